Background: an optimization exercise with open tools, aiming at small area. Do not read the settings as production practice.
At most, simulation tests tie the RTL to the original design; equivalence was not proved.
Order is by start time. A run may have started before the one above it ended, and the first run may already hold edits.
Not every run is shown, and edits may drop behaviour that the tests do not exercise.
Function not checked in runs 1 and 10: the RTL went through the layout flow alone.
The clock port is modelled as an ideal driver; clocking choices that lean on that would not hold on a real chip.

File: flow/run.sh
#!/bin/bash
# synth_recipe.tcl (not shown) runs the flow's synth.tcl, then flattens the netlist and writes it again
# the make line also repeats each setting of config.mk as NAME=value (left out here)
make -C /OpenROAD-flow-scripts/flow DESIGN_CONFIG=/design/flow/config.mk WORK_HOME=/design/flow/orfs CLKGATE_MAP_FILE= SYNTH_SCRIPT=/design/flow/synth_recipe.tcl finish
File: flow/config.mk
export PLATFORM = sky130hd
export DESIGN_NAME = temp_top
export DESIGN_NICKNAME = temp_top
export VERILOG_FILES = /design/flow/design.v
export SDC_FILE = /design/flow/constraint.sdc
export NUM_CORES = 4
export LEC_CHECK = 0
export CAP_MARGIN = 20
export CORE_MARGIN = 2
export CORE_UTILIZATION = 40
export SLEW_MARGIN = 20
File: flow/constraint.sdc
create_clock -name core_clock -period 250.0 [get_ports {clk}]
set_input_delay 50.0000 -clock core_clock [delete_from_list [all_inputs] [get_ports {clk}]]
set_output_delay 50.0000 -clock core_clock [all_outputs]
set_load 0.01 [all_outputs]
File: flow/design.v
module dig_demo #(parameter MS_1= 16'd50000)(
    input                                   clk                 ,    
    input                                   rst_n               ,    
    input               [15:0]              data_in             ,
    input               [ 1:0]              ratio               ,
    output      reg     [ 5:0]              SEL                 ,    
    output      reg     [ 7:0]              DIG                      
);
    reg                 [15:0]              cnt_flicker         ;    
    wire                                    SEL_change          ;    
    reg                 [ 3:0]              tmp_data            ;    
    reg                                     point               ;
    wire                [ 6:0]              part_integer        ;    
    reg                 [13:0]              part_decimal        ;    
    always @(posedge clk or negedge rst_n) begin
        if (!rst_n) begin
            cnt_flicker <= 'd0;
        end
        else if (SEL_change) begin
            cnt_flicker <= 'd0;
        end
        else begin
            cnt_flicker <= cnt_flicker + 'd1; 
        end
    end
    assign SEL_change = cnt_flicker >= MS_1 - 'd1 ? 1'b1 : 1'b0;
    always @(posedge clk or negedge rst_n) begin
        if (!rst_n) begin
            SEL <= 6'b011_111;
        end
        else if (SEL_change) begin
            SEL <= {SEL[4:0],SEL[5]};
        end
        else begin
            SEL <= SEL;
        end
    end
    assign part_integer = data_in[10:4];
    always @(*) begin
        case (ratio)
            2'd1 : part_decimal = data_in[3] ? 5 : 0;
            2'd2 : part_decimal = data_in[3] * 50 + data_in[2] * 25;
            2'd3 : part_decimal = data_in[3] * 500 + data_in[2] * 250 + data_in[1] * 125;
            default: part_decimal = data_in[3] * 5000 + data_in[2] * 2500 + data_in[1] * 1250 + data_in[0] * 625;
        endcase
    end
    always @(*) begin
        tmp_data = 4'd10;
        point = 1'b1;
        case (ratio)
            2'd0 : 
                begin 
                    case (SEL)
                        6'b111_110 : begin tmp_data = part_integer % 100 / 10;point = 1;end
                        6'b111_101 : begin tmp_data = part_integer % 100 % 10;point = 0;end
                        6'b111_011 : begin tmp_data = part_decimal / 1000;point = 1;end
                        6'b110_111 : begin tmp_data = part_decimal % 1000 / 100;point = 1;end
                        6'b101_111 : begin tmp_data = part_decimal % 1000 % 100 / 10;point = 1;end
                        6'b011_111 : begin tmp_data = part_decimal % 1000 % 100 % 10;point = 1;end
                    endcase
                end
            2'd1 : 
                begin 
                    case (SEL)
                        6'b111_110 : begin tmp_data = data_in[11] ? 11 : 10;point = 1;end
                        6'b111_101 : begin tmp_data = 10;point = 1;end
                        6'b111_011 : begin tmp_data = part_integer / 100 ? 1 : 10;point = 1;end
                        6'b110_111 : begin tmp_data = part_integer % 100 / 10;point = 1;end
                        6'b101_111 : begin tmp_data = part_integer % 100 % 10;point = 0;end
                        6'b011_111 : begin tmp_data = part_decimal;point = 1;end
                    endcase
                end
            2'd2 : 
                begin 
                    case (SEL)
                        6'b111_110 : begin tmp_data = data_in[11] ? 11 : 10;point = 1;end
                        6'b111_101 : begin tmp_data = part_integer / 100 ? 1 : 10;point = 1;end
                        6'b111_011 : begin tmp_data = part_integer % 100 / 10;point = 1;end
                        6'b110_111 : begin tmp_data = part_integer % 100 % 10;point = 0;end
                        6'b101_111 : begin tmp_data = part_decimal / 10;point = 1;end
                        6'b011_111 : begin tmp_data = part_decimal % 10;point = 1;end
                    endcase
                end
            2'd3 : 
                begin 
                    case (SEL)
                        6'b111_110 : begin tmp_data = data_in[11] ? 11 : 10;point = 1;end
                        6'b111_101 : begin tmp_data = part_integer % 100 / 10;point = 1;end
                        6'b111_011 : begin tmp_data = part_integer % 100 % 10;point = 0;end
                        6'b110_111 : begin tmp_data = part_decimal / 100;point = 1;end
                        6'b101_111 : begin tmp_data = part_decimal % 100 / 10;point = 1;end
                        6'b011_111 : begin tmp_data = part_decimal % 100 % 10;point = 1;end
                    endcase
                end
        endcase
    end
    always @(*) begin
        case (tmp_data)
            4'd0 : DIG = {point, 7'b100_0000};
            4'd1 : DIG = {point, 7'b111_1001};
            4'd2 : DIG = {point, 7'b010_0100};
            4'd3 : DIG = {point, 7'b011_0000};
            4'd4 : DIG = {point, 7'b001_1001};
            4'd5 : DIG = {point, 7'b001_0010};
            4'd6 : DIG = {point, 7'b000_0010};
            4'd7 : DIG = {point, 7'b111_1000};
            4'd8 : DIG = {point, 7'b000_0000};
            4'd9 : DIG = {point, 7'b001_0000};
            4'd10: DIG = {point, 7'b111_1111};
            4'd11: DIG = {point, 7'b011_1111};
            default : DIG = 8'b1111_1111;
        endcase
    end
endmodule
module ds18b20 #(parameter MS_200 = 24'd10_000_000)(
    input                               clk             ,
    input                               rst_n           ,
    input           [ 2:0]              press           ,
    input                               dq_in           ,
    output  reg                         dq_out          ,
    output  reg     [15:0]              data_out        ,
    output  reg     [ 1:0]              ratio_out
);
    parameter   IDLE            =   6'b000_001  ,
                INIT            =   6'b000_010  ,
                SKROM           =   6'b000_100  ,
                SET             =   6'b001_000  ,
                CONVERT         =   6'b010_000  ,
                READ            =   6'b100_000  ;
    parameter   order_skrom     =   8'hcc       ,
                order_wrscr     =   8'h4e       ,
                order_convert   =   8'h44       ,
                order_rdscr     =   8'hbe       ,
                temp_hight      =   8'h28       ,  
                temp_low        =   8'hf6       ;  
    reg             [ 5:0]              state_c         ;  
    reg             [ 5:0]              state_n         ;  
    wire                                idle2init       ;
    wire                                init2idle       ;  
    wire                                init2skrom      ;
    wire                                skrom2set       ;
    wire                                skrom2convert   ;
    wire                                skrom2read      ;
    wire                                set2idle        ;
    wire                                convert2idle    ;
    wire                                read2idle       ;
    reg             [23:0]              cnt_400ms       ;
    wire                                add_cnt_400ms   ;
    wire                                end_cnt_400ms   ;
    reg             [14:0]              MAX_slot        ;  
    reg             [ 2:0]              MAX_bit         ;  
    reg             [ 2:0]              MAX_byte        ;  
    reg             [14:0]              cnt_slot        ;  
    wire                                add_cnt_slot    ;
    wire                                end_cnt_slot    ;
    reg             [ 2:0]              cnt_bit         ;  
    wire                                add_cnt_bit     ;
    wire                                end_cnt_bit     ;
    reg             [ 3:0]              cnt_byte        ;  
    wire                                add_cnt_byte    ;
    wire                                end_cnt_byte    ;
    reg             [ 7:0]              send_data       ;  
    reg                                 flag_set        ;  
    reg                                 flag_convert    ;  
    reg                                 flag_read       ;  
    reg             [ 7:0]              ratio           ;
    reg                                 receive_en      ;  
    reg             [15:0]              receive_data    ;  
    always @(posedge clk or negedge rst_n) begin
        if (!rst_n) begin
            state_c <= IDLE;
        end
        else begin
            state_c <= state_n;
        end
    end
    always @(*) begin
        case (state_c)
            IDLE    :
                begin
                    if (idle2init) begin
                        state_n = INIT;
                    end
                    else begin
                        state_n = state_c;
                    end
                end
            INIT    :
                begin
                    if (init2idle) begin
                        state_n = IDLE;
                    end
                    else if (init2skrom) begin
                        state_n = SKROM;
                    end
                    else begin
                        state_n = state_c;
                    end
                end
            SKROM   :
                begin
                    if (skrom2set) begin
                        state_n = SET;
                    end
                    else if (skrom2convert) begin
                        state_n = CONVERT;
                    end
                    else if (skrom2read) begin
                        state_n = READ;
                    end
                    else begin
                        state_n = state_c;
                    end
                end
            SET     :
                begin
                    if (set2idle) begin
                        state_n = IDLE;
                    end
                    else begin
                        state_n = state_c;
                    end
                end
            CONVERT :
                begin
                    if (convert2idle) begin
                        state_n = IDLE;
                    end
                    else begin
                        state_n = state_c;
                    end
                end
            READ    :
                begin
                    if (read2idle) begin
                        state_n = IDLE;
                    end
                    else begin
                        state_n = state_c;
                    end
                end
            default : state_n = state_c;
        endcase
    end
    assign idle2init     = state_c == IDLE && (flag_convert || flag_set || flag_read);
    assign init2idle     = state_c == INIT && receive_en && end_cnt_byte && receive_data != 'd1;
    assign init2skrom    = state_c == INIT && receive_en && end_cnt_byte && receive_data == 'd1;
    assign skrom2set     = state_c == SKROM && flag_set && end_cnt_byte;
    assign skrom2convert = state_c == SKROM && flag_convert && end_cnt_byte;
    assign skrom2read    = state_c == SKROM && flag_read && end_cnt_byte;
    assign set2idle      = state_c == SET && end_cnt_byte;
    assign convert2idle  = state_c == CONVERT && receive_data == 'd1;
    assign read2idle     = state_c == READ && receive_en && end_cnt_byte;
    always @(posedge clk or negedge rst_n) begin
        if (!rst_n) begin
            cnt_400ms <= 'd0;
        end
        else if (add_cnt_400ms) begin
            if (end_cnt_400ms) begin
                cnt_400ms <= 'd0;
            end
            else begin
                cnt_400ms <= cnt_400ms + 'd1;
            end
        end
        else begin
            cnt_400ms <= 'd0;
        end
    end
    assign add_cnt_400ms = 1'b1;
    assign end_cnt_400ms = add_cnt_400ms && cnt_400ms >= MS_200 - 'd1;
    always @(posedge clk or negedge rst_n) begin
        if (!rst_n) begin
            flag_set <= 1'b0;
        end
        else if (press) begin
            flag_set <= 1'b1;
        end
        else if (set2idle) begin
            flag_set <= 1'b0;
        end
        else begin
            flag_set <= flag_set;
        end
    end
    always @(posedge clk or negedge rst_n) begin
        if (!rst_n) begin
            ratio <= 8'h7f; 
        end
        else begin
            case (press)
                3'b000 : ratio <= ratio;
                3'b100 : ratio <= 8'h1f;
                3'b010 : ratio <= 8'h3f;
                3'b001 : ratio <= 8'h5f;
                default: ratio <= 8'h7f;
            endcase
        end
    end
    always @(posedge clk or negedge rst_n) begin
        if (!rst_n) begin
            ratio_out <= 'd0;
        end
        else if (state_c == READ && receive_en && end_cnt_byte) begin
            case (ratio)
                8'h1f : ratio_out <= 'd1;  
                8'h3f : ratio_out <= 'd2;  
                8'h5f : ratio_out <= 'd3;  
                default: ratio_out <= 'd0;  
            endcase
        end
        else begin
            ratio_out <= ratio_out;
        end
    end
    always @(posedge clk or negedge rst_n) begin
        if (!rst_n) begin
            flag_convert <= 'd0;
        end
        else if (end_cnt_400ms) begin
            flag_convert <= 'd1;
        end
        else if (convert2idle) begin
            flag_convert <= 'd0;
        end
        else begin
            flag_convert <= flag_convert;
        end
    end
    always @(posedge clk or negedge rst_n) begin
        if (!rst_n) begin
            flag_read <= 'd0;
        end
        else if (convert2idle) begin
            flag_read <= 'd1;
        end
        else if (read2idle) begin
            flag_read <= 'd0;
        end
        else begin
            flag_read <= flag_read;
        end
    end
    always @(posedge clk or negedge rst_n) begin
        if (!rst_n) begin
            receive_en <= 'd0;
        end
        else if (state_c == INIT || state_c == CONVERT || state_c == READ) begin
            if (end_cnt_byte) begin
                receive_en <= 'd1;
            end
            else begin
                receive_en <= receive_en;
            end
        end
        else begin
            receive_en <= 'd0;
        end
    end
    always @(*) begin
        case (state_c)
            IDLE :
                begin
                    MAX_slot = 15'd5; 
                    MAX_bit = 3'd0; 
                    MAX_byte = 2'd0;
                end
            INIT : 
                begin
                    MAX_slot = 15'd25000;  
                    MAX_bit = 3'd0;  
                    MAX_byte = 2'd0;
                end
            SKROM :
                begin
                    MAX_slot = 15'd4000;  
                    MAX_bit = 3'd7;  
                    MAX_byte = 2'd0;  
                end
            SET :
                begin
                    MAX_slot = 15'd4000;  
                    MAX_bit = 3'd7;  
                    MAX_byte = 2'd3;  
                end
            CONVERT :
                begin
                    MAX_slot = 15'd4000;  
                    MAX_bit = 3'd7;  
                    MAX_byte = 2'd0;  
                end
            READ :
                begin
                    if (receive_en) begin
                        MAX_slot = 15'd4000;  
                        MAX_bit = 3'd7;  
                        MAX_byte = 2'd1;  
                    end
                    else begin
                        MAX_slot = 15'd4000;  
                        MAX_bit = 3'd7;  
                        MAX_byte = 2'd0;  
                    end
                end
            default :
                begin
                    MAX_slot = 15'd5;
                    MAX_bit = 3'd0;
                    MAX_byte = 2'd0;
                end
        endcase
    end
    always @(posedge clk or negedge rst_n) begin
        if (!rst_n) begin
            cnt_slot <= 15'd0;
        end
        else if (add_cnt_slot) begin
            if (end_cnt_slot) begin
                cnt_slot <= 15'd0;
            end
            else begin
                cnt_slot <= cnt_slot + 15'd1;
            end
        end
        else begin
            cnt_slot <= 15'd0;
        end
    end
    assign add_cnt_slot = state_c != IDLE;
    assign end_cnt_slot = add_cnt_slot && cnt_slot >= MAX_slot - 15'd1;
    always @(posedge clk or negedge rst_n) begin
        if (!rst_n) begin
            cnt_bit <= 3'd0;
        end
        else if (add_cnt_bit) begin
            if (end_cnt_bit) begin
                cnt_bit <= 3'd0;
            end
            else begin
                cnt_bit <= cnt_bit + 3'd1;
            end
        end
        else begin
            cnt_bit <= cnt_bit;
        end
    end
    assign add_cnt_bit = end_cnt_slot;
    assign end_cnt_bit = add_cnt_bit && cnt_bit >= MAX_bit;
    always @(posedge clk or negedge rst_n) begin
        if (!rst_n) begin
            cnt_byte <= 'd0;
        end
        else if (add_cnt_byte) begin
            if (end_cnt_byte) begin
                cnt_byte <= 'd0;
            end
            else begin
                cnt_byte <= cnt_byte + 'd1;
            end
        end
        else begin
            cnt_byte <= cnt_byte;
        end
    end
    assign add_cnt_byte = end_cnt_bit;
    assign end_cnt_byte = add_cnt_byte && cnt_byte >= MAX_byte;
    always @(*) begin
        case (state_c)
            SKROM : send_data = order_skrom;
            SET : 
                begin
                    case (cnt_byte)
                        0 : send_data = order_wrscr;
                        1 : send_data = temp_hight;  
                        2 : send_data = temp_low;  
                        3 : send_data = ratio;  
                        default: send_data = 'd0;
                    endcase
                end
            CONVERT : send_data = order_convert;
            READ : send_data = order_rdscr;
            default: send_data = 'd0;
        endcase
    end
    always @(*) begin
        case (state_c)
            IDLE : dq_out = 1'b1;
            INIT : 
                begin
                    if (receive_en) begin
                        dq_out = 1'b1;
                    end
                    else begin
                        dq_out = 1'b0;
                    end
                end
            SKROM, SET, CONVERT, READ: 
                begin
                    if (receive_en) begin
                        if (cnt_slot <= 150) begin
                            dq_out = 1'b0;
                        end
                        else begin
                            dq_out = 1'b1;
                        end
                    end
                    else begin  
                        if (send_data[cnt_bit]) begin  
                            if (cnt_slot <= 350) begin  
                                dq_out = 1'b0;
                            end
                            else begin
                                dq_out = 1'b1;
                            end
                        end
                        else begin  
                            if (cnt_slot <= 3500) begin  
                                dq_out = 1'b0;
                            end
                            else begin
                                dq_out = 1'b1;  
                            end
                        end 
                    end
                end
            default: dq_out = 1'b1;
        endcase
    end
    always @(posedge clk or negedge rst_n) begin
        if (!rst_n) begin
            receive_data <= 'd0;
        end
        else if (receive_en) begin
            if (state_c == INIT) begin
                if (dq_in == 1'b0) begin
                    receive_data <= 'd1;
                end
                else begin
                    receive_data <= receive_data;
                end
            end
            else if (state_c == CONVERT) begin
                if (cnt_slot == 600) begin
                    receive_data[0] <= dq_in;
                end
                else begin
                    receive_data <= receive_data;
                end
            end
            else begin
                if (cnt_slot == 600) begin
                    receive_data[(cnt_byte << 3) + cnt_bit] <= dq_in;
                end
                else begin
                    receive_data <= receive_data;
                end
            end
        end
        else begin
            receive_data <= 'd0;
        end
    end
    always @(posedge clk or negedge rst_n) begin
        if (!rst_n) begin
            data_out <= 'd0;
        end
        else if (state_c == READ && receive_en && end_cnt_byte) begin
            data_out <= receive_data;
        end
        else begin
            data_out <= data_out;
        end
    end
endmodule
module key_filter #(parameter MS_20 = 20'd1000_000)(
    input                               clk         ,
    input                               rst_n       ,
    input           [ 2:0]              key_in      ,
    output  reg     [ 2:0]              press
);
    reg             [ 2:0]              key_0       ;  
    reg             [ 2:0]              key_1       ;  
    wire            [ 2:0]              key_nedge   ;  
    reg                                 add_flag    ;  
    reg             [19:0]              delay_cnt   ;  
    always @(posedge clk or negedge rst_n) begin
        if (!rst_n) begin
            key_0 <= 'b1;
            key_1 <= 'b1;
        end
        else begin
            key_0 <= key_in;
            key_1 <= key_0;
        end
    end
    assign key_nedge = ~key_0 & key_1;
    always @(posedge clk or negedge rst_n) begin
        if (!rst_n) begin
            add_flag <= 'b0;
        end
        else if (key_nedge) begin
            add_flag <= 'b1;
        end
        else if (delay_cnt >= MS_20 - 1) begin
            add_flag <= 'b0;
        end
        else begin
            add_flag <= add_flag;
        end
    end
    always @(posedge clk or negedge rst_n) begin
        if (!rst_n) begin
            delay_cnt <= 20'd0;
        end
        else if (add_flag) begin
            if (delay_cnt >= MS_20 - 1) begin
                delay_cnt <= 20'd0;
            end
            else begin
                delay_cnt <= delay_cnt + 1;
            end
        end
        else begin
            delay_cnt <= 20'd0;
        end
    end
    always @(posedge clk or negedge rst_n) begin
        if (!rst_n) begin
            press <= 'b0;
        end
        else if (delay_cnt >= MS_20 - 1) begin
            press <= ~key_in;
        end
        else begin
            press <= 'b0;
        end
    end
endmodule
module temp_top #(parameter   MS_200 = 24'd400_000)(
    input                               clk             ,
    input                               rst_n           ,
    input           [ 2:0]              key_in          ,
    input                               dq_in           ,
    output                              dq_out          ,
    output          [ 5:0]              SEL             ,
    output          [ 7:0]              DIG
);
    wire            [15:0]              data            ;
    wire            [ 2:0]              press           ;
    wire            [ 1:0]              ratio           ;
    ds18b20 #(.MS_200(MS_200))      U_ds18b20(
           .clk            (clk    ),
           .rst_n          (rst_n  ),
           .press          (press  ),
           .dq_in          (dq_in  ),
           .dq_out         (dq_out ),
           .data_out       (data   ),
           .ratio_out      (ratio  )
    );
    dig_demo                        U_dig_demo(
           .clk            (clk    ),  
           .rst_n          (rst_n  ),  
           .data_in        (data   ),
           .ratio          (ratio  ),
           .SEL            (SEL    ),  
           .DIG            (DIG    )   
    );
    key_filter                      U_key_filter(
           .clk            (clk    ),
           .rst_n          (rst_n  ),
           .key_in         (key_in ),
           .press          (press  )   
    );
endmodule
==> results of run 1 <==
flip-flops by register name, indices dropped and copies added, names as in the netlist, 6 cells and up:
| name | cells |
|---|---|
| U_dig_demo.SEL | 6 |
| U_dig_demo.cnt_flicker | 16 |
| U_ds18b20.cnt_400ms | 24 |
| U_ds18b20.cnt_slot | 15 |
| U_ds18b20.data_out | 12 |
| U_ds18b20.receive_data | 16 |
| U_ds18b20.state_c | 6 |
| U_key_filter.delay_cnt | 20 |
area by class of cell:
class | count | area share [%]
Clock buffer | 18 | 2.29
Clock inverter | 14 | 0.756
Inverter | 57 | 1.11
Multi-Input combinational cell | 2074 | 71.6
Sequential cell | 140 | 18.3
Tap cell | 592 | 3.86
Timing Repair Buffer | 46 | 2.07
cells by family (layout without fill, tap and decap cells):
logic type / count (synthesis) / after routing / share of synthesized area, %
other cells: 2 / 7 / 0.0419
fa+ha+maj: 70 / 70 / 4.90
flops: 140 / 140 / 19.6
compound gates: 839 / 839 / 34.0
xor+xnor: 138 / 138 / 7.03
mux: 59 / 59 / 3.72
simple gates: 961 / 961 / 26.6
buf+inv: 175 / 135 / 4.02
cells in the final DEF, fill, tap and decap left out, types with 26 or more instances in the layout:
cell type / count
dfrtp_1: 130
nand3_1: 109
a211oi_1: 29
o211ai_1: 39
buf_4: 26
o21ai_0: 160
xor2_1: 45
and3_1: 42
a31oi_1: 39
nor3_1: 73
nand2_1: 221
o22ai_1: 28
xnor2_1: 88
or3_1: 27
mux2_2: 34
and2_1: 31
ha_1: 59
nor2_1: 244
inv_1: 55
a21oi_1: 161
nor4_1: 30
nand2b_1: 32
nand4_1: 36
through the flow:
step                      hold WS, ns  setup slack [ns]  util, %  instances
after detailed placement        0.361            184.10     42.1       2909
after CTS                       0.371            183.60     43.4       2941
after global routing            0.376            182.01     43.4       2941
after global placement          0.355            184.59     42.1       2909
after floorplan                 0.354            187.20        -       2389
final                           0.369            183.41     43.4       2941
how the worst max path moves through the flow:
stage,end,from,slack (ns),cells after the start
2_1_floorplan,DIG[3],U_ds18b20.data_out[3],187.20,55
3_3_place_gp,DIG[3],U_ds18b20.data_out[2],184.59,47
3_5_place_dp,DIG[1],U_ds18b20.data_out[2],184.10,47
4_1_cts,DIG[1],U_ds18b20.data_out[2],183.60,47
5_1_grt,DIG[1],U_ds18b20.data_out[2],182.01,47
6_report,DIG[1],U_ds18b20.data_out[2],183.41,47
per-layer routing:
metal / track usage (%) / routed length [um] / part of all wire, % / up-vias
met5: 0 / 0 / 0 / -
met1: 30.3 / 23900 / 45 / 8894
li1: - / - / - / 9020
met4: 8.51 / 1540 / 2.9 / 0
met2: 37.0 / 24600 / 47 / 677
met3: 2.18 / 2930 / 5.5 / 124
==> metrics.md, run 1 <==
| Metric | Value |
|---|---|
| Cell mode on critical path | ha_1 |
| Via density | 6.36 |
| CTS tree | yes |
| Synth top cells by count | nor2_1 (244), nand2_1 (221), a21oi_1 (161) |
| Worst Path Arrival | 16.59 ns |
| Postcts setup bufs | 0 |
| Clock root cell | clkbuf_16 |
| ANT nets after route | 0 |
| Mapped Cells | 2384 |
| Routed WL per cell | 18.0 um |
| Htree depth | 4 |
| FILL cells | 4440 |
| Placed Area | 18600 um2 |
| Synthesis-to-layout area growth | 6.97% |
| Core region area | 44200 um2 |
| Total iterations of the first detailed-routing run | 6 |
| Synthesized flop and latch total | 140 |
| Yosys cell types | 130 |
| Total GRT Usage | 22.4% |
| Vias | 18.7k |
| Hold Vio Cnt, Final | 0 |
| Vias in the first global route | 17.7k |
| Num CTS Buffers | 17 |
| Resized cells post-CTS | 0 |
| Most used DFF post-synth | dfrtp_1 |
| Clock Sinks | 140 |
| Largest net degree at the start of global routing | 77 |
| Sequential area share after synthesis | 19.6% |
| Fin crit share | 26.6% |
| Starting density of the core | 40.6% |
| Crit-path leading delay family | compound AO/OA/AOI/OAI gates |
| Crit end category | output pin |
| Global route total overflow | 0 |
| Initial DRC Count | 1807 |
| Most numerous cell in the Yosys netlist | nor2_1 |
| Setup tns final | 0 ns |
| RD Place Congestion | 0.894 |
| Die area | 46600 um2 |
| Final wirelength | 53.0 mm |
| RSZ-0062 raised after global routing | false |
| RR Startpoint | U_ds18b20.state_c[3] |
| Path depth of the worst reg2reg path | 29 |
| Slew margin rel. | 30.9% |
| CP Buf/Inv Count | 4 |
| Initial antenna violation count | 0 |
| Clk latency of the worst-skew pair | 0.44 ns |
| I/O pin count | 21 |
| Fin crit period | 66.59 ns |
| Ys async rst share | 100% |
| First-pass GRT wire length | 88.7 mm |
| HP Start | U_key_filter.key_0[0] |
| Max Cap Viol | 0 |
| Layout net count | 2404 |
| Slew at the pin with the worst max-slew slack | 1.03 ns |
| Final instance area | 19200 um2 |
| Hold Path Class | reg -> reg |
| RR Endpoint | U_ds18b20.data_out[0] |
| Cell Area, Synth | 17900 um2 |
| Setup Skew | 0.00919 ns |
| Number of remaining DRC errors | 0 |
| Dpl hpwl | 39.5 mm |
| WS Path Type | reg -> out |
| Reg area | 3520 um2 |
| Layout cells sized above 1 | 9.37% |
| Synth top area share | 18.1% |
| Final setup vio count | 0 |
| Die Span X | 216 um |
| Synth top area cells | dfrtp_1 (18%), nor2_1 (5.1%), nand2_1 (4.6%) |
| Hold path endpoint | U_key_filter.key_1[0] |
| CP Max Fanout | 25 |
| IO Port Bufs | 20 |
| Worst-path clk slew | 0.07 ns |
| Worst-path cell with the longest stage delay | dfrtp_1 |
| Fin. max-slew vios | 0 |
| EDFF count, synth | 0 |
| Die Y | 216 um |
| Synth Warn # | 3 |
| Critical path required time | 200.00 ns |
| Hold depth | 0 |
| Final antenna diode count | 0 |
| Synth Area per Inst | 7.53 um2 |
| R2R setup slack | 244.09 ns |
| Status | timing/DRC/antenna clean |
| Crit start category | flip-flop |
| CTS Hold Bufs | 0 |
| Max incr delay on CP | 0.75 ns |
| Multi-input gate area | 13700 um2 |
| # rows | 77 |
| Largest area contributor in the netlist | dfrtp_1 |
| CTS Buffer Depth | 2 |
| FMAX | 0.0150 GHz |
Power of run 1 is not shown: the default activity estimate is doubtful for this run.
==> inputs of run 2 (changes only) <==
==> flow/design.v (replaced) <==
module temp_top #(parameter MS_200 = 24'd400_000)(
    input               clk,
    input               rst_n,
    input       [2:0]   key_in,
    input               dq_in,
    output reg          dq_out,
    output      [5:0]   SEL,
    output reg  [7:0]   DIG
);
    reg  [15:0] fcnt;
    wire        tick = (fcnt == 16'hbcf9);       
    reg  [2:0]  jc;                              
    reg  [2:0]  q;
    wire        end400 = tick & (&q);
    always @(posedge clk or negedge rst_n) begin
        if (!rst_n) begin
            fcnt <= 16'd0;
            jc   <= 3'b100;
            q    <= 3'd0;
        end else begin
            fcnt <= tick ? 16'd0 : {~fcnt[14:0], ~(fcnt[15] ^ fcnt[6])};
            if (tick) begin
                jc <= {jc[1:0], ~jc[2]};
                q  <= q + 3'd1;
            end
        end
    end
    wire d0 = ~jc[2] & ~jc[0];
    wire d1 = ~jc[1] &  jc[0];
    wire d2 =  jc[1] & ~jc[2];
    wire d3 =  jc[2] &  jc[0];
    wire d4 =  jc[1] & ~jc[0];
    wire d5 =  jc[2] & ~jc[1];
    assign SEL = ~{d5, d4, d3, d2, d1, d0};
    reg  [2:0]  k0;
    reg         nreg, add_flag, dd;
    reg  [19:0] dcnt;
    wire        E   = add_flag & (dcnt == 20'h96226);    
    wire        run = add_flag & ~E;
    always @(posedge clk or negedge rst_n) begin
        if (!rst_n) begin
            k0       <= 3'b001;
            nreg     <= 1'b0;
            add_flag <= 1'b0;
            dd       <= 1'b0;
        end else begin
            k0       <= key_in;
            nreg     <= |(~key_in & k0);
            add_flag <= nreg | run;
            dd       <= E;
        end
    end
    always @(posedge clk)
        dcnt <= run ? {~dcnt[18:0], ~(dcnt[19] ^ dcnt[2])} : 20'd0;
    wire        anypress = dd & ~(&k0);
    localparam [3:0] S_IDLE  = 4'b0000,
                     S_INIT0 = 4'b0010,
                     S_INIT1 = 4'b0011,
                     S_SKROM = 4'b0100,
                     S_SET   = 4'b0101,
                     S_CONVW = 4'b0110,
                     S_READW = 4'b0111,
                     S_CONVR = 4'b1010,
                     S_READR = 4'b1011;
    reg  [3:0]  st;
    reg  [14:0] cnt;
    reg  [2:0]  bitc;
    reg  [1:0]  bytec;
    reg         rx;
    reg  [11:0] sr;
    reg  [11:0] data;
    reg  [1:0]  r;           
    reg  [1:0]  ro;          
    reg         flag_set, flag_convert, flag_read;
    wire s_idle  = (st == S_IDLE);
    wire s_init  = (st == S_INIT0) | (st == S_INIT1);
    wire s_write = (st == S_SKROM) | (st == S_SET) | (st == S_CONVW) | (st == S_READW);
    wire s_read  = (st == S_CONVR) | (st == S_READR);
    wire cnt_end  = s_init ? (cnt == 15'd24999) : (cnt == 15'd3999);
    wire se       = ~s_idle & cnt_end;
    wire byte_end = se & (&bitc);
    wire samp     = (cnt == 15'd600);
    wire set2idle  = (st == S_SET)   & byte_end & (&bytec);
    wire conv2idle = (st == S_CONVR) & rx;
    wire read2idle = (st == S_READR) & byte_end & bytec[0];
    reg  [7:0] sbyte;
    always @(*) begin
        case (st)
            S_SKROM: sbyte = 8'hcc;
            S_CONVW: sbyte = 8'h44;
            S_READW: sbyte = 8'hbe;
            default:
                case (bytec)
                    2'd0: sbyte = 8'h4e;
                    2'd1: sbyte = 8'h28;
                    2'd2: sbyte = 8'hf6;
                    default: sbyte = {1'b0, r, 5'h1f};
                endcase
        endcase
    end
    wire sbit = sbyte[bitc];
    always @(*) begin
        if (s_read)
            dq_out = (cnt > 15'd150);
        else if (s_write)
            dq_out = sbit ? (cnt > 15'd350) : (cnt > 15'd3500);
        else
            dq_out = (st != S_INIT0);
    end
    always @(posedge clk or negedge rst_n) begin
        if (!rst_n) begin
            st <= S_IDLE;
        end else begin
            case (st)
                S_IDLE:  if (flag_set | flag_convert | flag_read) st <= S_INIT0;
                S_INIT0: if (se) st <= S_INIT1;
                S_INIT1: if (se) st <= rx ? S_SKROM : S_IDLE;
                S_SKROM: if (byte_end) st <= flag_set ? S_SET : flag_convert ? S_CONVW : S_READW;
                S_SET:   if (set2idle) st <= S_IDLE;
                S_CONVW: if (byte_end) st <= S_CONVR;
                S_CONVR: if (rx) st <= S_IDLE;
                S_READW: if (byte_end) st <= S_READR;
                S_READR: if (read2idle) st <= S_IDLE;
                default: st <= S_IDLE;
            endcase
        end
    end
    always @(posedge clk) begin
        cnt <= (s_idle | cnt_end) ? 15'd0 : cnt + 15'd1;
        if (s_idle | s_init)
            bitc <= 3'd0;
        else if (se)
            bitc <= bitc + 3'd1;
        if (!((st == S_SET) | (st == S_READR)))
            bytec <= 2'd0;
        else if (byte_end)
            bytec <= bytec + 2'd1;
        if ((st == S_INIT0) | (st == S_CONVW))
            rx <= 1'b0;
        else if (st == S_INIT1)
            rx <= rx | ~dq_in;
        else if (samp)
            rx <= dq_in;
        if ((st == S_READR) & samp & ~(bytec[0] & bitc[2]))
            sr <= {dq_in, sr[11:1]};
    end
    always @(posedge clk or negedge rst_n) begin
        if (!rst_n) begin
            flag_set     <= 1'b0;
            flag_convert <= 1'b0;
            flag_read    <= 1'b0;
            r            <= 2'd3;
            ro           <= 2'd3;
            data         <= 12'd0;
        end else begin
            if (anypress)
                flag_set <= 1'b1;
            else if (set2idle)
                flag_set <= 1'b0;
            if (end400)
                flag_convert <= 1'b1;
            else if (conv2idle)
                flag_convert <= 1'b0;
            if (conv2idle)
                flag_read <= 1'b1;
            else if (read2idle)
                flag_read <= 1'b0;
            if (anypress)
                case (k0)
                    3'b011:  r <= 2'd0;
                    3'b101:  r <= 2'd1;
                    3'b110:  r <= 2'd2;
                    default: r <= 2'd3;
                endcase
            if (read2idle) begin
                data <= sr;
                ro   <= r;
            end
        end
    end
    wire [6:0] pi = data[10:4];
    wire       hund = (pi >= 7'd100);
    reg  [3:0] tens, units;
    always @(*) begin
        tens  = (pi % 7'd100) / 7'd10;
        units = pi % 7'd10;
    end
    reg  [3:0] m0a, m0b, m0c, m0d;       
    always @(*) begin
        case (data[3:0])
            4'd0:  {m0a, m0b, m0c, m0d} = 16'h0000;
            4'd1:  {m0a, m0b, m0c, m0d} = 16'h0625;
            4'd2:  {m0a, m0b, m0c, m0d} = 16'h1250;
            4'd3:  {m0a, m0b, m0c, m0d} = 16'h1875;
            4'd4:  {m0a, m0b, m0c, m0d} = 16'h2500;
            4'd5:  {m0a, m0b, m0c, m0d} = 16'h3125;
            4'd6:  {m0a, m0b, m0c, m0d} = 16'h3750;
            4'd7:  {m0a, m0b, m0c, m0d} = 16'h4375;
            4'd8:  {m0a, m0b, m0c, m0d} = 16'h5000;
            4'd9:  {m0a, m0b, m0c, m0d} = 16'h5625;
            4'd10: {m0a, m0b, m0c, m0d} = 16'h6250;
            4'd11: {m0a, m0b, m0c, m0d} = 16'h6875;
            4'd12: {m0a, m0b, m0c, m0d} = 16'h7500;
            4'd13: {m0a, m0b, m0c, m0d} = 16'h8125;
            4'd14: {m0a, m0b, m0c, m0d} = 16'h8750;
            default: {m0a, m0b, m0c, m0d} = 16'h9375;
        endcase
    end
    reg  [3:0] m3a, m3b, m3c;
    always @(*) begin
        case (data[3:1])
            3'd0: {m3a, m3b, m3c} = 12'h000;
            3'd1: {m3a, m3b, m3c} = 12'h125;
            3'd2: {m3a, m3b, m3c} = 12'h250;
            3'd3: {m3a, m3b, m3c} = 12'h375;
            3'd4: {m3a, m3b, m3c} = 12'h500;
            3'd5: {m3a, m3b, m3c} = 12'h625;
            3'd6: {m3a, m3b, m3c} = 12'h750;
            default: {m3a, m3b, m3c} = 12'h875;
        endcase
    end
    reg  [3:0] m2a, m2b;
    always @(*) begin
        case (data[3:2])
            2'd0: {m2a, m2b} = 8'h00;
            2'd1: {m2a, m2b} = 8'h25;
            2'd2: {m2a, m2b} = 8'h50;
            default: {m2a, m2b} = 8'h75;
        endcase
    end
    wire [3:0] sgn   = data[11] ? 4'd11 : 4'd10;
    wire [3:0] hdig  = hund ? 4'd1 : 4'd10;
    wire [1:0] mode  = ro + 2'd1;       
    reg  [3:0] tmp;
    reg        point;
    always @(*) begin
        point = 1'b1;
        tmp   = 4'd10;
        case (mode)
            2'd0: begin
                if (d0) tmp = tens;
                if (d1) begin tmp = units; point = 1'b0; end
                if (d2) tmp = m0a;
                if (d3) tmp = m0b;
                if (d4) tmp = m0c;
                if (d5) tmp = m0d;
            end
            2'd1: begin
                if (d0) tmp = sgn;
                if (d2) tmp = hdig;
                if (d3) tmp = tens;
                if (d4) begin tmp = units; point = 1'b0; end
                if (d5) tmp = data[3] ? 4'd5 : 4'd0;
            end
            2'd2: begin
                if (d0) tmp = sgn;
                if (d1) tmp = hdig;
                if (d2) tmp = tens;
                if (d3) begin tmp = units; point = 1'b0; end
                if (d4) tmp = m2a;
                if (d5) tmp = m2b;
            end
            default: begin
                if (d0) tmp = sgn;
                if (d1) tmp = tens;
                if (d2) begin tmp = units; point = 1'b0; end
                if (d3) tmp = m3a;
                if (d4) tmp = m3b;
                if (d5) tmp = m3c;
            end
        endcase
    end
    always @(*) begin
        case (tmp)
            4'd0 : DIG = {point, 7'b100_0000};
            4'd1 : DIG = {point, 7'b111_1001};
            4'd2 : DIG = {point, 7'b010_0100};
            4'd3 : DIG = {point, 7'b011_0000};
            4'd4 : DIG = {point, 7'b001_1001};
            4'd5 : DIG = {point, 7'b001_0010};
            4'd6 : DIG = {point, 7'b000_0010};
            4'd7 : DIG = {point, 7'b111_1000};
            4'd8 : DIG = {point, 7'b000_0000};
            4'd9 : DIG = {point, 7'b001_0000};
            4'd10: DIG = {point, 7'b111_1111};
            default: DIG = {point, 7'b011_1111};
        endcase
    end
endmodule
==> metrics.md, run 2 <==
| Metric | Value |
|---|---|
| Status | timing/DRC/antenna clean (unchanged) |
| Initial DRC Count | 505 (was 1807) |
| RR Endpoint | data[5] (was U_ds18b20.data_out[0]) |
| Slew margin rel. | 33.9% (was 30.9%) |
| CTS Hold Bufs | 0 (unchanged) |
| Die Span X | 127 um (was 216 um) |
| Critical path required time | 200.00 ns (about the same) |
| Final Util | 45.1% (was 43.4%) |
| Synth top area cells | dfrtp_1 (19%), dfxtp_1 (14%), edfxtp_1 (5.9%) (was dfrtp_1 (18%), nor2_1 (5.1%), nand2_1 (4.6%)) |
| Largest register by flop count | dcnt (was U_ds18b20.cnt_400ms) |
| Resized cells post-CTS | 0 (unchanged) |
| Critical path launch point | data[8] (was U_ds18b20.data_out[2]) |
| Htree depth | 3 (was 4) |
| Synth Warn # | 1 (was 3) |
| Initial antenna violation count | 0 (unchanged) |
| Largest net degree at the start of global routing | 52 (was 77) |
| Routed WL per cell | 16.2 um (was 18.0 um) |
| Most numerous cell in the Yosys netlist | nor2_1 (unchanged) |
| Global route total overflow | 0 (unchanged) |
| Fin crit period | 55.26 ns (was 66.59 ns) |
| Fin. max-slew vios | 0 (unchanged) |
| Ys async rst share | 49.0% (was 100%) |
| Vias in the first global route | 4819 (was 17.7k) |
| Worst Path Arrival | 5.26 ns (was 16.59 ns) |
| CTS tree | yes (unchanged) |
| Postcts setup bufs | 0 (unchanged) |
| Largest register FFs | 20 (was 24) |
| Crit end category | output pin (unchanged) |
| ANT nets after route | 0 (unchanged) |
| M1 wire length | 6.59 mm (was 23.9 mm) |
| FMAX | 0.0181 GHz (was 0.0150 GHz) |
| Synthesized flop and latch total | 104 (was 140) |
| Commonest cells after routing, fill and taps aside | nor2_1 (83), nand2_1 (45), dfrtp_1 (45) (was nor2_1 (244), nand2_1 (221), a21oi_1 (161)) |
| Via density | 5.89 (was 6.36) |
| Vias | 5087 (was 18.7k) |
| Final antenna diode count | 0 (unchanged) |
| Total GRT Usage | 17.9% (was 22.4%) |
| Final wirelength | 14.0 mm (was 53.0 mm) |
| CP Max Fanout | 25 (unchanged) |
| RR Startpoint | cnt[1] (was U_ds18b20.state_c[3]) |
| IO Port Bufs | 20 (unchanged) |
| Max Cap Viol | 0 (unchanged) |
| Starting density of the core | 41.4% (was 40.6%) |
| Most used DFF post-synth | dfrtp_1 (unchanged) |
| Clock root cell | clkbuf_16 (unchanged) |
| Clock Sinks | 104 (was 140) |
| Worst Setup EP | DIG[0] (was DIG[1]) |
| Core region area | 14600 um2 (was 44200 um2) |
| Synth top area share | 18.6% (was 18.1%) |
| Yosys cell types | 82 (was 130) |
| WS Path Type | reg -> out (unchanged) |
| Total iterations of the first detailed-routing run | 5 (was 6) |
| Die Y | 127 um (was 216 um) |
| Hold depth | 1 (was 0) |
| Setup tns final | 0 ns (unchanged) |
| Met2 wire len | 6.42 mm (was 24.6 mm) |
| Path depth of the worst reg2reg path | 7 (was 29) |
| Fin cells | 864 (was 2941) |
| Crit start category | flip-flop (unchanged) |
| Synthesis-to-layout area growth | 8.98% (was 6.97%) |
| Num CTS Buffers | 9 (was 17) |
| RD Place Congestion | 0.924 (was 0.894) |
| CTS Buffer Depth | 2 (unchanged) |
| Mapped Cells | 686 (was 2384) |
| I/O pin count | 21 (unchanged) |
| Worst-path clk slew | 0.07 ns (about the same) |
| Fin crit share | 22.1% (was 26.6%) |
| Clk latency of the worst-skew pair | 0.35 ns (was 0.44 ns) |
| R2R setup slack | 246.84 ns (was 244.09 ns) |
| RSZ-0062 raised after global routing | false (unchanged) |
| # rows | 44 (was 77) |
| Hold Path Class | reg -> reg (unchanged) |
| Number of remaining DRC errors | 0 (unchanged) |
| Sequential area share after synthesis | 40.7% (was 19.6%) |
| Layout net count | 699 (was 2404) |
| EDFF count, synth | 12 (was 0) |
| Max Used Layer | met4 (unchanged) |
| Largest area contributor in the netlist | dfrtp_1 (unchanged) |
| Slew at the pin with the worst max-slew slack | 0.986 ns (was 1.03 ns) |
| Biggest regs | dcnt (20), fcnt (16), cnt (15) (was U_ds18b20.cnt_400ms (24), U_key_filter.delay_cnt (20)) |
| Hold Vio Cnt, Final | 0 (unchanged) |
| First-pass GRT wire length | 23.9 mm (was 88.7 mm) |
| Die area | 16200 um2 (was 46600 um2) |
| Placed insts | 848 (was 2909) |
| Most common cell after layout, fill and taps aside | nor2_1 (unchanged) |
| Setup Skew | 0.00580 ns (was 0.00919 ns) |
| Cell Area, Synth | 6060 um2 (was 17900 um2) |
| Synth top cells by count | nor2_1 (83), dfrtp_1 (45), nand2_1 (45) (was nor2_1 (244), nand2_1 (221), a21oi_1 (161)) |
| Layout cells sized above 1 | 8.38% (was 9.37%) |
| Dpl hpwl | 10.0 mm (was 39.5 mm) |
| Final setup vio count | 0 (unchanged) |
| Synth Area per Inst | 8.84 um2 (was 7.53 um2) |
| Met3 Wirelength | 624 um (was 2.93 mm) |
-- run 2: cell types whose count changed after synthesis, sizes merged, moves of 34 or more --
cell,previous run,this run
ha,59,18
and3,42,3
o211ai,44,10
nor2,246,84
nand2,222,45
dfxtp,0,41
dfrtp,130,45
clkbuf,90,30
xnor2,90,8
nand3,110,22
o21ai,180,45
a21oi,167,28
nor3,77,14
-- run 2: metrics by stage --
| step | worst slack, ns | hold slack (ns) | area, um2 |
|---|---|---|---|
| floorplan | 196.59 | 0.377 | 6060 |
| global placement | 195.41 | 0.384 | 6310 |
| detailed placement | 195.22 | 0.392 | 6310 |
| CTS | 194.82 | 0.403 | 6600 |
| global route | 194.40 | 0.422 | 6610 |
| finish | 194.74 | 0.399 | 6610 |
-- run 2: area by class of cell --
type / instances / area, um2
clock buffer: 9 / 225
tap: 184 / 230
fill: 1422 / 8040
inverter: 38 / 143
timing repair buffer: 21 / 205
sequential: 104 / 2460
clock inverter: 7 / 66.3
multi-input combinational: 501 / 3270
-- run 2: worst min path at each step --
stage              from        to  slack (ns)
2_1_floorplan   fcnt[7]   fcnt[8]        0.38
3_3_place_gp    fcnt[0]   fcnt[1]        0.38
3_5_place_dp   dcnt[16]  dcnt[17]        0.39
4_1_cts        fcnt[11]  fcnt[12]        0.40
5_1_grt         fcnt[0]   fcnt[1]        0.42
6_report       fcnt[13]  fcnt[14]        0.40
-- run 2: worst max-delay path, cell delays in order (launching register included) --
cell	delay (ns)
dfrtp_1	0.78
nor2b_1	0.57
a22oi_1	0.14
o221a_2	0.32
ha_1	0.32
nor2b_1	0.23
a22oi_1	0.23
o21ai_0	0.14
a311oi_2	0.41
a41oi_1	0.19
o31ai_2	0.61
o21ai_0	0.18
a211o_1	0.33
clkdlybuf4s50_1	0.47
-- run 2: kinds of logic (layout without fill, tap and decap cells) --
group | after synthesis | after routing | share of synthesized area [%]
buf+inv | 81 | 75 | 5.47
flops | 104 | 104 | 40.7
mux | 28 | 28 | 4.98
fa+ha+maj | 18 | 18 | 3.72
simple gates | 254 | 254 | 21.3
compound gates | 178 | 178 | 20.6
xor+xnor | 23 | 23 | 3.32
-- run 2: per-layer routing --
| layer | track usage [%] | vias to the layer above |
|---|---|---|
| met3 | 2.60 | 28 |
| met5 | 0 | - |
| met4 | 7.05 | 0 |
| met2 | 28.7 | 134 |
| met1 | 24.4 | 2445 |
| li1 | - | 2480 |
Power of run 2 is not shown: the default activity estimate is doubtful for this run.
==> inputs of run 3 (changes only) <==
==> flow/design.v (replaced) <==
module disp_logic(
    input      [11:0] data,
    input      [1:0]  ro,
    input      [2:0]  pos,
    output reg [7:0]  DIG,
    output     [5:0]  SEL
);
    assign SEL = ~(6'b1 << pos);
    wire [5:0] p = data[10:5];
    reg        hund;
    reg  [3:0] tens;
    reg  [2:0] rm;
    always @(*) begin
        case (p)
            6'd0: {hund, tens, rm} = 8'b0_0000_000;
            6'd1: {hund, tens, rm} = 8'b0_0000_001;
            6'd2: {hund, tens, rm} = 8'b0_0000_010;
            6'd3: {hund, tens, rm} = 8'b0_0000_011;
            6'd4: {hund, tens, rm} = 8'b0_0000_100;
            6'd5: {hund, tens, rm} = 8'b0_0001_000;
            6'd6: {hund, tens, rm} = 8'b0_0001_001;
            6'd7: {hund, tens, rm} = 8'b0_0001_010;
            6'd8: {hund, tens, rm} = 8'b0_0001_011;
            6'd9: {hund, tens, rm} = 8'b0_0001_100;
            6'd10: {hund, tens, rm} = 8'b0_0010_000;
            6'd11: {hund, tens, rm} = 8'b0_0010_001;
            6'd12: {hund, tens, rm} = 8'b0_0010_010;
            6'd13: {hund, tens, rm} = 8'b0_0010_011;
            6'd14: {hund, tens, rm} = 8'b0_0010_100;
            6'd15: {hund, tens, rm} = 8'b0_0011_000;
            6'd16: {hund, tens, rm} = 8'b0_0011_001;
            6'd17: {hund, tens, rm} = 8'b0_0011_010;
            6'd18: {hund, tens, rm} = 8'b0_0011_011;
            6'd19: {hund, tens, rm} = 8'b0_0011_100;
            6'd20: {hund, tens, rm} = 8'b0_0100_000;
            6'd21: {hund, tens, rm} = 8'b0_0100_001;
            6'd22: {hund, tens, rm} = 8'b0_0100_010;
            6'd23: {hund, tens, rm} = 8'b0_0100_011;
            6'd24: {hund, tens, rm} = 8'b0_0100_100;
            6'd25: {hund, tens, rm} = 8'b0_0101_000;
            6'd26: {hund, tens, rm} = 8'b0_0101_001;
            6'd27: {hund, tens, rm} = 8'b0_0101_010;
            6'd28: {hund, tens, rm} = 8'b0_0101_011;
            6'd29: {hund, tens, rm} = 8'b0_0101_100;
            6'd30: {hund, tens, rm} = 8'b0_0110_000;
            6'd31: {hund, tens, rm} = 8'b0_0110_001;
            6'd32: {hund, tens, rm} = 8'b0_0110_010;
            6'd33: {hund, tens, rm} = 8'b0_0110_011;
            6'd34: {hund, tens, rm} = 8'b0_0110_100;
            6'd35: {hund, tens, rm} = 8'b0_0111_000;
            6'd36: {hund, tens, rm} = 8'b0_0111_001;
            6'd37: {hund, tens, rm} = 8'b0_0111_010;
            6'd38: {hund, tens, rm} = 8'b0_0111_011;
            6'd39: {hund, tens, rm} = 8'b0_0111_100;
            6'd40: {hund, tens, rm} = 8'b0_1000_000;
            6'd41: {hund, tens, rm} = 8'b0_1000_001;
            6'd42: {hund, tens, rm} = 8'b0_1000_010;
            6'd43: {hund, tens, rm} = 8'b0_1000_011;
            6'd44: {hund, tens, rm} = 8'b0_1000_100;
            6'd45: {hund, tens, rm} = 8'b0_1001_000;
            6'd46: {hund, tens, rm} = 8'b0_1001_001;
            6'd47: {hund, tens, rm} = 8'b0_1001_010;
            6'd48: {hund, tens, rm} = 8'b0_1001_011;
            6'd49: {hund, tens, rm} = 8'b0_1001_100;
            6'd50: {hund, tens, rm} = 8'b1_0000_000;
            6'd51: {hund, tens, rm} = 8'b1_0000_001;
            6'd52: {hund, tens, rm} = 8'b1_0000_010;
            6'd53: {hund, tens, rm} = 8'b1_0000_011;
            6'd54: {hund, tens, rm} = 8'b1_0000_100;
            6'd55: {hund, tens, rm} = 8'b1_0001_000;
            6'd56: {hund, tens, rm} = 8'b1_0001_001;
            6'd57: {hund, tens, rm} = 8'b1_0001_010;
            6'd58: {hund, tens, rm} = 8'b1_0001_011;
            6'd59: {hund, tens, rm} = 8'b1_0001_100;
            6'd60: {hund, tens, rm} = 8'b1_0010_000;
            6'd61: {hund, tens, rm} = 8'b1_0010_001;
            6'd62: {hund, tens, rm} = 8'b1_0010_010;
            6'd63: {hund, tens, rm} = 8'b1_0010_011;
            default: {hund, tens, rm} = 8'b0;
        endcase
    end
    wire [3:0] units = {rm, data[4]};
    wire [2:0] nd = {1'b0, ro} + 3'd1;           
    wire [3:0] w  = {1'b0, pos} + {1'b0, nd};    
    wire [3:0] nm = data[3:0] & ~(4'b0111 >> ro);
    wire [1:0] k  = w[1:0] + 2'd2;               
    reg  [3:0] dec;
    always @(*) begin
        case ({k, nm})
            6'd0: dec = 4'd0;
            6'd1: dec = 4'd0;
            6'd2: dec = 4'd1;
            6'd3: dec = 4'd1;
            6'd4: dec = 4'd2;
            6'd5: dec = 4'd3;
            6'd6: dec = 4'd3;
            6'd7: dec = 4'd4;
            6'd8: dec = 4'd5;
            6'd9: dec = 4'd5;
            6'd10: dec = 4'd6;
            6'd11: dec = 4'd6;
            6'd12: dec = 4'd7;
            6'd13: dec = 4'd8;
            6'd14: dec = 4'd8;
            6'd15: dec = 4'd9;
            6'd16: dec = 4'd0;
            6'd17: dec = 4'd6;
            6'd18: dec = 4'd2;
            6'd19: dec = 4'd8;
            6'd20: dec = 4'd5;
            6'd21: dec = 4'd1;
            6'd22: dec = 4'd7;
            6'd23: dec = 4'd3;
            6'd24: dec = 4'd0;
            6'd25: dec = 4'd6;
            6'd26: dec = 4'd2;
            6'd27: dec = 4'd8;
            6'd28: dec = 4'd5;
            6'd29: dec = 4'd1;
            6'd30: dec = 4'd7;
            6'd31: dec = 4'd3;
            6'd32: dec = 4'd0;
            6'd33: dec = 4'd2;
            6'd34: dec = 4'd5;
            6'd35: dec = 4'd7;
            6'd36: dec = 4'd0;
            6'd37: dec = 4'd2;
            6'd38: dec = 4'd5;
            6'd39: dec = 4'd7;
            6'd40: dec = 4'd0;
            6'd41: dec = 4'd2;
            6'd42: dec = 4'd5;
            6'd43: dec = 4'd7;
            6'd44: dec = 4'd0;
            6'd45: dec = 4'd2;
            6'd46: dec = 4'd5;
            6'd47: dec = 4'd7;
            6'd48: dec = 4'd0;
            6'd49: dec = 4'd5;
            6'd50: dec = 4'd0;
            6'd51: dec = 4'd5;
            6'd52: dec = 4'd0;
            6'd53: dec = 4'd5;
            6'd54: dec = 4'd0;
            6'd55: dec = 4'd5;
            6'd56: dec = 4'd0;
            6'd57: dec = 4'd5;
            6'd58: dec = 4'd0;
            6'd59: dec = 4'd5;
            6'd60: dec = 4'd0;
            6'd61: dec = 4'd5;
            6'd62: dec = 4'd0;
            6'd63: dec = 4'd5;
            default: dec = 4'd0;
        endcase
    end
    reg  [3:0] tmp;
    reg        point;
    always @(*) begin
        point = 1'b1;
        if (pos == 3'd0 && ro != 2'd3)
            tmp = data[11] ? 4'd11 : 4'd10;
        else if (w >= 4'd6)
            tmp = dec;
        else if (w == 4'd5) begin
            tmp = units;
            point = 1'b0;
        end else if (w == 4'd4)
            tmp = tens;
        else if (w == 4'd3)
            tmp = hund ? 4'd1 : 4'd10;
        else
            tmp = 4'd10;
    end
    always @(*) begin
        case (tmp)
            4'd0 : DIG = {point, 7'b100_0000};
            4'd1 : DIG = {point, 7'b111_1001};
            4'd2 : DIG = {point, 7'b010_0100};
            4'd3 : DIG = {point, 7'b011_0000};
            4'd4 : DIG = {point, 7'b001_1001};
            4'd5 : DIG = {point, 7'b001_0010};
            4'd6 : DIG = {point, 7'b000_0010};
            4'd7 : DIG = {point, 7'b111_1000};
            4'd8 : DIG = {point, 7'b000_0000};
            4'd9 : DIG = {point, 7'b001_0000};
            4'd10: DIG = {point, 7'b111_1111};
            default: DIG = {point, 7'b011_1111};
        endcase
    end
endmodule
module temp_top #(parameter MS_200 = 24'd400_000)(
    input               clk,
    input               rst_n,
    input       [2:0]   key_in,
    input               dq_in,
    output reg          dq_out,
    output      [5:0]   SEL,
    output      [7:0]   DIG
);
    reg  [15:0] fcnt;
    wire        tick = (fcnt == 16'hbcf9);       
    reg  [2:0]  pos;                             
    reg  [2:0]  q;
    wire        end400 = tick & (&q);
    always @(posedge clk or negedge rst_n) begin
        if (!rst_n) begin
            fcnt <= 16'd0;
            pos  <= 3'd5;
            q    <= 3'd0;
        end else begin
            fcnt <= tick ? 16'd0 : {~fcnt[14:0], ~(fcnt[15] ^ fcnt[6])};
            if (tick) begin
                pos <= (pos == 3'd5) ? 3'd0 : pos + 3'd1;
                q   <= q + 3'd1;
            end
        end
    end
    reg  [2:0]  k0;
    reg         nreg, add_flag, dd;
    reg  [19:0] dcnt;
    wire        E   = add_flag & (dcnt == 20'h96226);    
    wire        run = add_flag & ~E;
    always @(posedge clk or negedge rst_n) begin
        if (!rst_n) begin
            k0       <= 3'b001;
            nreg     <= 1'b0;
            add_flag <= 1'b0;
            dd       <= 1'b0;
        end else begin
            k0       <= key_in;
            nreg     <= |(~key_in & k0);
            add_flag <= nreg | run;
            dd       <= E;
        end
    end
    always @(posedge clk)
        dcnt <= run ? {~dcnt[18:0], ~(dcnt[19] ^ dcnt[2])} : 20'd0;
    wire        anypress = dd & ~(&k0);
    localparam [3:0] S_IDLE  = 4'b0000,
                     S_INIT0 = 4'b0010,
                     S_INIT1 = 4'b0011,
                     S_SKROM = 4'b0100,
                     S_SET   = 4'b0101,
                     S_CONVW = 4'b0110,
                     S_READW = 4'b0111,
                     S_CONVR = 4'b1010,
                     S_READR = 4'b1011;
    reg  [3:0]  st;
    reg  [11:0] cnt;
    reg  [2:0]  bitc;
    reg  [1:0]  bytec;
    reg         rx;
    reg  [11:0] sr;
    reg  [11:0] data;
    reg  [1:0]  r;           
    reg  [1:0]  ro;          
    reg         flag_set, flag_convert, flag_read;
    wire s_idle  = (st == S_IDLE);
    wire s_init  = (st == S_INIT0) | (st == S_INIT1);
    wire s_write = (st == S_SKROM) | (st == S_SET) | (st == S_CONVW) | (st == S_READW);
    wire s_read  = (st == S_CONVR) | (st == S_READR);
    wire c3999    = (cnt == 12'd3999);
    wire cnt_end  = s_init ? ((bitc == 3'd6) & (cnt == 12'd999)) : c3999;
    wire se       = ~s_idle & cnt_end;
    wire byte_end = se & (&bitc);
    wire samp     = (cnt == 12'd600);
    wire set2idle  = (st == S_SET)   & byte_end & (&bytec);
    wire conv2idle = (st == S_CONVR) & rx;
    wire read2idle = (st == S_READR) & byte_end & bytec[0];
    reg  [7:0] sbyte;
    always @(*) begin
        case (st)
            S_SKROM: sbyte = 8'hcc;
            S_CONVW: sbyte = 8'h44;
            S_READW: sbyte = 8'hbe;
            default:
                case (bytec)
                    2'd0: sbyte = 8'h4e;
                    2'd1: sbyte = 8'h28;
                    2'd2: sbyte = 8'hf6;
                    default: sbyte = {1'b0, r, 5'h1f};
                endcase
        endcase
    end
    wire sbit = sbyte[bitc];
    always @(*) begin
        if (s_read)
            dq_out = (cnt > 12'd150);
        else if (s_write)
            dq_out = sbit ? (cnt > 12'd350) : (cnt > 12'd3500);
        else
            dq_out = (st != S_INIT0);
    end
    always @(posedge clk or negedge rst_n) begin
        if (!rst_n) begin
            st <= S_IDLE;
        end else begin
            case (st)
                S_IDLE:  if (flag_set | flag_convert | flag_read) st <= S_INIT0;
                S_INIT0: if (se) st <= S_INIT1;
                S_INIT1: if (se) st <= rx ? S_SKROM : S_IDLE;
                S_SKROM: if (byte_end) st <= flag_set ? S_SET : flag_convert ? S_CONVW : S_READW;
                S_SET:   if (set2idle) st <= S_IDLE;
                S_CONVW: if (byte_end) st <= S_CONVR;
                S_CONVR: if (rx) st <= S_IDLE;
                S_READW: if (byte_end) st <= S_READR;
                S_READR: if (read2idle) st <= S_IDLE;
                default: st <= S_IDLE;
            endcase
        end
    end
    always @(posedge clk) begin
        cnt <= (s_idle | cnt_end | c3999) ? 12'd0 : cnt + 12'd1;
        if (s_idle | (s_init & cnt_end))
            bitc <= 3'd0;
        else if (c3999)
            bitc <= bitc + 3'd1;
        if (!((st == S_SET) | (st == S_READR)))
            bytec <= 2'd0;
        else if (byte_end)
            bytec <= bytec + 2'd1;
        if ((st == S_INIT0) | (st == S_CONVW))
            rx <= 1'b0;
        else if (st == S_INIT1)
            rx <= rx | ~dq_in;
        else if (samp)
            rx <= dq_in;
        if ((st == S_READR) & samp & ~(bytec[0] & bitc[2]))
            sr <= {dq_in, sr[11:1]};
    end
    always @(posedge clk or negedge rst_n) begin
        if (!rst_n) begin
            flag_set     <= 1'b0;
            flag_convert <= 1'b0;
            flag_read    <= 1'b0;
            r            <= 2'd3;
            ro           <= 2'd3;
            data         <= 12'd0;
        end else begin
            if (anypress)
                flag_set <= 1'b1;
            else if (set2idle)
                flag_set <= 1'b0;
            if (end400)
                flag_convert <= 1'b1;
            else if (conv2idle)
                flag_convert <= 1'b0;
            if (conv2idle)
                flag_read <= 1'b1;
            else if (read2idle)
                flag_read <= 1'b0;
            if (anypress)
                case (k0)
                    3'b011:  r <= 2'd0;
                    3'b101:  r <= 2'd1;
                    3'b110:  r <= 2'd2;
                    default: r <= 2'd3;
                endcase
            if (read2idle) begin
                data <= sr;
                ro   <= r;
            end
        end
    end
    disp_logic u_disp (
        .data (data),
        .ro   (ro),
        .pos  (pos),
        .DIG  (DIG),
        .SEL  (SEL)
    );
endmodule
--- a/flow/config.mk
+++ b/flow/config.mk
@@ -6,6 +6,8 @@
 export NUM_CORES = 4
 export LEC_CHECK = 0
+export ABC_AREA = 1
 export CAP_MARGIN = 20
 export CORE_MARGIN = 2
 export CORE_UTILIZATION = 40
+export CTS_BUF_LIST = sky130_fd_sc_hd__clkbuf_8
 export SLEW_MARGIN = 20
==> metrics.md, run 3 <==
| Metric | Value |
|---|---|
| Starting density of the core | 41.3% (was 41.4%) |
| Worst-path cell with the longest stage delay | dfstp_2 (was dfrtp_1) |
| Slew margin rel. | 42.8% (was 33.9%) |
| Die Y | 121 um (was 127 um) |
| Max Used Layer | met4 (unchanged) |
| CTS Buffer Depth | 2 (unchanged) |
| Vias in the first global route | 4510 (was 4819) |
| Die Span X | 121 um (was 127 um) |
| Num CTS Buffers | 9 (unchanged) |
| Hold Vio Cnt, Final | 0 (unchanged) |
| Initial DRC Count | 257 (was 505) |
| RD Place Congestion | 0.890 (was 0.924) |
| Layout net count | 788 (was 699) |
| Sequential area share after synthesis | 43.6% (was 40.7%) |
| Fin crit share | 21.5% (was 22.1%) |
| Pre-CTS setup slack | 196.73 ns (was 195.22 ns) |
| CTS tree | yes (unchanged) |
| First-pass GRT wire length | 20.0 mm (was 23.9 mm) |
| CTS Hold Bufs | 0 (unchanged) |
| Most common cell after layout, fill and taps aside | nand2_1 (was nor2_1) |
| Final setup vio count | 0 (unchanged) |
| Synthesized flop and latch total | 101 (was 104) |
| Setup Skew | 0.0141 ns (was 0.00580 ns) |
| Status | timing/DRC/antenna clean (unchanged) |
| Slew at the pin with the worst max-slew slack | 0.856 ns (was 0.986 ns) |
| FMAX | 0.0186 GHz (was 0.0181 GHz) |
| Global route total overflow | 0 (unchanged) |
| Clock root cell | clkbuf_8 (was clkbuf_16) |
| Crit start category | flip-flop (unchanged) |
| Total GRT Usage | 16.5% (was 17.9%) |
| EDFF count, synth | 12 (unchanged) |
| Clock Sinks | 101 (was 104) |
| Most used DFF post-synth | dfrtp_1 (unchanged) |
| Commonest cells after routing, fill and taps aside | nand2_1 (203), inv_1 (101), nor2_1 (78) (was nor2_1 (83), nand2_1 (45), dfrtp_1 (45)) |
| Clk latency of the worst-skew pair | 0.37 ns (was 0.35 ns) |
| Final wirelength | 11.4 mm (was 14.0 mm) |
| Largest area contributor in the netlist | dfrtp_1 (unchanged) |
| Resized cells post-CTS | 0 (unchanged) |
| Postcts setup bufs | 0 (unchanged) |
| Met2 wire len | 5.45 mm (was 6.42 mm) |
| Largest register by flop count | dcnt (unchanged) |
| RSZ-0062 raised after global routing | false (unchanged) |
| Mapped Cells | 738 (was 686) |
| Yosys cell types | 48 (was 82) |
| Synth Warn # | 2 (was 1) |
| Largest net degree at the start of global routing | 52 (unchanged) |
| Layout cells sized above 1 | 5.66% (was 8.38%) |
| M1 wire length | 5.45 mm (was 6.59 mm) |
| Met3 Wirelength | 376 um (was 624 um) |
| Crit end category | output pin (unchanged) |
| Synth Area per Inst | 7.47 um2 (was 8.84 um2) |
| Via density | 5.02 (was 5.89) |
| Worst-path clk slew | 0.11 ns (was 0.07 ns) |
| Max incr delay on CP | 0.57 ns (was 0.78 ns) |
| Cell mode on critical path | nand2_1 |
| I/O pin count | 21 (unchanged) |
| Total iterations of the first detailed-routing run | 7 (was 5) |
| Number of remaining DRC errors | 0 (unchanged) |
| Initial antenna violation count | 0 (unchanged) |
| Crit-path leading delay family | simple AND/OR/NAND/NOR gates (was compound AO/OA/AOI/OAI gates) |
| Synthesis-to-layout area growth | 9.62% (was 8.98%) |
| # rows | 42 (was 44) |
| Most numerous cell in the Yosys netlist | nand2_1 (was nor2_1) |
| Ys async rst share | 50.5% (was 49.0%) |
| WS Path Type | reg -> out (unchanged) |
| Max Cap Viol | 0 (unchanged) |
| Cell Area, Synth | 5510 um2 (was 6060 um2) |
| Setup tns final | 0 ns (unchanged) |
| Htree depth | 3 (unchanged) |
| Final antenna diode count | 0 (unchanged) |
| Synth top area cells | dfrtp_1 (20%), nand2_1 (14%), dfxtp_1 (14%) (was dfrtp_1 (19%), dfxtp_1 (14%), edfxtp_1 (5.9%)) |
| CP Max Fanout | 6 (was 25) |
| Biggest regs | dcnt (20), fcnt (16) (was dcnt (20), fcnt (16), cnt (15)) |
| Synth top area share | 20.0% (was 18.6%) |
| FILL cells | 1384 (was 1422) |
| Critical path required time | 200.00 ns (about the same) |
| IO Port Bufs | 20 (unchanged) |
| Synth top cells by count | nand2_1 (203), inv_1 (101), nor2_1 (78) (was nor2_1 (83), dfrtp_1 (45), nand2_1 (45)) |
| Cell chain of the critical path | inv_1 > ha_1 > fa_1 > nor2_1 > nand2_1 > nor2_1 > nand3_1 > nand2_1 > nand2_1 > nand3_1 > nand2_1 > nor2_1 > nand3_1 > nand2_1 > nor2_1 > nand2_1 > clkdlybuf4s50_1 (was nor2b_1 > a22oi_1 > o221a_2 > ha_1 > nor2b_1 > a22oi_1 > o21ai_0 > a311oi_2 > a41oi_1 > o31ai_2 > o21ai_0 > a211o_1 > clkdlybuf4s50_1) |
| ANT nets after route | 0 (unchanged) |
| CP Buf/Inv Count | 2 (was 1) |
| Dpl hpwl | 8.55 mm (was 10.0 mm) |
| Fin. max-slew vios | 0 (unchanged) |
| Largest register FFs | 20 (unchanged) |
| Core region area | 13300 um2 (was 14600 um2) |
| Vias | 4700 (was 5087) |
| Worst Path Arrival | 3.73 ns (was 5.26 ns) |
| Fin worst setup slack | 196.27 ns (was 194.74 ns) |
| Die area | 14700 um2 (was 16200 um2) |
| Fin crit period | 53.73 ns (was 55.26 ns) |
| Hold Path Class | reg -> reg (unchanged) |
| Routed WL per cell | 12.2 um (was 16.2 um) |
run 3: cell types whose count changed after synthesis, moves of 9 or more:
cell,previous run,this run
a31oi_1,11,1
nor2b_1,14,0
a21oi_1,28,18
nand3_1,22,75
o21ai_0,40,28
mux2_2,17,1
nand2_1,45,203
nand2b_1,18,0
mux2i_1,11,0
clkbuf_1,30,2
inv_1,34,101
xor2_1,15,6
run 3: worst register-to-register path, stage by stage (launching register included):
cell and delay [ns]:
dfxtp_1 0.39, ha_1 0.23, nand2_2 0.09, nor2_1 0.20, nand3_2 0.18, o21ai_2 0.20, nand2_4 0.12, nor3_4 0.67
inv_1 0.21, nand2_1 0.12, nand2_1 0.05
run 3: logic make-up (layout without fill, tap and decap cells):
logic type | Yosys count | in the layout | synth area share [%]
flip-flops | 101 | 101 | 43.6
XOR/XNOR | 7 | 7 | 1.11
AND/OR/NAND/NOR | 406 | 406 | 31.9
AO/OA/AOI/OAI | 75 | 75 | 7.94
multiplexers | 1 | 1 | 0.204
buffers and inverters | 121 | 143 | 8.92
adder cells (fa/ha/maj) | 27 | 27 | 6.26
run 3: routing by layer:
layer  GRT usage, %  vias up
li1               -     2420
met1           21.7     2180
met2           28.2       92
met3           2.40        8
met4           4.60        0
met5              0        -
run 3: through the flow:
stage          instances  hold slack [ns]  utilization, %  instance area [um2]
3_3_place_gp         920            0.389            43.8                 5850
3_5_place_dp         920            0.390            43.8                 5850
5_1_grt              936            0.423            45.3                 6040
6_report             936            0.383            45.3                 6040
2_1_floorplan        738            0.377               -                 5510
4_1_cts              936            0.397            45.3                 6040
run 3: worst paths after layout:
path	start	end	slack, ns	cells after the start
setup reg to reg	cnt[1]	data[11]	247.43	10
min in group asynchronous	rst_n	data[3]	49.71	2
max in group asynchronous	rst_n	data[8]	199.85	2
hold / removal	fcnt[3]	fcnt[4]	0.38	1
hold reg to reg	fcnt[3]	fcnt[4]	0.38	1
setup / recovery	pos[0]	DIG[3]	196.27	17
run 3: layout make-up:
cell class | instances | area (um2) | area share [%]
clock buffer | 9 | 124 | 2.05
sequential | 101 | 2410 | 39.8
timing repair buffer | 22 | 210 | 3.48
clock inverter | 7 | 73.8 | 1.22
tap | 176 | 220 | 3.64
multi-input combinational | 516 | 2620 | 43.3
inverter | 105 | 394 | 6.52
Power of run 3 is not shown: the default activity estimate is doubtful for this run.
==> inputs of run 4 (changes only) <==
==> flow/flow/run.sh (new file) <==
#!/bin/bash
# Own layout flow: the standard synthesis, then its combinational logic
# mapped again with a stronger, area-oriented ABC script (the flip-flops,
# their names and cell types are kept as the standard synthesis made them),
# then the standard layout, with 1x buffers on the ports.
# Each tool's output goes to a log file of its own in the work folder.
set -euo pipefail
W=$(pwd)
F=$W/flow
R=$W/orfs/results/$FLOW_PLATFORM/temp_top/base
L=$W/orfs/logs/$FLOW_PLATFORM/temp_top/base
LIB=$FLOW_HOME/platforms/$FLOW_PLATFORM/lib/sky130_fd_sc_hd__tt_025C_1v80.lib
YOSYS=$FLOW_HOME/../tools/install/yosys/bin/yosys
[[ -x $YOSYS ]] || YOSYS=$(command -v yosys)

# 1. standard synthesis
bash standard.sh "$R/1_2_yosys.v" > "$W/flow_synth.log" 2>&1
cp "$R/1_2_yosys.v" "$W/std_1_2_yosys.v"

# 2. remap the combinational logic
python3 "$F/gen_models.py" "$LIB" "$W/combmodels.v" > "$W/flow_models.log" 2>&1
DONT_USE=$(grep -o -- '-dont_use [A-Za-z0-9_]*' "$L/1_2_yosys.log" | sort -u | tr '\n' ' ')
cat > "$W/remap.ys" <<EOF
read_liberty -lib $LIB
read_verilog -overwrite $W/combmodels.v
read_verilog $W/std_1_2_yosys.v
hierarchy -top $FLOW_TOP
flatten
proc
techmap
opt -fast -purge
abc -liberty $LIB $DONT_USE -script $F/remap.abc
opt_clean -purge
hilomap -singleton -hicell sky130_fd_sc_hd__conb_1 HI -locell sky130_fd_sc_hd__conb_1 LO
insbuf -buf sky130_fd_sc_hd__buf_4 A X
opt_clean -purge
stat -liberty $LIB
write_verilog -noattr -nohex -nodec $W/remap_1_2_yosys.v
EOF
"$YOSYS" -s "$W/remap.ys" > "$W/flow_remap.log" 2>&1
cat > "$W/remap_check.ys" <<EOF
read_liberty -lib $LIB
read_verilog $W/remap_1_2_yosys.v
hierarchy -top $FLOW_TOP
check -assert -mapped
stat -liberty $LIB
EOF
"$YOSYS" -s "$W/remap_check.ys" > "$W/flow_remap_check.log" 2>&1
cp "$W/remap_1_2_yosys.v" "$R/1_2_yosys.v"

# 3. standard layout from the remapped netlist
export BUFFER_PORTS_ARGS="-buffer_cell sky130_fd_sc_hd__buf_1"
bash standard.sh > "$W/flow_layout.log" 2>&1
==> flow/flow/gen_models.py (new file) <==
#!/usr/bin/env python3
"""Write a Verilog model (assign statements) of every combinational cell of a
liberty file, so that Yosys can flatten a mapped netlist's gates back into
logic while the flip-flops stay as library cells.
usage: gen_models.py LIB OUT.v"""
import re
import sys

lib = open(sys.argv[1]).read()
out = []
for c in re.split(r'\n\s*cell\s*\(', lib)[1:]:
    name = re.match(r'\s*"?(\w+)"?', c).group(1)
    if re.search(r'\n\s*(ff|ff_bank|latch|latch_bank|statetable)\s*\(', c):
        continue
    ins, outs = [], []
    for m in re.finditer(r'(?<![\w])pin\s*\(\s*"?(\w+)"?\s*\)\s*\{', c):
        body = c[m.end():]
        d = re.search(r'direction\s*:\s*"?(\w+)"?', body).group(1)
        if d == 'input':
            ins.append(m.group(1))
        elif d == 'output':
            head = body.split('timing')[0]
            f = re.search(r'function\s*:\s*"([^"]*)"', head)
            outs.append((m.group(1), f.group(1) if f else None))
    if not outs or any(f is None or 'VPWR' in f or 'VGND' in f for _, f in outs):
        continue
    s = 'module %s(%s);\n' % (name, ', '.join(ins + [o for o, _ in outs]))
    for i in ins:
        s += '  input %s;\n' % i
    for o, f in outs:
        s += '  output %s;\n  assign %s = %s;\n' % (o, o, f.replace('!', '~'))
    out.append(s + 'endmodule\n')
open(sys.argv[2], 'w').write(''.join(out))
print(len(out), 'combinational cell models')
==> flow/flow/remap.abc (new file) <==
strash
&get -n
&deepsyn -T 30
&put
strash
dch -f
amap
topo
==> flow/standard.sh (new file) <==
#!/bin/bash
# synth_recipe.tcl (not shown) runs the flow's synth.tcl, then flattens the netlist and writes it again
# the make line also repeats each setting of config.mk as NAME=value (left out here)
make -C /OpenROAD-flow-scripts/flow DESIGN_CONFIG=/design/flow/config.mk WORK_HOME=/design/flow/orfs CLKGATE_MAP_FILE= SYNTH_SCRIPT=/design/flow/synth_recipe.tcl "${@:-finish}"
--- a/flow/config.mk
+++ b/flow/config.mk
@@ -6,5 +6,4 @@
 export NUM_CORES = 4
 export LEC_CHECK = 0
-export ABC_AREA = 1
 export CAP_MARGIN = 20
 export CORE_MARGIN = 2
removed: flow/run.sh
==> metrics.md, run 4 <==
| Metric | Value |
|---|---|
| Synthesis-to-layout area growth | 10.3% (was 9.62%) |
| # rows | 38 (was 42) |
| Worst-path cell with the longest stage delay | dfstp_2 (unchanged) |
| Final antenna diode count | 0 (unchanged) |
| RSZ-0062 raised after global routing | false (unchanged) |
| R2R setup slack | 246.55 ns (was 247.43 ns) |
| Htree depth | 3 (unchanged) |
| Routed WL per cell | 13.0 um (was 12.2 um) |
| Setup tns final | 0 ns (unchanged) |
| CP Buf/Inv Count | 5 (was 2) |
| Crit end category | output pin (unchanged) |
| Total GRT Usage | 16.5% (about the same) |
| Resized cells post-CTS | 0 (unchanged) |
| Placed Area | 4630 um2 (was 5850 um2) |
| Starting density of the core | 40.6% (was 41.3%) |
| FMAX | 0.0186 GHz (about the same) |
| First-pass GRT wire length | 15.6 mm (was 20.0 mm) |
| Commonest cells after routing, fill and taps aside | nor2_1 (120), clkinv_1 (83), dfrtp_1 (44) (was nand2_1 (203), inv_1 (101), nor2_1 (78)) |
| Clk latency of the worst-skew pair | 0.36 ns (was 0.37 ns) |
| Biggest regs | dcnt (20), fcnt (16) (unchanged) |
| Max Cap Viol | 0 (unchanged) |
| Synth Warn # | 2 (unchanged) |
| Layout cells sized above 1 | 4.57% (was 5.66%) |
| Worst-path clk slew | 0.11 ns (about the same) |
| Final wirelength | 8.92 mm (was 11.4 mm) |
| CTS Hold Bufs | 0 (unchanged) |
| Hold path endpoint | dcnt[17] (was fcnt[4]) |
| Cell Area, Synth | 4360 um2 (was 5510 um2) |
| Status | timing/DRC/antenna clean (unchanged) |
| Slew margin rel. | 35.5% (was 42.8%) |
| Synth Area per Inst | 8.57 um2 (was 7.47 um2) |
| Largest register by flop count | dcnt (unchanged) |
| RR Startpoint | cnt[2] (was cnt[1]) |
| Setup Skew | 0.0140 ns (was 0.0141 ns) |
| Path depth of the worst reg2reg path | 14 (was 10) |
| CTS tree | yes (unchanged) |
| Hold Path Class | reg -> reg (unchanged) |
| Final setup vio count | 0 (unchanged) |
| Clock root cell | clkbuf_8 (unchanged) |
| Number of remaining DRC errors | 0 (unchanged) |
| Num CTS Buffers | 9 (unchanged) |
| Layout net count | 548 (was 788) |
| HP Start | dcnt[16] (was fcnt[3]) |
| Global route total overflow | 0 (unchanged) |
| Crit start category | flip-flop (unchanged) |
| Fin. max-slew vios | 0 (unchanged) |
| IO Port Bufs | 20 (unchanged) |
| Crit-path leading delay family | compound AO/OA/AOI/OAI gates (was simple AND/OR/NAND/NOR gates) |
| Initial DRC Count | 223 (was 257) |
| Fin crit period | 53.66 ns (was 53.73 ns) |
| Die Span X | 108 um (was 121 um) |
| Die area | 11800 um2 (was 14700 um2) |
| Initial antenna violation count | 0 (unchanged) |
| Final instance area | 4810 um2 (was 6040 um2) |
| FILL cells | 1130 (was 1384) |
| Largest register FFs | 20 (unchanged) |
| Cell mode on critical path | clkinv_1 (was nand2_1) |
| Clock Sinks | 101 (unchanged) |
| Cell chain of the critical path | clkinv_1 > nor2_1 > clkinv_1 > o211ai_1 > clkinv_1 > o2111ai_1 > a32o_1 > nor2_1 > o221ai_1 > o311ai_0 > clkinv_1 > o21ai_0 > a31oi_1 > nand2_1 > o21ai_0 > buf_1 (was inv_1 > ha_1 > fa_1 > nor2_1 > nand2_1 > nor2_1 > nand3_1 > nand2_1 > nand2_1 > nand3_1 > nand2_1 > nor2_1 > nand3_1 > nand2_1 > nor2_1 > nand2_1 > clkdlybuf4s50_1) |
| Postcts setup bufs | 0 (unchanged) |
| Most common cell after layout, fill and taps aside | nor2_1 (was nand2_1) |
| Die Y | 108 um (was 121 um) |
| Worst Path Arrival | 3.66 ns (was 3.73 ns) |
| Max incr delay on CP | 0.60 ns (was 0.57 ns) |
| ANT nets after route | 0 (unchanged) |
| CTS Buffer Depth | 2 (unchanged) |
| Fin crit share | 21.5% (about the same) |
| Hold Vio Cnt, Final | 0 (unchanged) |
| Via density | 5.15 (was 5.02) |
| Vias | 3540 (was 4700) |
| Critical path required time | 200.00 ns (about the same) |
| Vias in the first global route | 3376 (was 4510) |
| CP Max Fanout | 6 (unchanged) |
| Mapped Cells | 509 (was 738) |
| Core region area | 10700 um2 (was 13300 um2) |
| Total iterations of the first detailed-routing run | 6 (was 7) |
| Dpl hpwl | 6.67 mm (was 8.55 mm) |
| I/O pin count | 21 (unchanged) |
| Hold depth | 1 (unchanged) |
| RR Endpoint | data[11] (unchanged) |
| RD Place Congestion | 0.996 (was 0.890) |
| Largest net degree at the start of global routing | 52 (unchanged) |
| Slew at the pin with the worst max-slew slack | 0.958 ns (was 0.856 ns) |
| WS Path Type | reg -> out (unchanged) |
[run 4: changes by cell type in the layout (fill, tap and decap cells not counted), moves of 19 or more]
cell / delta
nand2_1: -165
inv_1: -100
clkinv_1: +83
nand3_1: -67
nor2_1: +42
ha_1: -26
buf_1: +19
clkdlybuf4s50_1: -19
[run 4: per-stage QoR]
step / setup slack (ns) / util [%] / hold slack [ns] / instances
CTS: 196.38 / 44.8 / 0.409 / 687
global placement: 196.93 / 43.1 / 0.392 / 671
floorplan: 197.19 / - / 0.378 / 509
finish: 196.34 / 44.8 / 0.404 / 687
detailed placement: 196.81 / 43.1 / 0.394 / 671
global route: 195.91 / 44.8 / 0.421 / 687
[run 4: worst max-delay path by stage]
stage           start  endpoint  slack, ns  cells after the start
2_1_floorplan   ro[0]    DIG[3]     197.19                     14
3_3_place_gp   pos[0]    DIG[6]     196.93                     16
3_5_place_dp   pos[0]    DIG[6]     196.81                     16
4_1_cts        pos[0]    DIG[6]     196.38                     16
5_1_grt        pos[0]    DIG[6]     195.91                     16
6_report       pos[0]    DIG[6]     196.34                     16
[run 4: area by class of cell]
class | instances | area [um2] | share of cell area, %
sequential | 101 | 2410 | 50.0
multi-input combinational | 325 | 1650 | 34.2
inverter | 83 | 312 | 6.48
tap | 140 | 175 | 3.64
clock buffer | 9 | 124 | 2.57
timing repair buffer | 22 | 91.3 | 1.90
clock inverter | 7 | 57.6 | 1.20
[run 4: routing by layer]
metal / up-vias / GRT usage (%) / part of all wire (%)
met5: - / 0 / 0
met1: 1636 / 22.1 / 50
met3: 10 / 2.89 / 3.8
li1: 1819 / - / -
met4: 0 / 5.40 / 1.2
met2: 75 / 27.1 / 45
Power of run 4 is not shown: the default activity estimate is doubtful for this run.
==> inputs of run 5 (changes only) <==
--- a/flow/flow/run.sh
+++ b/flow/flow/run.sh
@@ -51,3 +51,4 @@
 # 3. standard layout from the remapped netlist
 export BUFFER_PORTS_ARGS="-buffer_cell sky130_fd_sc_hd__buf_1"
+export CTS_ARGS="-sink_clustering_enable -repair_clock_nets -buf_list {sky130_fd_sc_hd__clkbuf_4 sky130_fd_sc_hd__clkbuf_8} -root_buf sky130_fd_sc_hd__clkbuf_8 -dont_use_dummy_load -sink_clustering_size 12"
 bash standard.sh > "$W/flow_layout.log" 2>&1
==> metrics.md, run 5 <==
| Metric | Value |
|---|---|
| Crit end category | output pin (unchanged) |
| Biggest regs | dcnt (20), fcnt (16) (unchanged) |
| Die Span X | 108 um (about the same) |
| CTS Hold Bufs | 0 (unchanged) |
| Core region area | 10700 um2 (about the same) |
| Max incr delay on CP | 0.56 ns (was 0.60 ns) |
| # rows | 38 (unchanged) |
| Global route total overflow | 0 (unchanged) |
| Clock Sinks | 101 (unchanged) |
| Largest net degree at the start of global routing | 52 (unchanged) |
| Total iterations of the first detailed-routing run | 4 (was 6) |
| Hold Path Class | reg -> reg (unchanged) |
| Final Util | 44.4% (was 44.8%) |
| Crit-path leading delay family | simple AND/OR/NAND/NOR gates (was compound AO/OA/AOI/OAI gates) |
| Fin crit share | 21.6% (was 21.5%) |
| Hold Vio Cnt, Final | 0 (unchanged) |
| Resized cells post-CTS | 0 (unchanged) |
| CP Depth | 16 (unchanged) |
| FILL cells | 1102 (was 1130) |
| Die Y | 108 um (about the same) |
| Critical path required time | 200.00 ns (about the same) |
| Layout net count | 536 (was 548) |
| RSZ-0062 raised after global routing | false (unchanged) |
| CTS Buffer Depth | 2 (unchanged) |
| Starting density of the core | 40.6% (about the same) |
| RD Place Congestion | 0.935 (was 0.996) |
| Setup tns final | 0 ns (unchanged) |
| Cell mode on critical path | nor2_1 (was clkinv_1) |
| Setup Skew | 0.0227 ns (was 0.0140 ns) |
| Routed WL per cell | 13.5 um (was 13.0 um) |
| Slew at the pin with the worst max-slew slack | 0.947 ns (was 0.958 ns) |
| Vias in the first global route | 3396 (was 3376) |
| Slew margin rel. | 36.7% (was 35.5%) |
| Most common cell after layout, fill and taps aside | nor2_1 (unchanged) |
| FMAX | 0.0185 GHz (was 0.0186 GHz) |
| Initial DRC Count | 244 (was 223) |
| ANT nets after route | 0 (unchanged) |
| Total GRT Usage | 16.6% (was 16.5%) |
| Reg area | 2410 um2 (unchanged) |
| Clk latency of the worst-skew pair | 0.37 ns (was 0.36 ns) |
| Vias | 3550 (was 3540) |
| CP Buf/Inv Count | 4 (was 5) |
| Status | timing/DRC/antenna clean (unchanged) |
| WS Path Type | reg -> out (unchanged) |
| Final antenna diode count | 0 (unchanged) |
| Layout cells sized above 1 | 4.17% (was 4.57%) |
| Max Cap Viol | 0 (unchanged) |
| Number of remaining DRC errors | 0 (unchanged) |
| First-pass GRT wire length | 15.5 mm (was 15.6 mm) |
| IO Port Bufs | 20 (unchanged) |
| Worst Path Arrival | 4.12 ns (was 3.66 ns) |
| Fin worst setup slack | 195.88 ns (was 196.34 ns) |
| Largest register FFs | 20 (unchanged) |
| Fin. max-slew vios | 0 (unchanged) |
| I/O pin count | 21 (unchanged) |
| Final wirelength | 9.00 mm (was 8.92 mm) |
| CTS tree | yes (unchanged) |
| Worst-path cell with the longest stage delay | dfstp_2 (unchanged) |
| Commonest cells after routing, fill and taps aside | nor2_1 (112), clkinv_1 (71), dfrtp_1 (44) (was nor2_1 (120), clkinv_1 (83), dfrtp_1 (44)) |
| Placed Area | 4630 um2 (unchanged) |
| Num CTS Buffers | 9 (unchanged) |
| Multi-input gate area | 1680 um2 (was 1650 um2) |
| Via density | 5.31 (was 5.15) |
| Largest register by flop count | dcnt (unchanged) |
| Synth Warn # | 2 (unchanged) |
| Final instance area | 4750 um2 (was 4810 um2) |
| Path depth of the worst reg2reg path | 14 (unchanged) |
| Postcts setup bufs | 0 (unchanged) |
| Synthesis-to-layout area growth | 9.48% (was 10.3%) |
| Initial antenna violation count | 0 (unchanged) |
| Cell chain of the critical path | clkinv_1 > nor2_1 > clkinv_1 > nor4_1 > nor2b_1 > o32ai_1 > o22a_1 > nor2_1 > nor2_1 > o311a_1 > nor3_1 > clkinv_1 > a21oi_1 > nor2_1 > a21o_1 > buf_1 (was clkinv_1 > nor2_1 > clkinv_1 > o211ai_1 > clkinv_1 > o2111ai_1 > a32o_1 > nor2_1 > o221ai_1 > o311ai_0 > clkinv_1 > o21ai_0 > a31oi_1 > nand2_1 > o21ai_0 > buf_1) |
| CP Max Fanout | 7 (was 6) |
| Final setup vio count | 0 (unchanged) |
| Die area | 11700 um2 (was 11800 um2) |
| Dpl hpwl | 6.63 mm (was 6.67 mm) |
| Clock root cell | clkbuf_8 (unchanged) |
| Worst-path clk slew | 0.10 ns (was 0.11 ns) |
| Crit start category | flip-flop (unchanged) |
| Mapped Cells | 495 (was 509) |
| Htree depth | 3 (unchanged) |
| Pre-CTS setup slack | 196.35 ns (was 196.81 ns) |
| Synth Area per Inst | 8.77 um2 (was 8.57 um2) |
| Cell Area, Synth | 4340 um2 (was 4360 um2) |
| Fin crit period | 54.12 ns (was 53.66 ns) |
| Hold depth | 1 (unchanged) |
==> run 5: routing by layer <==
layer / GRT usage, % / routed length, um / share of wire [%]
met5: 0 / 0 / 0
met4: 6.59 / 176 / 2.0
met3: 2.71 / 338 / 3.8
met2: 27.3 / 4170 / 46
met1: 22.0 / 4310 / 48
==> run 5: final cells by class <==
| class | count | area share, % |
|---|---|---|
| Tap cell | 140 | 3.69 |
| Timing Repair Buffer | 24 | 2.24 |
| Sequential cell | 101 | 50.6 |
| Inverter | 71 | 5.61 |
| Clock buffer | 9 | 2.61 |
| Multi-Input combinational cell | 323 | 35.2 |
==> run 5: path summary, 6_finish.rpt <==
| kind | from | end | slack, ns |
|---|---|---|---|
| max reg2reg | cnt[2] | st[0] | 246.22 |
| max | pos[0] | DIG[3] | 195.88 |
| min in group asynchronous | rst_n | k0[2] | 49.72 |
| min reg2reg | dcnt[14] | dcnt[15] | 0.39 |
| min | dcnt[14] | dcnt[15] | 0.39 |
| max in group asynchronous | rst_n | data[2] | 199.83 |
==> run 5: per-stage QoR <==
| stage | std cells | hold slack [ns] |
|---|---|---|
| global route | 668 | 0.403 |
| CTS | 668 | 0.393 |
| finish | 668 | 0.391 |
| detailed placement | 659 | 0.398 |
| floorplan | 495 | 0.378 |
| global placement | 659 | 0.390 |
Power of run 5 is not shown: the default activity estimate is doubtful for this run.
==> inputs of run 6 (changes only) <==
--- a/flow/design.v
+++ b/flow/design.v
@@ -200,5 +200,5 @@
 );
     reg  [15:0] fcnt;
-    wire        tick = (fcnt == 16'hbcf9);       
+    wire        tick = (fcnt == 16'h98c6);
     reg  [2:0]  pos;                             
     reg  [2:0]  q;
@@ -206,9 +206,9 @@
     always @(posedge clk or negedge rst_n) begin
         if (!rst_n) begin
-            fcnt <= 16'd0;
+            fcnt <= 16'h218c;
             pos  <= 3'd5;
             q    <= 3'd0;
         end else begin
-            fcnt <= tick ? 16'd0 : {~fcnt[14:0], ~(fcnt[15] ^ fcnt[6])};
+            fcnt <= {fcnt[14:12], fcnt[11] ^ tick, fcnt[10:0], fcnt[15] ^ fcnt[2]};
             if (tick) begin
                 pos <= (pos == 3'd5) ? 3'd0 : pos + 3'd1;
@@ -252,5 +252,5 @@
     reg  [1:0]  bytec;
     reg         rx;
-    reg  [11:0] sr;
+    reg  [12:0] sr;          
     reg  [11:0] data;
     reg  [1:0]  r;           
@@ -266,4 +266,12 @@
     wire byte_end = se & (&bitc);
     wire samp     = (cnt == 12'd600);
+    wire ins = (st == S_READR) & samp & ~(bytec[0] & bitc[2]);
+    wire [11:0] rd;
+    genvar gk;
+    generate
+        for (gk = 0; gk < 12; gk = gk + 1) begin : g_rd
+            assign rd[gk] = sr[(9 * gk + 2) % 13];
+        end
+    endgenerate
     wire set2idle  = (st == S_SET)   & byte_end & (&bytec);
     wire conv2idle = (st == S_CONVR) & rx;
@@ -327,6 +335,5 @@
         else if (samp)
             rx <= dq_in;
-        if ((st == S_READR) & samp & ~(bytec[0] & bitc[2]))
-            sr <= {dq_in, sr[11:1]};
+        sr <= {ins ? dq_in : sr[0], sr[12:1]};
     end
     always @(posedge clk or negedge rst_n) begin
@@ -359,5 +366,5 @@
                 endcase
             if (read2idle) begin
-                data <= sr;
+                data <= rd;
                 ro   <= r;
             end
==> metrics.md, run 6 <==
| Metric | Value |
|---|---|
| Starting density of the core | 41.1% (was 40.6%) |
| FILL cells | 1036 (was 1102) |
| Crit end category | output pin (unchanged) |
| Initial antenna violation count | 0 (unchanged) |
| Worst-path clk slew | 0.09 ns (was 0.10 ns) |
| Die area | 11400 um2 (was 11700 um2) |
| Htree depth | 3 (unchanged) |
| Hold Vio Cnt, Final | 0 (unchanged) |
| Clock root cell | clkbuf_8 (unchanged) |
| Num CTS Buffers | 9 (unchanged) |
| Layout net count | 529 (was 536) |
| RD Place Congestion | 0.903 (was 0.935) |
| Critical path required time | 200.00 ns (about the same) |
| Met2 wire len | 4.14 mm (was 4.17 mm) |
| Final wirelength | 8.85 mm (was 9.00 mm) |
| Setup Skew | 0.0266 ns (was 0.0227 ns) |
| Synthesis-to-layout area growth | 8.91% (was 9.48%) |
| Max Used Layer | met4 (unchanged) |
| Resized cells post-CTS | 0 (unchanged) |
| IO Port Bufs | 20 (unchanged) |
| Crit start category | flip-flop (unchanged) |
| Layout cells sized above 1 | 4.41% (was 4.17%) |
| Total iterations of the first detailed-routing run | 5 (was 4) |
| Core region area | 10300 um2 (was 10700 um2) |
| Worst Path Arrival | 3.96 ns (was 4.12 ns) |
| Vias in the first global route | 3412 (was 3396) |
| Synth Area per Inst | 8.64 um2 (was 8.77 um2) |
| Max Cap Viol | 0 (unchanged) |
| Path depth of the worst reg2reg path | 14 (unchanged) |
| Most common cell after layout, fill and taps aside | nor2_1 (unchanged) |
| Hold depth | 0 (was 1) |
| Fin crit share | 21.6% (about the same) |
| Vias | 3474 (was 3550) |
| Dpl hpwl | 6.68 mm (was 6.63 mm) |
| Commonest cells after routing, fill and taps aside | nor2_1 (104), clkinv_1 (66), dfxtp_1 (51) (was nor2_1 (112), clkinv_1 (71), dfrtp_1 (44)) |
| Fin crit period | 53.96 ns (was 54.12 ns) |
| Die Y | 107 um (was 108 um) |
| CTS Buffer Depth | 2 (unchanged) |
| CTS Hold Bufs | 0 (unchanged) |
| M1 wire length | 4.19 mm (was 4.31 mm) |
| Routed WL per cell | 13.5 um (about the same) |
| Initial DRC Count | 145 (was 244) |
| Largest register by flop count | dcnt (unchanged) |
| CP Max Fanout | 6 (was 7) |
| Hold Path Class | reg -> reg (unchanged) |
| Clk latency of the worst-skew pair | 0.36 ns (was 0.37 ns) |
| Biggest regs | dcnt (20), fcnt (16), sr (13) (was dcnt (20), fcnt (16)) |
| Via density | 5.29 (was 5.31) |
| First-pass GRT wire length | 15.7 mm (was 15.5 mm) |
| Mapped Cells | 491 (was 495) |
| Setup tns final | 0 ns (unchanged) |
| Slew at the pin with the worst max-slew slack | 0.851 ns (was 0.947 ns) |
| Clock Sinks | 102 (was 101) |
| ANT nets after route | 0 (unchanged) |
| Die Span X | 107 um (was 108 um) |
| Slew margin rel. | 42.8% (was 36.7%) |
| RSZ-0062 raised after global routing | false (unchanged) |
| CTS tree | yes (unchanged) |
| Final antenna diode count | 0 (unchanged) |
| Number of remaining DRC errors | 0 (unchanged) |
| Met3 Wirelength | 311 um (was 338 um) |
| Largest register FFs | 20 (unchanged) |
| Largest net degree at the start of global routing | 52 (unchanged) |
| Total GRT Usage | 17.0% (was 16.6%) |
| I/O pin count | 21 (unchanged) |
| FMAX | 0.0185 GHz (about the same) |
| Fin. max-slew vios | 0 (unchanged) |
| Postcts setup bufs | 0 (unchanged) |
| WS Path Type | reg -> out (unchanged) |
| Global route total overflow | 0 (unchanged) |
| Cell Area, Synth | 4240 um2 (was 4340 um2) |
| Final setup vio count | 0 (unchanged) |
| Synth Warn # | 2 (unchanged) |
| Status | timing/DRC/antenna clean (unchanged) |
| # rows | 37 (was 38) |
-- run 6: cell types whose count changed in the layout (fill, tap and decap cells not counted), sizes merged, moves of 7 or more --
cell    change
nor2        -8
nand2      +10
dfxtp      +13
a21oi       -7
nand3       +7
edfxtp     -12
-- run 6: per-layer routing --
| layer | track usage [%] | up-vias |
|---|---|---|
| met2 | 27.9 | 77 |
| met5 | 0 | - |
| li1 | - | 1772 |
| met1 | 22.0 | 1610 |
| met4 | 6.96 | 0 |
| met3 | 3.47 | 15 |
-- run 6: worst max-delay path, stage by stage (launching register included) --
cell and delay [ns]:
dfstp_2 0.59, clkinv_1 0.15, nor2_1 0.22, clkinv_1 0.16
o21ai_0 0.25, nor3_1 0.16, a211oi_1 0.34, nand3_1 0.11
nor2_1 0.16, o32ai_1 0.12, o311a_1 0.12, o22ai_1 0.24
clkinv_1 0.17, nor2_1 0.21, nand2_1 0.12, o32ai_1 0.17
nor2b_1 0.17, buf_1 0.15
-- run 6: final cells by class --
class	instances	area (um2)	area share [%]
sequential	102	2310	50.1
multi-input combinational	323	1680	36.4
inverter	66	248	5.36
tap	136	170	3.68
clock buffer	9	124	2.68
timing repair buffer	21	83.8	1.81
-- run 6: per-stage QoR --
| step | util [%] | area (um2) | worst slack [ns] | hold WS [ns] | std cells |
|---|---|---|---|---|---|
| 2_1_floorplan | - | 4240 | 196.97 | 0.310 | 491 |
| 3_3_place_gp | 43.5 | 4500 | 196.64 | 0.311 | 648 |
| 3_5_place_dp | 43.5 | 4500 | 196.54 | 0.321 | 648 |
| 4_1_cts | 44.7 | 4620 | 196.12 | 0.332 | 657 |
| 5_1_grt | 44.7 | 4620 | 195.63 | 0.350 | 657 |
| 6_report | 44.7 | 4620 | 196.04 | 0.331 | 657 |
-- run 6: path summary, 6_finish.rpt --
kind	from	end	slack (ns)
worst max register to register	cnt[2]	data[2]	245.89
worst min register to register	sr[6]	sr[5]	0.33
max in group asynchronous	rst_n	data[3]	199.83
min in group asynchronous	rst_n	st[3]	49.74
worst max-delay path	pos[0]	DIG[0]	196.04
worst min-delay path	sr[6]	sr[5]	0.33
Power of run 6 is not shown: the default activity estimate is doubtful for this run.
==> inputs of run 7 (changes only) <==
--- a/flow/design.v
+++ b/flow/design.v
@@ -201,5 +201,6 @@
     reg  [15:0] fcnt;
     wire        tick = (fcnt == 16'h98c6);
-    reg  [2:0]  pos;                             
+    reg  [2:0]  posx;                            
+    wire [2:0]  pos = posx ^ 3'd5;
     reg  [2:0]  q;
     wire        end400 = tick & (&q);
@@ -207,15 +208,16 @@
         if (!rst_n) begin
             fcnt <= 16'h218c;
-            pos  <= 3'd5;
+            posx <= 3'd0;
             q    <= 3'd0;
         end else begin
             fcnt <= {fcnt[14:12], fcnt[11] ^ tick, fcnt[10:0], fcnt[15] ^ fcnt[2]};
             if (tick) begin
-                pos <= (pos == 3'd5) ? 3'd0 : pos + 3'd1;
+                posx <= ((pos == 3'd5) ? 3'd0 : pos + 3'd1) ^ 3'd5;
                 q   <= q + 3'd1;
             end
         end
     end
-    reg  [2:0]  k0;
+    reg  [2:0]  k0x;                             
+    wire [2:0]  k0 = k0x ^ 3'b001;
     reg         nreg, add_flag, dd;
     reg  [19:0] dcnt;
@@ -224,10 +226,10 @@
     always @(posedge clk or negedge rst_n) begin
         if (!rst_n) begin
-            k0       <= 3'b001;
+            k0x      <= 3'b000;
             nreg     <= 1'b0;
             add_flag <= 1'b0;
             dd       <= 1'b0;
         end else begin
-            k0       <= key_in;
+            k0x      <= key_in ^ 3'b001;
             nreg     <= |(~key_in & k0);
             add_flag <= nreg | run;
@@ -253,7 +255,10 @@
     reg         rx;
     reg  [12:0] sr;          
-    reg  [11:0] data;
-    reg  [1:0]  r;           
-    reg  [1:0]  ro;          
+    reg  [11:0] data;        
+    reg         valid;
+    reg  [1:0]  rn;          
+    reg  [1:0]  ron;         
+    wire [1:0]  r  = ~rn;
+    wire [1:0]  ro = ~ron;
     reg         flag_set, flag_convert, flag_read;
     wire s_idle  = (st == S_IDLE);
@@ -337,4 +342,7 @@
         sr <= {ins ? dq_in : sr[0], sr[12:1]};
     end
+    always @(posedge clk)
+        if (read2idle)
+            data <= rd;
     always @(posedge clk or negedge rst_n) begin
         if (!rst_n) begin
@@ -342,7 +350,7 @@
             flag_convert <= 1'b0;
             flag_read    <= 1'b0;
-            r            <= 2'd3;
-            ro           <= 2'd3;
-            data         <= 12'd0;
+            rn           <= 2'd0;
+            ron          <= 2'd0;
+            valid        <= 1'b0;
         end else begin
             if (anypress)
@@ -360,17 +368,17 @@
             if (anypress)
                 case (k0)
-                    3'b011:  r <= 2'd0;
-                    3'b101:  r <= 2'd1;
-                    3'b110:  r <= 2'd2;
-                    default: r <= 2'd3;
+                    3'b011:  rn <= 2'd3;
+                    3'b101:  rn <= 2'd2;
+                    3'b110:  rn <= 2'd1;
+                    default: rn <= 2'd0;
                 endcase
             if (read2idle) begin
-                data <= rd;
-                ro   <= r;
+                valid <= 1'b1;
+                ron   <= rn;
             end
         end
     end
     disp_logic u_disp (
-        .data (data),
+        .data (data & {12{valid}}),
         .ro   (ro),
         .pos  (pos),
--- a/flow/flow/run.sh
+++ b/flow/flow/run.sh
@@ -3,5 +3,6 @@
 # mapped again with a stronger, area-oriented ABC script (the flip-flops,
 # their names and cell types are kept as the standard synthesis made them),
-# then the standard layout, with 1x buffers on the ports.
+# then the standard layout, with 1x buffers on the ports and a clock
+# tree without dummy loads.
 # Each tool's output goes to a log file of its own in the work folder.
 set -euo pipefail
@@ -18,11 +19,20 @@
 cp "$R/1_2_yosys.v" "$W/std_1_2_yosys.v"
 
-# 2. remap the combinational logic
+# 2. remap the combinational logic: rounds of ABC runs with different seeds,
+#    each round starting from the smallest netlist so far
 python3 "$F/gen_models.py" "$LIB" "$W/combmodels.v" > "$W/flow_models.log" 2>&1
 DONT_USE=$(grep -o -- '-dont_use [A-Za-z0-9_]*' "$L/1_2_yosys.log" | sort -u | tr '\n' ' ')
-cat > "$W/remap.ys" <<EOF
+area() { grep 'Chip area' "$1" | tail -1 | awk '{print $NF}'; }
+
+cur=$W/std_1_2_yosys.v
+best=""
+for round in 1 2 3; do
+  for s in 1 2 3 4; do
+    tag=r${round}_s${s}
+    sed "s/&deepsyn -T 30/\&deepsyn -T 60 -S $s/" "$F/remap.abc" > "$W/remap_$tag.abc"
+    cat > "$W/remap_$tag.ys" <<EOF
 read_liberty -lib $LIB
 read_verilog -overwrite $W/combmodels.v
-read_verilog $W/std_1_2_yosys.v
+read_verilog $cur
 hierarchy -top $FLOW_TOP
 flatten
@@ -30,5 +40,5 @@
 techmap
 opt -fast -purge
-abc -liberty $LIB $DONT_USE -script $F/remap.abc
+abc -liberty $LIB $DONT_USE -script $W/remap_$tag.abc
 opt_clean -purge
 hilomap -singleton -hicell sky130_fd_sc_hd__conb_1 HI -locell sky130_fd_sc_hd__conb_1 LO
@@ -36,10 +46,23 @@
 opt_clean -purge
 stat -liberty $LIB
-write_verilog -noattr -nohex -nodec $W/remap_1_2_yosys.v
+write_verilog -noattr -nohex -nodec $W/remap_$tag.v
 EOF
-"$YOSYS" -s "$W/remap.ys" > "$W/flow_remap.log" 2>&1
+    "$YOSYS" -s "$W/remap_$tag.ys" > "$W/flow_remap_$tag.log" 2>&1 &
+  done
+  wait
+  for s in 1 2 3 4; do
+    tag=r${round}_s${s}
+    a=$(area "$W/flow_remap_$tag.log" || true)
+    [[ -n "$a" && -s "$W/remap_$tag.v" ]] || continue
+    if [[ -z "$best" ]] || python3 -c "import sys; sys.exit(0 if $a < $best else 1)"; then
+      best=$a; cur=$W/remap_$tag.v
+    fi
+  done
+  echo "round $round: best $best from $cur" >> "$W/flow_remap_rounds.log"
+done
+
 cat > "$W/remap_check.ys" <<EOF
 read_liberty -lib $LIB
-read_verilog $W/remap_1_2_yosys.v
+read_verilog $cur
 hierarchy -top $FLOW_TOP
 check -assert -mapped
@@ -47,5 +70,5 @@
 EOF
 "$YOSYS" -s "$W/remap_check.ys" > "$W/flow_remap_check.log" 2>&1
-cp "$W/remap_1_2_yosys.v" "$R/1_2_yosys.v"
+cp "$cur" "$R/1_2_yosys.v"
 
 # 3. standard layout from the remapped netlist
==> metrics.md, run 7 <==
| Metric | Value |
|---|---|
| Final antenna diode count | 0 (unchanged) |
| Hold Path Class | reg -> reg (unchanged) |
| Htree depth | 3 (unchanged) |
| IO Port Bufs | 20 (unchanged) |
| Biggest regs | dcnt (20), fcnt (16), sr (13) (unchanged) |
| Fin crit period | 54.21 ns (was 53.96 ns) |
| Vias in the first global route | 3122 (was 3412) |
| Clk latency of the worst-skew pair | 0.36 ns (about the same) |
| Status | timing/DRC/antenna clean (unchanged) |
| Clock root cell | clkbuf_8 (unchanged) |
| HP Start | sr[6] (unchanged) |
| Critical path required time | 200.00 ns (about the same) |
| Largest net degree at the start of global routing | 41 (was 52) |
| Slew at the pin with the worst max-slew slack | 0.936 ns (was 0.851 ns) |
| Met2 Usage GRT | 24.3% (was 27.9%) |
| ANT nets after route | 0 (unchanged) |
| Largest register FFs | 20 (unchanged) |
| Routed WL per cell | 12.8 um (was 13.5 um) |
| Synth Warn # | 2 (unchanged) |
| CP Max Fanout | 8 (was 6) |
| GR peak layer | met2 (unchanged) |
| Synth Area per Inst | 9.05 um2 (was 8.64 um2) |
| Crit end category | output pin (unchanged) |
| Crit start category | flip-flop (unchanged) |
| Worst-path clk slew | 0.08 ns (was 0.09 ns) |
| Die area | 11200 um2 (was 11400 um2) |
| FMAX | 0.0184 GHz (was 0.0185 GHz) |
| Final setup vio count | 0 (unchanged) |
| Fin crit share | 21.7% (was 21.6%) |
| Starting density of the core | 40.7% (was 41.1%) |
| Cell Area, Synth | 4140 um2 (was 4240 um2) |
| RD Place Congestion | 0.871 (was 0.903) |
| Reg area | 2390 um2 (was 2310 um2) |
| Resized cells post-CTS | 0 (unchanged) |
| RSZ-0062 raised after global routing | false (unchanged) |
| Final wirelength | 7.98 mm (was 8.85 mm) |
| Met3 GRT Util | 3.34% (was 3.47%) |
| Fin. max-slew vios | 0 (unchanged) |
| WS Path Type | reg -> out (unchanged) |
| I/O pin count | 21 (unchanged) |
| CTS Buffer Depth | 2 (unchanged) |
| Global route total overflow | 0 (unchanged) |
| Commonest cells after routing, fill and taps aside | nor2_1 (100), clkinv_1 (53), dfxtp_1 (51) (was nor2_1 (104), clkinv_1 (66), dfxtp_1 (51)) |
| Die Y | 106 um (was 107 um) |
| Setup tns final | 0 ns (unchanged) |
| Total GRT Usage | 15.4% (was 17.0%) |
| # rows | 37 (unchanged) |
| CTS tree | yes (unchanged) |
| Synthesis-to-layout area growth | 9.30% (was 8.91%) |
| Initial DRC Count | 191 (was 145) |
| Slew margin rel. | 37.6% (was 42.8%) |
| Vias | 3281 (was 3474) |
| Hold Vio Cnt, Final | 0 (unchanged) |
| Layout net count | 497 (was 529) |
| Most common cell after layout, fill and taps aside | nor2_1 (unchanged) |
| Initial antenna violation count | 0 (unchanged) |
| FILL cells | 1012 (was 1036) |
| First-pass GRT wire length | 13.9 mm (was 15.7 mm) |
| Met1 Use GR | 20.2% (was 22.0%) |
| Critical path launch point | posx[0] (was pos[0]) |
| Num CTS Buffers | 9 (unchanged) |
| Via density | 5.25 (was 5.29) |
| Largest register by flop count | dcnt (unchanged) |
| Postcts setup bufs | 0 (unchanged) |
| Multi-input gate area | 1560 um2 (was 1680 um2) |
| Dpl hpwl | 5.95 mm (was 6.68 mm) |
| RR Startpoint | cnt[1] (was cnt[2]) |
| Number of remaining DRC errors | 0 (unchanged) |
| Layout cells sized above 1 | 3.48% (was 4.41%) |
| Worst Path Arrival | 4.21 ns (was 3.96 ns) |
| CTS Hold Bufs | 0 (unchanged) |
| Total iterations of the first detailed-routing run | 5 (unchanged) |
| Mapped Cells | 458 (was 491) |
| Clock Sinks | 103 (was 102) |
| Die Span X | 106 um (was 107 um) |
| Max Cap Viol | 0 (unchanged) |
| Setup Skew | 0.0251 ns (was 0.0266 ns) |
| Core region area | 10200 um2 (was 10300 um2) |
-- run 7: layout make-up --
type                            instances  share of cell area, %
Timing Repair Buffer                   22                   2.02
Tap cell                              136                   3.76
Clock buffer                            9                   2.74
Multi-Input combinational cell        302                   34.3
Sequential cell                       103                   52.7
Inverter                               53                   4.39
-- run 7: worst paths after layout --
path / endpoint / slack (ns) / cells past startpoint
max: DIG[3] / 195.79 / 16
min: sr[5] / 0.33 / 0
max in group asynchronous: st[2] / 199.63 / 1
min reg2reg: sr[5] / 0.33 / 0
max reg2reg: st[1] / 247.16 / 15
min in group asynchronous: add_flag / 49.76 / 1
-- run 7: worst max-delay path: stages (launching register included) --
cell and delay (ns):
dfrtp_1 0.42, clkinv_1 0.14, nor2_1 0.09, nor2_1 0.37
clkinv_1 0.20, nand2_1 0.13, clkinv_1 0.08, a41oi_1 0.23
o21ai_0 0.17, o41a_1 0.14, or3_1 0.34, a222oi_1 0.69
nor2_1 0.13, a22oi_1 0.26, o31ai_1 0.13, or2_0 0.23
buf_1 0.13
-- run 7: through the flow --
stage                     instance area, um2  worst slack, ns  hold WS [ns]  cells  util [%]
after global routing                    4530           195.51         0.346    625      44.5
after global placement                  4400           196.54         0.313    616      43.2
after floorplan                         4140           196.78         0.310    458         -
after CTS                               4530           195.88         0.333    625      44.5
after detailed placement                4400           196.28         0.316    616      43.2
final                                   4530           195.79         0.330    625      44.5
-- run 7: routing by layer --
metal / share of wire, % / wire length, um / vias up
li1: - / - / 1682
met2: 46 / 3650 / 56
met5: 0 / 0 / -
met4: 1.4 / 110 / 0
met3: 4.2 / 334 / 11
met1: 49 / 3880 / 1532
Power of run 7 is not shown: the default activity estimate is doubtful for this run.
==> inputs of run 8 (changes only) <==
--- a/flow/design.v
+++ b/flow/design.v
@@ -201,21 +201,31 @@
     reg  [15:0] fcnt;
     wire        tick = (fcnt == 16'h98c6);
-    reg  [2:0]  posx;                            
-    wire [2:0]  pos = posx ^ 3'd5;
-    reg  [2:0]  q;
+    reg  [2:0]  q;                               
+    reg  [1:0]  ax;                              
     wire        end400 = tick & (&q);
     always @(posedge clk or negedge rst_n) begin
         if (!rst_n) begin
             fcnt <= 16'h218c;
-            posx <= 3'd0;
             q    <= 3'd0;
+            ax   <= 2'd0;
         end else begin
             fcnt <= {fcnt[14:12], fcnt[11] ^ tick, fcnt[10:0], fcnt[15] ^ fcnt[2]};
             if (tick) begin
-                posx <= ((pos == 3'd5) ? 3'd0 : pos + 3'd1) ^ 3'd5;
-                q   <= q + 3'd1;
+                q  <= q + 3'd1;
+                ax <= (ax == 2'd0) ? 2'd2 : (ax == 2'd2) ? 2'd3 : 2'd0;
             end
         end
     end
+    reg  [2:0]  pos;
+    always @(*) begin
+        case ({ax ^ 2'd2, q[0]})
+            3'b00_1: pos = 3'd0;
+            3'b00_0: pos = 3'd3;
+            3'b01_1: pos = 3'd4;
+            3'b01_0: pos = 3'd1;
+            3'b10_1: pos = 3'd2;
+            default: pos = 3'd5;
+        endcase
+    end
     reg  [2:0]  k0x;                             
     wire [2:0]  k0 = k0x ^ 3'b001;
@@ -240,17 +250,20 @@
         dcnt <= run ? {~dcnt[18:0], ~(dcnt[19] ^ dcnt[2])} : 20'd0;
     wire        anypress = dd & ~(&k0);
-    localparam [3:0] S_IDLE  = 4'b0000,
-                     S_INIT0 = 4'b0010,
-                     S_INIT1 = 4'b0011,
-                     S_SKROM = 4'b0100,
-                     S_SET   = 4'b0101,
-                     S_CONVW = 4'b0110,
-                     S_READW = 4'b0111,
-                     S_CONVR = 4'b1010,
-                     S_READR = 4'b1011;
+    localparam [3:0] S_IDLE   = 4'b0000,
+                     S_INIT0  = 4'b0001,
+                     S_INIT1  = 4'b0011,
+                     S_SKROM  = 4'b0010,
+                     S_SET0   = 4'b0100,
+                     S_SET1   = 4'b0101,
+                     S_SET2   = 4'b0110,
+                     S_SET3   = 4'b0111,
+                     S_CONVW  = 4'b1000,
+                     S_READW  = 4'b1001,
+                     S_CONVR  = 4'b1100,
+                     S_READR0 = 4'b1101,
+                     S_READR1 = 4'b1111;
     reg  [3:0]  st;
     reg  [11:0] cnt;
     reg  [2:0]  bitc;
-    reg  [1:0]  bytec;
     reg         rx;
     reg  [12:0] sr;          
@@ -264,6 +277,6 @@
     wire s_idle  = (st == S_IDLE);
     wire s_init  = (st == S_INIT0) | (st == S_INIT1);
-    wire s_write = (st == S_SKROM) | (st == S_SET) | (st == S_CONVW) | (st == S_READW);
-    wire s_read  = (st == S_CONVR) | (st == S_READR);
+    wire s_read  = (st == S_CONVR) | (st == S_READR0) | (st == S_READR1);
+    wire s_write = ~s_idle & ~s_init & ~s_read;
     wire c3999    = (cnt == 12'd3999);
     wire cnt_end  = s_init ? ((bitc == 3'd6) & (cnt == 12'd999)) : c3999;
@@ -271,5 +284,5 @@
     wire byte_end = se & (&bitc);
     wire samp     = (cnt == 12'd600);
-    wire ins = (st == S_READR) & samp & ~(bytec[0] & bitc[2]);
+    wire ins = ((st == S_READR0) | ((st == S_READR1) & ~bitc[2])) & samp;
     wire [11:0] rd;
     genvar gk;
@@ -279,7 +292,7 @@
         end
     endgenerate
-    wire set2idle  = (st == S_SET)   & byte_end & (&bytec);
-    wire conv2idle = (st == S_CONVR) & rx;
-    wire read2idle = (st == S_READR) & byte_end & bytec[0];
+    wire set2idle  = (st == S_SET3)   & byte_end;
+    wire conv2idle = (st == S_CONVR)  & rx;
+    wire read2idle = (st == S_READR1) & byte_end;
     reg  [7:0] sbyte;
     always @(*) begin
@@ -288,11 +301,8 @@
             S_CONVW: sbyte = 8'h44;
             S_READW: sbyte = 8'hbe;
-            default:
-                case (bytec)
-                    2'd0: sbyte = 8'h4e;
-                    2'd1: sbyte = 8'h28;
-                    2'd2: sbyte = 8'hf6;
-                    default: sbyte = {1'b0, r, 5'h1f};
-                endcase
+            S_SET0:  sbyte = 8'h4e;
+            S_SET1:  sbyte = 8'h28;
+            S_SET2:  sbyte = 8'hf6;
+            default: sbyte = {1'b0, r, 5'h1f};
         endcase
     end
@@ -311,14 +321,18 @@
         end else begin
             case (st)
-                S_IDLE:  if (flag_set | flag_convert | flag_read) st <= S_INIT0;
-                S_INIT0: if (se) st <= S_INIT1;
-                S_INIT1: if (se) st <= rx ? S_SKROM : S_IDLE;
-                S_SKROM: if (byte_end) st <= flag_set ? S_SET : flag_convert ? S_CONVW : S_READW;
-                S_SET:   if (set2idle) st <= S_IDLE;
-                S_CONVW: if (byte_end) st <= S_CONVR;
-                S_CONVR: if (rx) st <= S_IDLE;
-                S_READW: if (byte_end) st <= S_READR;
-                S_READR: if (read2idle) st <= S_IDLE;
-                default: st <= S_IDLE;
+                S_IDLE:   if (flag_set | flag_convert | flag_read) st <= S_INIT0;
+                S_INIT0:  if (se) st <= S_INIT1;
+                S_INIT1:  if (se) st <= rx ? S_SKROM : S_IDLE;
+                S_SKROM:  if (byte_end) st <= flag_set ? S_SET0 : flag_convert ? S_CONVW : S_READW;
+                S_SET0:   if (byte_end) st <= S_SET1;
+                S_SET1:   if (byte_end) st <= S_SET2;
+                S_SET2:   if (byte_end) st <= S_SET3;
+                S_SET3:   if (byte_end) st <= S_IDLE;
+                S_CONVW:  if (byte_end) st <= S_CONVR;
+                S_CONVR:  if (rx) st <= S_IDLE;
+                S_READW:  if (byte_end) st <= S_READR0;
+                S_READR0: if (byte_end) st <= S_READR1;
+                S_READR1: if (byte_end) st <= S_IDLE;
+                default:  st <= S_IDLE;
             endcase
         end
@@ -330,8 +344,4 @@
         else if (c3999)
             bitc <= bitc + 3'd1;
-        if (!((st == S_SET) | (st == S_READR)))
-            bytec <= 2'd0;
-        else if (byte_end)
-            bytec <= bytec + 2'd1;
         if ((st == S_INIT0) | (st == S_CONVW))
             rx <= 1'b0;
--- a/flow/flow/run.sh
+++ b/flow/flow/run.sh
@@ -74,4 +74,4 @@
 # 3. standard layout from the remapped netlist
 export BUFFER_PORTS_ARGS="-buffer_cell sky130_fd_sc_hd__buf_1"
-export CTS_ARGS="-sink_clustering_enable -repair_clock_nets -buf_list {sky130_fd_sc_hd__clkbuf_4 sky130_fd_sc_hd__clkbuf_8} -root_buf sky130_fd_sc_hd__clkbuf_8 -dont_use_dummy_load -sink_clustering_size 12"
+export CTS_ARGS="-sink_clustering_enable -repair_clock_nets -buf_list {sky130_fd_sc_hd__clkbuf_16} -root_buf sky130_fd_sc_hd__clkbuf_16 -dont_use_dummy_load -sink_clustering_size 50 -sink_clustering_max_diameter 200"
 bash standard.sh > "$W/flow_layout.log" 2>&1
==> metrics.md, run 8 <==
| Metric | Value |
|---|---|
| Die area | 11100 um2 (was 11200 um2) |
| Layout cells sized above 1 | 3.46% (was 3.48%) |
| Most common cell after layout, fill and taps aside | nor2_1 (unchanged) |
| Vias | 3266 (was 3281) |
| Vias in the first global route | 3113 (was 3122) |
| Largest register FFs | 20 (unchanged) |
| Slew at the pin with the worst max-slew slack | 0.908 ns (was 0.936 ns) |
| Final setup vio count | 0 (unchanged) |
| Synthesis-to-layout area growth | 11.8% (was 9.30%) |
| Commonest cells after routing, fill and taps aside | nor2_1 (88), clkinv_1 (65), dfxtp_1 (49) (was nor2_1 (100), clkinv_1 (53), dfxtp_1 (51)) |
| RSZ-0062 raised after global routing | false (unchanged) |
| Clock Sinks | 100 (was 103) |
| Max Cap Viol | 0 (unchanged) |
| Total iterations of the first detailed-routing run | 4 (was 5) |
| Worst-path clk slew | 0.07 ns (was 0.08 ns) |
| Hold Vio Cnt, Final | 0 (unchanged) |
| Largest register by flop count | dcnt (unchanged) |
| Fin crit period | 54.06 ns (was 54.21 ns) |
| Routed WL per cell | 12.9 um (was 12.8 um) |
| Worst-path cell with the longest stage delay | a2111oi_0 (was a222oi_1) |
| Total GRT Usage | 15.7% (was 15.4%) |
| ANT nets after route | 0 (unchanged) |
| CP Max Fanout | 6 (was 8) |
| Crit start category | flip-flop (unchanged) |
| Layout net count | 499 (was 497) |
| Fin. max-slew vios | 0 (unchanged) |
| Die Y | 105 um (was 106 um) |
| M1 wire length | 3.94 mm (was 3.88 mm) |
| Number of remaining DRC errors | 0 (unchanged) |
| IO Port Bufs | 20 (unchanged) |
| Crit end category | output pin (unchanged) |
| Cell chain of the critical path | clkinv_1 > nand2_1 > nor2_1 > a2111oi_0 > nor2_1 > a21oi_1 > clkinv_1 > a31oi_1 > o21ai_0 > a31oi_1 > nor2_1 > o21ai_0 > clkinv_1 > a22oi_1 > nand2_1 > o221ai_1 > and2_0 > a21o_1 > buf_1 (was clkinv_1 > nor2_1 > nor2_1 > clkinv_1 > nand2_1 > clkinv_1 > a41oi_1 > o21ai_0 > o41a_1 > or3_1 > a222oi_1 > nor2_1 > a22oi_1 > o31ai_1 > or2_0 > buf_1) |
| Postcts setup bufs | 0 (unchanged) |
| Met2 wire len | 3.67 mm (was 3.65 mm) |
| Initial DRC Count | 228 (was 191) |
| Core region area | 9860 um2 (was 10200 um2) |
| First-pass GRT wire length | 14.3 mm (was 13.9 mm) |
| Htree depth | 3 (unchanged) |
| Setup Skew | 0.0162 ns (was 0.0251 ns) |
| WS Path Type | reg -> out (unchanged) |
| Global route total overflow | 0 (unchanged) |
| Initial antenna violation count | 0 (unchanged) |
| Resized cells post-CTS | 0 (unchanged) |
| Fin crit share | 21.6% (was 21.7%) |
| Hold Path Class | reg -> reg (unchanged) |
| Biggest regs | dcnt (20), fcnt (16), sr (13) (unchanged) |
| Max incr delay on CP | 0.56 ns (was 0.69 ns) |
| RD Place Congestion | 0.909 (was 0.871) |
| Clk latency of the worst-skew pair | 0.34 ns (was 0.36 ns) |
| CTS Buffer Depth | 2 (unchanged) |
| Worst Path Arrival | 4.06 ns (was 4.21 ns) |
| Final Util | 46.5% (was 44.5%) |
| I/O pin count | 21 (unchanged) |
| # rows | 36 (was 37) |
| Met3 Wirelength | 338 um (was 334 um) |
| CTS tree | yes (unchanged) |
| Final wirelength | 8.07 mm (was 7.98 mm) |
| Num CTS Buffers | 9 (unchanged) |
| Starting density of the core | 41.6% (was 40.7%) |
| Slew margin rel. | 39.4% (was 37.6%) |
| Cell Area, Synth | 4100 um2 (was 4140 um2) |
| Critical path required time | 200.00 ns (about the same) |
| Via density | 5.23 (was 5.25) |
| Max Used Layer | met4 (unchanged) |
| Mapped Cells | 460 (was 458) |
| FMAX | 0.0185 GHz (was 0.0184 GHz) |
| Largest net degree at the start of global routing | 40 (was 41) |
| Setup tns final | 0 ns (unchanged) |
| Placed Area | 4360 um2 (was 4400 um2) |
| Synth Area per Inst | 8.92 um2 (was 9.05 um2) |
| FILL cells | 948 (was 1012) |
| Final instance area | 4590 um2 (was 4530 um2) |
| Die Span X | 105 um (was 106 um) |
| CTS Hold Bufs | 0 (unchanged) |
| Dpl hpwl | 5.97 mm (was 5.95 mm) |
| Final antenna diode count | 0 (unchanged) |
| Synth Warn # | 2 (unchanged) |
| Status | timing/DRC/antenna clean (unchanged) |
| Clock root cell | clkbuf_16 (was clkbuf_8) |
## run 8: cell count changes in the layout (fill, tap and decap cells not counted), sizes merged, moves of 4 or more
cell	delta
clkinv	+12
nor3	-4
nor4	+4
a31oi	+4
a211oi	+4
o21ai	-6
a21oi	+17
nor2	-12
o21a	+4
## run 8: through the flow
stage / setup slack [ns] / cells / hold WS, ns
after global placement: 196.68 / 615 / 0.313
after floorplan: 196.87 / 460 / 0.310
after detailed placement: 196.45 / 615 / 0.319
final: 195.94 / 624 / 0.342
after global routing: 195.49 / 624 / 0.349
after CTS: 196.05 / 624 / 0.341
## run 8: path summary, 6_finish.rpt
path                             start         to  slack [ns]  depth (start not counted)
worst max register to register  cnt[3]  flag_read      246.13                         17
max in group asynchronous        rst_n  flag_read      199.64                          1
min in group asynchronous        rst_n   fcnt[15]       49.78                          1
worst min-delay path             sr[1]      sr[0]        0.34                          0
worst min register to register   sr[1]      sr[0]        0.34                          0
worst max-delay path             ax[0]     DIG[0]      195.94                         19
## run 8: area by class of cell
cell class,instances,area [um2],area share (%)
Multi-Input combinational cell,295,1540,33.5
Clock buffer,9,225,4.91
Inverter,65,244,5.32
Tap cell,133,166,3.63
Timing Repair Buffer,22,91.3,1.99
Sequential cell,100,2320,50.7
## run 8: worst max-delay path: cells and delay by family, from the launching register on
family	cells	cell delay, ns
AOI/OAI and AO/OA	9	2.05
DFF	1	0.44
buffers and inverters	4	0.56
and+or+nand+nor	6	0.66
## run 8: per-layer routing
layer	GRT usage (%)	up-vias
met5	0	-
met4	5.14	0
met3	3.90	16
met2	24.1	70
met1	21.8	1511
li1	-	1669
Power of run 8 is not shown: the default activity estimate is doubtful for this run.
==> inputs of run 9 (changes only) <==
--- a/flow/flow/run.sh
+++ b/flow/flow/run.sh
@@ -74,4 +74,4 @@
 # 3. standard layout from the remapped netlist
 export BUFFER_PORTS_ARGS="-buffer_cell sky130_fd_sc_hd__buf_1"
-export CTS_ARGS="-sink_clustering_enable -repair_clock_nets -buf_list {sky130_fd_sc_hd__clkbuf_16} -root_buf sky130_fd_sc_hd__clkbuf_16 -dont_use_dummy_load -sink_clustering_size 50 -sink_clustering_max_diameter 200"
+export CTS_ARGS="-sink_clustering_enable -repair_clock_nets -buf_list {sky130_fd_sc_hd__clkbuf_4 sky130_fd_sc_hd__clkbuf_8} -root_buf sky130_fd_sc_hd__clkbuf_8 -dont_use_dummy_load -sink_clustering_size 12"
 bash standard.sh > "$W/flow_layout.log" 2>&1
==> metrics.md, run 9 <==
| Metric | Value |
|---|---|
| Status | timing/DRC/antenna clean (unchanged) |
| Commonest cells after routing, fill and taps aside | nor2_1 (88), clkinv_1 (65), dfxtp_1 (49) (unchanged) |
| Clock root cell | clkbuf_8 (was clkbuf_16) |
| Clk latency of the worst-skew pair | 0.36 ns (was 0.34 ns) |
| Postcts setup bufs | 0 (unchanged) |
| Die area | 11100 um2 (unchanged) |
| Final instance area | 4480 um2 (was 4590 um2) |
| Global route total overflow | 0 (unchanged) |
| Crit-path leading delay family | compound AO/OA/AOI/OAI gates (unchanged) |
| First-pass GRT wire length | 14.2 mm (was 14.3 mm) |
| Via density | 5.24 (was 5.23) |
| CP Buf/Inv Count | 4 (unchanged) |
| Mapped Cells | 460 (unchanged) |
| Largest net degree at the start of global routing | 40 (unchanged) |
| Total GRT Usage | 15.6% (was 15.7%) |
| Clock Sinks | 100 (unchanged) |
| Initial DRC Count | 232 (was 228) |
| Synth Area per Inst | 8.92 um2 (unchanged) |
| Worst Path Arrival | 4.06 ns (about the same) |
| Worst-path cell with the longest stage delay | a2111oi_0 (unchanged) |
| Number of remaining DRC errors | 0 (unchanged) |
| Layout net count | 499 (unchanged) |
| Biggest regs | dcnt (20), fcnt (16), sr (13) (unchanged) |
| Initial antenna violation count | 0 (unchanged) |
| CTS Hold Bufs | 0 (unchanged) |
| Cell Area, Synth | 4100 um2 (unchanged) |
| CTS Buffer Depth | 2 (unchanged) |
| CTS tree | yes (unchanged) |
| Critical path required time | 200.00 ns (about the same) |
| RD Place Congestion | 0.909 (unchanged) |
| Die Span X | 105 um (unchanged) |
| Max incr delay on CP | 0.53 ns (was 0.56 ns) |
| Largest register by flop count | dcnt (unchanged) |
| Slew margin rel. | 38.6% (was 39.4%) |
| Vias | 3271 (was 3266) |
| Max Cap Viol | 0 (unchanged) |
| Setup Skew | 0.0234 ns (was 0.0162 ns) |
| Cell chain of the critical path | clkinv_1 > nand2_1 > nor2_1 > a2111oi_0 > nor2_1 > a21oi_1 > clkinv_1 > a31oi_1 > o21ai_0 > a31oi_1 > nor2_1 > o21ai_0 > clkinv_1 > a22oi_1 > nand2_1 > o221ai_1 > and2_0 > a21o_1 > buf_1 (unchanged) |
| Final wirelength | 8.05 mm (was 8.07 mm) |
| Htree depth | 3 (unchanged) |
| Crit start category | flip-flop (unchanged) |
| Placed Area | 4360 um2 (unchanged) |
| Fin worst setup slack | 195.94 ns (unchanged) |
| Synthesis-to-layout area growth | 9.30% (was 11.8%) |
| Hold Vio Cnt, Final | 0 (unchanged) |
| Most common cell after layout, fill and taps aside | nor2_1 (unchanged) |
| Fin. max-slew vios | 0 (unchanged) |
| CP Max Fanout | 6 (unchanged) |
| Fin crit share | 21.6% (unchanged) |
| Synth Warn # | 2 (unchanged) |
| Multi-input gate area | 1540 um2 (unchanged) |
| FILL cells | 964 (was 948) |
| FMAX | 0.0185 GHz (unchanged) |
| WS Path Type | reg -> out (unchanged) |
| Routed WL per cell | 12.9 um (about the same) |
| Crit end category | output pin (unchanged) |
| Dpl hpwl | 5.97 mm (unchanged) |
| Hold Path Class | reg -> reg (unchanged) |
| Pre-CTS setup slack | 196.45 ns (unchanged) |
| Slew at the pin with the worst max-slew slack | 0.920 ns (was 0.908 ns) |
| Worst-path clk slew | 0.10 ns (was 0.07 ns) |
| Starting density of the core | 41.6% (unchanged) |
| ANT nets after route | 0 (unchanged) |
| Die Y | 105 um (unchanged) |
| CP Depth | 19 (unchanged) |
| Num CTS Buffers | 9 (unchanged) |
| Fin crit period | 54.06 ns (unchanged) |
| Path depth of the worst reg2reg path | 17 (unchanged) |
| I/O pin count | 21 (unchanged) |
| Hold depth | 0 (unchanged) |
| Final Util | 45.5% (was 46.5%) |
| Final setup vio count | 0 (unchanged) |
| Core region area | 9860 um2 (unchanged) |
| Largest register FFs | 20 (unchanged) |
| Reg area | 2320 um2 (unchanged) |
| Layout cells sized above 1 | 3.46% (unchanged) |
| Vias in the first global route | 3074 (was 3113) |
| Final antenna diode count | 0 (unchanged) |
| RSZ-0062 raised after global routing | false (unchanged) |
| Total iterations of the first detailed-routing run | 4 (unchanged) |
| Setup tns final | 0 ns (unchanged) |
| Resized cells post-CTS | 0 (unchanged) |
| # rows | 36 (unchanged) |
| IO Port Bufs | 20 (unchanged) |
## run 9: routing by layer
metal / vias to the layer above / routed length, um / share of wire, % / GRT usage [%]
li1: 1671 / - / - / -
met1: 1530 / 3990 / 50 / 21.8
met2: 64 / 3680 / 46 / 24.0
met4: 0 / 70 / 0.87 / 4.00
met5: - / 0 / 0 / 0
met3: 6 / 306 / 3.8 / 4.27
## run 9: through the flow
step | hold slack, ns | std cells
5_1_grt | 0.341 | 624
3_3_place_gp | 0.313 | 615
3_5_place_dp | 0.319 | 615
4_1_cts | 0.334 | 624
6_report | 0.337 | 624
2_1_floorplan | 0.310 | 460
## run 9: layout make-up
| class | count | share of cell area (%) |
|---|---|---|
| timing repair buffer | 22 | 2.04 |
| clock buffer | 9 | 2.76 |
| sequential | 100 | 51.8 |
| multi-input combinational | 295 | 34.2 |
| tap | 133 | 3.71 |
| inverter | 65 | 5.44 |
## run 9: worst paths after layout
check / startpoint / to / slack [ns]
worst max-delay path: ax[0] / DIG[0] / 195.94
worst min-delay path: sr[1] / sr[0] / 0.34
worst max register to register: cnt[3] / flag_read / 246.14
worst min register to register: sr[1] / sr[0] / 0.34
max in group asynchronous: rst_n / flag_read / 199.65
min in group asynchronous: rst_n / fcnt[15] / 49.76
Power of run 9 is not shown: the default activity estimate is doubtful for this run.
==> inputs of run 10 (changes only) <==
--- a/flow/design.v
+++ b/flow/design.v
@@ -262,9 +262,10 @@
                      S_CONVR  = 4'b1100,
                      S_READR0 = 4'b1101,
-                     S_READR1 = 4'b1111;
+                     S_READR1 = 4'b1111,
+                     S_INIT1P = 4'b1011,     
+                     S_CONVD  = 4'b1110;     
     reg  [3:0]  st;
     reg  [11:0] cnt;
     reg  [2:0]  bitc;
-    reg         rx;
     reg  [12:0] sr;          
     reg  [11:0] data;        
@@ -276,6 +277,6 @@
     reg         flag_set, flag_convert, flag_read;
     wire s_idle  = (st == S_IDLE);
-    wire s_init  = (st == S_INIT0) | (st == S_INIT1);
-    wire s_read  = (st == S_CONVR) | (st == S_READR0) | (st == S_READR1);
+    wire s_init  = (st == S_INIT0) | (st == S_INIT1) | (st == S_INIT1P);
+    wire s_read  = (st == S_CONVR) | (st == S_CONVD) | (st == S_READR0) | (st == S_READR1);
     wire s_write = ~s_idle & ~s_init & ~s_read;
     wire c3999    = (cnt == 12'd3999);
@@ -293,5 +294,5 @@
     endgenerate
     wire set2idle  = (st == S_SET3)   & byte_end;
-    wire conv2idle = (st == S_CONVR)  & rx;
+    wire conv2idle = (st == S_CONVD);
     wire read2idle = (st == S_READR1) & byte_end;
     reg  [7:0] sbyte;
@@ -323,5 +324,6 @@
                 S_IDLE:   if (flag_set | flag_convert | flag_read) st <= S_INIT0;
                 S_INIT0:  if (se) st <= S_INIT1;
-                S_INIT1:  if (se) st <= rx ? S_SKROM : S_IDLE;
+                S_INIT1:  if (se) st <= S_IDLE; else if (~dq_in) st <= S_INIT1P;
+                S_INIT1P: if (se) st <= S_SKROM;
                 S_SKROM:  if (byte_end) st <= flag_set ? S_SET0 : flag_convert ? S_CONVW : S_READW;
                 S_SET0:   if (byte_end) st <= S_SET1;
@@ -330,5 +332,6 @@
                 S_SET3:   if (byte_end) st <= S_IDLE;
                 S_CONVW:  if (byte_end) st <= S_CONVR;
-                S_CONVR:  if (rx) st <= S_IDLE;
+                S_CONVR:  if (samp & dq_in) st <= S_CONVD;
+                S_CONVD:  st <= S_IDLE;
                 S_READW:  if (byte_end) st <= S_READR0;
                 S_READR0: if (byte_end) st <= S_READR1;
@@ -344,10 +347,4 @@
         else if (c3999)
             bitc <= bitc + 3'd1;
-        if ((st == S_INIT0) | (st == S_CONVW))
-            rx <= 1'b0;
-        else if (st == S_INIT1)
-            rx <= rx | ~dq_in;
-        else if (samp)
-            rx <= dq_in;
         sr <= {ins ? dq_in : sr[0], sr[12:1]};
     end
==> metrics.md, run 10 <==
| Metric | Value |
|---|---|
| Status | timing/DRC/antenna clean (unchanged) |
| I/O pin count | 21 (unchanged) |
| Global route total overflow | 0 (unchanged) |
| FILL cells | 972 (was 964) |
| Initial antenna violation count | 0 (unchanged) |
| Worst-path clk slew | 0.09 ns (was 0.10 ns) |
| WS Path Type | reg -> out (unchanged) |
| Total GRT Usage | 15.5% (was 15.6%) |
| Cell Area, Synth | 4070 um2 (was 4100 um2) |
| Crit start category | flip-flop (unchanged) |
| Mapped Cells | 459 (was 460) |
| Layout cells sized above 1 | 3.27% (was 3.46%) |
| Layout net count | 497 (was 499) |
| ANT nets after route | 0 (unchanged) |
| Clock root cell | clkbuf_8 (unchanged) |
| Synth Area per Inst | 8.87 um2 (was 8.92 um2) |
| Die Y | 105 um (about the same) |
| Setup Skew | 0.0212 ns (was 0.0234 ns) |
| Fin. max-slew vios | 0 (unchanged) |
| Final wirelength | 8.15 mm (was 8.05 mm) |
| Slew margin rel. | 38.5% (was 38.6%) |
| Synthesis-to-layout area growth | 9.19% (was 9.30%) |
| Final antenna diode count | 0 (unchanged) |
| Max Cap Viol | 0 (unchanged) |
| Largest net degree at the start of global routing | 40 (unchanged) |
| Starting density of the core | 41.5% (was 41.6%) |
| IO Port Bufs | 20 (unchanged) |
| Routed WL per cell | 13.1 um (was 12.9 um) |
| Slew at the pin with the worst max-slew slack | 0.922 ns (was 0.920 ns) |
| Die area | 11000 um2 (was 11100 um2) |
| Hold Vio Cnt, Final | 0 (unchanged) |
| Vias in the first global route | 3000 (was 3074) |
| Die Span X | 105 um (about the same) |
| FMAX | 0.0183 GHz (was 0.0185 GHz) |
| Crit end category | output pin (unchanged) |
| Final setup vio count | 0 (unchanged) |
| Num CTS Buffers | 9 (unchanged) |
| Fin crit period | 54.53 ns (was 54.06 ns) |
| Core region area | 9820 um2 (was 9860 um2) |
| CP Max Fanout | 6 (unchanged) |
| Total iterations of the first detailed-routing run | 5 (was 4) |
| Worst Path Arrival | 4.53 ns (was 4.06 ns) |
| RSZ-0062 raised after global routing | false (unchanged) |
| R2R setup slack | 246.39 ns (was 246.14 ns) |
| First-pass GRT wire length | 13.9 mm (was 14.2 mm) |
| CTS tree | yes (unchanged) |
| CTS Buffer Depth | 2 (unchanged) |
| Postcts setup bufs | 0 (unchanged) |
| Via density | 5.28 (was 5.24) |
| Clock Sinks | 99 (was 100) |
| Synth Warn # | 2 (unchanged) |
| # rows | 36 (unchanged) |
| Clk latency of the worst-skew pair | 0.36 ns (about the same) |
| Pre-CTS setup slack | 195.93 ns (was 196.45 ns) |
| Fin crit share | 21.8% (was 21.6%) |
| Hold Path Class | reg -> reg (unchanged) |
| Fin worst setup slack | 195.47 ns (was 195.94 ns) |
| CTS Hold Bufs | 0 (unchanged) |
| Critical path required time | 200.00 ns (about the same) |
| Dpl hpwl | 6.06 mm (was 5.97 mm) |
| Resized cells post-CTS | 0 (unchanged) |
| Vias | 3284 (was 3271) |
| Biggest regs | dcnt (20), fcnt (16), sr (13) (unchanged) |
| Number of remaining DRC errors | 0 (unchanged) |
| Htree depth | 3 (unchanged) |
| Setup tns final | 0 ns (unchanged) |
| Largest register FFs | 20 (unchanged) |
| Final Util | 45.3% (was 45.5%) |
| Commonest cells after routing, fill and taps aside | nor2_1 (97), clkinv_1 (61), dfxtp_1 (48) (was nor2_1 (88), clkinv_1 (65), dfxtp_1 (49)) |
| Largest register by flop count | dcnt (unchanged) |
| RD Place Congestion | 0.925 (was 0.909) |
| Most common cell after layout, fill and taps aside | nor2_1 (unchanged) |
| Initial DRC Count | 126 (was 232) |
run 10: layer usage:
metal / track usage (%) / vias to the layer above / wire (um)
li1: - / 1687 / -
met1: 21.7 / 1519 / 4040
met2: 23.3 / 70 / 3670
met3: 4.93 / 8 / 355
met4: 3.81 / 0 / 82
met5: 0 / - / 0
run 10: per-stage QoR:
stage               instance area, um2  std cells  hold WS (ns)
detailed placement                4320        613         0.312
global route                      4450        622         0.354
finish                            4450        622         0.345
global placement                  4320        613         0.313
CTS                               4450        622         0.348
floorplan                         4070        459         0.310
run 10: area by class of cell:
cell class | count | area [um2] | share of cell area (%)
clock buffer | 9 | 124 | 2.79
inverter | 61 | 229 | 5.15
multi-input combinational | 299 | 1540 | 34.6
sequential | 99 | 2300 | 51.8
tap | 133 | 166 | 3.74
timing repair buffer | 21 | 83.8 | 1.89
run 10: final timing paths:
| path | cells past startpoint | from | to |
|---|---|---|---|
| max in group asynchronous | 1 | rst_n | ax[1] |
| min in group asynchronous | 1 | rst_n | fcnt[9] |
| worst min register to register | 0 | sr[6] | sr[5] |
| worst max-delay path | 22 | ax[1] | DIG[0] |
| worst max register to register | 16 | cnt[3] | ron[1] |
| worst min-delay path | 0 | sr[6] | sr[5] |
run 10: critical path, cell delays in order (launching register included):
cell and delay (ns):
dfrtp_1 0.43, clkinv_1 0.17, nor2_1 0.27, clkinv_1 0.15, nor2_1 0.23, o21ai_0 0.16
nand2_1 0.12, clkinv_1 0.08, a222oi_1 0.44, o21a_1 0.26, nor2_1 0.09, o21ai_0 0.10
nand2_1 0.08, nand2_1 0.15, a211oi_1 0.08, a31oi_1 0.36, clkinv_1 0.17, a22oi_1 0.20
nor2_1 0.07, a21oi_1 0.16, o21bai_1 0.15, o21a_1 0.14, buf_1 0.14
Power of run 10 is not shown: the default activity estimate is doubtful for this run.
==> inputs of run 11 (changes only) <==
--- a/flow/design.v
+++ b/flow/design.v
@@ -81,95 +81,60 @@
     end
     wire [3:0] units = {rm, data[4]};
-    wire [2:0] nd = {1'b0, ro} + 3'd1;           
-    wire [3:0] w  = {1'b0, pos} + {1'b0, nd};    
     wire [3:0] nm = data[3:0] & ~(4'b0111 >> ro);
-    wire [1:0] k  = w[1:0] + 2'd2;               
-    reg  [3:0] dec;
+    reg  [3:0] dk0, dk1, dk2, dk3;
     always @(*) begin
-        case ({k, nm})
-            6'd0: dec = 4'd0;
-            6'd1: dec = 4'd0;
-            6'd2: dec = 4'd1;
-            6'd3: dec = 4'd1;
-            6'd4: dec = 4'd2;
-            6'd5: dec = 4'd3;
-            6'd6: dec = 4'd3;
-            6'd7: dec = 4'd4;
-            6'd8: dec = 4'd5;
-            6'd9: dec = 4'd5;
-            6'd10: dec = 4'd6;
-            6'd11: dec = 4'd6;
-            6'd12: dec = 4'd7;
-            6'd13: dec = 4'd8;
-            6'd14: dec = 4'd8;
-            6'd15: dec = 4'd9;
-            6'd16: dec = 4'd0;
-            6'd17: dec = 4'd6;
-            6'd18: dec = 4'd2;
-            6'd19: dec = 4'd8;
-            6'd20: dec = 4'd5;
-            6'd21: dec = 4'd1;
-            6'd22: dec = 4'd7;
-            6'd23: dec = 4'd3;
-            6'd24: dec = 4'd0;
-            6'd25: dec = 4'd6;
-            6'd26: dec = 4'd2;
-            6'd27: dec = 4'd8;
-            6'd28: dec = 4'd5;
-            6'd29: dec = 4'd1;
-            6'd30: dec = 4'd7;
-            6'd31: dec = 4'd3;
-            6'd32: dec = 4'd0;
-            6'd33: dec = 4'd2;
-            6'd34: dec = 4'd5;
-            6'd35: dec = 4'd7;
-            6'd36: dec = 4'd0;
-            6'd37: dec = 4'd2;
-            6'd38: dec = 4'd5;
-            6'd39: dec = 4'd7;
-            6'd40: dec = 4'd0;
-            6'd41: dec = 4'd2;
-            6'd42: dec = 4'd5;
-            6'd43: dec = 4'd7;
-            6'd44: dec = 4'd0;
-            6'd45: dec = 4'd2;
-            6'd46: dec = 4'd5;
-            6'd47: dec = 4'd7;
-            6'd48: dec = 4'd0;
-            6'd49: dec = 4'd5;
-            6'd50: dec = 4'd0;
-            6'd51: dec = 4'd5;
-            6'd52: dec = 4'd0;
-            6'd53: dec = 4'd5;
-            6'd54: dec = 4'd0;
-            6'd55: dec = 4'd5;
-            6'd56: dec = 4'd0;
-            6'd57: dec = 4'd5;
-            6'd58: dec = 4'd0;
-            6'd59: dec = 4'd5;
-            6'd60: dec = 4'd0;
-            6'd61: dec = 4'd5;
-            6'd62: dec = 4'd0;
-            6'd63: dec = 4'd5;
-            default: dec = 4'd0;
+        case (nm)
+            4'd0: {dk0, dk1, dk2, dk3} = 16'h0000;
+            4'd1: {dk0, dk1, dk2, dk3} = 16'h0625;
+            4'd2: {dk0, dk1, dk2, dk3} = 16'h1250;
+            4'd3: {dk0, dk1, dk2, dk3} = 16'h1875;
+            4'd4: {dk0, dk1, dk2, dk3} = 16'h2500;
+            4'd5: {dk0, dk1, dk2, dk3} = 16'h3125;
+            4'd6: {dk0, dk1, dk2, dk3} = 16'h3750;
+            4'd7: {dk0, dk1, dk2, dk3} = 16'h4375;
+            4'd8: {dk0, dk1, dk2, dk3} = 16'h5000;
+            4'd9: {dk0, dk1, dk2, dk3} = 16'h5625;
+            4'd10: {dk0, dk1, dk2, dk3} = 16'h6250;
+            4'd11: {dk0, dk1, dk2, dk3} = 16'h6875;
+            4'd12: {dk0, dk1, dk2, dk3} = 16'h7500;
+            4'd13: {dk0, dk1, dk2, dk3} = 16'h8125;
+            4'd14: {dk0, dk1, dk2, dk3} = 16'h8750;
+            4'd15: {dk0, dk1, dk2, dk3} = 16'h9375;
+            default: {dk0, dk1, dk2, dk3} = 16'h0000;
         endcase
     end
+    wire [3:0] sgn  = data[11] ? 4'd11 : 4'd10;
+    wire [3:0] hdig = hund ? 4'd1 : 4'd10;
     reg  [3:0] tmp;
     reg        point;
     always @(*) begin
         point = 1'b1;
-        if (pos == 3'd0 && ro != 2'd3)
-            tmp = data[11] ? 4'd11 : 4'd10;
-        else if (w >= 4'd6)
-            tmp = dec;
-        else if (w == 4'd5) begin
-            tmp = units;
-            point = 1'b0;
-        end else if (w == 4'd4)
-            tmp = tens;
-        else if (w == 4'd3)
-            tmp = hund ? 4'd1 : 4'd10;
-        else
-            tmp = 4'd10;
+        tmp   = 4'd10;
+        case ({ro, pos})
+            {2'd3, 3'd0}: tmp = tens;
+            {2'd3, 3'd1}: begin tmp = units; point = 1'b0; end
+            {2'd3, 3'd2}: tmp = dk0;
+            {2'd3, 3'd3}: tmp = dk1;
+            {2'd3, 3'd4}: tmp = dk2;
+            {2'd3, 3'd5}: tmp = dk3;
+            {2'd0, 3'd0}: tmp = sgn;
+            {2'd0, 3'd2}: tmp = hdig;
+            {2'd0, 3'd3}: tmp = tens;
+            {2'd0, 3'd4}: begin tmp = units; point = 1'b0; end
+            {2'd0, 3'd5}: tmp = dk0;
+            {2'd1, 3'd0}: tmp = sgn;
+            {2'd1, 3'd1}: tmp = hdig;
+            {2'd1, 3'd2}: tmp = tens;
+            {2'd1, 3'd3}: begin tmp = units; point = 1'b0; end
+            {2'd1, 3'd4}: tmp = dk0;
+            {2'd1, 3'd5}: tmp = dk1;
+            {2'd2, 3'd0}: tmp = sgn;
+            {2'd2, 3'd1}: tmp = tens;
+            {2'd2, 3'd2}: begin tmp = units; point = 1'b0; end
+            {2'd2, 3'd3}: tmp = dk0;
+            {2'd2, 3'd4}: tmp = dk1;
+            {2'd2, 3'd5}: tmp = dk2;
+            default: tmp = 4'd10;
+        endcase
     end
     always @(*) begin
@@ -251,18 +216,18 @@
     wire        anypress = dd & ~(&k0);
     localparam [3:0] S_IDLE   = 4'b0000,
-                     S_INIT0  = 4'b0001,
-                     S_INIT1  = 4'b0011,
-                     S_SKROM  = 4'b0010,
-                     S_SET0   = 4'b0100,
-                     S_SET1   = 4'b0101,
-                     S_SET2   = 4'b0110,
-                     S_SET3   = 4'b0111,
-                     S_CONVW  = 4'b1000,
-                     S_READW  = 4'b1001,
-                     S_CONVR  = 4'b1100,
-                     S_READR0 = 4'b1101,
-                     S_READR1 = 4'b1111,
-                     S_INIT1P = 4'b1011,     
-                     S_CONVD  = 4'b1110;     
+                     S_INIT0  = 4'b0100,
+                     S_INIT1  = 4'b0101,
+                     S_SKROM  = 4'b0110,
+                     S_SET0   = 4'b1110,
+                     S_SET1   = 4'b1111,
+                     S_SET2   = 4'b1101,
+                     S_SET3   = 4'b1100,
+                     S_CONVW  = 4'b0010,
+                     S_READW  = 4'b1010,
+                     S_CONVR  = 4'b0011,
+                     S_READR0 = 4'b1011,
+                     S_READR1 = 4'b1001,
+                     S_INIT1P = 4'b0111,     
+                     S_CONVD  = 4'b0001;     
     reg  [3:0]  st;
     reg  [11:0] cnt;
--- a/flow/flow/run.sh
+++ b/flow/flow/run.sh
@@ -27,8 +27,8 @@
 cur=$W/std_1_2_yosys.v
 best=""
-for round in 1 2 3; do
+for round in 1 2 3 4; do
   for s in 1 2 3 4; do
     tag=r${round}_s${s}
-    sed "s/&deepsyn -T 30/\&deepsyn -T 60 -S $s/" "$F/remap.abc" > "$W/remap_$tag.abc"
+    sed "s/&deepsyn -T 30/\&deepsyn -T 90 -S $s/" "$F/remap.abc" > "$W/remap_$tag.abc"
     cat > "$W/remap_$tag.ys" <<EOF
 read_liberty -lib $LIB
==> metrics.md, run 11 <==
| Metric | Value |
|---|---|
| Resized cells post-CTS | 0 (unchanged) |
| Final setup vio count | 0 (unchanged) |
| Die Y | 104 um (was 105 um) |
| CTS tree | yes (unchanged) |
| Initial DRC Count | 203 (was 126) |
| Largest register by flop count | dcnt (unchanged) |
| RD Place Congestion | 0.879 (was 0.925) |
| Synthesis-to-layout area growth | 9.20% (was 9.19%) |
| Layout cells sized above 1 | 3.25% (was 3.27%) |
| Cell Area, Synth | 4000 um2 (was 4070 um2) |
| Crit end category | output pin (unchanged) |
| Clock root cell | clkbuf_8 (unchanged) |
| Critical path required time | 200.00 ns (about the same) |
| Via density | 5.24 (was 5.28) |
| Setup tns final | 0 ns (unchanged) |
| FILL cells | 997 (was 972) |
| Commonest cells after routing, fill and taps aside | nor2_1 (91), clkinv_1 (59), dfxtp_1 (48) (was nor2_1 (97), clkinv_1 (61), dfxtp_1 (48)) |
| Largest register FFs | 20 (unchanged) |
| Final instance area | 4370 um2 (was 4450 um2) |
| Most common cell after layout, fill and taps aside | nor2_1 (unchanged) |
| Crit-path leading delay family | compound AO/OA/AOI/OAI gates (unchanged) |
| Clk latency of the worst-skew pair | 0.36 ns (about the same) |
| Die Span X | 104 um (was 105 um) |
| IO Port Bufs | 20 (unchanged) |
| CTS Hold Bufs | 0 (unchanged) |
| CTS Buffer Depth | 2 (unchanged) |
| Fin. max-slew vios | 0 (unchanged) |
| Max Cap Viol | 0 (unchanged) |
| Hold Path Class | reg -> reg (unchanged) |
| Htree depth | 3 (unchanged) |
| Number of remaining DRC errors | 0 (unchanged) |
| Num CTS Buffers | 9 (unchanged) |
| Hold Vio Cnt, Final | 0 (unchanged) |
| Setup Skew | 0.0183 ns (was 0.0212 ns) |
| RSZ-0062 raised after global routing | false (unchanged) |
| Total GRT Usage | 15.1% (was 15.5%) |
| Worst-path clk slew | 0.08 ns (was 0.09 ns) |
| Clock Sinks | 99 (unchanged) |
| Multi-input gate area | 1470 um2 (was 1540 um2) |
| Slew margin rel. | 38.5% (about the same) |
| Slew at the pin with the worst max-slew slack | 0.923 ns (was 0.922 ns) |
| Final wirelength | 7.80 mm (was 8.15 mm) |
| Cell mode on critical path | clkinv_1 |
| Vias | 3118 (was 3284) |
| WS Path Type | reg -> out (unchanged) |
| Vias in the first global route | 2932 (was 3000) |
| Worst Path Arrival | 3.97 ns (was 4.53 ns) |
| Synth Warn # | 2 (unchanged) |
| Starting density of the core | 41.1% (was 41.5%) |
| Postcts setup bufs | 0 (unchanged) |
| Fin crit period | 53.97 ns (was 54.53 ns) |
| Biggest regs | dcnt (20), fcnt (16), sr (13) (unchanged) |
| Global route total overflow | 0 (unchanged) |
| Initial antenna violation count | 0 (unchanged) |
| CP Buf/Inv Count | 4 (was 5) |
| # rows | 36 (unchanged) |
| Synth Area per Inst | 9.23 um2 (was 8.87 um2) |
| First-pass GRT wire length | 13.4 mm (was 13.9 mm) |
| Crit start category | flip-flop (unchanged) |
| Status | timing/DRC/antenna clean (unchanged) |
| Routed WL per cell | 13.1 um (about the same) |
| Core region area | 9730 um2 (was 9820 um2) |
| ANT nets after route | 0 (unchanged) |
| I/O pin count | 21 (unchanged) |
| Largest net degree at the start of global routing | 40 (unchanged) |
| Layout net count | 470 (was 497) |
| Reg area | 2300 um2 (unchanged) |
| Dpl hpwl | 5.78 mm (was 6.06 mm) |
| Max incr delay on CP | 0.44 ns (about the same) |
| FMAX | 0.0185 GHz (was 0.0183 GHz) |
| Placed Area | 4240 um2 (was 4320 um2) |
| Total iterations of the first detailed-routing run | 5 (unchanged) |
| Final antenna diode count | 0 (unchanged) |
| Mapped Cells | 433 (was 459) |
| Die area | 10800 um2 (was 11000 um2) |
| Cell chain of the critical path | clkinv_1 > nor2_1 > nand2_1 > o22a_1 > a222oi_1 > clkinv_1 > a211oi_1 > a2111oi_0 > nor2_1 > clkinv_1 > or3_1 > o21ai_0 > nand3_1 > o21ai_0 > a21boi_0 > buf_1 (was clkinv_1 > nor2_1 > clkinv_1 > nor2_1 > o21ai_0 > nand2_1 > clkinv_1 > a222oi_1 > o21a_1 > nor2_1 > o21ai_0 > nand2_1 > nand2_1 > a211oi_1 > a31oi_1 > clkinv_1 > a22oi_1 > nor2_1 > a21oi_1 > o21bai_1 > o21a_1 > buf_1) |
| CP Max Fanout | 5 (was 6) |
| Worst-path cell with the longest stage delay | a222oi_1 (unchanged) |
| Fin crit share | 21.6% (was 21.8%) |
[run 11: path summary, 6_finish.rpt]
kind / from / to / slack [ns] / depth (start not counted)
setup / recovery: q[0] / DIG[1] / 196.03 / 16
hold / removal: sr[6] / sr[5] / 0.33 / 0
setup reg to reg: cnt[8] / data[0] / 246.96 / 12
hold reg to reg: sr[6] / sr[5] / 0.33 / 0
max in group asynchronous: rst_n / ron[1] / 199.65 / 1
min in group asynchronous: rst_n / rn[1] / 49.77 / 1
[run 11: per-layer routing]
layer / vias to the layer above / wire length, um / global-route usage [%]
li1: 1603 / - / -
met1: 1447 / 3910 / 20.8
met2: 54 / 3420 / 22.6
met3: 14 / 319 / 4.70
met4: 0 / 146 / 4.83
met5: - / 0 / 0
[run 11: through the flow]
stage	hold slack [ns]	std cells	worst slack [ns]	utilization (%)
2_1_floorplan	0.310	433	196.92	-
3_3_place_gp	0.313	586	196.48	43.6
3_5_place_dp	0.320	586	196.53	43.6
4_1_cts	0.337	595	196.08	44.9
5_1_grt	0.349	595	195.55	44.9
6_report	0.332	595	196.03	44.9
[run 11: final cells by class]
type	count	share of cell area, %
Tap cell	133	3.81
Clock buffer	9	2.84
Inverter	59	5.07
Sequential cell	99	52.8
Timing Repair Buffer	20	1.75
Multi-Input combinational cell	275	33.8
Power of run 11 is not shown: the default activity estimate is doubtful for this run.
==> inputs of run 12 (changes only) <==
--- a/flow/flow/run.sh
+++ b/flow/flow/run.sh
@@ -27,8 +27,8 @@
 cur=$W/std_1_2_yosys.v
 best=""
-for round in 1 2 3 4; do
+for round in 1; do
   for s in 1 2 3 4; do
     tag=r${round}_s${s}
-    sed "s/&deepsyn -T 30/\&deepsyn -T 90 -S $s/" "$F/remap.abc" > "$W/remap_$tag.abc"
+    sed "s/&deepsyn -T 30/\&deepsyn -T 30 -S $s/" "$F/remap.abc" > "$W/remap_$tag.abc"
     cat > "$W/remap_$tag.ys" <<EOF
 read_liberty -lib $LIB
@@ -74,4 +74,4 @@
 # 3. standard layout from the remapped netlist
 export BUFFER_PORTS_ARGS="-buffer_cell sky130_fd_sc_hd__buf_1"
-export CTS_ARGS="-sink_clustering_enable -repair_clock_nets -buf_list {sky130_fd_sc_hd__clkbuf_4 sky130_fd_sc_hd__clkbuf_8} -root_buf sky130_fd_sc_hd__clkbuf_8 -dont_use_dummy_load -sink_clustering_size 12"
+export CTS_ARGS="-sink_clustering_enable -repair_clock_nets -buf_list {sky130_fd_sc_hd__clkbuf_4} -root_buf sky130_fd_sc_hd__clkbuf_8 -dont_use_dummy_load"
 bash standard.sh > "$W/flow_layout.log" 2>&1
--- a/flow/config.mk
+++ b/flow/config.mk
@@ -8,5 +8,5 @@
 export CAP_MARGIN = 20
 export CORE_MARGIN = 2
-export CORE_UTILIZATION = 40
+export CORE_UTILIZATION = 70
 export CTS_BUF_LIST = sky130_fd_sc_hd__clkbuf_8
 export SLEW_MARGIN = 20
==> metrics.md, run 12 <==
| Metric | Value |
|---|---|
| Status | timing/DRC/antenna clean (unchanged) |
| Worst Path Arrival | 3.92 ns (was 3.97 ns) |
| CTS tree | yes (unchanged) |
| Via density | 6.14 (was 5.24) |
| Global route total overflow | 0 (unchanged) |
| Clock root cell | clkbuf_8 (unchanged) |
| FILL cells | 402 (was 997) |
| Die Y | 80.1 um (was 104 um) |
| First-pass GRT wire length | 13.1 mm (was 13.4 mm) |
| Commonest cells after routing, fill and taps aside | nor2_1 (91), clkinv_1 (63), dfxtp_1 (48) (was nor2_1 (91), clkinv_1 (59), dfxtp_1 (48)) |
| Largest net degree at the start of global routing | 40 (unchanged) |
| Synth Warn # | 2 (unchanged) |
| ANT nets after route | 0 (unchanged) |
| Biggest regs | dcnt (20), fcnt (16), sr (13) (unchanged) |
| Largest register by flop count | dcnt (unchanged) |
| Crit start category | flip-flop (unchanged) |
| Final wirelength | 7.82 mm (was 7.80 mm) |
| Num CTS Buffers | 9 (unchanged) |
| Final antenna diode count | 0 (unchanged) |
| Hold Path Class | reg -> reg (unchanged) |
| IO Port Bufs | 20 (unchanged) |
| Hold Vio Cnt, Final | 0 (unchanged) |
| CTS Buffer Depth | 2 (unchanged) |
| Clock Sinks | 99 (unchanged) |
| I/O pin count | 21 (unchanged) |
| CP Max Fanout | 4 (was 5) |
| Postcts setup bufs | 0 (unchanged) |
| Die area | 6420 um2 (was 10800 um2) |
| Initial DRC Count | 298 (was 203) |
| Starting density of the core | 73.2% (was 41.1%) |
| Htree depth | 3 (unchanged) |
| CTS Hold Bufs | 0 (unchanged) |
| Setup Skew | 0.0291 ns (was 0.0183 ns) |
| Crit end category | output pin (unchanged) |
| Max Cap Viol | 0 (unchanged) |
| Core region area | 5540 um2 (was 9730 um2) |
| Slew at the pin with the worst max-slew slack | 0.928 ns (was 0.923 ns) |
| Layout cells sized above 1 | 3.38% (was 3.25%) |
| Critical path required time | 200.00 ns (about the same) |
| Cell Area, Synth | 4050 um2 (was 4000 um2) |
| Vias in the first global route | 3026 (was 2932) |
| RSZ-0062 raised after global routing | false (unchanged) |
| Most common cell after layout, fill and taps aside | nor2_1 (unchanged) |
| Fin crit period | 53.92 ns (was 53.97 ns) |
| Slew margin rel. | 38.1% (was 38.5%) |
| Synthesis-to-layout area growth | 7.35% (was 9.20%) |
| Dpl hpwl | 5.91 mm (was 5.78 mm) |
| Fin crit share | 21.6% (about the same) |
| FMAX | 0.0185 GHz (about the same) |
| Worst-path clk slew | 0.07 ns (was 0.08 ns) |
| Total GRT Usage | 26.1% (was 15.1%) |
| Initial antenna violation count | 0 (unchanged) |
| WS Path Type | reg -> out (unchanged) |
| Clk latency of the worst-skew pair | 0.36 ns (about the same) |
| Synth Area per Inst | 9.15 um2 (was 9.23 um2) |
| Resized cells post-CTS | 0 (unchanged) |
| Largest register FFs | 20 (unchanged) |
| # rows | 27 (was 36) |
| Number of remaining DRC errors | 0 (unchanged) |
| Setup tns final | 0 ns (unchanged) |
| Die Span X | 80.1 um (was 104 um) |
| Mapped Cells | 443 (was 433) |
| Vias | 3344 (was 3118) |
| Fin. max-slew vios | 0 (unchanged) |
| Final setup vio count | 0 (unchanged) |
| RD Place Congestion | 0.974 (was 0.879) |
| Layout net count | 481 (was 470) |
| Total iterations of the first detailed-routing run | 6 (was 5) |
| Routed WL per cell | 14.3 um (was 13.1 um) |
run 12: changes by cell type in the layout (fill, tap and decap cells not counted), moves of 3 or more:
cell / delta
a31oi_1: +11
a21oi_1: +8
nand3_1: -7
o21ai_0: -7
nand2_1: +6
or4b_1: +6
a2111oi_0: -5
clkinv_1: +4
nor3_1: -3
or4_1: -3
run 12: per-stage QoR:
step	cell area (um2)	hold slack, ns	std cells	util, %	setup WS (ns)
global route	4350	0.343	545	78.5	195.81
detailed placement	4230	0.314	536	76.3	196.62
CTS	4350	0.340	545	78.5	196.25
finish	4350	0.341	545	78.5	196.08
global placement	4230	0.311	536	76.3	196.85
floorplan	4050	0.310	443	-	197.05
run 12: metal layers:
layer  global-route usage, %  wire (um)  vias up
li1                        -          -     1615
met1                    34.0       3300     1548
met2                    43.8       3780      160
met3                    5.84        606       21
met4                    8.31        132        0
met5                       0          0        -
run 12: worst max-delay path: stages (launching register included):
cell and delay (ns):
edfxtp_1 0.43, clkinv_1 0.10, nor2_1 0.07, o21ai_0 0.28, clkinv_1 0.17, nor3_1 0.21, a221o_1 0.17, nor2_1 0.04
a311oi_1 0.40, nor2_1 0.09, a21oi_1 0.16, nor2_1 0.07, o41ai_1 0.48, nand2_1 0.17, or2_0 0.27, o21a_1 0.12
or2_0 0.22, buf_1 0.13
run 12: cell type report:
| type | instances | area [um2] | area share [%] |
|---|---|---|---|
| Clock buffer | 9 | 124 | 2.85 |
| Inverter | 63 | 236 | 5.43 |
| Tap cell | 72 | 90.1 | 2.07 |
| Sequential cell | 99 | 2300 | 52.9 |
| Timing Repair Buffer | 21 | 83.8 | 1.93 |
| Multi-Input combinational cell | 281 | 1510 | 34.8 |
run 12: path summary, 6_finish.rpt:
| path | start | endpoint | slack, ns | cells after the start |
|---|---|---|---|---|
| setup reg to reg | cnt[3] | flag_set | 246.77 | 11 |
| hold / removal | sr[6] | sr[5] | 0.34 | 0 |
| hold reg to reg | sr[6] | sr[5] | 0.34 | 0 |
| setup / recovery | data[9] | DIG[3] | 196.08 | 17 |
| min in group asynchronous | rst_n | st[2] | 49.77 | 1 |
| max in group asynchronous | rst_n | valid | 199.63 | 1 |
Power of run 12 is not shown: the default activity estimate is doubtful for this run.
==> inputs of run 13 (changes only) <==
--- a/flow/flow/run.sh
+++ b/flow/flow/run.sh
@@ -3,6 +3,7 @@
 # mapped again with a stronger, area-oriented ABC script (the flip-flops,
 # their names and cell types are kept as the standard synthesis made them),
-# then the standard layout, with 1x buffers on the ports and a clock
-# tree without dummy loads.
+# then the standard layout, with 1x buffers on the ports and the clock
+# buffered by hand (four clkbuf_16 straight from the clock port, see
+# manual_cts.tcl) in place of TritonCTS's tree.
 # Each tool's output goes to a log file of its own in the work folder.
 set -euo pipefail
@@ -27,8 +28,8 @@
 cur=$W/std_1_2_yosys.v
 best=""
-for round in 1; do
+for round in 1 2 3 4; do
   for s in 1 2 3 4; do
     tag=r${round}_s${s}
-    sed "s/&deepsyn -T 30/\&deepsyn -T 30 -S $s/" "$F/remap.abc" > "$W/remap_$tag.abc"
+    sed "s/&deepsyn -T 30/\&deepsyn -T 90 -S $s/" "$F/remap.abc" > "$W/remap_$tag.abc"
     cat > "$W/remap_$tag.ys" <<EOF
 read_liberty -lib $LIB
@@ -74,4 +75,5 @@
 # 3. standard layout from the remapped netlist
 export BUFFER_PORTS_ARGS="-buffer_cell sky130_fd_sc_hd__buf_1"
-export CTS_ARGS="-sink_clustering_enable -repair_clock_nets -buf_list {sky130_fd_sc_hd__clkbuf_4} -root_buf sky130_fd_sc_hd__clkbuf_8 -dont_use_dummy_load"
+export PRE_CTS_TCL="$F/manual_cts.tcl"
+export CTS_ARGS="-sink_clustering_enable -repair_clock_nets -buf_list {sky130_fd_sc_hd__clkbuf_4 sky130_fd_sc_hd__clkbuf_8} -root_buf sky130_fd_sc_hd__clkbuf_8 -dont_use_dummy_load -sink_clustering_size 12"
 bash standard.sh > "$W/flow_layout.log" 2>&1
==> flow/flow/manual_cts.tcl (new file) <==
# Clock buffering by hand: the flip-flop clock pins on net clk are split
# into NB groups by position, and each group gets one clkbuf_16 at its
# centroid, driven straight from the clock port.
proc manual_clock_buffers { nb cell } {
  set block [ord::get_db_block]
  set net [$block findNet clk]
  set sinks {}
  foreach it [$net getITerms] {
    if { [$it isInputSignal] || [$it isClocked] } {
      set inst [$it getInst]
      set loc [$inst getLocation]
      lappend sinks [list [lindex $loc 0] [lindex $loc 1] [$inst getName]/[[$it getMTerm] getName]]
    }
  }
  set n [llength $sinks]
  # split by x into two halves, each by y into nb/2 groups
  set byx [lsort -integer -index 0 $sinks]
  set half [expr { ($n + 1) / 2 }]
  set groups {}
  foreach part [list [lrange $byx 0 [expr {$half - 1}]] [lrange $byx $half end]] {
    set byy [lsort -integer -index 1 $part]
    set m [llength $byy]
    set k [expr { $nb / 2 }]
    for { set g 0 } { $g < $k } { incr g } {
      set lo [expr { $g * $m / $k }]
      set hi [expr { ($g + 1) * $m / $k - 1 }]
      lappend groups [lrange $byy $lo $hi]
    }
  }
  set dbu [$block getDbUnitsPerMicron]
  set i 0
  foreach grp $groups {
    set sx 0; set sy 0; set pins {}
    foreach s $grp {
      set sx [expr { $sx + [lindex $s 0] }]
      set sy [expr { $sy + [lindex $s 1] }]
      lappend pins [get_pins [lindex $s 2]]
    }
    set c [llength $grp]
    set x [expr { double($sx) / $c / $dbu }]
    set y [expr { double($sy) / $c / $dbu }]
    insert_buffer -buffer_cell $cell -net clk -load_pins $pins -location [list $x $y] -buffer_name clkbuf_m$i -net_name clknet_m$i
    puts "clock buffer clkbuf_m$i: $c sinks at ($x, $y)"
    incr i
  }
}

# Sourced by ORFS's cts.tcl before clock_tree_synthesis (PRE_CTS_TCL): buffer
# the clock by hand with four clkbuf_16, then keep TritonCTS off these nets.
manual_clock_buffers 4 sky130_fd_sc_hd__clkbuf_16
set_cts_config -skip_nets {clk clknet_m0 clknet_m1 clknet_m2 clknet_m3}
==> metrics.md, run 13 <==
| Metric | Value |
|---|---|
| Status | timing/DRC/antenna clean (unchanged) |
| CP Max Fanout | 5 (was 4) |
| RD Place Congestion | 0.866 (was 0.974) |
| Worst-path clk slew | 0.09 ns (was 0.07 ns) |
| Initial antenna violation count | 0 (unchanged) |
| IO Port Bufs | 20 (unchanged) |
| RSZ-0062 raised after global routing | false (unchanged) |
| Layout net count | 465 (was 481) |
| Synth Area per Inst | 9.23 um2 (was 9.15 um2) |
| FILL cells | 386 (was 402) |
| Clk latency of the worst-skew pair | 0.16 ns (was 0.36 ns) |
| ANT nets after route | 0 (unchanged) |
| Via density | 6.21 (was 6.14) |
| Largest register by flop count | dcnt (unchanged) |
| FMAX | 0.0186 GHz (was 0.0185 GHz) |
| Total GRT Usage | 24.9% (was 26.1%) |
| Total iterations of the first detailed-routing run | 5 (was 6) |
| Resized cells post-CTS | 0 (unchanged) |
| Number of remaining DRC errors | 0 (unchanged) |
| Dpl hpwl | 5.79 mm (was 5.91 mm) |
| Routed WL per cell | 14.8 um (was 14.3 um) |
| Biggest regs | dcnt (20), fcnt (16), sr (13) (unchanged) |
| Worst-path cell with the longest stage delay | a222oi_1 (was o41ai_1) |
| Hold Path Class | reg -> reg (unchanged) |
| Cell chain of the critical path | clkinv_1 > nor2_1 > nand2_1 > o22a_1 > a222oi_1 > clkinv_1 > a211oi_1 > a2111oi_0 > nor2_1 > clkinv_1 > or3_1 > o21ai_0 > nand3_1 > o21ai_0 > a21boi_0 > buf_1 (was clkinv_1 > nor2_1 > o21ai_0 > clkinv_1 > nor3_1 > a221o_1 > nor2_1 > a311oi_1 > nor2_1 > a21oi_1 > nor2_1 > o41ai_1 > nand2_1 > or2_0 > o21a_1 > or2_0 > buf_1) |
| Postcts setup bufs | 0 (unchanged) |
| Critical path required time | 200.00 ns (about the same) |
| Slew at the pin with the worst max-slew slack | 0.919 ns (was 0.928 ns) |
| Largest register FFs | 20 (unchanged) |
| Hold Vio Cnt, Final | 0 (unchanged) |
| Final Util | 77.5% (was 78.5%) |
| Die area | 6330 um2 (was 6420 um2) |
| Crit end category | output pin (unchanged) |
| Pre-CTS setup slack | 196.51 ns (was 196.62 ns) |
| Commonest cells after routing, fill and taps aside | nor2_1 (91), clkinv_1 (59), dfxtp_1 (48) (was nor2_1 (91), clkinv_1 (63), dfxtp_1 (48)) |
| Core region area | 5510 um2 (was 5540 um2) |
| Setup Skew | 0.0117 ns (was 0.0291 ns) |
| # rows | 27 (unchanged) |
| Die Span X | 79.6 um (was 80.1 um) |
| Cell Area, Synth | 4000 um2 (was 4050 um2) |
| Final wirelength | 7.83 mm (was 7.82 mm) |
| Max incr delay on CP | 0.43 ns (was 0.48 ns) |
| Vias | 3286 (was 3344) |
| Layout cells sized above 1 | 2.19% (was 3.38%) |
| Synthesis-to-layout area growth | 6.70% (was 7.35%) |
| Max Cap Viol | 0 (unchanged) |
| Setup tns final | 0 ns (unchanged) |
| CTS Hold Bufs | 0 (unchanged) |
| Fin crit share | 21.5% (was 21.6%) |
| WHS | 0.352 ns (was 0.341 ns) |
| Fin crit period | 53.87 ns (was 53.92 ns) |
| WS Path Type | reg -> out (unchanged) |
| First-pass GRT wire length | 13.0 mm (was 13.1 mm) |
| Vias in the first global route | 2952 (was 3026) |
| Crit start category | flip-flop (unchanged) |
| Mapped Cells | 433 (was 443) |
| Worst Path Arrival | 3.87 ns (was 3.92 ns) |
| Most common cell after layout, fill and taps aside | nor2_1 (unchanged) |
| I/O pin count | 21 (unchanged) |
| Starting density of the core | 72.6% (was 73.2%) |
| Slew margin rel. | 38.8% (was 38.1%) |
| Die Y | 79.6 um (was 80.1 um) |
| Fin worst setup slack | 196.13 ns (was 196.08 ns) |
| Initial DRC Count | 262 (was 298) |
| Global route total overflow | 0 (unchanged) |
| Cell mode on critical path | clkinv_1 (was nor2_1) |
| Largest net degree at the start of global routing | 40 (unchanged) |
| Final antenna diode count | 0 (unchanged) |
| Fin. max-slew vios | 0 (unchanged) |
| Synth Warn # | 2 (unchanged) |
| Final setup vio count | 0 (unchanged) |
## run 13: per-stage QoR
stage          instances  cell area, um2
4_1_cts              529            4260
6_report             529            4270
5_1_grt              529            4270
3_5_place_dp         525            4160
3_3_place_gp         525            4160
2_1_floorplan        433            4000
## run 13: worst paths after layout
path | startpoint | to | slack [ns] | cells past startpoint
setup / recovery | q[0] | DIG[1] | 196.13 | 16
hold / removal | sr[6] | sr[5] | 0.35 | 0
setup reg to reg | cnt[8] | data[7] | 246.92 | 12
hold reg to reg | sr[6] | sr[5] | 0.35 | 0
max in group asynchronous | rst_n | add_flag | 199.47 | 1
min in group asynchronous | rst_n | ax[1] | 49.96 | 1
## run 13: cell type report, clock buffers not listed
class,count,area [um2],area share (%)
sequential,99,2300,54.0
timing repair buffer,20,76.3,1.79
tap,72,90.1,2.11
multi-input combinational,275,1470,34.6
inverter,59,221,5.19
## run 13: worst max-delay path: cells and delay by family (launching register included)
kind	cells	cell delay, ns
compound gates	7	1.47
simple gates	5	1.22
buf+inv	4	0.67
flops	1	0.36
## run 13: layer usage
layer	up-vias	global-route usage [%]	part of all wire (%)	wire (um)
li1	1594	-	-	-
met1	1528	33.3	42	3320
met2	141	44.5	48	3800
met3	23	1.70	6.0	471
met4	0	5.52	3.1	240
met5	-	0	0	0
Power of run 13 is not shown: the default activity estimate is doubtful for this run.
==> inputs of run 14 (changes only) <==
--- a/flow/design.v
+++ b/flow/design.v
@@ -245,9 +245,10 @@
     wire s_read  = (st == S_CONVR) | (st == S_CONVD) | (st == S_READR0) | (st == S_READR1);
     wire s_write = ~s_idle & ~s_init & ~s_read;
-    wire c3999    = (cnt == 12'd3999);
-    wire cnt_end  = s_init ? ((bitc == 3'd6) & (cnt == 12'd999)) : c3999;
+    localparam [11:0] C0 = 12'd0;
+    wire c3999    = &(cnt | ~(C0 + 12'd3999));
+    wire cnt_end  = s_init ? ((bitc == 3'd6) & (cnt == C0 + 12'd999)) : c3999;
     wire se       = ~s_idle & cnt_end;
     wire byte_end = se & (&bitc);
-    wire samp     = (cnt == 12'd600);
+    wire samp     = (cnt == C0 + 12'd600);
     wire ins = ((st == S_READR0) | ((st == S_READR1) & ~bitc[2])) & samp;
     wire [11:0] rd;
@@ -276,7 +277,7 @@
     always @(*) begin
         if (s_read)
-            dq_out = (cnt > 12'd150);
+            dq_out = (cnt > C0 + 12'd150);
         else if (s_write)
-            dq_out = sbit ? (cnt > 12'd350) : (cnt > 12'd3500);
+            dq_out = sbit ? (cnt > C0 + 12'd350) : (cnt > C0 + 12'd3500);
         else
             dq_out = (st != S_INIT0);
@@ -307,5 +308,5 @@
     end
     always @(posedge clk) begin
-        cnt <= (s_idle | cnt_end | c3999) ? 12'd0 : cnt + 12'd1;
+        cnt <= (s_idle | cnt_end | c3999) ? C0 : cnt + 12'd1;
         if (s_idle | (s_init & cnt_end))
             bitc <= 3'd0;
==> metrics.md, run 14 <==
| Metric | Value |
|---|---|
| Crit start category | flip-flop (unchanged) |
| Met2 wire len | 3.78 mm (was 3.80 mm) |
| WS Path Type | reg -> out (unchanged) |
| Final antenna diode count | 0 (unchanged) |
| Met3 Wirelength | 396 um (was 471 um) |
| Initial antenna violation count | 0 (unchanged) |
| Fin crit share | 21.7% (was 21.5%) |
| Via density | 5.98 (was 6.21) |
| Largest register by flop count | dcnt (unchanged) |
| IO Port Bufs | 20 (unchanged) |
| Worst-path clk slew | 0.09 ns (about the same) |
| First-pass GRT wire length | 13.2 mm (was 13.0 mm) |
| Global route total overflow | 0 (unchanged) |
| Postcts setup bufs | 0 (unchanged) |
| Biggest regs | dcnt (20), fcnt (16), sr (13) (unchanged) |
| Resized cells post-CTS | 0 (unchanged) |
| Crit end category | output pin (unchanged) |
| Setup tns final | 0 ns (unchanged) |
| Number of remaining DRC errors | 0 (unchanged) |
| Worst Path Arrival | 4.31 ns (was 3.87 ns) |
| Synth Warn # | 2 (unchanged) |
| Fin. max-slew vios | 0 (unchanged) |
| Multi-input gate area | 1470 um2 (about the same) |
| Routed WL per cell | 14.7 um (was 14.8 um) |
| Die area | 6360 um2 (was 6330 um2) |
| Reg area | 2300 um2 (unchanged) |
| Vias in the first global route | 2946 (was 2952) |
| Synthesis-to-layout area growth | 6.83% (was 6.70%) |
| Slew at the pin with the worst max-slew slack | 0.903 ns (was 0.919 ns) |
| CTS Hold Bufs | 0 (unchanged) |
| Mapped Cells | 451 (was 433) |
| Largest register FFs | 20 (unchanged) |
| FILL cells | 370 (was 386) |
| Status | timing/DRC/antenna clean (unchanged) |
| ANT nets after route | 0 (unchanged) |
| Largest net degree at the start of global routing | 40 (unchanged) |
| Synth Area per Inst | 8.90 um2 (was 9.23 um2) |
| RD Place Congestion | 0.972 (was 0.866) |
| Die Y | 79.7 um (was 79.6 um) |
| Clk latency of the worst-skew pair | 0.16 ns (about the same) |
| Dpl hpwl | 6.19 mm (was 5.79 mm) |
| Critical path required time | 200.00 ns (about the same) |
| Max Cap Viol | 0 (unchanged) |
| # rows | 27 (unchanged) |
| Total iterations of the first detailed-routing run | 5 (unchanged) |
| Setup Skew | 0.0103 ns (was 0.0117 ns) |
| Starting density of the core | 72.9% (was 72.6%) |
| Core region area | 5510 um2 (unchanged) |
| Layout net count | 484 (was 465) |
| Slew margin rel. | 39.8% (was 38.8%) |
| RSZ-0062 raised after global routing | false (unchanged) |
| Final setup vio count | 0 (unchanged) |
| Layout cells sized above 1 | 2.31% (was 2.19%) |
| Initial DRC Count | 207 (was 262) |
| Final wirelength | 8.07 mm (was 7.83 mm) |
| Cell Area, Synth | 4010 um2 (was 4000 um2) |
| Max Used Layer | met4 (unchanged) |
| Hold Vio Cnt, Final | 0 (unchanged) |
| Commonest cells after routing, fill and taps aside | nor2_1 (94), clkinv_1 (64), dfxtp_1 (48) (was nor2_1 (91), clkinv_1 (59), dfxtp_1 (48)) |
| FMAX | 0.0184 GHz (was 0.0186 GHz) |
| Die Span X | 79.7 um (was 79.6 um) |
| CP Max Fanout | 6 (was 5) |
| M1 wire length | 3.75 mm (was 3.32 mm) |
| R2R setup slack | 247.26 ns (was 246.92 ns) |
| Hold Path Class | reg -> reg (unchanged) |
| I/O pin count | 21 (unchanged) |
| Most common cell after layout, fill and taps aside | nor2_1 (unchanged) |
| Total GRT Usage | 25.8% (was 24.9%) |
| Fin crit period | 54.31 ns (was 53.87 ns) |
| Vias | 3277 (was 3286) |
==> run 14: final cells by class, clock buffers not listed <==
class / count / area share [%]
multi-input cells: 288 / 34.3
inverters: 64 / 5.60
repair buffers: 21 / 1.96
flip-flops and latches: 99 / 53.7
well taps: 72 / 2.10
==> run 14: worst max-delay path, stage by stage (launching register included) <==
cell and delay [ns]:
dfrtp_1 0.40, clkinv_1 0.16, nor2_1 0.27, o21ai_0 0.14, nand2_1 0.12, clkinv_1 0.11, o22ai_1 0.19, clkinv_1 0.12
a32oi_1 0.32, clkinv_1 0.15, nand2_1 0.13, o32ai_1 0.09, or4_1 0.42, nor3_1 0.48, o21a_1 0.22, or2_0 0.15
o21ai_0 0.11, o21ai_0 0.30, o21ai_0 0.14, buf_1 0.15
==> run 14: layer usage <==
layer  vias to the layer above  global-route usage, %
met5                         -                      0
met4                         0                   4.31
met3                        13                   1.24
met2                       118                   43.0
met1                      1531                   38.4
li1                       1615                      -
==> run 14: path summary, 6_finish.rpt <==
kind                       startpoint      endpoint  cells after the start
min in group asynchronous       rst_n  flag_convert                      1
setup reg to reg               cnt[0]      data[10]                     11
setup / recovery                 q[0]        DIG[3]                     19
max in group asynchronous       rst_n      add_flag                      1
hold reg to reg                 sr[6]         sr[5]                      0
hold / removal                  sr[6]         sr[5]                      0
==> run 14: metrics by stage <==
step	util, %	instance area, um2	std cells	setup slack, ns	hold WS (ns)
global placement	76.1	4190	544	196.34	0.316
finish	77.9	4290	548	195.69	0.333
CTS	77.9	4290	548	196.00	0.316
detailed placement	76.1	4190	544	196.02	0.316
floorplan	-	4010	451	196.50	0.310
global route	77.9	4290	548	195.34	0.341
Power of run 14 is not shown: the default activity estimate is doubtful for this run.
==> inputs of run 15 (changes only) <==
--- a/flow/design.v
+++ b/flow/design.v
@@ -247,5 +247,5 @@
     localparam [11:0] C0 = 12'd0;
     wire c3999    = &(cnt | ~(C0 + 12'd3999));
-    wire cnt_end  = s_init ? ((bitc == 3'd6) & (cnt == C0 + 12'd999)) : c3999;
+    wire cnt_end  = s_init ? ((&bitc[2:1]) & (cnt == C0 + 12'd999)) : c3999;
     wire se       = ~s_idle & cnt_end;
     wire byte_end = se & (&bitc);
==> metrics.md, run 15 <==
| Metric | Value |
|---|---|
| Setup tns final | 0 ns (unchanged) |
| Largest register by flop count | dcnt (unchanged) |
| Worst-path cell with the longest stage delay | o41ai_1 (was nor3_1) |
| Vias in the first global route | 3017 (was 2946) |
| Total GRT Usage | 26.0% (was 25.8%) |
| CP Buf/Inv Count | 3 (was 5) |
| Mapped Cells | 451 (unchanged) |
| Routed WL per cell | 14.2 um (was 14.7 um) |
| Global route total overflow | 0 (unchanged) |
| Slew at the pin with the worst max-slew slack | 1.02 ns (was 0.903 ns) |
| Crit start category | flip-flop (unchanged) |
| Cell Area, Synth | 4010 um2 (about the same) |
| Biggest regs | dcnt (20), fcnt (16), sr (13) (unchanged) |
| Starting density of the core | 72.8% (was 72.9%) |
| Final antenna diode count | 0 (unchanged) |
| Largest net degree at the start of global routing | 40 (unchanged) |
| Crit end category | output pin (unchanged) |
| Worst-path clk slew | 0.09 ns (about the same) |
| RSZ-0062 raised after global routing | false (unchanged) |
| Fin crit share | 21.5% (was 21.7%) |
| # rows | 27 (unchanged) |
| Fin. max-slew vios | 0 (unchanged) |
| Resized cells post-CTS | 0 (unchanged) |
| FILL cells | 381 (was 370) |
| Final wirelength | 7.79 mm (was 8.07 mm) |
| WS Path Type | reg -> out (unchanged) |
| CP Max Fanout | 5 (was 6) |
| Crit-path leading delay family | compound AO/OA/AOI/OAI gates (was simple AND/OR/NAND/NOR gates) |
| Layout net count | 483 (was 484) |
| Die Y | 79.7 um (about the same) |
| I/O pin count | 21 (unchanged) |
| Status | timing/DRC/antenna clean (unchanged) |
| Worst Path Arrival | 3.74 ns (was 4.31 ns) |
| Layout cells sized above 1 | 2.32% (was 2.31%) |
| Final Util | 77.7% (was 77.9%) |
| Setup Skew | 0.00794 ns (was 0.0103 ns) |
| Postcts setup bufs | 0 (unchanged) |
| Number of remaining DRC errors | 0 (unchanged) |
| Synth Area per Inst | 8.89 um2 (was 8.90 um2) |
| Commonest cells after routing, fill and taps aside | nor2_1 (85), clkinv_1 (66), dfxtp_1 (48) (was nor2_1 (94), clkinv_1 (64), dfxtp_1 (48)) |
| Initial antenna violation count | 0 (unchanged) |
| Synthesis-to-layout area growth | 6.71% (was 6.83%) |
| Cell chain of the critical path | clkinv_1 > nor3_1 > o21a_1 > or2_0 > nor3_1 > a21oi_1 > o32a_1 > o21ai_0 > o41ai_1 > clkinv_1 > nor4_1 > nor2_1 > o31ai_1 > buf_1 (was clkinv_1 > nor2_1 > o21ai_0 > nand2_1 > clkinv_1 > o22ai_1 > clkinv_1 > a32oi_1 > clkinv_1 > nand2_1 > o32ai_1 > or4_1 > nor3_1 > o21a_1 > or2_0 > o21ai_0 > o21ai_0 > o21ai_0 > buf_1) |
| Total iterations of the first detailed-routing run | 6 (was 5) |
| Hold Vio Cnt, Final | 0 (unchanged) |
| Core region area | 5510 um2 (unchanged) |
| CTS Hold Bufs | 0 (unchanged) |
| Fin crit period | 53.74 ns (was 54.31 ns) |
| Largest register FFs | 20 (unchanged) |
| First-pass GRT wire length | 13.5 mm (was 13.2 mm) |
| Die area | 6350 um2 (was 6360 um2) |
| Synth Warn # | 2 (unchanged) |
| Critical path required time | 200.00 ns (about the same) |
| Dpl hpwl | 5.92 mm (was 6.19 mm) |
| ANT nets after route | 0 (unchanged) |
| Vias | 3278 (was 3277) |
| FMAX | 0.0186 GHz (was 0.0184 GHz) |
| Die Span X | 79.7 um (about the same) |
| IO Port Bufs | 20 (unchanged) |
| Most common cell after layout, fill and taps aside | nor2_1 (unchanged) |
| RD Place Congestion | 0.983 (was 0.972) |
| Hold Path Class | reg -> reg (unchanged) |
| Clk latency of the worst-skew pair | 0.16 ns (about the same) |
| Slew margin rel. | 31.5% (was 39.8%) |
| Max Cap Viol | 0 (unchanged) |
| Via density | 5.99 (was 5.98) |
| Max incr delay on CP | 0.46 ns (was 0.48 ns) |
| Final setup vio count | 0 (unchanged) |
| Initial DRC Count | 261 (was 207) |
## run 15: stage by stage
step / std cells / area, um2 / hold slack (ns) / setup slack [ns]
4_1_cts: 547 / 4280 / 0.316 / 196.55
2_1_floorplan: 451 / 4010 / 0.310 / 197.11
6_report: 547 / 4280 / 0.335 / 196.26
3_3_place_gp: 543 / 4180 / 0.313 / 196.84
3_5_place_dp: 543 / 4180 / 0.316 / 196.60
5_1_grt: 547 / 4280 / 0.341 / 195.82
## run 15: final timing paths
kind,start,to,slack (ns),depth (start not counted)
max in group asynchronous,rst_n,flag_set,199.48,1
worst min-delay path,sr[6],sr[5],0.34,0
worst max-delay path,ax[0],DIG[6],196.26,14
worst max register to register,cnt[8],ron[1],246.92,12
worst min register to register,sr[6],sr[5],0.34,0
min in group asynchronous,rst_n,ax[0],49.96,1
## run 15: cell type report, clock buffers not listed
cell class              instances  area, um2  area share, %
inverters                      66        248           5.79
multi-input cells             286       1460           34.1
flip-flops and latches         99       2300           53.8
well taps                      72       90.1           2.11
repair buffers                 20       76.3           1.78
## run 15: layer usage
layer | GRT usage, % | wire length [um] | up-vias
met5 | 0 | 0 | -
met4 | 6.21 | 180 | 0
met3 | 1.47 | 487 | 23
met2 | 44.5 | 3710 | 136
met1 | 36.8 | 3410 | 1503
li1 | - | - | 1616
Power of run 15 is not shown: the default activity estimate is doubtful for this run.
==> inputs of run 16 (changes only) <==
--- a/flow/design.v
+++ b/flow/design.v
@@ -245,10 +245,9 @@
     wire s_read  = (st == S_CONVR) | (st == S_CONVD) | (st == S_READR0) | (st == S_READR1);
     wire s_write = ~s_idle & ~s_init & ~s_read;
-    localparam [11:0] C0 = 12'd0;
-    wire c3999    = &(cnt | ~(C0 + 12'd3999));
-    wire cnt_end  = s_init ? ((&bitc[2:1]) & (cnt == C0 + 12'd999)) : c3999;
+    wire c3999    = &(cnt | ~12'd3999);
+    wire cnt_end  = s_init ? ((&bitc[2:1]) & (cnt == 12'd999)) : c3999;
     wire se       = ~s_idle & cnt_end;
     wire byte_end = se & (&bitc);
-    wire samp     = (cnt == C0 + 12'd600);
+    wire samp     = (cnt == 12'd600);
     wire ins = ((st == S_READR0) | ((st == S_READR1) & ~bitc[2])) & samp;
     wire [11:0] rd;
@@ -277,7 +276,7 @@
     always @(*) begin
         if (s_read)
-            dq_out = (cnt > C0 + 12'd150);
+            dq_out = (cnt > 12'd150);
         else if (s_write)
-            dq_out = sbit ? (cnt > C0 + 12'd350) : (cnt > C0 + 12'd3500);
+            dq_out = sbit ? (cnt > 12'd350) : (cnt > 12'd3500);
         else
             dq_out = (st != S_INIT0);
@@ -308,5 +307,5 @@
     end
     always @(posedge clk) begin
-        cnt <= (s_idle | cnt_end | c3999) ? C0 : cnt + 12'd1;
+        cnt <= (s_idle | cnt_end | c3999) ? 12'd0 : cnt + 12'd1;
         if (s_idle | (s_init & cnt_end))
             bitc <= 3'd0;
--- a/flow/flow/run.sh
+++ b/flow/flow/run.sh
@@ -31,5 +31,6 @@
   for s in 1 2 3 4; do
     tag=r${round}_s${s}
-    sed "s/&deepsyn -T 30/\&deepsyn -T 90 -S $s/" "$F/remap.abc" > "$W/remap_$tag.abc"
+    seed=$(( (round - 1) * 4 + s ))
+    sed "s/&deepsyn -T 30/\&deepsyn -T 90 -S $seed/" "$F/remap.abc" > "$W/remap_$tag.abc"
     cat > "$W/remap_$tag.ys" <<EOF
 read_liberty -lib $LIB
==> metrics.md, run 16 <==
| Metric | Value |
|---|---|
| Core region area | 5510 um2 (unchanged) |
| Mapped Cells | 444 (was 451) |
| Resized cells post-CTS | 0 (unchanged) |
| Worst Path Arrival | 3.67 ns (was 3.74 ns) |
| Synth Warn # | 2 (unchanged) |
| IO Port Bufs | 20 (unchanged) |
| Status | timing/DRC/antenna clean (unchanged) |
| Setup tns final | 0 ns (unchanged) |
| R2R setup slack | 246.83 ns (was 246.92 ns) |
| Largest register by flop count | dcnt (unchanged) |
| Path depth of the worst reg2reg path | 12 (unchanged) |
| CP Max Fanout | 6 (was 5) |
| Fin. max-slew vios | 0 (unchanged) |
| Number of remaining DRC errors | 0 (unchanged) |
| RR Endpoint | ron[0] (was ron[1]) |
| Layout net count | 477 (was 483) |
| Postcts setup bufs | 0 (unchanged) |
| Die area | 6320 um2 (was 6350 um2) |
| Vias in the first global route | 2941 (was 3017) |
| Hold Path Class | reg -> reg (unchanged) |
| Initial DRC Count | 238 (was 261) |
| Synth Area per Inst | 8.99 um2 (was 8.89 um2) |
| # rows | 27 (unchanged) |
| Clk latency of the worst-skew pair | 0.16 ns (about the same) |
| Slew margin rel. | 38.9% (was 31.5%) |
| Final setup vio count | 0 (unchanged) |
| Final antenna diode count | 0 (unchanged) |
| Critical path launch point | q[0] (was ax[0]) |
| Most common cell after layout, fill and taps aside | nor2_1 (unchanged) |
| RR Startpoint | cnt[2] (was cnt[8]) |
| Die Span X | 79.5 um (was 79.7 um) |
| Global route total overflow | 0 (unchanged) |
| FMAX | 0.0186 GHz (about the same) |
| First-pass GRT wire length | 13.4 mm (was 13.5 mm) |
| Cell Area, Synth | 3990 um2 (was 4010 um2) |
| Slew at the pin with the worst max-slew slack | 0.917 ns (was 1.02 ns) |
| Critical path required time | 200.00 ns (about the same) |
| Commonest cells after routing, fill and taps aside | nor2_1 (97), clkinv_1 (59), dfxtp_1 (48) (was nor2_1 (85), clkinv_1 (66), dfxtp_1 (48)) |
| I/O pin count | 21 (unchanged) |
| Final Util | 77.6% (was 77.7%) |
| Largest net degree at the start of global routing | 40 (unchanged) |
| Total iterations of the first detailed-routing run | 6 (unchanged) |
| Crit end category | output pin (unchanged) |
| Dpl hpwl | 5.73 mm (was 5.92 mm) |
| CTS Hold Bufs | 0 (unchanged) |
| WS Path Type | reg -> out (unchanged) |
| Worst-path clk slew | 0.09 ns (about the same) |
| Setup Skew | 0.00519 ns (was 0.00794 ns) |
| Final wirelength | 7.80 mm (was 7.79 mm) |
| Crit start category | flip-flop (unchanged) |
| Biggest regs | dcnt (20), fcnt (16), sr (13) (unchanged) |
| Hold Vio Cnt, Final | 0 (unchanged) |
| RSZ-0062 raised after global routing | false (unchanged) |
| Initial antenna violation count | 0 (unchanged) |
| Total GRT Usage | 25.6% (was 26.0%) |
| Via density | 5.94 (was 5.99) |
| Worst Setup EP | DIG[6] (unchanged) |
| Fin crit share | 21.5% (about the same) |
| Synthesis-to-layout area growth | 7.15% (was 6.71%) |
| ANT nets after route | 0 (unchanged) |
| Die Y | 79.5 um (was 79.7 um) |
| FILL cells | 377 (was 381) |
| WHS | 0.339 ns (was 0.335 ns) |
| Max Cap Viol | 0 (unchanged) |
| RD Place Congestion | 1.00 (was 0.983) |
| Vias | 3215 (was 3278) |
| Fin crit period | 53.67 ns (was 53.74 ns) |
| Routed WL per cell | 14.4 um (was 14.2 um) |
| Starting density of the core | 72.5% (was 72.8%) |
| Layout cells sized above 1 | 2.56% (was 2.32%) |
| Largest register FFs | 20 (unchanged) |
run 16: worst min-delay path by stage:
stage                     endpoint  cells after the start  slack, ns   from
after floorplan              sr[5]                      0       0.31  sr[6]
after global routing         sr[5]                      0       0.36  sr[6]
after global placement       sr[5]                      0       0.31  sr[6]
final                        sr[5]                      0       0.34  sr[6]
after CTS                    sr[5]                      0       0.31  sr[6]
after detailed placement     sr[5]                      0       0.31  sr[6]
run 16: worst max-delay path: stages (launching register included):
cell	delay [ns]
dfrtp_1	0.39
clkinv_1	0.17
nor2_1	0.20
clkinv_1	0.13
nor2_1	0.16
o21a_1	0.16
or2_0	0.13
o21ai_0	0.17
a32o_1	0.28
o41ai_1	0.57
clkinv_1	0.22
nor4_1	0.36
nor2_1	0.10
a21o_1	0.16
o21ai_0	0.16
buf_1	0.17
run 16: per-layer routing:
metal,track usage (%),wire length (um),vias to the layer above
li1,-,-,1596
met1,36.6,3440,1469
met2,44.8,3710,136
met3,1.58,530,14
met4,2.93,119,0
met5,0,0,-
run 16: area by class of cell, clock buffers not listed:
cell class / instances / area, um2 / area share (%)
inverter: 59 / 221 / 5.18
sequential: 99 / 2300 / 53.9
timing repair buffer: 21 / 83.8 / 1.96
tap: 72 / 90.1 / 2.11
multi-input combinational: 286 / 1480 / 34.5
run 16: stage by stage:
step	instances	setup slack, ns	area (um2)
6_report	541	196.33	4280
5_1_grt	541	195.90	4280
3_3_place_gp	537	196.91	4170
4_1_cts	541	196.61	4270
2_1_floorplan	444	197.05	3990
3_5_place_dp	537	196.65	4170
Power of run 16 is not shown: the default activity estimate is doubtful for this run.
==> inputs of run 17 (changes only) <==
--- a/flow/flow/run.sh
+++ b/flow/flow/run.sh
@@ -4,5 +4,5 @@
 # their names and cell types are kept as the standard synthesis made them),
 # then the standard layout, with 1x buffers on the ports and the clock
-# buffered by hand (four clkbuf_16 straight from the clock port, see
+# buffered by hand (three clkbuf_16 straight from the clock port, see
 # manual_cts.tcl) in place of TritonCTS's tree.
 # Each tool's output goes to a log file of its own in the work folder.
==> flow/flow/manual_cts.tcl (replaced) <==
# Clock buffering by hand: the flip-flop clock pins on net clk are split
# into NB groups by position (NB columns, by x), and each group gets one
# clock buffer at its centroid, driven straight from the clock port.
proc manual_clock_buffers { nb cell } {
  set block [ord::get_db_block]
  set net [$block findNet clk]
  set sinks {}
  foreach it [$net getITerms] {
    if { [$it isInputSignal] || [$it isClocked] } {
      set inst [$it getInst]
      set loc [$inst getLocation]
      lappend sinks [list [lindex $loc 0] [lindex $loc 1] [$inst getName]/[[$it getMTerm] getName]]
    }
  }
  set n [llength $sinks]
  # split by x into nb columns
  set byx [lsort -integer -index 0 $sinks]
  set groups {}
  for { set g 0 } { $g < $nb } { incr g } {
    set lo [expr { $g * $n / $nb }]
    set hi [expr { ($g + 1) * $n / $nb - 1 }]
    lappend groups [lrange $byx $lo $hi]
  }
  set dbu [$block getDbUnitsPerMicron]
  set i 0
  foreach grp $groups {
    set sx 0; set sy 0; set pins {}
    foreach s $grp {
      set sx [expr { $sx + [lindex $s 0] }]
      set sy [expr { $sy + [lindex $s 1] }]
      lappend pins [get_pins [lindex $s 2]]
    }
    set c [llength $grp]
    set x [expr { double($sx) / $c / $dbu }]
    set y [expr { double($sy) / $c / $dbu }]
    insert_buffer -buffer_cell $cell -net clk -load_pins $pins -location [list $x $y] -buffer_name clkbuf_m$i -net_name clknet_m$i
    puts "clock buffer clkbuf_m$i: $c sinks at ($x, $y)"
    incr i
  }
}

# Sourced by ORFS's cts.tcl before clock_tree_synthesis (PRE_CTS_TCL): buffer
# the clock by hand with three clkbuf_16, then keep TritonCTS off these nets.
manual_clock_buffers 3 sky130_fd_sc_hd__clkbuf_16
set_cts_config -skip_nets {clk clknet_m0 clknet_m1 clknet_m2}
==> metrics.md, run 17 <==
| Metric | Value |
|---|---|
| Number of remaining DRC errors | 0 (unchanged) |
| Fin crit share | 21.5% (about the same) |
| Most common cell after layout, fill and taps aside | nor2_1 (unchanged) |
| Via density | 6.07 (was 5.94) |
| Crit end category | output pin (unchanged) |
| RR Endpoint | ron[0] (unchanged) |
| Worst-path clk slew | 0.11 ns (was 0.09 ns) |
| I/O pin count | 21 (unchanged) |
| Worst Setup EP | DIG[6] (unchanged) |
| Postcts setup bufs | 0 (unchanged) |
| Routed WL per cell | 14.6 um (was 14.4 um) |
| First-pass GRT wire length | 13.6 mm (was 13.4 mm) |
| Multi-input gate area | 1510 um2 (was 1480 um2) |
| Layout net count | 482 (was 477) |
| Starting density of the core | 72.8% (was 72.5%) |
| Initial DRC Count | 198 (was 238) |
| Worst-path cell with the longest stage delay | a2111oi_0 (was o41ai_1) |
| FMAX | 0.0186 GHz (about the same) |
| RD Place Congestion | 0.942 (was 1.00) |
| CP Max Fanout | 5 (was 6) |
| Cell chain of the critical path | clkinv_1 > nand2_1 > or2_0 > nand3_1 > nor2_1 > a221oi_1 > nor2_1 > a2111oi_0 > nor2_1 > nor2_1 > o21ai_0 > nor2_1 > a21oi_1 > o21ai_0 > o21ai_0 > o21ai_0 > buf_1 (was clkinv_1 > nor2_1 > clkinv_1 > nor2_1 > o21a_1 > or2_0 > o21ai_0 > a32o_1 > o41ai_1 > clkinv_1 > nor4_1 > nor2_1 > a21o_1 > o21ai_0 > buf_1) |
| Layout cells sized above 1 | 2.11% (was 2.56%) |
| Hold Vio Cnt, Final | 0 (unchanged) |
| Synth Area per Inst | 8.95 um2 (was 8.99 um2) |
| Crit-path leading delay family | compound AO/OA/AOI/OAI gates (unchanged) |
| R2R setup slack | 246.22 ns (was 246.83 ns) |
| Fin. max-slew vios | 0 (unchanged) |
| Worst Path Arrival | 3.63 ns (was 3.67 ns) |
| IO Port Bufs | 20 (unchanged) |
| Total iterations of the first detailed-routing run | 4 (was 6) |
| Reg area | 2300 um2 (unchanged) |
| Dpl hpwl | 5.99 mm (was 5.73 mm) |
| CP Buf/Inv Count | 2 (was 4) |
| Vias | 3313 (was 3215) |
| Cell Area, Synth | 4040 um2 (was 3990 um2) |
| Total GRT Usage | 25.8% (was 25.6%) |
| Core region area | 5540 um2 (was 5510 um2) |
| Slew at the pin with the worst max-slew slack | 0.916 ns (was 0.917 ns) |
| Resized cells post-CTS | 0 (unchanged) |
| WS Path Type | reg -> out (unchanged) |
| Max Cap Viol | 0 (unchanged) |
| FILL cells | 385 (was 377) |
| Commonest cells after routing, fill and taps aside | nor2_1 (92), clkinv_1 (63), dfxtp_1 (48) (was nor2_1 (97), clkinv_1 (59), dfxtp_1 (48)) |
| Setup tns final | 0 ns (unchanged) |
| Crit start category | flip-flop (unchanged) |
| Final antenna diode count | 0 (unchanged) |
| Fin crit period | 53.63 ns (was 53.67 ns) |
| CTS Hold Bufs | 0 (unchanged) |
| Global route total overflow | 0 (unchanged) |
| Clk latency of the worst-skew pair | 0.17 ns (was 0.16 ns) |
| Initial antenna violation count | 0 (unchanged) |
| RSZ-0062 raised after global routing | false (unchanged) |
| Status | timing/DRC/antenna clean (unchanged) |
| # rows | 27 (unchanged) |
| Hold Path Class | reg -> reg (unchanged) |
| Mapped Cells | 451 (was 444) |
| Max incr delay on CP | 0.55 ns (was 0.57 ns) |
| CP Depth | 17 (was 15) |
| Synth Warn # | 2 (unchanged) |
| RR Startpoint | st[1] (was cnt[2]) |
| Largest net degree at the start of global routing | 40 (unchanged) |
| Biggest regs | dcnt (20), fcnt (16), sr (13) (unchanged) |
| Critical path required time | 200.00 ns (about the same) |
| Path depth of the worst reg2reg path | 13 (was 12) |
| Die Span X | 79.9 um (was 79.5 um) |
| Die Y | 79.9 um (was 79.5 um) |
| Slew margin rel. | 38.9% (about the same) |
| Critical path launch point | data[9] (was q[0]) |
| Final wirelength | 7.97 mm (was 7.80 mm) |
| Synthesis-to-layout area growth | 6.26% (was 7.15%) |
| Die area | 6390 um2 (was 6320 um2) |
| Largest register by flop count | dcnt (unchanged) |
| Largest register FFs | 20 (unchanged) |
| Vias in the first global route | 3058 (was 2941) |
| ANT nets after route | 0 (unchanged) |
| Setup Skew | 0.00793 ns (was 0.00519 ns) |
| Final setup vio count | 0 (unchanged) |
| Cell mode on critical path | nor2_1 |
==> run 17: how the worst min path moves through the flow <==
stage / start / endpoint / slack (ns) / depth (start not counted)
floorplan: sr[6] / sr[5] / 0.31 / 0
global placement: sr[6] / sr[5] / 0.31 / 0
detailed placement: sr[6] / sr[5] / 0.31 / 0
CTS: sr[6] / sr[5] / 0.31 / 0
global route: sr[6] / sr[5] / 0.35 / 0
finish: sr[6] / sr[5] / 0.34 / 0
==> run 17: layout make-up, clock buffers not listed <==
type | instances | share of cell area [%]
inverters | 63 | 5.52
multi-input cells | 289 | 35.1
flip-flops and latches | 99 | 53.7
well taps | 72 | 2.10
repair buffers | 20 | 1.78
==> run 17: stage by stage <==
| stage | util (%) | setup slack [ns] | hold WS, ns | area, um2 | std cells |
|---|---|---|---|---|---|
| 6_report | 77.4 | 196.37 | 0.339 | 4290 | 546 |
| 5_1_grt | 77.4 | 195.97 | 0.350 | 4290 | 546 |
| 2_1_floorplan | - | 197.09 | 0.310 | 4040 | 451 |
| 3_3_place_gp | 75.9 | 196.85 | 0.311 | 4210 | 543 |
| 3_5_place_dp | 75.9 | 196.66 | 0.312 | 4210 | 543 |
| 4_1_cts | 77.3 | 196.63 | 0.312 | 4280 | 546 |
==> run 17: metal layers <==
metal  GRT usage, %  up-vias  wire, um
met5              0        -         0
met4           6.27        0       162
met3           1.13       17       421
met2           47.3      143      3970
met1           33.7     1531      3410
li1               -     1622         -
Power of run 17 is not shown: the default activity estimate is doubtful for this run.
==> inputs of run 18 (changes only) <==
--- a/flow/flow/run.sh
+++ b/flow/flow/run.sh
@@ -28,9 +28,9 @@
 cur=$W/std_1_2_yosys.v
 best=""
-for round in 1 2 3 4; do
+for round in 1 2 3 4 5; do
   for s in 1 2 3 4; do
     tag=r${round}_s${s}
     seed=$(( (round - 1) * 4 + s ))
-    sed "s/&deepsyn -T 30/\&deepsyn -T 90 -S $seed/" "$F/remap.abc" > "$W/remap_$tag.abc"
+    sed "s/&deepsyn -T 30/\&deepsyn -T 120 -S $seed/" "$F/remap.abc" > "$W/remap_$tag.abc"
     cat > "$W/remap_$tag.ys" <<EOF
 read_liberty -lib $LIB
==> metrics.md, run 18 <==
| Metric | Value |
|---|---|
| Status | timing/DRC/antenna clean (unchanged) |
| Clk latency of the worst-skew pair | 0.17 ns (about the same) |
| Largest net degree at the start of global routing | 40 (unchanged) |
| Largest register FFs | 20 (unchanged) |
| Final wirelength | 7.93 mm (was 7.97 mm) |
| Final setup vio count | 0 (unchanged) |
| First-pass GRT wire length | 13.1 mm (was 13.6 mm) |
| Crit end category | output pin (unchanged) |
| Total iterations of the first detailed-routing run | 5 (was 4) |
| RD Place Congestion | 0.980 (was 0.942) |
| Worst-path clk slew | 0.11 ns (about the same) |
| Most common cell after layout, fill and taps aside | nor2_1 (unchanged) |
| CTS Hold Bufs | 0 (unchanged) |
| Mapped Cells | 434 (was 451) |
| Synth Warn # | 2 (unchanged) |
| Postcts setup bufs | 0 (unchanged) |
| Placed Area | 4150 um2 (was 4210 um2) |
| Global route total overflow | 0 (unchanged) |
| FILL cells | 384 (was 385) |
| Number of remaining DRC errors | 0 (unchanged) |
| Die Span X | 79.4 um (was 79.9 um) |
| FMAX | 0.0186 GHz (about the same) |
| RR Startpoint | cnt[2] (was st[1]) |
| Critical path launch point | ax[0] (was data[9]) |
| Hold Path Class | reg -> reg (unchanged) |
| Vias in the first global route | 2989 (was 3058) |
| Vias | 3282 (was 3313) |
| # rows | 27 (unchanged) |
| Slew at the pin with the worst max-slew slack | 0.974 ns (was 0.916 ns) |
| IO Port Bufs | 20 (unchanged) |
| Initial antenna violation count | 0 (unchanged) |
| Path depth of the worst reg2reg path | 14 (was 13) |
| Synth Area per Inst | 9.17 um2 (was 8.95 um2) |
| ANT nets after route | 0 (unchanged) |
| Fin crit share | 21.5% (about the same) |
| Synthesis-to-layout area growth | 6.13% (was 6.26%) |
| RR Endpoint | ron[1] (was ron[0]) |
| Fin. max-slew vios | 0 (unchanged) |
| Starting density of the core | 72.3% (was 72.8%) |
| Worst Path Arrival | 3.65 ns (was 3.63 ns) |
| RSZ-0062 raised after global routing | false (unchanged) |
| Setup tns final | 0 ns (unchanged) |
| Resized cells post-CTS | 0 (unchanged) |
| Worst Setup EP | DIG[3] (was DIG[6]) |
| Final antenna diode count | 0 (unchanged) |
| Setup Skew | 0.00719 ns (was 0.00793 ns) |
| Via density | 6.20 (was 6.07) |
| CP Max Fanout | 5 (unchanged) |
| Commonest cells after routing, fill and taps aside | nor2_1 (97), clkinv_1 (59), dfxtp_1 (48) (was nor2_1 (92), clkinv_1 (63), dfxtp_1 (48)) |
| Final instance area | 4230 um2 (was 4290 um2) |
| Die Y | 79.4 um (was 79.9 um) |
| Slew margin rel. | 35.1% (was 38.9%) |
| Fin crit period | 53.65 ns (was 53.63 ns) |
| Final Util | 76.7% (was 77.4%) |
| Initial DRC Count | 180 (was 198) |
| Routed WL per cell | 15.0 um (was 14.6 um) |
| Max Cap Viol | 0 (unchanged) |
| Cell Area, Synth | 3980 um2 (was 4040 um2) |
| Critical path required time | 200.00 ns (about the same) |
| Die area | 6310 um2 (was 6390 um2) |
| Multi-input gate area | 1460 um2 (was 1510 um2) |
| Layout net count | 465 (was 482) |
| I/O pin count | 21 (unchanged) |
| Reg area | 2300 um2 (unchanged) |
| Core region area | 5510 um2 (was 5540 um2) |
| Crit start category | flip-flop (unchanged) |
| R2R setup slack | 246.66 ns (was 246.22 ns) |
| Dpl hpwl | 5.86 mm (was 5.99 mm) |
| WS Path Type | reg -> out (unchanged) |
| Hold Vio Cnt, Final | 0 (unchanged) |
| Biggest regs | dcnt (20), fcnt (16), sr (13) (unchanged) |
| Total GRT Usage | 25.1% (was 25.8%) |
| Largest register by flop count | dcnt (unchanged) |
| Layout cells sized above 1 | 2.19% (was 2.11%) |
[run 18: critical path: stages (launching register included)]
cell and delay, ns:
dfrtp_1 0.44, clkinv_1 0.16, nor3_1 0.35, clkinv_1 0.16, a32oi_1 0.29, o32a_1 0.31
o221ai_1 0.13, a2111oi_0 0.64, o21ai_0 0.30, nor3_1 0.29, nor2_1 0.06, o21ai_0 0.10
o21ai_0 0.12, buf_1 0.14
[run 18: final cells by class, clock buffers not listed]
cell class | count | share of cell area, %
Timing Repair Buffer | 20 | 1.81
Tap cell | 72 | 2.13
Inverter | 59 | 5.24
Multi-Input combinational cell | 276 | 34.5
Sequential cell | 99 | 54.5
[run 18: stage by stage]
step,std cells,hold WS (ns),setup slack (ns)
floorplan,434,0.310,197.19
global placement,526,0.311,196.97
detailed placement,526,0.321,196.72
CTS,529,0.321,196.70
global route,529,0.350,195.98
finish,529,0.344,196.35
[run 18: worst min-delay path by stage]
stage,end,slack (ns),depth (start not counted),startpoint
global route,sr[5],0.35,0,sr[6]
detailed placement,sr[5],0.32,0,sr[6]
finish,sr[5],0.34,0,sr[6]
CTS,sr[5],0.32,0,sr[6]
floorplan,sr[5],0.31,0,sr[6]
global placement,sr[5],0.31,0,sr[6]
[run 18: layer usage]
layer / global-route usage [%] / vias to the layer above / part of all wire, %
met1: 33.3 / 1519 / 43
met2: 45.7 / 145 / 49
met3: 1.47 / 23 / 5.3
met4: 5.86 / 0 / 2.5
met5: 0 / - / 0
li1: - / 1595 / -
Power of run 18 is not shown: the default activity estimate is doubtful for this run.
==> inputs of run 19 (changes only) <==
--- a/flow/flow/run.sh
+++ b/flow/flow/run.sh
@@ -28,5 +28,5 @@
 cur=$W/std_1_2_yosys.v
 best=""
-for round in 1 2 3 4 5; do
+for round in 1 2 3 4 5 6 7; do
   for s in 1 2 3 4; do
     tag=r${round}_s${s}
==> metrics.md, run 19 <==
| Metric | Value |
|---|---|
| Fin worst setup slack | 196.13 ns (was 196.35 ns) |
| Slew margin rel. | 38.4% (was 35.1%) |
| WS Path Type | reg -> out (unchanged) |
| Fin crit period | 53.87 ns (was 53.65 ns) |
| Die Span X | 79.5 um (was 79.4 um) |
| Max Cap Viol | 0 (unchanged) |
| Postcts setup bufs | 0 (unchanged) |
| IO Port Bufs | 20 (unchanged) |
| Setup tns final | 0 ns (unchanged) |
| Total iterations of the first detailed-routing run | 5 (unchanged) |
| Dpl hpwl | 5.93 mm (was 5.86 mm) |
| Biggest regs | dcnt (20), fcnt (16), sr (13) (unchanged) |
| Fin crit share | 21.5% (about the same) |
| Layout net count | 478 (was 465) |
| RR Endpoint | st[2] (was ron[1]) |
| Hold depth | 0 (unchanged) |
| Pre-CTS setup slack | 196.43 ns (was 196.72 ns) |
| Most common cell after layout, fill and taps aside | nor2_1 (unchanged) |
| Path depth of the worst reg2reg path | 14 (unchanged) |
| Worst Path Arrival | 3.87 ns (was 3.65 ns) |
| Largest net degree at the start of global routing | 40 (unchanged) |
| First-pass GRT wire length | 13.8 mm (was 13.1 mm) |
| RSZ-0062 raised after global routing | false (unchanged) |
| Mapped Cells | 446 (was 434) |
| I/O pin count | 21 (unchanged) |
| Core region area | 5510 um2 (unchanged) |
| Clk latency of the worst-skew pair | 0.17 ns (about the same) |
| Cell chain of the critical path | clkinv_1 > nor2_1 > clkinv_1 > nor2_1 > nor3_1 > a31oi_1 > o21ai_0 > o221a_1 > a2111oi_0 > clkinv_1 > o22ai_1 > clkinv_1 > nor2_1 > nor3_1 > a21o_1 > buf_1 (was clkinv_1 > nor3_1 > clkinv_1 > a32oi_1 > o32a_1 > o221ai_1 > a2111oi_0 > o21ai_0 > nor3_1 > nor2_1 > o21ai_0 > o21ai_0 > buf_1) |
| Hold Path Class | reg -> reg (unchanged) |
| Largest register by flop count | dcnt (unchanged) |
| Layout cells sized above 1 | 2.13% (was 2.19%) |
| Synth Area per Inst | 8.94 um2 (was 9.17 um2) |
| Synth Warn # | 2 (unchanged) |
| Cell Area, Synth | 3990 um2 (was 3980 um2) |
| Routed WL per cell | 14.4 um (was 15.0 um) |
| Fin. max-slew vios | 0 (unchanged) |
| Final antenna diode count | 0 (unchanged) |
| Status | timing/DRC/antenna clean (unchanged) |
| Final wirelength | 7.79 mm (was 7.93 mm) |
| Slew at the pin with the worst max-slew slack | 0.924 ns (was 0.974 ns) |
| Hold path endpoint | sr[5] (unchanged) |
| Die Y | 79.5 um (was 79.4 um) |
| Setup Skew | 0.00713 ns (was 0.00719 ns) |
| R2R setup slack | 247.02 ns (was 246.66 ns) |
| Global route total overflow | 0 (unchanged) |
| Vias | 3260 (was 3282) |
| Initial DRC Count | 191 (was 180) |
| Final setup vio count | 0 (unchanged) |
| Cell mode on critical path | clkinv_1 (was o21ai_0) |
| Crit start category | flip-flop (unchanged) |
| RD Place Congestion | 0.923 (was 0.980) |
| RR Startpoint | cnt[2] (unchanged) |
| Number of remaining DRC errors | 0 (unchanged) |
| Worst-path cell with the longest stage delay | a2111oi_0 (unchanged) |
| CP Buf/Inv Count | 5 (was 3) |
| Total GRT Usage | 26.4% (was 25.1%) |
| FMAX | 0.0186 GHz (about the same) |
| # rows | 27 (unchanged) |
| Crit end category | output pin (unchanged) |
| Initial antenna violation count | 0 (unchanged) |
| Critical path required time | 200.00 ns (about the same) |
| Crit-path leading delay family | compound AO/OA/AOI/OAI gates (unchanged) |
| Largest register FFs | 20 (unchanged) |
| Synthesis-to-layout area growth | 6.24% (was 6.13%) |
| Worst-path clk slew | 0.11 ns (about the same) |
| ANT nets after route | 0 (unchanged) |
| Starting density of the core | 72.4% (was 72.3%) |
| FILL cells | 417 (was 384) |
| Commonest cells after routing, fill and taps aside | nor2_1 (99), clkinv_1 (59), dfxtp_1 (48) (was nor2_1 (97), clkinv_1 (59), dfxtp_1 (48)) |
| Max incr delay on CP | 0.65 ns (was 0.64 ns) |
| Hold Vio Cnt, Final | 0 (unchanged) |
| Die area | 6320 um2 (was 6310 um2) |
| Vias in the first global route | 3110 (was 2989) |
| Resized cells post-CTS | 0 (unchanged) |
| CP Max Fanout | 6 (was 5) |
| HP Start | sr[6] (unchanged) |
| CTS Hold Bufs | 0 (unchanged) |
| Via density | 6.01 (was 6.20) |
run 19: worst max-delay path by stage:
| stage | from | to | slack [ns] | cells after the start |
|---|---|---|---|---|
| 2_1_floorplan | data[9] | DIG[3] | 196.89 | 14 |
| 3_3_place_gp | data[9] | DIG[3] | 196.76 | 16 |
| 3_5_place_dp | data[9] | DIG[3] | 196.43 | 16 |
| 4_1_cts | data[9] | DIG[3] | 196.41 | 16 |
| 5_1_grt | data[9] | DIG[3] | 195.59 | 16 |
| 6_report | data[9] | DIG[3] | 196.13 | 16 |
run 19: layout make-up, clock buffers not listed:
cell class / count / area [um2] / share of cell area (%)
inverters: 59 / 221 / 5.23
multi-input cells: 288 / 1460 / 34.5
flip-flops and latches: 99 / 2300 / 54.4
well taps: 72 / 90.1 / 2.13
repair buffers: 21 / 83.8 / 1.98
run 19: per-stage QoR:
stage	hold WS [ns]	std cells	cell area [um2]	util, %
4_1_cts	0.322	542	4240	76.9
5_1_grt	0.352	542	4240	76.9
3_3_place_gp	0.310	539	4160	75.6
2_1_floorplan	0.310	446	3990	-
3_5_place_dp	0.322	539	4160	75.6
6_report	0.348	542	4240	76.9
run 19: routing by layer:
layer,up-vias,global-route usage [%],wire (um)
met3,14,1.47,367
met1,1522,34.7,3390
met4,0,3.97,112
met2,129,49.2,3920
met5,-,0,0
li1,1595,-,-
Power of run 19 is not shown: the default activity estimate is doubtful for this run.

-- re-timing with driven ports --
Ports are ideal in the flow. The routed layouts listed here were re-timed in OpenROAD. Step 1: set_driving_cell puts a clkbuf_16 on clk and a buf_2 on each other input, an assumption about the parent block. Step 2 adds t to the input delays and takes it off the output delays; t is the mean of the earliest and latest rising clock arrival at the registers after step 1. Input paths then give back, and output paths get back, about the clock's delay inside the block. Slacks: ideal ports / drivers / drivers and shift; pairs: ideal ports / drivers.
run | shift t [ns] | setup slack, ns | worst setup path after step 2 | slew at the worst register clock pin (ns)
run 1 | 0.474 | 183.408 / 183.366 / 183.840 | register to output | 0.07 / 0.07
run 2 | 0.381 | 194.740 / 194.702 / 195.083 | register to output | 0.07 / 0.07
run 3 | 0.399 | 196.266 / 196.232 / 196.631 | register to output | 0.11 / 0.11
run 4 | 0.383 | 196.338 / 196.304 / 196.687 | register to output | 0.11 / 0.11
run 5 | 0.383 | 195.881 / 195.849 / 196.232 | register to output | 0.11 / 0.11
run 6 | 0.380 | 196.037 / 196.004 / 196.383 | register to output | 0.10 / 0.10
run 7 | 0.377 | 195.792 / 195.761 / 196.138 | register to output | 0.10 / 0.10
run 8 | 0.365 | 195.943 / 195.909 / 196.274 | register to output | 0.07 / 0.07
run 9 | 0.378 | 195.943 / 195.910 / 196.288 | register to output | 0.10 / 0.10
run 10 | 0.379 | 195.472 / 195.438 / 195.817 | register to output | 0.09 / 0.09
run 11 | 0.381 | 196.028 / 195.995 / 196.376 | register to output | 0.09 / 0.09
run 12 | 0.369 | 196.082 / 196.054 / 196.423 | register to output | 0.10 / 0.10
run 13 | 0.225 | 196.130 / 196.057 / 196.282 | register to output | 0.09 / 0.09
run 14 | 0.226 | 195.690 / 195.616 / 195.842 | register to output | 0.09 / 0.09
run 15 | 0.228 | 196.264 / 196.188 / 196.415 | register to output | 0.09 / 0.09
run 16 | 0.226 | 196.328 / 196.256 / 196.481 | register to output | 0.09 / 0.09
run 17 | 0.227 | 196.367 / 196.309 / 196.536 | register to output | 0.12 / 0.12
run 18 | 0.229 | 196.350 / 196.288 / 196.517 | register to output | 0.11 / 0.11
run 19 | 0.226 | 196.130 / 196.071 / 196.297 | register to output | 0.11 / 0.11
After both steps setup and hold are still met in every run listed.
